Context: an optimization exercise on an open-source flow, tuned for small area, a short achievable clock period and few clock cycles. The choices shown serve that exercise and are no tape-out recipe.
At most, simulation tests tie the RTL to the original design; equivalence was not proved.
Order is by start time. A run may have started before the one above it ended, and the first run may already hold edits.
Some runs may be left out. An edit can pass the tests and still lose a function that they never use.
Function not checked in runs 5, 11, 12, 18 and 19: the RTL went through the layout flow alone.
The flow treats the clock pin as an ideal source, which a real chip does not have.
Power and IR drop assume default switching activity.

`flow/run.sh`:
```
#!/bin/bash
# synth_recipe.tcl (not shown) runs the flow's synth.tcl, then flattens the netlist and writes it again
# the make line also repeats each setting of config.mk as NAME=value (left out here)
make -C /OpenROAD-flow-scripts/flow DESIGN_CONFIG=/design/flow/config.mk WORK_HOME=/design/flow/orfs CLKGATE_MAP_FILE= SYNTH_SCRIPT=/design/flow/synth_recipe.tcl finish
```
`flow/config.mk`:
```
export PLATFORM = sky130hd
export DESIGN_NAME = Processor
export DESIGN_NICKNAME = Processor
export VERILOG_FILES = /design/flow/design.v
export SDC_FILE = /design/flow/constraint.sdc
export NUM_CORES = 4
export LEC_CHECK = 0
export CAP_MARGIN = 20
export CORE_MARGIN = 2
export CORE_UTILIZATION = 40
export PLACE_DENSITY = 0.6
export SLEW_MARGIN = 20
```
`flow/constraint.sdc`:
```
create_clock -name core_clock -period 4.0 [get_ports {clk}]
set_input_delay 0.8000 -clock core_clock [delete_from_list [all_inputs] [get_ports {clk}]]
set_output_delay 0.8000 -clock core_clock [all_outputs]
set_load 0.01 [all_outputs]
```
`flow/design.v`:
```
module Decoder (in, out);
input [2:0]in;
output [7:0] out;
wire [7:0] out;
assign out =
(in == 3'b000 ) ? 8'b0000_0001 :
(in == 3'b001 ) ? 8'b0000_0010 :
(in == 3'b010 ) ? 8'b0000_0100 :
(in == 3'b011 ) ? 8'b0000_1000 :
(in == 3'b100 ) ? 8'b0001_0000 :
(in == 3'b101 ) ? 8'b0010_0000 :
(in == 3'b110 ) ? 8'b0100_0000 :
(in == 3'b111 ) ? 8'b1000_0000 : 8'h00;
endmodule
module Mux16Bit(a,b,sel,out);
input [15:0] a,b;
input sel;
output [15:0]out;
assign out=(sel)?b:a;
endmodule
module Addition(input [15:0]Rs,
                 input [15:0]Rd,
                 input Enable,
                 output reg[2:0] Ccr,
                 output reg[15:0] Out
               );
always@ * begin
if( Enable==1'b1)
begin
 {Ccr[2],Out}=Rs+Rd;
Ccr[0] = (Out == 16'b0) ? 1'b1 : 1'b0 ;
Ccr[1] = (Out[15]== 1'b1) ? 1'b1 : 1'b0 ;
end
else begin
Out=16'b0;
Ccr=3'b0;
end
end
endmodule
module Ldm(input[15:0] ImmediateValue,input Enable,output reg[15:0] Out);
always@* begin
if(Enable == 1'b1) begin
Out = ImmediateValue;
end else begin
Out = 16'b0;
end
end
endmodule
module Not(input[15:0] Rs,input Enable,output reg[15:0] Out,output reg[2:0] Ccr);
always@* begin
Ccr[2] = 1'b0;
if(Enable == 1'b1) begin
Out = ~Rs;
if(Out == 16'b0) begin
Ccr[0] = 1'b1;
end else begin
Ccr[0] = 1'b0;
end
if(Out[15] == 1'b1) begin
Ccr[1] = 1'b1;
end else begin
Ccr[1] = 1'b0;
end
end else begin
Out = 16'b0;
Ccr = 3'b0;
end
end
endmodule
module Sw(input[15:0] ImmediateValue,input Enable,output reg[15:0] Out);
  always@*
  begin
    if(Enable == 1'b1)
    begin
      Out = ImmediateValue;
    end
    else
    begin
      Out = 16'b0;
    end
  end
endmodule
module ALU(input [15:0]Rs,
           input [15:0]Rd,
           input[2:0]AluOp,
            output[2:0] Ccr,
            output[15:0] Out
                 );
wire [7:0] DecOut;
wire [15:0] addOut, ldmOut, notOut, swOut;
wire [2:0] addCcr, notCcr;
 Decoder deco(AluOp,DecOut);
Addition addOp (Rs,Rd,DecOut[3], addCcr, addOut);
Ldm ldmOp (Rd ,DecOut[1], ldmOut);
 Not notOp ( Rd, DecOut[4], notOut, notCcr);
 Sw swOp( Rs,DecOut[2] ,swOut);
assign Out = addOut | ldmOut | notOut | swOut;
assign Ccr = addCcr | notCcr;
endmodule
module Execution(input [15:0]op1,
                 input [15:0]op2,
                 input[15:0]immediate,
                 input[2:0]AluOp,
                 input AluScr,
                 output[2:0] Ccr,
                 output[15:0]MemoryAddress,
                 output[15:0] Out
                 );
wire [15:0] Rd;
 Mux16Bit muxRd(op2,immediate,AluScr,Rd);
 ALU alu(op1,Rd,AluOp,Ccr, Out);
assign MemoryAddress=Rd;
endmodule
module controlUnit (
    input[4:0] opCode,
    output[4:0] aluOp,
    output RegWR, MemR, MemWR, aluSrc, ldm
  );
  assign aluSrc = ~opCode[4] & ~opCode[3] & ~opCode[2] & ~opCode[1] & opCode[0];
  assign MemR = 1'b0;
  assign ldm = aluSrc;
  assign aluOp = opCode;
  assign MemWR = ~opCode[4] & ~opCode[3] & ~opCode[2] & opCode[1] & ~opCode[0];
  assign RegWR = ~opCode[4] & ~opCode[3] & (opCode[2] & ~opCode[1] & ~opCode[0] | ~opCode[2] & opCode[0]);
endmodule
module RegFile_memo #(parameter N = 16) (write_enable, read_data1, read_data2, write_data, clk, rst, read_addr1, read_addr2, write_addr);
  input write_enable, clk, rst;
  input [N-1:0] write_data;
  output [N-1:0] read_data1;
  output [N-1:0] read_data2;
  input [2:0] read_addr1;
  input [2:0] read_addr2;
  input [2:0] write_addr;
  integer i;
  reg [N-1:0] arr_regs [7:0];
  always @(posedge clk, posedge rst)
  begin
    if(rst)
    begin
      for(i = 0; i < 8; i = i + 1)
        arr_regs[i] <= 0;
    end
    else if(write_enable)
      arr_regs[write_addr] <= write_data;
  end
  assign read_data1 = arr_regs[read_addr1];
  assign read_data2 = arr_regs[read_addr2];
endmodule
module ID #(parameter width = 16) (
    instruction, RW_sig_out, aluSrc_sig, MemWR_sig, MemR_sig, RW_Sig_in, Reg_data, aluOp_sig, op1, R_op2, I_op2, RW_Out_addr, RW_In_addr, clk, rst, ldm
  );
  input clk, rst;
  input [width - 1 : 0] instruction;
  wire [2 : 0] read_addr1, read_addr2;    
  output [15 : 0] op1, R_op2, I_op2;
  output [2 : 0] RW_Out_addr;   
  input [2 : 0] RW_In_addr;
  wire [4:0] opCode;
  output wire [4:0] aluOp_sig;
  output wire RW_sig_out, aluSrc_sig, MemWR_sig, MemR_sig;   
  input RW_Sig_in;
  input [15:0] Reg_data;
  output ldm;
  RegFile_memo
    RegFile_memo_dut (
      .write_enable ( RW_Sig_in ),
      .clk ( clk ),
      .rst ( rst ),
      .write_data (Reg_data ),
      .read_data1 (op1 ),
      .read_data2 (R_op2 ),
      .read_addr1 (read_addr1 ),
      .read_addr2 (read_addr2 ),
      .write_addr  ( RW_In_addr)
    );
  controlUnit
    controlUnit_dut (
      .opCode (opCode ),
      .aluOp (aluOp_sig ),
      .RegWR (RW_sig_out ),
      .MemR (MemR_sig ),
      .MemWR (MemWR_sig ),
      .aluSrc  ( aluSrc_sig),
      .ldm(ldm)
    );
  assign opCode = instruction  [width - 1 : width - 5];
  assign read_addr1 = instruction[width - 6 : width - 8];
  assign read_addr2 = instruction[width - 9 : width - 11];
  assign RW_Out_addr = instruction[width - 9 : width - 11];
  assign I_op2 = instruction[width - 1 : 0];
endmodule
module pcCircuit #(parameter addressWidth = 20) (
    clk, enable, rst, addR
  );
  input clk, enable, rst;
  output [addressWidth - 1 : 0] addR;   
  reg [addressWidth - 1 : 0] pc;
  always @(posedge clk, posedge rst)
  begin
    if(rst)
      pc <= 20'h20;
    else if (enable)
      pc <= pc + 1'b1;
  end
  assign addR = pc;
endmodule
module IF (
    clk, rst, enable, pc, imem_data, instruction
  );
  input clk, rst, enable;
  output [19:0] pc;
  input [15:0] imem_data;
  output [15:0] instruction;
  pcCircuit
    pcCircuit_dut (
      .clk (clk ),
      .enable (enable ),
      .rst ( rst ),
      .addR  ( pc )
    );
  assign instruction = imem_data;
endmodule
module WriteBack(input [15:0]Load,
                 input [15:0]Rd,
                 input Wb,
                 output wire[15:0] WriteData
               );
Mux16Bit mux(Rd,Load,Wb,WriteData);
endmodule
module Processor (
    clk, rst, start,
    imem_addr, imem_data,
    dmem_we, dmem_addr, dmem_wdata
  );
  input clk, rst, start;
  output [19:0] imem_addr;
  input  [15:0] imem_data;
  output        dmem_we;
  output [11:0] dmem_addr;
  output [15:0] dmem_wdata;
  wire [15:0] instruction;
  wire [19:0] pc;
  reg [15:0] IFIDReg;   
  reg [40:0] IDEReg;    
  reg [15:0] IDEImm;    
  wire MemR_sig, MemWR_sig, RW_sig_out, aluSrc_sig;
  wire [15:0] I_op2, R_op2, op1, Reg_data;
  wire [4:0] aluOp_sig;
  wire [2:0] RW_Out_addr;
  reg [32:0] EXMEMO_Reg;   
  reg [19:0] MEMOWB_Reg;   
  wire [2:0] Ccr;
  wire [15:0] MemoryAddress;
  wire [15:0] Out_Excute;
  reg fetch_enable;
  wire ldm;
  reg [2:0] current_state, next_state;
  localparam idle_state = 3'd0, fetch_state = 3'd1, decode_state = 3'd2, execute_state = 3'd3, memory_state = 3'd4, write_back_state = 3'd5;
  IF
    IF_dut (
      .clk (clk ),
      .rst ( rst ),
      .enable(fetch_enable),
      .pc (pc ),
      .imem_data (imem_data ),
      .instruction  ( instruction)
    );
  ID
    ID_dut (
      .instruction (IFIDReg),
      .op1 (op1 ),
      .R_op2 ( R_op2 ),
      .I_op2 ( I_op2 ),
      .RW_Out_addr (RW_Out_addr ),
      .RW_In_addr (MEMOWB_Reg[2:0]),
      .aluOp_sig (aluOp_sig ),
      .RW_sig_out (RW_sig_out ),
      .aluSrc_sig ( aluSrc_sig ),
      .MemWR_sig ( MemWR_sig ),
      .MemR_sig ( MemR_sig ),
      .RW_Sig_in (MEMOWB_Reg[3] & (current_state == write_back_state)),
      .Reg_data  ( Reg_data),
      .clk (clk ),
      .rst ( rst ),
      .ldm(ldm)
    );
  Execution  Execute(.op1( IDEReg[31:16]),
                     .op2( IDEReg[15:0]),
                     .immediate( IDEImm),
                     .AluOp( IDEReg[34:32]),
                     .AluScr( IDEReg[35]),
                     .Ccr(Ccr),
                     .MemoryAddress(MemoryAddress),
                     .Out(Out_Excute)
                    );
  assign dmem_we    = (current_state == memory_state) & EXMEMO_Reg[4];
  assign dmem_addr  = EXMEMO_Reg[16:5];
  assign dmem_wdata = EXMEMO_Reg[32:17];
  assign imem_addr  = pc;
  WriteBack Write_Back(.Load( MEMOWB_Reg[19:4]),
                       .Rd( 16'b0 ),
                       .Wb( MEMOWB_Reg[3]),
                       .WriteData(Reg_data)
                      );
  always @(*)
  begin
    fetch_enable = 1'b0;
    if (current_state == fetch_state)
      fetch_enable = 1'b1;
    if (current_state == decode_state && ldm)
      fetch_enable = 1'b1;
  end
  always @(posedge clk, posedge rst)
  begin
    if (rst)
    begin
      IFIDReg    <= 16'b0;
      IDEReg     <= 41'b0;
      IDEImm     <= 16'b0;
      EXMEMO_Reg <= 33'b0;
      MEMOWB_Reg <= 20'b0;
    end
    else
    begin
      case (current_state)
        fetch_state:
          IFIDReg <= instruction;
        decode_state:
        begin
          IDEReg <= {RW_sig_out, RW_Out_addr, MemWR_sig, aluSrc_sig, aluOp_sig[2:0], op1, R_op2};
          IDEImm <= instruction;
        end
        execute_state:
          EXMEMO_Reg <= {Out_Excute, MemoryAddress[11:0], IDEReg[36], IDEReg[40], IDEReg[39:37]};
        memory_state:
          MEMOWB_Reg <= {EXMEMO_Reg[32:17], EXMEMO_Reg[3], EXMEMO_Reg[2:0]};
        default: ;
      endcase
    end
  end
  always @(*)
  begin
    case (current_state)
      idle_state:       next_state = start ? fetch_state : idle_state;
      fetch_state:      next_state = decode_state;
      decode_state:     next_state = execute_state;
      execute_state:    next_state = memory_state;
      memory_state:     next_state = write_back_state;
      write_back_state: next_state = fetch_state;
      default:          next_state = idle_state;
    endcase
  end
  always @(posedge clk, posedge rst)
  begin
    if (rst)
      current_state <= idle_state;
    else
      current_state <= next_state;
  end
endmodule
```
==> results of run 1 <==
## logic make-up (layout without fill, tap and decap cells)
group / count (synthesis) / after routing
buffers and inverters: 140 / 178
muxes: 108 / 108
adders and majority gates: 17 / 17
xor gates and xnor gates: 33 / 33
AOI/OAI and AO/OA: 367 / 367
DFF: 272 / 272
and+or+nand+nor: 484 / 484
## power by group through the flow
stage	registers (mW)	logic, mW	clock network [mW]
finish	2.96	0.556	2.80
global route	2.97	0.612	2.99
CTS	2.96	0.559	2.86
detailed placement	3.01	0.556	0
global placement	3.00	0.547	0
floorplan	2.97	0.367	0
## critical path, delay by kind of cell, from the launching register on
kind	cells	cell delay, ns
mux	1	0.37
buf+inv	1	0.13
fa+ha+maj	1	0.31
flops	1	0.67
compound gates	6	1.37
xor+xnor	1	0.15
## layer usage
layer | vias to the layer above | routed length (um) | GRT usage
met1 | 5034 | 16900 | 0.295
met5 | - | 0 | 0
li1 | 4944 | - | -
met4 | 0 | 767 | 0.0554
met3 | 72 | 2130 | 0.0288
met2 | 301 | 16400 | 0.336
## worst paths after layout
kind	end	slack (ns)
max in group asynchronous	IF_dut.pcCircuit_dut.pc[5]$_DFFE_PP1P_	2.38
hold reg to reg	EXMEMO_Reg[1]$_DFFE_PP0N_	0.46
min in group asynchronous	current_state[1]$_DFF_PP0_	0.78
hold / removal	EXMEMO_Reg[1]$_DFFE_PP0N_	0.46
setup reg to reg	EXMEMO_Reg[32]$_DFFE_PP0N_	0.86
setup / recovery	EXMEMO_Reg[32]$_DFFE_PP0N_	0.86
## state kept, by name, indices dropped and copies added (netlist names)
name	flops
IF_dut.pcCircuit_dut.pc	20
IDEImm	16
EXMEMO_Reg	33
ID_dut.RegFile_memo_dut.arr_regs	128
IDEReg	41
current_state	3
IFIDReg	11
MEMOWB_Reg	20
## layout by cell type (no fill, tap or decap), types with 7 or more instances in the layout
cell and count:
xnor2_1 26, nand2b_1 8, mux4_2 21, a22oi_1 17, nand3_1 11, ha_1 16, mux2i_1 36, mux2_2 51
o22ai_1 15, a21o_1 8, inv_1 18, clkdlybuf4s50_1 67, or3_1 9, a21oi_1 41, nor2b_1 7, o31ai_1 9
o221ai_1 9, dfrtp_1 270, a31oi_1 15, o21ai_0 213, xor2_1 7, nand2_1 360, clkbuf_16 29, clkinv_2 10
buf_4 33, nor2_1 52
## final cells by class
type	instances	area, um2	area share
Multi-Input combinational cell	1009	6050	0.390
Clock buffer	38	820	0.0528
Timing Repair Buffer	105	1020	0.0656
Inverter	20	78.8	0.00508
Sequential cell	272	6810	0.439
Clock inverter	15	178	0.0115
Tap cell	448	561	0.0361
## through the flow
stage          utilization  total power, mW
2_1_floorplan            -             3.34
6_report             0.465             6.31
3_5_place_dp         0.435             3.56
4_1_cts              0.465             6.37
5_1_grt              0.465             6.57
3_3_place_gp         0.435             3.55
==> metrics.md, run 1 <==
| Metric | Value |
|---|---|
| Distinct cells, synth | `58` |
| Max-slew violation count | `0` |
| Overall via count from detail_route | `about 10000` |
| Worst setup SP type | `flop` |
| Post-synth EDFFs | `0` |
| Wire length per cell | `19.0 um` |
| Clk root buf | `clkbuf_16` |
| Final period util | `0.786` |
| Io pins | `68` |
| Warnings, synthesis | `8` |
| Fraction of the yosys area taken by sequential cells | `0.504` |
| Placed Cells | `roughly 1900` |
| Number of cell rows | `67` |
| XOR/XNOR share of the synthesized area | `0.0214` |
| Combinational family with the most area after synthesis | `compound AO/OA/AOI/OAI gates` |
| Clock-pin slew on the worst setup and hold paths | `0.06 ns` |
| Ordered list of cells on the worst path | `mux2i_1 > inv_1 > ha_1 > a211oi_1 > o211ai_1 > a41oi_2 > o21ai_1 > a31oi_1 > xnor2_1 > o221ai_1` |
| Number of DRC markers after the initial detailed-route iteration | `around 810` |
| Most common flop cell mapped by yosys | `dfrtp_1` |
| Worst setup slack before clock tree synthesis | `roughly 0.9 ns` |
| Half-perimeter wire length after detailed placement | `24.4 mm` |
| Worst EP required | `about 4.4 ns` |
| Instance count of the mapped netlist | `approximately 1400` |
| Via count of the first global-routing pass | `10402` |
| Most numerous cell in the Yosys netlist | `nand2_1` |
| Post-synthesis to final-layout area growth | `14.8%` |
| H-tree levels | `1` |
| Width of the die | `~190 um` |
| Post-synth net total | `1457` |
| IO Port Bufs | `67` |
| Share of power burned in the clock network | `0.443` |
| Number of sinks handled by clock tree synthesis | `between 200 and 300` |
| Power spent charging and discharging nets | `1.53 mW` |
| Switching portion of total power | `0.242` |
| Outcome | `finished clean` |
| Share of layout cells above drive strength 1 | `0.118` |
| TritonCTS clock tree | `yes` |
| Remaining antenna violation count after routing | `0` |
| Total of cells resized after clock tree synthesis | `0` |
| Kind of critical path | `reg2reg` |
| Share of the synthesized area in compound gates (AO/OA/AOI/OAI) | `0.156` |
| Clock latency at the later pin of the worst-skew pair | `approximately 0.55 ns` |
| Max stage delay on crit path | `roughly 0.67 ns` |
| Die ar. | `0.0353 mm2` |
| Number of cells in the finished layout apart from fillers | `about 1900` |
| First-pass GRT wire length | `roughly 59 mm` |
| Max-capacitance violation count | `0` |
| Most common library cells after synthesis | `360 x nand2_1, 271 x dfrtp_1, 213 x o21ai_0` |
| Initial cell density of the core | `0.405` |
| Antenna violations before repair | `0` |
| Number of post-CTS setup repair buffers | `0` |
| Number of cells on the worst reg-to-reg path | `10` |
| Number of buffers added by the clock tree synthesis step | `29` |
| Clock buffer depth | `3` |
| Area leader, netlist | `dfrtp_1` |
| Worst voltage drop across the vdd grid | `roughly 270 uV` |
| Number of stages on the worst hold path | `2` |
| Data arrival time at the worst-slack endpoint | `roughly 3.5 ns` |
| Period minus WS final | `approximately 3.1 ns` |
| Unrepaired setup endpoints after global routing | `no` |
| Number of nets in the layout | `1473` |
| Count of final setup violators | `0` |
| Remaining routing DRC violations | `0` |
| Cell-internal power | `approximately 4.8 mW` |
| Top cells by area in the synthesized netlist | `dfrtp_1 50%, nand2_1 10%, o21ai_0 7.9%` |
| Transition time of the tightest slew-check pin | `0.946 ns` |
| Sequential power share | `0.469` |
| Maximum operating frequency | `approximately 0.32 GHz` |
| Post-layout worst setup margin | `0.856 ns` |
| Reg-to-reg startpoint | `IDEReg[35]$_DFFE_PP0P_` |
| Via/cell ratio | `between 5 and 6` |
| Total Wirelength | `about 36 mm` |
| Area fraction of the dominant cell type after synthesis | `0.502` |
| Length of the first detailed-routing pass in iterations | `5` |
| Avg Inst Size Synth | `9.51 um2` |
| Number of hold violations in the final report | `0` |
| Finished layout cell area | `between 0.015 and 0.02 mm2` |
| Kind of end point of the critical path | `flop` |
| Startpoint of the lowest-slack hold path | `IDEReg[38]$_DFFE_PP0P_` |
| Proportion of synthesized area in mux cells | `0.104` |
| All-layer global routing usage | `0.208` |
| Worst-case headroom to the max-slew limit | `0.367` |
| Highest fanout seen on the critical path | `10` |
| Post-Synthesis Cell Area | `between 0.01 and 0.015 mm2` |
| Adder-cell share of the synthesized area | `0.0163` |
| Worst path slowest cell | `dfrtp_1` |
| Worst hold slack | `about 0.46 ns` |
| Fill count | `around 3200` |
| Congestion Overflow GR | `0` |
| Crit path from | `IDEReg[35]$_DFFE_PP0P_` |
| Simple-gate share of the synthesized area | `0.149` |
| Share of total power in combinational logic | `0.088` |
| Power density of the placed cells | `407 mW/mm2` |
| Leakage Power | `slightly below 7 nW` |
| Setup skew after layout | `~0.016 ns` |
| Routability Congestion | `between 0.8 and 0.9` |
| Number of flip-flops and latches in the synthesized netlist | `~270` |
| Overall die height | `around 190 um` |
| Placement-stage cell area | `around 0.015 mm2` |
| Classification of the worst-slack hold path | `reg2reg` |
| Maximum number of pins on one net before global-route repair | `62` |
| Core Box Area | `~0.033 mm2` |
| Final sum of negative setup slack | `0 ns` |
| Share of async-settable or async-resettable flops after synthesis | `1.00` |
| Hold bufs inserted after CTS | `0` |
| Count of antenna diodes in the layout | `0` |
Testbench counts, summed over its fixed seeds: cycles 39,608.
==> inputs of run 2 (changes only) <==
--- a/flow/design.v
+++ b/flow/design.v
@@ -238,123 +238,69 @@
   output        dmem_we;
   output [11:0] dmem_addr;
   output [15:0] dmem_wdata;
-  wire [15:0] instruction;
-  wire [19:0] pc;
-  reg [15:0] IFIDReg;   
-  reg [40:0] IDEReg;    
-  reg [15:0] IDEImm;    
-  wire MemR_sig, MemWR_sig, RW_sig_out, aluSrc_sig;
-  wire [15:0] I_op2, R_op2, op1, Reg_data;
-  wire [4:0] aluOp_sig;
-  wire [2:0] RW_Out_addr;
-  reg [32:0] EXMEMO_Reg;   
-  reg [19:0] MEMOWB_Reg;   
-  wire [2:0] Ccr;
-  wire [15:0] MemoryAddress;
-  wire [15:0] Out_Excute;
-  reg fetch_enable;
-  wire ldm;
-  reg [2:0] current_state, next_state;
-  localparam idle_state = 3'd0, fetch_state = 3'd1, decode_state = 3'd2, execute_state = 3'd3, memory_state = 3'd4, write_back_state = 3'd5;
-  IF
-    IF_dut (
-      .clk (clk ),
-      .rst ( rst ),
-      .enable(fetch_enable),
-      .pc (pc ),
-      .imem_data (imem_data ),
-      .instruction  ( instruction)
-    );
-  ID
-    ID_dut (
-      .instruction (IFIDReg),
-      .op1 (op1 ),
-      .R_op2 ( R_op2 ),
-      .I_op2 ( I_op2 ),
-      .RW_Out_addr (RW_Out_addr ),
-      .RW_In_addr (MEMOWB_Reg[2:0]),
-      .aluOp_sig (aluOp_sig ),
-      .RW_sig_out (RW_sig_out ),
-      .aluSrc_sig ( aluSrc_sig ),
-      .MemWR_sig ( MemWR_sig ),
-      .MemR_sig ( MemR_sig ),
-      .RW_Sig_in (MEMOWB_Reg[3] & (current_state == write_back_state)),
-      .Reg_data  ( Reg_data),
-      .clk (clk ),
-      .rst ( rst ),
-      .ldm(ldm)
-    );
-  Execution  Execute(.op1( IDEReg[31:16]),
-                     .op2( IDEReg[15:0]),
-                     .immediate( IDEImm),
-                     .AluOp( IDEReg[34:32]),
-                     .AluScr( IDEReg[35]),
-                     .Ccr(Ccr),
-                     .MemoryAddress(MemoryAddress),
-                     .Out(Out_Excute)
-                    );
-  assign dmem_we    = (current_state == memory_state) & EXMEMO_Reg[4];
-  assign dmem_addr  = EXMEMO_Reg[16:5];
-  assign dmem_wdata = EXMEMO_Reg[32:17];
-  assign imem_addr  = pc;
-  WriteBack Write_Back(.Load( MEMOWB_Reg[19:4]),
-                       .Rd( 16'b0 ),
-                       .Wb( MEMOWB_Reg[3]),
-                       .WriteData(Reg_data)
-                      );
-  always @(*)
-  begin
-    fetch_enable = 1'b0;
-    if (current_state == fetch_state)
-      fetch_enable = 1'b1;
-    if (current_state == decode_state && ldm)
-      fetch_enable = 1'b1;
-  end
+  reg        run;           
+  reg [19:0] pc;
+  reg [15:0] IR;            
+  reg        dv;            
+  reg [15:0] A, B;          
+  reg        e_we, e_add, e_not, e_std;
+  reg [2:0]  e_wa;
+  reg [15:0] R [0:7];
+  wire go = run | start;
+  wire [4:0] op = IR[15:11];
+  wire [2:0] rs = IR[10:8];
+  wire [2:0] rt = IR[7:5];
+  wire d_ldm = dv & (op == 5'd1);
+  wire d_std = dv & (op == 5'd2);
+  wire d_add = dv & (op == 5'd3);
+  wire d_not = dv & (op == 5'd4);
+  wire [15:0] sum    = A + B;
+  wire [15:0] result = e_add ? sum : (B ^ {16{e_not}});
+  wire [15:0] rd_s = (e_we && e_wa == rs) ? result : R[rs];
+  wire [15:0] rd_t = (e_we && e_wa == rt) ? result : R[rt];
   always @(posedge clk, posedge rst)
   begin
     if (rst)
     begin
-      IFIDReg    <= 16'b0;
-      IDEReg     <= 41'b0;
-      IDEImm     <= 16'b0;
-      EXMEMO_Reg <= 33'b0;
-      MEMOWB_Reg <= 20'b0;
+      run   <= 1'b0;
+      pc    <= 20'h20;
+      dv    <= 1'b0;
+      e_we  <= 1'b0;
+      e_std <= 1'b0;
     end
     else
     begin
-      case (current_state)
-        fetch_state:
-          IFIDReg <= instruction;
-        decode_state:
-        begin
-          IDEReg <= {RW_sig_out, RW_Out_addr, MemWR_sig, aluSrc_sig, aluOp_sig[2:0], op1, R_op2};
-          IDEImm <= instruction;
-        end
-        execute_state:
-          EXMEMO_Reg <= {Out_Excute, MemoryAddress[11:0], IDEReg[36], IDEReg[40], IDEReg[39:37]};
-        memory_state:
-          MEMOWB_Reg <= {EXMEMO_Reg[32:17], EXMEMO_Reg[3], EXMEMO_Reg[2:0]};
-        default: ;
-      endcase
+      run   <= go;
+      pc    <= pc + {19'b0, go};
+      dv    <= go & ~d_ldm;
+      e_we  <= d_ldm | d_add | d_not;
+      e_std <= d_std;
     end
   end
-  always @(*)
-  begin
-    case (current_state)
-      idle_state:       next_state = start ? fetch_state : idle_state;
-      fetch_state:      next_state = decode_state;
-      decode_state:     next_state = execute_state;
-      execute_state:    next_state = memory_state;
-      memory_state:     next_state = write_back_state;
-      write_back_state: next_state = fetch_state;
-      default:          next_state = idle_state;
-    endcase
-  end
-  always @(posedge clk, posedge rst)
+  always @(posedge clk)
   begin
-    if (rst)
-      current_state <= idle_state;
-    else
-      current_state <= next_state;
+    IR    <= imem_data;
+    A     <= rd_s;
+    B     <= d_ldm ? imem_data : rd_t;
+    e_wa  <= rt;
+    e_add <= d_add;
+    e_not <= d_not;
   end
+  genvar g;
+  generate
+    for (g = 0; g < 8; g = g + 1)
+    begin : regs
+      always @(posedge clk, posedge rst)
+      begin
+        if (rst)
+          R[g] <= 16'b0;
+        else if (e_we && e_wa == g)
+          R[g] <= result;
+      end
+    end
+  endgenerate
+  assign imem_addr  = pc;
+  assign dmem_we    = e_std;
+  assign dmem_addr  = B[11:0];
+  assign dmem_wdata = A;
 endmodule
==> run 2 against run 1 <==
Compared with the run above:
- largest power group unchanged
- count of clock-buffer cells in the layout decreased by 19
- sequential cell count decreased by 72
- non-clock buffer count decreased by 4
- fmax increased by 8.0%
- still clean
- register-to-register slack improved by 0.23 ns
- first-iteration DRC count decreased by 12%
- global-route usage increased by 2.0 points
- sequential power decreased by 18%
==> metrics.md, run 2 <==
| Metric | Value |
|---|---|
| Half-perimeter wire length after detailed placement | `20.6 mm (-16%)` |
| Number of sinks handled by clock tree synthesis | `200 (-26%)` |
| Total Wirelength | `30.1 mm (-17%)` |
| Most numerous cell in the Yosys netlist | `nand2_1` |
| Post-synthesis to final-layout area growth | `15.2%` |
| Period minus WS final | `2.91 ns (-0.234 ns)` |
| Post-synth net total | `1166 (-20%)` |
| Max-slew violation count | `0 (unchanged)` |
| Clock latency at the later pin of the worst-skew pair | `0.44 ns (-0.11 ns)` |
| Remaining antenna violation count after routing | `0 (unchanged)` |
| Top Registers | `R (128), pc (20)` |
| Highest fanout seen on the critical path | `10 (unchanged)` |
| Antenna violations before repair | `0 (unchanged)` |
| Distinct cells, synth | `63 (+8.6%)` |
| Congestion Overflow GR | `0 (unchanged)` |
| Remaining routing DRC violations | `0 (unchanged)` |
| TritonCTS clock tree | `yes` |
| Clock-pin slew on the worst setup and hold paths | `0.08 ns (+0.02 ns)` |
| Outcome | `finished clean` |
| Number of buffers added by the clock tree synthesis step | `17 (-41%)` |
| Wire length per cell | `20.0 um (+5.3%)` |
| Maximum number of pins on one net before global-route repair | `71 (+15%)` |
| Warnings, synthesis | `2 (-6)` |
| Most common library cells after synthesis | `188 x nand2_1, 165 x o21ai_0, 151 x dfrtp_1` |
| First-pass GRT wire length | `47.1 mm (-20%)` |
| Number of nets in the layout | `1197 (-19%)` |
| Length of the first detailed-routing pass in iterations | `6 (+1)` |
| Max-capacitance violation count | `0 (unchanged)` |
| Max stage delay on crit path | `0.79 ns (+0.12 ns)` |
| Kind of end point of the critical path | `flop` |
| Post-layout worst setup margin | `1.09 ns (+0.234 ns)` |
| Count of antenna diodes in the layout | `0 (unchanged)` |
| Io pins | `68 (unchanged)` |
| Post-Synthesis Cell Area | `0.0104 mm2 (-23%)` |
| Most common flop cell mapped by yosys | `dfrtp_1` |
| Worst setup slack before clock tree synthesis | `1.08 ns (+0.184 ns)` |
| Total stage count of the critical path | `7 (-3)` |
| Routability Congestion | `0.860 (-3.7%)` |
| H-tree levels | `4 (+3)` |
| Fraction of the yosys area taken by sequential cells | `0.458 (-0.0459)` |
| Maximum operating frequency | `0.344 GHz (+8.0%)` |
| Final period util | `0.728 (-0.0584)` |
| Clock buffer depth | `2 (-1)` |
| All-layer global routing usage | `0.228 (+0.0200)` |
| Area fraction of the dominant cell type after synthesis | `0.363 (-0.139)` |
| IO Port Bufs | `67 (unchanged)` |
| Share of async-settable or async-resettable flops after synthesis | `0.760 (-0.240)` |
| Clk root buf | `clkbuf_16` |
| Number of hold violations in the final report | `0 (unchanged)` |
| Flip-flop count of the largest register after layout | `128 (unchanged)` |
| Worst reg2reg setup slack | `1.09 ns (+0.23 ns)` |
| Worst path slowest cell | `o211ai_1` |
| Initial cell density of the core | `0.403 (-0.00217)` |
| Instance count of the mapped netlist | `1129 (-21%)` |
| Core Box Area | `0.0258 mm2 (-23%)` |
| Number of DRC markers after the initial detailed-route iteration | `719 (-12%)` |
| Classification of the worst-slack hold path | `reg2reg` |
| Number of post-CTS setup repair buffers | `0 (unchanged)` |
| Worst voltage drop across the vdd grid | `289 uV (+6.6%)` |
| Share of layout cells above drive strength 1 | `0.0980 (-0.0198)` |
| Top cells by area in the synthesized netlist | `dfrtp_1 36%, dfxtp_1 9.2%, o21ai_0 7.9%` |
| Die ar. | `0.0273 mm2 (-23%)` |
| Width of the die | `165 um (-12%)` |
| Register with the most flip-flops | `R` |
| Power density of the placed cells | `436 mW/mm2 (+7.2%)` |
| Worst EP required | `4.32 ns (-0.08 ns)` |
| Leakage Power | `4.92 nW (-28%)` |
| Area leader, netlist | `dfrtp_1` |
| Kind of critical path | `reg2reg` |
| Total of cells resized after clock tree synthesis | `0 (unchanged)` |
| Via count of the first global-routing pass | `8191 (-21%)` |
| Via/cell ratio | `5.71 (+5.2%)` |
| Final sum of negative setup slack | `0 ns (unchanged)` |
| Highest-count cells in the layout ignoring fill and taps | `188 x nand2_1, 165 x o21ai_0, 151 x dfrtp_1` |
| Fill count | `2454 (-23%)` |
| Ordered list of cells on the worst path | `ha_1 > fa_1 > a21o_1 > a221o_1 > o211ai_1 > o22a_1 > a21oi_1` |
| Overall die height | `165 um (-12%)` |
| Number of cells on the worst reg-to-reg path | `7 (-3)` |
| Critical path buffers and inverters | `0 (-1)` |
| Count of final setup violators | `0 (unchanged)` |
| Most common cell after layout, fill and taps aside | `nand2_1` |
| Number of flip-flops and latches in the synthesized netlist | `200 (-26%)` |
| Unrepaired setup endpoints after global routing | `no` |
| Worst-case headroom to the max-slew limit | `0.324 (-0.0433)` |
| Worst setup SP type | `flop` |
| Post-synth EDFFs | `0 (unchanged)` |
| Area used by sequential logic in the layout | `0.00477 mm2 (-30%)` |
| Hold bufs inserted after CTS | `0 (unchanged)` |
| Combined area of the multi-input logic cells | `0.00518 mm2 (-14%)` |
| Cell family contributing the most delay on the critical path | `compound AO/OA/AOI/OAI gates` |
| Avg Inst Size Synth | `9.22 um2 (-3.1%)` |
| Setup skew after layout | `0.0106 ns (-0.00543 ns)` |
| Overall via count from detail_route | `8613 (-17%)` |
| Number of cell rows | `59 (-12%)` |
| Data arrival time at the worst-slack endpoint | `3.23 ns (-0.31 ns)` |
| Transition time of the tightest slew-check pin | `1.01 ns (+0.0671 ns)` |
| Number of stages on the worst hold path | `1 (-1)` |
-- run 2: cell count changes after synthesis, moves of 19 or more --
cell,delta
nand2_1,-172
dfrtp_1,-120
dfxtp_1,+48
o21ai_0,-48
mux2_2,-39
o211ai_1,+32
buf_4,-19
-- run 2: cells by family (layout without fill, tap and decap cells) --
logic type	Yosys count	in the layout	share of synthesized area
xor gates and xnor gates	52	52	0.0445
AOI/OAI and AO/OA	360	360	0.207
buffers and inverters	104	148	0.0443
adders and majority gates	18	18	0.0224
muxes	60	60	0.0844
and+or+nand+nor	335	335	0.140
DFF	200	200	0.458
-- run 2: layer usage --
metal | GRT usage | wire length (um) | up-vias
met5 | 0 | 0 | -
met4 | 0.0807 | 863 | 0
met3 | 0.0382 | 1820 | 54
met2 | 0.363 | 13800 | 291
met1 | 0.315 | 13600 | 4177
li1 | - | - | 4091
-- run 2: final timing paths --
| path | startpoint | end |
|---|---|---|
| worst min-delay path | run$_DFF_PP0_ | run$_DFF_PP0_ |
| max in group asynchronous | rst | pc[5]$_DFF_PP1_ |
| min in group asynchronous | rst | pc[17]$_DFF_PP0_ |
| worst max register to register | B[0]$_DFF_P_ | B[8]$_DFF_P_ |
| worst min register to register | run$_DFF_PP0_ | run$_DFF_PP0_ |
| worst max-delay path | B[0]$_DFF_P_ | B[8]$_DFF_P_ |
-- run 2: cell type report --
class | instances | area share
timing repair buffer | 101 | 0.0799
clock inverter | 13 | 0.0132
clock buffer | 19 | 0.0369
sequential | 200 | 0.398
multi-input combinational | 825 | 0.432
tap | 335 | 0.0350
inverter | 15 | 0.00501
-- run 2: report_power, final --
part	leakage, nW	switching (mW)	internal [mW]
combinational	2.18	0.570	0.474
sequential	2.46	0.198	2.24
clock	0.290	0.843	0.909
total	4.92	1.61	3.62
-- run 2: per-stage QoR --
stage,power (mW),cell area [um2],utilization,hold slack [ns],std cells
3_3_place_gp,3.50,11400,0.440,0.446,1475
2_1_floorplan,3.12,10400,-,0.360,1129
3_5_place_dp,3.52,11400,0.441,0.462,1476
5_1_grt,5.49,12000,0.464,0.515,1508
6_report,5.23,12000,0.464,0.477,1508
4_1_cts,5.26,12000,0.464,0.483,1508
Testbench counts for the RTL of run 2, summed over its fixed seeds: cycles 9,893.
==> inputs of run 3 (changes only) <==
--- a/flow/design.v
+++ b/flow/design.v
@@ -238,63 +238,101 @@
   output        dmem_we;
   output [11:0] dmem_addr;
   output [15:0] dmem_wdata;
-  reg        run;           
-  reg [19:0] pc;
-  reg [15:0] IR;            
-  reg        dv;            
-  reg [15:0] A, B;          
-  reg        e_we, e_add, e_not, e_std;
-  reg [2:0]  e_wa;
+  reg        run;               
+  reg [19:0] pcx;               
+  wire [19:0] pc = pcx ^ 20'h20;
+  reg        d_ldm, d_std, d_add, d_not;
+  reg [2:0]  rt;                
+  reg [7:0]  sel_s, sel_t;      
+  reg        fa_add, fa_nadd;   
+  reg        fb_add, fb_nadd;   
+  reg [15:0] A, B;              
+  reg        e_add, e_pass, e_not, e_std;
+  reg [7:0]  e_wen;             
   reg [15:0] R [0:7];
   wire go = run | start;
-  wire [4:0] op = IR[15:11];
-  wire [2:0] rs = IR[10:8];
-  wire [2:0] rt = IR[7:5];
-  wire d_ldm = dv & (op == 5'd1);
-  wire d_std = dv & (op == 5'd2);
-  wire d_add = dv & (op == 5'd3);
-  wire d_not = dv & (op == 5'd4);
-  wire [15:0] sum    = A + B;
-  wire [15:0] result = e_add ? sum : (B ^ {16{e_not}});
-  wire [15:0] rd_s = (e_we && e_wa == rs) ? result : R[rs];
-  wire [15:0] rd_t = (e_we && e_wa == rt) ? result : R[rt];
+  wire [19:0] pc_next;
+  Inc20 pc_inc (.a(pc), .ci(go), .y(pc_next));
+  wire d_wr = d_ldm | d_add | d_not;
+  wire       n_val = go & ~d_ldm;
+  wire [4:0] n_op  = imem_data[15:11];
+  wire [2:0] n_rs  = imem_data[10:8];
+  wire [2:0] n_rt  = imem_data[7:5];
+  wire       n_ldm = n_op == 5'd1;
+  wire       hit_s = rt == n_rs;    
+  wire       hit_t = rt == n_rt;
+  wire [15:0] sum;
+  Adder16 add (.a(A), .b(B), .s(sum));
+  wire [15:0] bn     = B ^ {16{e_not}};
+  wire [15:0] bx     = bn & {16{e_pass}};
+  wire [15:0] result;    
+  LateOr16 res_or (.s(sum), .en(e_add), .e(bx), .y(result));
+  reg  [15:0] rf_s, rf_t;
+  integer k;
+  always @(*)
+  begin
+    rf_s = 16'b0;
+    rf_t = 16'b0;
+    for (k = 0; k < 8; k = k + 1)
+    begin
+      rf_s = rf_s | (R[k] & {16{sel_s[k]}});
+      rf_t = rf_t | (R[k] & {16{sel_t[k]}});
+    end
+  end
+  wire [15:0] early_s = rf_s | (bn & {16{fa_nadd}});
+  wire [15:0] early_t = rf_t | (bn & {16{fb_nadd}}) | (imem_data & {16{d_ldm}});
+  wire [15:0] rd_s, rd_t;
+  LateOr16 fwd_s (.s(sum), .en(fa_add), .e(early_s), .y(rd_s));
+  LateOr16 fwd_t (.s(sum), .en(fb_add), .e(early_t), .y(rd_t));
   always @(posedge clk, posedge rst)
   begin
     if (rst)
     begin
-      run   <= 1'b0;
-      pc    <= 20'h20;
-      dv    <= 1'b0;
-      e_we  <= 1'b0;
-      e_std <= 1'b0;
+      run    <= 1'b0;
+      pcx    <= 20'h0;
+      d_ldm  <= 1'b0;
+      d_std  <= 1'b0;
+      d_add  <= 1'b0;
+      d_not  <= 1'b0;
+      e_add  <= 1'b0;
+      e_pass <= 1'b0;
+      e_std  <= 1'b0;
+      e_wen  <= 8'hff;
     end
     else
     begin
-      run   <= go;
-      pc    <= pc + {19'b0, go};
-      dv    <= go & ~d_ldm;
-      e_we  <= d_ldm | d_add | d_not;
-      e_std <= d_std;
+      run    <= go;
+      pcx    <= pc_next ^ 20'h20;
+      d_ldm  <= n_val & (n_op == 5'd1);
+      d_std  <= n_val & (n_op == 5'd2);
+      d_add  <= n_val & (n_op == 5'd3);
+      d_not  <= n_val & (n_op == 5'd4);
+      e_add  <= d_add;
+      e_pass <= d_ldm | d_not;
+      e_std  <= d_std;
+      e_wen  <= ({8{d_wr}} & (8'b1 << rt)) | {8{~go}};
     end
   end
   always @(posedge clk)
   begin
-    IR    <= imem_data;
-    A     <= rd_s;
-    B     <= d_ldm ? imem_data : rd_t;
-    e_wa  <= rt;
-    e_add <= d_add;
-    e_not <= d_not;
+    rt      <= n_rt;
+    sel_s   <= (8'b1 << n_rs) & {8{~(d_wr & hit_s)}};
+    sel_t   <= (8'b1 << n_rt) & {8{~((d_wr & hit_t) | n_ldm)}};
+    fa_add  <= d_add & hit_s;
+    fa_nadd <= (d_ldm | d_not) & hit_s;
+    fb_add  <= d_add & hit_t & ~n_ldm;
+    fb_nadd <= (d_ldm | d_not) & hit_t & ~n_ldm;
+    A       <= rd_s;
+    B       <= rd_t;
+    e_not   <= d_not;
   end
   genvar g;
   generate
     for (g = 0; g < 8; g = g + 1)
     begin : regs
-      always @(posedge clk, posedge rst)
+      always @(posedge clk)
       begin
-        if (rst)
-          R[g] <= 16'b0;
-        else if (e_we && e_wa == g)
+        if (e_wen[g])
           R[g] <= result;
       end
     end
@@ -304,3 +342,158 @@
   assign dmem_addr  = B[11:0];
   assign dmem_wdata = A;
 endmodule
+module LateOr16 (s, en, e, y);
+  input  [15:0] s, e;
+  input         en;
+  output [15:0] y;
+  genvar i;
+  generate
+    for (i = 0; i < 16; i = i + 1)
+    begin : b
+      LateOr1 c (.s(s[i]), .en(en), .e(e[i]), .y(y[i]));
+    end
+  endgenerate
+endmodule
+module LateOr1 (s, en, e, y);
+  input s, en, e;
+  output y;
+  assign y = (s & en) | e;
+endmodule
+module Adder16 (a, b, s);
+  input  [15:0] a, b;
+  output [15:0] s;
+  wire [15:0] h;                         
+  wire [15:0] gn0, pn0;                  
+  wire [15:0] g1, p1;                    
+  wire [15:0] gn2, pn2;                  
+  wire [15:0] g3, p3;                    
+  wire [15:0] gn4;                       
+  genvar i;
+  generate
+    for (i = 0; i < 16; i = i + 1)
+    begin : bt
+      AddXor  hx (.a(a[i]), .b(b[i]), .y(h[i]));
+      AddNand gg (.a(a[i]), .b(b[i]), .y(gn0[i]));
+      AddNor  pp (.a(a[i]), .b(b[i]), .y(pn0[i]));
+      if (i >= 1) begin : l1
+        AddOai21 g (.a1(pn0[i]), .a2(gn0[i-1]), .b1(gn0[i]), .y(g1[i]));
+        AddNor   p (.a(pn0[i]), .b(pn0[i-1]), .y(p1[i]));
+      end else begin : l1
+        AddInv   g (.a(gn0[i]), .y(g1[i]));
+        AddInv   p (.a(pn0[i]), .y(p1[i]));
+      end
+      if (i >= 2) begin : l2
+        AddAoi21 g (.a1(p1[i]), .a2(g1[i-2]), .b1(g1[i]), .y(gn2[i]));
+        AddNand  p (.a(p1[i]), .b(p1[i-2]), .y(pn2[i]));
+      end else begin : l2
+        AddInv   g (.a(g1[i]), .y(gn2[i]));
+        AddInv   p (.a(p1[i]), .y(pn2[i]));
+      end
+      if (i >= 4) begin : l3
+        AddOai21 g (.a1(pn2[i]), .a2(gn2[i-4]), .b1(gn2[i]), .y(g3[i]));
+        AddNor   p (.a(pn2[i]), .b(pn2[i-4]), .y(p3[i]));
+      end else begin : l3
+        AddInv   g (.a(gn2[i]), .y(g3[i]));
+        assign p3[i] = 1'b0;
+      end
+      if (i >= 8) begin : l4
+        AddAoi21 g (.a1(p3[i]), .a2(g3[i-8]), .b1(g3[i]), .y(gn4[i]));
+      end else begin : l4
+        AddInv   g (.a(g3[i]), .y(gn4[i]));
+      end
+      if (i >= 1) begin : sm
+        AddXnor x (.a(h[i]), .b(gn4[i-1]), .y(s[i]));
+      end else begin : sm
+        assign s[i] = h[i];
+      end
+    end
+  endgenerate
+endmodule
+module AddXor (a, b, y);
+  input a, b;
+  output y;
+  assign y = a ^ b;
+endmodule
+module AddXnor (a, b, y);
+  input a, b;
+  output y;
+  assign y = ~(a ^ b);
+endmodule
+module AddNand (a, b, y);
+  input a, b;
+  output y;
+  assign y = ~(a & b);
+endmodule
+module AddNor (a, b, y);
+  input a, b;
+  output y;
+  assign y = ~(a | b);
+endmodule
+module AddInv (a, y);
+  input a;
+  output y;
+  assign y = ~a;
+endmodule
+module AddOai21 (a1, a2, b1, y);
+  input a1, a2, b1;
+  output y;
+  assign y = ~((a1 | a2) & b1);
+endmodule
+module AddAoi21 (a1, a2, b1, y);
+  input a1, a2, b1;
+  output y;
+  assign y = ~((a1 & a2) | b1);
+endmodule
+module Inc20 (a, ci, y);
+  input  [19:0] a;
+  input         ci;
+  output [19:0] y;
+  wire [3:0] ones;     
+  wire [4:0] cg;       
+  wire [19:0] c;       
+  genvar k, j;
+  generate
+    for (k = 0; k < 4; k = k + 1)
+    begin : grp
+      IncAnd4 o (.a(a[4*k]), .b(a[4*k+1]), .c(a[4*k+2]), .d(a[4*k+3]), .y(ones[k]));
+    end
+  endgenerate
+  assign cg[0] = ci;
+  IncAnd2 cg1 (.a(ci), .b(ones[0]), .y(cg[1]));
+  IncAnd3 cg2 (.a(ci), .b(ones[0]), .c(ones[1]), .y(cg[2]));
+  IncAnd4 cg3 (.a(ci), .b(ones[0]), .c(ones[1]), .d(ones[2]), .y(cg[3]));
+  IncAnd5 cg4 (.a(ci), .b(ones[0]), .c(ones[1]), .d(ones[2]), .e(ones[3]), .y(cg[4]));
+  generate
+    for (k = 0; k < 5; k = k + 1)
+    begin : bits
+      assign c[4*k] = cg[k];
+      IncAnd2 c1 (.a(cg[k]), .b(a[4*k]), .y(c[4*k+1]));
+      IncAnd3 c2 (.a(cg[k]), .b(a[4*k]), .c(a[4*k+1]), .y(c[4*k+2]));
+      IncAnd4 c3 (.a(cg[k]), .b(a[4*k]), .c(a[4*k+1]), .d(a[4*k+2]), .y(c[4*k+3]));
+      for (j = 0; j < 4; j = j + 1)
+      begin : x
+        AddXor s (.a(a[4*k+j]), .b(c[4*k+j]), .y(y[4*k+j]));
+      end
+    end
+  endgenerate
+endmodule
+module IncAnd2 (a, b, y);
+  input a, b;
+  output y;
+  assign y = a & b;
+endmodule
+module IncAnd3 (a, b, c, y);
+  input a, b, c;
+  output y;
+  assign y = a & b & c;
+endmodule
+module IncAnd4 (a, b, c, d, y);
+  input a, b, c, d;
+  output y;
+  assign y = a & b & c & d;
+endmodule
+module IncAnd5 (a, b, c, d, e, y);
+  input a, b, c, d, e;
+  output y;
+  assign y = a & b & c & d & e;
+endmodule
--- a/flow/config.mk
+++ b/flow/config.mk
@@ -7,6 +7,9 @@
 export LEC_CHECK = 0
 export CAP_MARGIN = 20
 export CORE_MARGIN = 2
-export CORE_UTILIZATION = 40
-export PLACE_DENSITY = 0.6
+export CORE_UTILIZATION = 45
+export PLACE_DENSITY = 0.65
+export SETUP_SLACK_MARGIN = 2.0
 export SLEW_MARGIN = 20
+export SYNTH_HIERARCHICAL = 1
+export SYNTH_MINIMUM_KEEP_SIZE = 0
==> run 3 against run 2 <==
Compared with the run above:
- clock power increased by 31%
- still clean on timing, DRC and antenna
- critical path type is now reg2out
- total power up 12%
- core utilization rose by 7.5 points
- fmax up 47%
- sequential power is 9.4% higher
- cell area fell by 1.5%
- hold slack got worse by 0.11 ns
- largest cell class is now registers
- critical endpoint is now dmem_addr[1]
- synthesized cell count decreased by 25%
- sequential cell count grew 20
- wire length is 2.7% lower
- worst setup slack gained 0.93 ns
==> metrics.md, run 3 <==
| Metric | Value |
|---|---|
| Outcome | `finished clean` |
| Maximum operating frequency | `0.504 GHz (+47%)` |
| Most numerous cell in the Yosys netlist | `edfxtp_1` |
| Hold bufs inserted after CTS | `0 (unchanged)` |
| Number of DRC markers after the initial detailed-route iteration | `715 (-0.56%)` |
| Area fraction of the dominant cell type after synthesis | `0.383 (+0.0197)` |
| First-pass GRT wire length | `43.9 mm (-6.9%)` |
| Count of final setup violators | `0 (unchanged)` |
| Final sum of negative setup slack | `0 ns (unchanged)` |
| Top cells by area in the synthesized netlist | `edfxtp_1 38%, dfxtp_1 11%, dfrtp_1 7.0%` |
| Routability Congestion | `0.859 (-0.20%)` |
| IO Port Bufs | `67 (unchanged)` |
| Die ar. | `0.0235 mm2 (-14%)` |
| Instance count of the mapped netlist | `846 (-25%)` |
| Data arrival time at the worst-slack endpoint | `1.18 ns (-2.05 ns)` |
| Register with the most flip-flops | `R` |
| Fraction of the yosys area taken by sequential cells | `0.585 (+0.127)` |
| Wire length per cell | `24.8 um (+24%)` |
| Clock latency at the later pin of the worst-skew pair | `0.53 ns (+0.09 ns)` |
| Cell family contributing the most delay on the critical path | `flip-flops` |
| Switching portion of total power | `0.264 (-0.0441)` |
| Kind of end point of the critical path | `output port` |
| Power density of the placed cells | `494 mW/mm2 (+13%)` |
| Io pins | `68 (unchanged)` |
| Share of total power in combinational logic | `0.149 (-0.051)` |
| H-tree levels | `1 (-3)` |
| TritonCTS clock tree | `yes` |
| Maximum number of pins on one net before global-route repair | `37 (-48%)` |
| Top Registers | `R (128), pcx (20)` |
| Clock-pin slew on the worst setup and hold paths | `0.06 ns (-0.02 ns)` |
| Post-synthesis to final-layout area growth | `17.6%` |
| Leakage Power | `4.73 nW (-3.9%)` |
| Max stage delay on crit path | `0.39 ns (-0.40 ns)` |
| Total Wirelength | `29.3 mm (-2.7%)` |
| Classification of the worst-slack hold path | `reg2reg` |
| Number of nets in the layout | `904 (-24%)` |
| Highest-count cells in the layout ignoring fill and taps | `128 x edfxtp_1, 80 x a22oi_1, 63 x nand2_1` |
| Area leader, netlist | `edfxtp_1` |
| Clk root buf | `clkbuf_16` |
| Number of cell rows | `54 (-8.5%)` |
| Antenna violations before repair | `0 (unchanged)` |
| Worst voltage drop across the vdd grid | `349 uV (+21%)` |
| Post-synth net total | `865 (-26%)` |
| Most common flop cell mapped by yosys | `edfxtp_1` |
| Max-slew violation count | `0 (unchanged)` |
| Most common cell after layout, fill and taps aside | `edfxtp_1` |
| Flip-flop count of the largest register after layout | `128 (unchanged)` |
| Via count of the first global-routing pass | `7447 (-9.1%)` |
| Number of buffers added by the clock tree synthesis step | `24 (+7)` |
| Cell-internal power | `4.30 mW (+19%)` |
| Number of flip-flops and latches in the synthesized netlist | `220 (+10%)` |
| All-layer global routing usage | `0.246 (+0.0178)` |
| Distinct cells, synth | `44 (-30%)` |
| Highest fanout seen on the critical path | `5 (-5)` |
| Number of cells on the worst reg-to-reg path | `7 (unchanged)` |
| Via/cell ratio | `6.19 (+8.3%)` |
| Setup skew after layout | `0.0158 ns (+0.00524 ns)` |
| Remaining antenna violation count after routing | `0 (unchanged)` |
| Overall via count from detail_route | `7317 (-15%)` |
| Number of sinks handled by clock tree synthesis | `220 (+10%)` |
| Share of layout cells above drive strength 1 | `0.182 (+0.0836)` |
| Core Box Area | `0.0219 mm2 (-15%)` |
| Warnings, synthesis | `8 (+6)` |
| Final core utilization | `0.540 (+0.0754)` |
| Share of async-settable or async-resettable flops after synthesis | `0.164 (-0.596)` |
| Worst path slowest cell | `dfxtp_4` |
| Share of power burned in the clock network | `0.395 (+0.060)` |
| Post-Synthesis Cell Area | `0.0100 mm2 (-3.5%)` |
| Number of stages on the worst hold path | `0 (-1)` |
| Critical path buffers and inverters | `1 (+1)` |
| Unrepaired setup endpoints after global routing | `yes` |
| Overall die height | `153 um (-7.2%)` |
| Fill count | `1862 (-24%)` |
| Post-synth EDFFs | `128 (+128)` |
| Placed Cells | `1116 (-24%)` |
| Period minus WS final | `1.98 ns (-0.927 ns)` |
| Final period util | `0.496 (-0.232)` |
| Length of the first detailed-routing pass in iterations | `8 (+2)` |
| Remaining routing DRC violations | `0 (unchanged)` |
| Half-perimeter wire length after detailed placement | `17.2 mm (-17%)` |
| Power spent charging and discharging nets | `1.54 mW (-4.4%)` |
| Number of cells in the finished layout apart from fillers | `1183 (-22%)` |
| Ordered list of cells on the worst path | `dlygate4sd2_1` |
| Max-capacitance violation count | `0 (unchanged)` |
| Avg Inst Size Synth | `11.9 um2 (+29%)` |
| Most common library cells after synthesis | `128 x edfxtp_1, 80 x a22oi_1, 63 x nand2_1` |
| Worst-case headroom to the max-slew limit | `0.206 (-0.118)` |
| Congestion Overflow GR | `0 (unchanged)` |
| Initial cell density of the core | `0.459 (+0.0560)` |
| Width of the die | `153 um (-7.2%)` |
| Number of hold violations in the final report | `0 (unchanged)` |
| Transition time of the tightest slew-check pin | `1.19 ns (+0.177 ns)` |
| Worst setup SP type | `flop` |
| Count of antenna diodes in the layout | `0 (unchanged)` |
| Kind of critical path | `reg2out` |
| Sequential power share | `0.456 (-0.010)` |
| Worst EP required | `3.20 ns (-1.12 ns)` |
| Clock buffer depth | `3 (+1)` |
| Total stage count of the critical path | `1 (-6)` |
run 3: cell count changes in the layout (fill, tap and decap cells not counted), sizes merged, moves of 42 or more:
cell,delta
edfxtp,+128
o21ai,-145
a21oi,-42
nand2,-125
clkdlybuf4s50,-52
a21o,+45
dfrtp,-123
a22oi,+75
run 3: layout make-up:
cell class	count	area, um2	share of cell area
Sequential cell	220	5930	0.502
Tap cell	280	350	0.0297
Inverter	20	77.6	0.00657
Clock inverter	13	186	0.0158
Clock buffer	31	647	0.0548
Timing Repair Buffer	92	840	0.0711
Multi-Input combinational cell	527	3780	0.320
run 3: what timing repair did:
action | in CTS | in global routing
pin swaps | 2 | 3
setup endpoints to repair | 160 | 142
resized for setup | 109 | 55
setup buffers | 19 | 4
run 3: through the flow:
stage	hold slack, ns	setup slack, ns	power [mW]	area (um2)
2_1_floorplan	0.331	2.04	3.19	10000
3_3_place_gp	0.344	1.29	3.47	10600
3_5_place_dp	0.343	1.29	3.47	10600
4_1_cts	0.367	1.99	5.80	11700
5_1_grt	0.376	1.90	6.05	11800
6_report	0.363	2.02	5.84	11800
run 3: cell families (layout without fill, tap and decap cells):
group | Yosys count | in the layout | share of synthesized area
DFF | 220 | 220 | 0.585
buffers and inverters | 99 | 156 | 0.0514
xor gates and xnor gates | 73 | 73 | 0.0636
AOI/OAI and AO/OA | 230 | 230 | 0.174
and+or+nand+nor | 224 | 224 | 0.126
run 3: worst paths after layout:
kind	startpoint	end	slack, ns
worst max-delay path	B[1]$_DFF_P_	dmem_addr[1]	2.02
worst min-delay path	d_std$_DFF_PP0_	e_std$_DFF_PP0_	0.36
worst max register to register	B[6]$_DFF_P_	R[7][15]$_DFFE_PP_	2.05
worst min register to register	d_std$_DFF_PP0_	e_std$_DFF_PP0_	0.36
max in group asynchronous	rst	d_ldm$_DFF_PP0_	2.96
min in group asynchronous	rst	d_std$_DFF_PP0_	0.68
run 3: power by group through the flow:
stage	clock network, mW	logic (mW)	registers, mW
after floorplan	0	0.576	2.62
after global placement	0	0.763	2.71
after detailed placement	0	0.767	2.71
after CTS	2.32	0.819	2.65
after global routing	2.42	0.949	2.67
final	2.30	0.870	2.67
run 3: modules after synthesis, one instance, submodules excluded, a selection:
module	area [um2]	cells inside	flops+latches	times used
AddAoi21	8.76	1	0	20
AddNor	3.75	1	0	34
AddXnor	8.76	1	0	15
Adder16	7.51	1	0	1
IncAnd2	6.26	1	0	6
IncAnd3	6.26	1	0	6
IncAnd5	12.5	3	0	1
Processor	8470	601	220	1
run 3: layer usage:
| layer | up-vias | wire [um] | global-route usage |
|---|---|---|---|
| li1 | 3238 | - | - |
| met1 | 3536 | 11700 | 0.332 |
| met2 | 448 | 12900 | 0.372 |
| met3 | 95 | 3530 | 0.0680 |
| met4 | 0 | 1170 | 0.110 |
| met5 | - | 0 | 0 |
Testbench counts for the RTL of run 3, summed over its fixed seeds: cycles 9,893.
==> inputs of run 4 (changes only) <==
==> flow/flow/run.sh (new file) <==
#!/bin/bash
# The standard layout (standard.sh), with the input and output ports
# buffered by a plain buffer (sky130_fd_sc_hd__buf_2) instead of the cell
# the resizer picks by itself (a delay cell). Each tool's full output stays
# in orfs/logs/; make's own output goes to flow_make.log.
set -euo pipefail
export BUFFER_PORTS_ARGS="-buffer_cell sky130_fd_sc_hd__buf_2"
bash standard.sh finish > flow_make.log 2>&1
==> flow/standard.sh (new file) <==
#!/bin/bash
# synth_recipe.tcl (not shown) runs the flow's synth.tcl, then flattens the netlist and writes it again
# the make line also repeats each setting of config.mk as NAME=value (left out here)
make -C /OpenROAD-flow-scripts/flow DESIGN_CONFIG=/design/flow/config.mk WORK_HOME=/design/flow/orfs CLKGATE_MAP_FILE= SYNTH_SCRIPT=/design/flow/synth_recipe.tcl "${@:-finish}"
--- a/flow/config.mk
+++ b/flow/config.mk
@@ -8,8 +8,10 @@
 export CAP_MARGIN = 20
 export CORE_MARGIN = 2
 export CORE_UTILIZATION = 45
+export CTS_CLUSTER_DIAMETER = 100
+export CTS_CLUSTER_SIZE = 30
 export PLACE_DENSITY = 0.65
-export SETUP_SLACK_MARGIN = 2.0
+export SETUP_SLACK_MARGIN = 2.25
 export SLEW_MARGIN = 20
 export SYNTH_HIERARCHICAL = 1
 export SYNTH_MINIMUM_KEEP_SIZE = 0
removed: flow/run.sh
==> run 4 against run 3 <==
Compared with the run above:
- sequential cell count is the same
- worst setup slack better by 0.13 ns
- critical path depth up 6
- cell area decreased by 1.3%
- sequential power about the same
- combinational power is 22% higher
- final cell count shrank 0.34%
- largest cell class unchanged
==> metrics.md, run 4 <==
| Metric | Value |
|---|---|
| Fraction of the yosys area taken by sequential cells | `0.585 (unchanged)` |
| Kind of critical path | `reg2reg` |
| First-pass GRT wire length | `44.3 mm (+0.94%)` |
| Worst-case headroom to the max-slew limit | `0.257 (+0.0512)` |
| All-layer global routing usage | `0.248 (+0.00230)` |
| Area fraction of the dominant cell type after synthesis | `0.383 (unchanged)` |
| Number of cells on the worst reg-to-reg path | `7 (unchanged)` |
| Worst path slowest cell | `dfxtp_4` |
| Final sum of negative setup slack | `0 ns (unchanged)` |
| Share of async-settable or async-resettable flops after synthesis | `0.164 (unchanged)` |
| Most common flop cell mapped by yosys | `edfxtp_1` |
| Clock latency at the later pin of the worst-skew pair | `0.48 ns (-0.05 ns)` |
| Warnings, synthesis | `8 (unchanged)` |
| Antenna violations before repair | `0 (unchanged)` |
| Overall via count from detail_route | `7482 (+2.3%)` |
| Flip-flop count of the largest register after layout | `128 (unchanged)` |
| Worst setup slack before clock tree synthesis | `1.94 ns (+0.651 ns)` |
| Most common library cells after synthesis | `128 x edfxtp_1, 80 x a22oi_1, 63 x nand2_1` |
| Worst reg2reg path endpoint | `R[0][14]$_DFFE_PP_` |
| Via/cell ratio | `6.35 (+2.6%)` |
| GRT Max-Usage Layer | `met2` |
| Period minus WS final | `1.85 ns (-0.130 ns)` |
| Cell family contributing the most delay on the critical path | `compound AO/OA/AOI/OAI gates` |
| Most common cell after layout, fill and taps aside | `edfxtp_1` |
| Fill count | `1869 (+0.38%)` |
| Clock-pin slew on the worst setup and hold paths | `0.12 ns (+0.06 ns)` |
| Io pins | `68 (unchanged)` |
| Share of layout cells above drive strength 1 | `0.316 (+0.134)` |
| Distinct cells, synth | `44 (unchanged)` |
| TritonCTS clock tree | `yes` |
| Placement-stage cell area | `0.0103 mm2 (-2.9%)` |
| Unrepaired setup endpoints after global routing | `yes` |
| Highest-count cells in the layout ignoring fill and taps | `128 x edfxtp_1, 80 x a22oi_1, 59 x nand2_1` |
| Count of final setup violators | `0 (unchanged)` |
| Number of nets in the layout | `914 (+1.1%)` |
| Number of hold violations in the final report | `0 (unchanged)` |
| Transition time of the tightest slew-check pin | `1.11 ns (-0.0767 ns)` |
| Worst setup SP type | `flop` |
| Initial cell density of the core | `0.459 (unchanged)` |
| Instance count of the mapped netlist | `846 (unchanged)` |
| Grt met2 use | `0.388 (+0.0168)` |
| Routability Congestion | `0.869 (+1.2%)` |
| Post-synth net total | `865 (unchanged)` |
| Worst reg2reg setup slack | `2.15 ns (+0.10 ns)` |
| Most numerous cell in the Yosys netlist | `edfxtp_1` |
| Leakage Power | `4.68 nW (-0.98%)` |
| IO Port Bufs | `67 (unchanged)` |
| Data arrival time at the worst-slack endpoint | `2.06 ns (+0.88 ns)` |
| Overall die height | `153 um (unchanged)` |
| Number of DRC markers after the initial detailed-route iteration | `895 (+25%)` |
| Top cells by area in the synthesized netlist | `edfxtp_1 38%, dfxtp_1 11%, dfrtp_1 7.0%` |
| Finished layout cell area | `0.0117 mm2 (-1.3%)` |
| Top Registers | `R (128), pcx (20)` |
| Met3 global-route usage | `0.0431 (-0.0250)` |
| Number of buffers added by the clock tree synthesis step | `11 (-54%)` |
| Remaining routing DRC violations | `0 (unchanged)` |
| Core Box Area | `0.0219 mm2 (unchanged)` |
| H-tree levels | `1 (unchanged)` |
| Max stage delay on crit path | `0.39 ns (about the same)` |
| Kind of end point of the critical path | `flop` |
| Clk root buf | `clkbuf_16` |
| Count of antenna diodes in the layout | `0 (unchanged)` |
| Power density of the placed cells | `425 mW/mm2 (-14%)` |
| Register with the most flip-flops | `R` |
| Number of cell rows | `54 (unchanged)` |
| Area leader, netlist | `edfxtp_1` |
| Reg-to-reg startpoint | `B[4]$_DFF_P_` |
| Total stage count of the critical path | `7 (+6)` |
| Width of the die | `153 um (unchanged)` |
| Remaining antenna violation count after routing | `0 (unchanged)` |
| Max-capacitance violation count | `0 (unchanged)` |
| Outcome | `finished clean` |
| Congestion Overflow GR | `0 (unchanged)` |
| Post-synth EDFFs | `128 (unchanged)` |
| Highest fanout seen on the critical path | `8 (+3)` |
| Crit path from | `B[4]$_DFF_P_` |
| Number of sinks handled by clock tree synthesis | `220 (unchanged)` |
| Length of the first detailed-routing pass in iterations | `5 (-3)` |
| Half-perimeter wire length after detailed placement | `17.6 mm (+2.1%)` |
| Endpoint of the worst setup timing path | `R[0][14]$_DFFE_PP_` |
| Hold bufs inserted after CTS | `0 (unchanged)` |
| Ordered list of cells on the worst path | `nor2_4 > nor2_4 > a21oi_2 > o21ai_2 > a21oi_2 > xnor2_2 > a21o_1` |
| Post-synthesis to final-layout area growth | `16.1%` |
| Met1 usage | `0.347 (+0.0151)` |
| Post-layout worst setup margin | `2.15 ns (+0.130 ns)` |
| Maximum number of pins on one net before global-route repair | `32 (-14%)` |
| Final core utilization | `0.533 (-0.00686)` |
| Wire length per cell | `25.3 um (+2.1%)` |
| Setup skew after layout | `0.0208 ns (+0.00496 ns)` |
| Worst EP required | `4.21 ns (+1.01 ns)` |
| Total power | `4.95 mW (-15%)` |
| Classification of the worst-slack hold path | `reg2reg` |
| Number of flip-flops and latches in the synthesized netlist | `220 (unchanged)` |
| Via count of the first global-routing pass | `7318 (-1.7%)` |
| Critical path buffers and inverters | `0 (-1)` |
| Clock buffer depth | `3 (unchanged)` |
| Die ar. | `0.0235 mm2 (unchanged)` |
| Final period util | `0.463 (-0.0325)` |
| Post-Synthesis Cell Area | `0.0100 mm2 (unchanged)` |
| Worst voltage drop across the vdd grid | `264 uV (-24%)` |
| Startpoint of the lowest-slack hold path | `d_std$_DFF_PP0_` |
| Maximum operating frequency | `0.539 GHz (+7.0%)` |
| Total Wirelength | `29.8 mm (+1.8%)` |
| Max-slew violation count | `0 (unchanged)` |
| Avg Inst Size Synth | `11.9 um2 (unchanged)` |
run 4: cell count changes in the layout (fill, tap and decap cells not counted), sizes merged, moves of 4 or more:
cell | previous run | this run
buf | 27 | 115
dlygate4sd2 | 13 | 0
bufinv | 4 | 0
clkdlybuf4s15 | 33 | 0
clkinv | 6 | 2
clkdlybuf4s50 | 15 | 0
clkbuf | 33 | 15
run 4: metrics by stage:
step	cells	hold WS, ns
2_1_floorplan	846	0.331
3_3_place_gp	1116	0.333
3_5_place_dp	1116	0.348
4_1_cts	1167	0.370
5_1_grt	1179	0.396
6_report	1179	0.366
run 4: area by class of cell:
cell class | instances | area [um2] | area share
flip-flops and latches | 220 | 5990 | 0.514
multi-input cells | 527 | 4040 | 0.347
repair buffers | 115 | 887 | 0.0761
well taps | 280 | 350 | 0.0300
clock buffers | 15 | 290 | 0.0249
inverters | 20 | 76.3 | 0.00654
clock inverters | 2 | 23.8 | 0.00204
run 4: modules after synthesis (local to each module, per instance), a selection:
module | flops+latches | cells inside | copies in the design | cell area (um2)
AddAoi21 | 0 | 1 | 20 | 8.76
AddInv | 0 | 1 | 15 | 3.75
AddNand | 0 | 1 | 26 | 3.75
AddNor | 0 | 1 | 34 | 3.75
AddOai21 | 0 | 1 | 25 | 5.00
AddXnor | 0 | 1 | 15 | 8.76
AddXor | 0 | 1 | 36 | 8.76
Adder16 | 0 | 1 | 1 | 7.51
IncAnd2 | 0 | 1 | 6 | 6.26
IncAnd3 | 0 | 1 | 6 | 6.26
LateOr1 | 0 | 1 | 48 | 7.51
Processor | 220 | 601 | 1 | 8470
run 4: per-layer routing:
metal	routed length, um	part of all wire	vias to the layer above
met5	0	0	-
met4	1120	0.038	0
met2	13500	0.45	472
li1	-	-	3251
met3	3430	0.11	87
met1	11800	0.40	3672
run 4: kinds of logic after synthesis:
family / share of synthesized area
buf+inv: 0.0514
flops: 0.585
xor+xnor: 0.0636
simple gates: 0.126
compound gates: 0.174
run 4: worst min path at each step:
stage               depth (start not counted)  slack, ns               to
finish                                      0       0.37  e_std$_DFF_PP0_
CTS                                         0       0.37  e_std$_DFF_PP0_
global placement                            0       0.33  e_std$_DFF_PP0_
detailed placement                          0       0.35  e_std$_DFF_PP0_
global route                                0       0.40  e_std$_DFF_PP0_
floorplan                                   0       0.33  e_std$_DFF_PP0_
run 4: where the power goes:
part | leakage (nW) | switching (mW) | internal (mW)
clock | 0.152 | 0.705 | 0.530
sequential | 2.12 | 0.167 | 2.49
combinational | 2.41 | 0.553 | 0.506
run 4: timing repair:
action,CTS,global route
endpoints found under the setup margin,194,184
resized for setup,155,31
buffers inserted,34,12
pin swaps,22,12
endpoints found under the hold margin,0,0
==> inputs of run 5 (changes only) <==
--- a/flow/design.v
+++ b/flow/design.v
@@ -245,10 +245,13 @@
   reg [2:0]  rt;                
   reg [7:0]  sel_s, sel_t;      
   reg        fa_add, fa_nadd;   
-  reg        fb_add, fb_nadd;   
+  reg        fa_w;              
+  reg        fb_add, fb_nadd, fb_w;   
   reg [15:0] A, B;              
-  reg        e_add, e_pass, e_not, e_std;
-  reg [7:0]  e_wen;             
+  reg        e_add, e_pass, e_not, e_std, e_we;
+  reg [2:0]  e_rt;
+  reg [15:0] W;
+  reg [7:0]  w_wen;             
   reg [15:0] R [0:7];
   wire go = run | start;
   wire [19:0] pc_next;
@@ -259,8 +262,10 @@
   wire [2:0] n_rs  = imem_data[10:8];
   wire [2:0] n_rt  = imem_data[7:5];
   wire       n_ldm = n_op == 5'd1;
-  wire       hit_s = rt == n_rs;    
-  wire       hit_t = rt == n_rt;
+  wire       hit_s = d_wr & (rt == n_rs);
+  wire       hit_t = d_wr & (rt == n_rt);
+  wire       hitw_s = e_we & (e_rt == n_rs);
+  wire       hitw_t = e_we & (e_rt == n_rt);
   wire [15:0] sum;
   Adder16 add (.a(A), .b(B), .s(sum));
   wire [15:0] bn     = B ^ {16{e_not}};
@@ -279,8 +284,9 @@
       rf_t = rf_t | (R[k] & {16{sel_t[k]}});
     end
   end
-  wire [15:0] early_s = rf_s | (bn & {16{fa_nadd}});
-  wire [15:0] early_t = rf_t | (bn & {16{fb_nadd}}) | (imem_data & {16{d_ldm}});
+  wire [15:0] early_s = rf_s | (bn & {16{fa_nadd}}) | (W & {16{fa_w}});
+  wire [15:0] early_t = rf_t | (bn & {16{fb_nadd}}) | (W & {16{fb_w}})
+                      | (imem_data & {16{d_ldm}});
   wire [15:0] rd_s, rd_t;
   LateOr16 fwd_s (.s(sum), .en(fa_add), .e(early_s), .y(rd_s));
   LateOr16 fwd_t (.s(sum), .en(fb_add), .e(early_t), .y(rd_t));
@@ -297,7 +303,9 @@
       e_add  <= 1'b0;
       e_pass <= 1'b0;
       e_std  <= 1'b0;
-      e_wen  <= 8'hff;
+      e_we   <= 1'b0;
+      W      <= 16'b0;
+      w_wen  <= 8'hff;
     end
     else
     begin
@@ -310,18 +318,23 @@
       e_add  <= d_add;
       e_pass <= d_ldm | d_not;
       e_std  <= d_std;
-      e_wen  <= ({8{d_wr}} & (8'b1 << rt)) | {8{~go}};
+      e_we   <= d_wr;
+      W      <= result;
+      w_wen  <= ({8{e_we}} & (8'b1 << e_rt)) | {8{~go}};
     end
   end
   always @(posedge clk)
   begin
     rt      <= n_rt;
-    sel_s   <= (8'b1 << n_rs) & {8{~(d_wr & hit_s)}};
-    sel_t   <= (8'b1 << n_rt) & {8{~((d_wr & hit_t) | n_ldm)}};
+    e_rt    <= rt;
+    sel_s   <= (8'b1 << n_rs) & {8{~(hit_s | hitw_s)}};
+    sel_t   <= (8'b1 << n_rt) & {8{~(hit_t | hitw_t | n_ldm)}};
     fa_add  <= d_add & hit_s;
-    fa_nadd <= (d_ldm | d_not) & hit_s;
+    fa_nadd <= ~d_add & hit_s;
+    fa_w    <= hitw_s & ~hit_s;
     fb_add  <= d_add & hit_t & ~n_ldm;
-    fb_nadd <= (d_ldm | d_not) & hit_t & ~n_ldm;
+    fb_nadd <= ~d_add & hit_t & ~n_ldm;
+    fb_w    <= hitw_t & ~hit_t & ~n_ldm;
     A       <= rd_s;
     B       <= rd_t;
     e_not   <= d_not;
@@ -332,8 +345,8 @@
     begin : regs
       always @(posedge clk)
       begin
-        if (e_wen[g])
-          R[g] <= result;
+        if (w_wen[g])
+          R[g] <= W;
       end
     end
   endgenerate
==> flow/flow/run.sh (replaced) <==
#!/bin/bash
# The standard layout (standard.sh) with two changes:
#  - the input and output ports are buffered by a plain buffer
#    (sky130_fd_sc_hd__buf_2) instead of the cell the resizer picks by
#    itself (a delay cell);
#  - after CTS, the level of clock buffers between the root buffer and the
#    leaf buffers is removed (flatten_tree.tcl), so that the root buffer
#    drives the leaf buffers directly: a shorter clock tree, the same for
#    every register.
# Each tool's full output stays in orfs/logs/; make's output goes to
# flow_make_*.log and the tree edit's to flow_tree.log.
set -euo pipefail
export BUFFER_PORTS_ARGS="-buffer_cell sky130_fd_sc_hd__buf_2"
bash standard.sh cts > flow_make_1.log 2>&1
export CTS_ODB=orfs/results/${FLOW_PLATFORM}/Processor/base/4_cts.odb
openroad -no_init -exit flow/flatten_tree.tcl > flow_tree.log 2>&1
bash standard.sh finish > flow_make_2.log 2>&1
==> flow/flow/flatten_tree.tcl (new file) <==
# Drive the leaf clock buffers straight from the root clock buffer: each
# buffer between them is removed and its loads are moved to the root's net.
read_db $::env(CTS_ODB)
set block [ord::get_db_block]
set root [$block findInst clkbuf_0_clk]
if {$root eq "NULL"} {
  puts "no root clock buffer clkbuf_0_clk; tree left as it is"
} else {
  set rootnet [[$root findITerm X] getNet]
  set mids {}
  foreach it [$rootnet getITerms] {
    set inst [$it getInst]
    if {$inst eq $root} { continue }
    set master [[$inst getMaster] getName]
    if {[string match sky130_fd_sc_hd__clkbuf_* $master] && [string match clkbuf_* [$inst getName]]} {
      lappend mids $inst
    }
  }
  foreach mid $mids {
    set midnet [[$mid findITerm X] getNet]
    set loads {}
    foreach it [$midnet getITerms] {
      if {[$it getInst] ne $mid} { lappend loads $it }
    }
    foreach it $loads {
      $it disconnect
      $it connect $rootnet
    }
    [$mid findITerm A] disconnect
    [$mid findITerm X] disconnect
    puts "removed [$mid getName]: [llength $loads] loads moved to [$rootnet getName]"
    odb::dbInst_destroy $mid
    odb::dbNet_destroy $midnet
  }
  write_db $::env(CTS_ODB)
}
--- a/flow/config.mk
+++ b/flow/config.mk
@@ -11,7 +11,7 @@
 export CTS_CLUSTER_DIAMETER = 100
 export CTS_CLUSTER_SIZE = 30
 export PLACE_DENSITY = 0.65
-export SETUP_SLACK_MARGIN = 2.25
+export SETUP_SLACK_MARGIN = 2.35
 export SLEW_MARGIN = 20
 export SYNTH_HIERARCHICAL = 1
 export SYNTH_MINIMUM_KEEP_SIZE = 0
==> run 5 against run 4 <==
Compared with the run above:
- wire length up 13%
- first-iteration DRC count up 15%
- count of clock-buffer cells in the layout up 1
==> metrics.md, run 5 <==
| Metric | Value |
|---|---|
| Worst voltage drop across the vdd grid | `343 uV (+30%)` |
| Overall via count from detail_route | `8181 (+9.3%)` |
| Length of the first detailed-routing pass in iterations | `6 (+1)` |
| Number of cell rows | `56 (+3.7%)` |
| Area leader, netlist | `edfxtp_1` |
| Worst setup slack before clock tree synthesis | `1.64 ns (-0.302 ns)` |
| Post-synth EDFFs | `128 (unchanged)` |
| Setup skew after layout | `0.0447 ns (+0.0239 ns)` |
| Area fraction of the dominant cell type after synthesis | `0.353 (-0.0293)` |
| Via count of the first global-routing pass | `7865 (+7.5%)` |
| Die ar. | `0.0254 mm2 (+8.1%)` |
| Number of sinks handled by clock tree synthesis | `242 (+10%)` |
| Total power | `5.43 mW (+9.5%)` |
| Clk root buf | `clkbuf_16` |
| Kind of critical path | `reg2out` |
| Period minus WS final | `1.80 ns (-0.0552 ns)` |
| Simple-gate share of the synthesized area | `0.130 (+0.00439)` |
| Outcome | `finished clean` |
| Avg Inst Size Synth | `11.7 um2 (-1.3%)` |
| Clock-pin slew on the worst setup and hold paths | `0.12 ns (about the same)` |
| Worst path slowest cell | `dfrtp_1` |
| Finished layout cell area | `0.0130 mm2 (+11%)` |
| Maximum number of pins on one net before global-route repair | `33 (+3.1%)` |
| Max stage delay on crit path | `0.43 ns (+0.04 ns)` |
| Number of cells in the finished layout apart from fillers | `1312 (+11%)` |
| Final sum of negative setup slack | `0 ns (unchanged)` |
| Wire length per cell | `25.7 um (+1.5%)` |
| Remaining antenna violation count after routing | `0 (unchanged)` |
| Cell family contributing the most delay on the critical path | `flip-flops` |
| First-pass GRT wire length | `48.1 mm (+8.6%)` |
| Post-synthesis to final-layout area growth | `19.3%` |
| Via/cell ratio | `6.24 (-1.7%)` |
| Io pins | `68 (unchanged)` |
| Routability Congestion | `0.839 (-3.5%)` |
| H-tree levels | `1 (unchanged)` |
| Classification of the worst-slack hold path | `reg2reg` |
| Post-layout worst setup margin | `2.20 ns (+0.0552 ns)` |
| Register with the most flip-flops | `R` |
| Number of DRC markers after the initial detailed-route iteration | `1028 (+15%)` |
| Highest-count cells in the layout ignoring fill and taps | `128 x edfxtp_1, 128 x a22oi_1, 58 x xor2_1` |
| Share of async-settable or async-resettable flops after synthesis | `0.219 (+0.0554)` |
| Core Box Area | `0.0236 mm2 (+7.9%)` |
| Overall die height | `159 um (+4.0%)` |
| Critical path buffers and inverters | `1 (+1)` |
| Number of hold violations in the final report | `0 (unchanged)` |
| Post-synth net total | `947 (+9.5%)` |
| Initial cell density of the core | `0.461 (+0.00188)` |
| Unrepaired setup endpoints after global routing | `yes` |
| Worst-case headroom to the max-slew limit | `0.295 (+0.0378)` |
| Proportion of synthesized area in mux cells | `0 (unchanged)` |
| Worst hold slack | `0.386 ns (+0.0195 ns)` |
| Most common library cells after synthesis | `128 x a22oi_1, 128 x edfxtp_1, 66 x nand2_1` |
| Count of antenna diodes in the layout | `0 (unchanged)` |
| Top Registers | `R (128), pcx (20)` |
| Number of nets in the layout | `1006 (+10%)` |
| Worst EP required | `3.20 ns (-1.01 ns)` |
| Max-capacitance violation count | `0 (unchanged)` |
| Ordered list of cells on the worst path | `buf_2` |
| Warnings, synthesis | `8 (unchanged)` |
| Antenna violations before repair | `0 (unchanged)` |
| Instance count of the mapped netlist | `928 (+9.7%)` |
| IO Port Bufs | `67 (unchanged)` |
| Share of the synthesized area in compound gates (AO/OA/AOI/OAI) | `0.168 (-0.00647)` |
| Adder-cell share of the synthesized area | `0 (unchanged)` |
| Final core utilization | `0.550 (+0.0170)` |
| XOR/XNOR share of the synthesized area | `0.0636 (about the same)` |
| Highest fanout seen on the critical path | `3 (-5)` |
| Width of the die | `159 um (+4.0%)` |
| Kind of end point of the critical path | `output port` |
| Combinational family with the most area after synthesis | `compound AO/OA/AOI/OAI gates` |
| Total Wirelength | `33.7 mm (+13%)` |
| Number of buffers added by the clock tree synthesis step | `12 (+1)` |
| Count of final setup violators | `0 (unchanged)` |
| Transition time of the tightest slew-check pin | `1.06 ns (-0.0566 ns)` |
| Congestion Overflow GR | `0 (unchanged)` |
| Leakage Power | `5.21 nW (+11%)` |
| Top cells by area in the synthesized netlist | `edfxtp_1 35%, dfxtp_1 11%, dfrtp_1 10%` |
| Fraction of the yosys area taken by sequential cells | `0.588 (+0.00344)` |
| Final period util | `0.450 (-0.0138)` |
| Most common flop cell mapped by yosys | `edfxtp_1` |
| Placed Cells | `1229 (+10%)` |
| All-layer global routing usage | `0.252 (+0.00392)` |
| Clock buffer depth | `3 (unchanged)` |
| Flip-flop count of the largest register after layout | `128 (unchanged)` |
| Max-slew violation count | `0 (unchanged)` |
| Half-perimeter wire length after detailed placement | `19.0 mm (+8.1%)` |
| Hold bufs inserted after CTS | `0 (unchanged)` |
| Power density of the placed cells | `418 mW/mm2 (-1.6%)` |
| Placement-stage cell area | `0.0112 mm2 (+8.6%)` |
| Remaining routing DRC violations | `0 (unchanged)` |
| Maximum operating frequency | `0.556 GHz (+3.1%)` |
| Worst setup SP type | `flop` |
| TritonCTS clock tree | `yes` |
| Share of layout cells above drive strength 1 | `0.323 (+0.00736)` |
| Number of flip-flops and latches in the synthesized netlist | `242 (+10%)` |
| Distinct cells, synth | `44 (unchanged)` |
| Data arrival time at the worst-slack endpoint | `1.00 ns (-1.06 ns)` |
| Clock latency at the later pin of the worst-skew pair | `0.42 ns (-0.06 ns)` |
| Post-Synthesis Cell Area | `0.0109 mm2 (+8.3%)` |
[run 5: changes by cell type after synthesis, sizes merged, moves of 5 or more]
cell / change
a22o: -16
dfxtp: +5
a221oi: -16
dfrtp: +17
a22oi: +48
and3: +16
xor2: +5
nor4: +8
[run 5: layout make-up]
type / count / area [um2]
well taps: 319 / 399
repair buffers: 134 / 1100
multi-input cells: 579 / 4550
inverters: 20 / 83.8
flip-flops and latches: 242 / 6510
clock buffers: 16 / 294
clock inverters: 2 / 47.5
fillers: 1998 / 10600
[run 5: timing repair]
action	in CTS	in global routing
setup endpoints to repair	121	111
gates resized for setup	120	109
setup buffers	43	22
pin swaps	11	43
[run 5: per-module statistics from Yosys, one instance, submodules excluded, excerpt]
module     flip-flops and latches  area, um2  copies in the design  cells inside
AddAoi21                        0       8.76                    20             1
AddNand                         0       3.75                    26             1
AddNor                          0       3.75                    34             1
AddOai21                        0       5.00                    25             1
AddXnor                         0       8.76                    15             1
AddXor                          0       8.76                    36             1
Adder16                         0       7.51                     1             1
IncAnd5                         0       12.5                     1             3
LateOr1                         0       7.51                    48             1
Processor                     242       9310                     1           683
[run 5: power by group]
group	internal, mW	switching [mW]
combinational	0.545	0.642
clock	0.564	0.771
sequential	2.72	0.178
[run 5: worst paths after layout]
check                                  startpoint                 end  slack, ns  cells past startpoint
worst min-delay path              d_std$_DFF_PP0_     e_std$_DFF_PP0_       0.39                      0
worst max-delay path            pcx[14]$_DFF_PP0_       imem_addr[14]       2.20                      1
worst max register to register      B[11]$_DFF_P_     W[12]$_DFF_PP0_       2.23                      8
worst min register to register    d_std$_DFF_PP0_     e_std$_DFF_PP0_       0.39                      0
min in group asynchronous                     rst   pcx[16]$_DFF_PP0_       0.45                      2
max in group asynchronous                     rst  w_wen[4]$_DFF_PP1_       2.67                      3
[run 5: kinds of logic (layout without fill, tap and decap cells)]
kind of cell / count (synthesis) / count (layout)
DFF: 242 / 242
xor gates and xnor gates: 79 / 79
buffers and inverters: 107 / 172
and+or+nand+nor: 255 / 255
AOI/OAI and AO/OA: 245 / 245
[run 5: per-layer routing]
metal | vias up | track usage | share of wire
met5 | - | 0.0189 | 0.0019
met4 | 2 | 0.0876 | 0.033
met3 | 97 | 0.0636 | 0.10
met2 | 509 | 0.396 | 0.46
met1 | 4027 | 0.339 | 0.41
li1 | 3546 | - | -
==> inputs of run 6 (changes only) <==
--- a/flow/design.v
+++ b/flow/design.v
@@ -245,13 +245,12 @@
   reg [2:0]  rt;                
   reg [7:0]  sel_s, sel_t;      
   reg        fa_add, fa_nadd;   
-  reg        fa_w;              
-  reg        fb_add, fb_nadd, fb_w;   
+  reg        fb_add, fb_nadd;   
   reg [15:0] A, B;              
-  reg        e_add, e_pass, e_not, e_std, e_we;
+  reg        e_add, e_pass, e_not, e_std;
+  reg        e_we;              
+  reg        e_clr;             
   reg [2:0]  e_rt;
-  reg [15:0] W;
-  reg [7:0]  w_wen;             
   reg [15:0] R [0:7];
   wire go = run | start;
   wire [19:0] pc_next;
@@ -262,10 +261,8 @@
   wire [2:0] n_rs  = imem_data[10:8];
   wire [2:0] n_rt  = imem_data[7:5];
   wire       n_ldm = n_op == 5'd1;
-  wire       hit_s = d_wr & (rt == n_rs);
-  wire       hit_t = d_wr & (rt == n_rt);
-  wire       hitw_s = e_we & (e_rt == n_rs);
-  wire       hitw_t = e_we & (e_rt == n_rt);
+  wire       hit_s = rt == n_rs;    
+  wire       hit_t = rt == n_rt;
   wire [15:0] sum;
   Adder16 add (.a(A), .b(B), .s(sum));
   wire [15:0] bn     = B ^ {16{e_not}};
@@ -284,9 +281,8 @@
       rf_t = rf_t | (R[k] & {16{sel_t[k]}});
     end
   end
-  wire [15:0] early_s = rf_s | (bn & {16{fa_nadd}}) | (W & {16{fa_w}});
-  wire [15:0] early_t = rf_t | (bn & {16{fb_nadd}}) | (W & {16{fb_w}})
-                      | (imem_data & {16{d_ldm}});
+  wire [15:0] early_s = rf_s | (bn & {16{fa_nadd}});
+  wire [15:0] early_t = rf_t | (bn & {16{fb_nadd}}) | (imem_data & {16{d_ldm}});
   wire [15:0] rd_s, rd_t;
   LateOr16 fwd_s (.s(sum), .en(fa_add), .e(early_s), .y(rd_s));
   LateOr16 fwd_t (.s(sum), .en(fb_add), .e(early_t), .y(rd_t));
@@ -304,8 +300,7 @@
       e_pass <= 1'b0;
       e_std  <= 1'b0;
       e_we   <= 1'b0;
-      W      <= 16'b0;
-      w_wen  <= 8'hff;
+      e_clr  <= 1'b1;
     end
     else
     begin
@@ -319,22 +314,19 @@
       e_pass <= d_ldm | d_not;
       e_std  <= d_std;
       e_we   <= d_wr;
-      W      <= result;
-      w_wen  <= ({8{e_we}} & (8'b1 << e_rt)) | {8{~go}};
+      e_clr  <= ~go;
     end
   end
   always @(posedge clk)
   begin
     rt      <= n_rt;
     e_rt    <= rt;
-    sel_s   <= (8'b1 << n_rs) & {8{~(hit_s | hitw_s)}};
-    sel_t   <= (8'b1 << n_rt) & {8{~(hit_t | hitw_t | n_ldm)}};
+    sel_s   <= (8'b1 << n_rs) & {8{~(d_wr & hit_s)}};
+    sel_t   <= (8'b1 << n_rt) & {8{~((d_wr & hit_t) | n_ldm)}};
     fa_add  <= d_add & hit_s;
-    fa_nadd <= ~d_add & hit_s;
-    fa_w    <= hitw_s & ~hit_s;
+    fa_nadd <= (d_ldm | d_not) & hit_s;
     fb_add  <= d_add & hit_t & ~n_ldm;
-    fb_nadd <= ~d_add & hit_t & ~n_ldm;
-    fb_w    <= hitw_t & ~hit_t & ~n_ldm;
+    fb_nadd <= (d_ldm | d_not) & hit_t & ~n_ldm;
     A       <= rd_s;
     B       <= rd_t;
     e_not   <= d_not;
@@ -345,8 +337,8 @@
     begin : regs
       always @(posedge clk)
       begin
-        if (w_wen[g])
-          R[g] <= W;
+        if ((e_we && e_rt == g) || e_clr)
+          R[g] <= result;
       end
     end
   endgenerate
--- a/flow/config.mk
+++ b/flow/config.mk
@@ -7,11 +7,11 @@
 export LEC_CHECK = 0
 export CAP_MARGIN = 20
 export CORE_MARGIN = 2
-export CORE_UTILIZATION = 45
+export CORE_UTILIZATION = 50
 export CTS_CLUSTER_DIAMETER = 100
 export CTS_CLUSTER_SIZE = 30
 export PLACE_DENSITY = 0.65
-export SETUP_SLACK_MARGIN = 2.35
+export SETUP_SLACK_MARGIN = 2.3
 export SLEW_MARGIN = 20
 export SYNTH_HIERARCHICAL = 1
 export SYNTH_MINIMUM_KEEP_SIZE = 0
==> run 6 against run 5 <==
Compared with the run above:
- still clean on timing, DRC and antenna
- non-clock buffer count is 8 lower
- fmax decreased by 4.1%
- synthesized cell count decreased by 9.3%
- combinational power decreased by 7%
- count of clock-buffer cells in the layout down 2
- final cell count is 11% lower
- largest cell class unchanged
==> metrics.md, run 6 <==
| Metric | Value |
|---|---|
| Placed Cells | `1097 (-11%)` |
| Power spent charging and discharging nets | `1.42 mW (-11%)` |
| Share of async-settable or async-resettable flops after synthesis | `0.138 (-0.0808)` |
| Unrepaired setup endpoints after global routing | `yes` |
| Highest fanout seen on the critical path | `8 (+5)` |
| Worst setup SP type | `flop` |
| Cell family contributing the most delay on the critical path | `compound AO/OA/AOI/OAI gates` |
| Core Box Area | `0.0195 mm2 (-17%)` |
| Fraction of the yosys area taken by sequential cells | `0.578 (-0.0100)` |
| Area leader, netlist | `edfxtp_1` |
| Length of the first detailed-routing pass in iterations | `7 (+1)` |
| Final period util | `0.469 (+0.0192)` |
| IO Port Bufs | `67 (unchanged)` |
| Most common cell after layout, fill and taps aside | `edfxtp_1` |
| Transition time of the tightest slew-check pin | `1.10 ns (+0.0436 ns)` |
| Clk root buf | `clkbuf_16` |
| Width of the die | `145 um (-8.9%)` |
| Setup skew after layout | `0.0332 ns (-0.0115 ns)` |
| Kind of critical path | `reg2reg` |
| First-pass GRT wire length | `45.1 mm (-6.3%)` |
| Overall via count from detail_route | `7636 (-6.7%)` |
| Cell-internal power | `3.43 mW (-10%)` |
| Count of final setup violators | `0 (unchanged)` |
| Routability Congestion | `0.846 (+0.83%)` |
| Data arrival time at the worst-slack endpoint | `1.99 ns (+0.99 ns)` |
| Final sum of negative setup slack | `0 ns (unchanged)` |
| Period minus WS final | `1.88 ns (+0.0768 ns)` |
| Register with the most flip-flops | `R` |
| Power density of the placed cells | `414 mW/mm2 (-1.0%)` |
| Max stage delay on crit path | `0.39 ns (-0.04 ns)` |
| Post-synthesis to final-layout area growth | `17.6%` |
| Worst-case headroom to the max-slew limit | `0.266 (-0.0291)` |
| Worst voltage drop across the vdd grid | `351 uV (+2.5%)` |
| Number of flip-flops and latches in the synthesized netlist | `217 (-10%)` |
| Area fraction of the dominant cell type after synthesis | `0.385 (+0.0315)` |
| Clock latency at the later pin of the worst-skew pair | `0.41 ns (about the same)` |
| Initial cell density of the core | `0.512 (+0.0508)` |
| Worst EP required | `4.11 ns (+0.91 ns)` |
| Number of sinks handled by clock tree synthesis | `217 (-10%)` |
| Remaining antenna violation count after routing | `0 (unchanged)` |
| Leakage Power | `4.79 nW (-8.2%)` |
| Hold bufs inserted after CTS | `0 (unchanged)` |
| Worst reg2reg setup slack | `2.12 ns (-0.11 ns)` |
| Number of cell rows | `51 (-8.9%)` |
| Overall die height | `145 um (-8.9%)` |
| Classification of the worst-slack hold path | `reg2reg` |
| Number of cells in the finished layout apart from fillers | `1171 (-11%)` |
| Final core utilization | `0.601 (+0.0517)` |
| Maximum operating frequency | `0.533 GHz (-4.1%)` |
| Maximum number of pins on one net before global-route repair | `32 (-3.0%)` |
| H-tree levels | `1 (unchanged)` |
| Kind of end point of the critical path | `flop` |
| Critical path buffers and inverters | `0 (-1)` |
| Antenna violations before repair | `0 (unchanged)` |
| Most numerous cell in the Yosys netlist | `edfxtp_1` |
| Share of total power in combinational logic | `0.228 (+0.009)` |
| Number of DRC markers after the initial detailed-route iteration | `987 (-4.0%)` |
| Clock-pin slew on the worst setup and hold paths | `0.11 ns (about the same)` |
| Outcome | `finished clean` |
| Remaining routing DRC violations | `0 (unchanged)` |
| Via/cell ratio | `6.52 (+4.6%)` |
| Max-slew violation count | `0 (unchanged)` |
| All-layer global routing usage | `0.282 (+0.0299)` |
| Worst path slowest cell | `dfxtp_4` |
| Congestion Overflow GR | `0 (unchanged)` |
| Post-synth EDFFs | `128 (unchanged)` |
| Warnings, synthesis | `8 (unchanged)` |
| Met1 usage | `0.376 (+0.0365)` |
| Max-capacitance violation count | `0 (unchanged)` |
| Number of buffers added by the clock tree synthesis step | `11 (-1)` |
| Total Wirelength | `30.5 mm (-9.6%)` |
| Instance count of the mapped netlist | `842 (-9.3%)` |
| Via count of the first global-routing pass | `7688 (-2.3%)` |
| Met3 global-route usage | `0.0693 (+0.00572)` |
| Most common flop cell mapped by yosys | `edfxtp_1` |
| Share of layout cells above drive strength 1 | `0.328 (+0.00455)` |
| Die ar. | `0.0211 mm2 (-17%)` |
| Post-synth net total | `861 (-9.1%)` |
| Grt met2 use | `0.451 (+0.0544)` |
| Io pins | `68 (unchanged)` |
| Share of power burned in the clock network | `0.230 (-0.016)` |
| GRT Max-Usage Layer | `met2` |
| TritonCTS clock tree | `yes` |
| Post-Synthesis Cell Area | `0.00999 mm2 (-8.2%)` |
| Top Registers | `R (128), pcx (20)` |
| Ordered list of cells on the worst path | `nor2_4 > o21ai_4 > a21oi_2 > o21ai_2 > a21oi_4 > xnor2_2 > a21o_2` |
| Half-perimeter wire length after detailed placement | `17.3 mm (-8.7%)` |
| Number of hold violations in the final report | `0 (unchanged)` |
| Sequential power share | `0.542 (+0.007)` |
| Count of antenna diodes in the layout | `0 (unchanged)` |
| Worst setup slack before clock tree synthesis | `1.85 ns (+0.207 ns)` |
| Post-layout worst setup margin | `2.12 ns (-0.0768 ns)` |
| Clock buffer depth | `3 (unchanged)` |
| Wire length per cell | `26.0 um (+1.3%)` |
| Number of nets in the layout | `921 (-8.4%)` |
| Top cells by area in the synthesized netlist | `edfxtp_1 38%, dfxtp_1 12%, dfrtp_1 7.3%` |
| Switching portion of total power | `0.293 (about the same)` |
| Highest-count cells in the layout ignoring fill and taps | `128 x edfxtp_1, 80 x a22oi_1, 57 x nand2_1` |
| Flip-flop count of the largest register after layout | `128 (unchanged)` |
| Distinct cells, synth | `42 (-4.5%)` |
| Most common library cells after synthesis | `128 x edfxtp_1, 80 x a22oi_1, 62 x nand2_1` |
| Avg Inst Size Synth | `11.9 um2 (+1.2%)` |
==> run 6: layout make-up <==
cell class                 instances  area, um2
clock buffer                      14        244
clock inverter                     1       30.0
fill                            1557       7780
inverter                          23       86.3
multi-input combinational        525       4170
sequential                       217       5900
tap                              265        332
timing repair buffer             126        987
==> run 6: power groups by stage <==
stage | combinational [mW] | sequential, mW | clock (mW)
final | 1.11 | 2.63 | 1.12
after global routing | 1.19 | 2.64 | 1.22
after CTS | 0.995 | 2.62 | 1.24
after detailed placement | 0.698 | 2.67 | 0
after global placement | 0.691 | 2.66 | 0
after floorplan | 0.581 | 2.59 | 0
==> run 6: Yosys stat by module (local to each module, per instance), excerpt <==
| module | cells | area [um2] | flops+latches |
|---|---|---|---|
| AddInv | 1 | 3.75 | 0 |
| IncAnd5 | 3 | 12.5 | 0 |
| AddOai21 | 1 | 5.00 | 0 |
| AddNand | 1 | 3.75 | 0 |
| AddAoi21 | 1 | 8.76 | 0 |
| AddXnor | 1 | 8.76 | 0 |
| IncAnd2 | 1 | 6.26 | 0 |
| Adder16 | 1 | 7.51 | 0 |
| AddXor | 1 | 8.76 | 0 |
| IncAnd3 | 1 | 6.26 | 0 |
| AddNor | 1 | 3.75 | 0 |
==> run 6: cells by family after synthesis <==
family	count (synthesis)	synth area share
simple gates	223	0.127
xor+xnor	73	0.0640
buf+inv	100	0.0530
flops	217	0.578
compound gates	229	0.178
==> run 6: what timing repair did <==
action                     4_1_cts  5_1_grt
pin swaps                       24       21
setup endpoints to repair      337      207
resized for setup              172       36
setup buffers                   37       22
==> run 6: final timing paths <==
kind                                 start                 end  cells after the start
max in group asynchronous              rst     d_ldm$_DFF_PP0_                      2
min reg2reg                d_std$_DFF_PP0_     e_std$_DFF_PP0_                      0
max reg2reg                   B[4]$_DFF_P_  R[6][15]$_DFFE_PP_                      7
min                        d_std$_DFF_PP0_     e_std$_DFF_PP0_                      0
max                           B[4]$_DFF_P_  R[6][15]$_DFFE_PP_                      7
min in group asynchronous              rst    pcx[0]$_DFF_PP0_                      2
==> run 6: metal layers <==
layer | wire length, um | vias to the layer above
met5 | 0 | -
met4 | 949 | 0
met3 | 3740 | 86
met2 | 14100 | 554
met1 | 11600 | 3729
li1 | - | 3267
==> run 6: per-stage QoR <==
stage          hold slack [ns]  instance area, um2  power (mW)
2_1_floorplan            0.331               10000        3.17
3_3_place_gp             0.345               10200        3.35
3_5_place_dp             0.336               10200        3.36
4_1_cts                  0.376               11500        4.86
5_1_grt                  0.380               11700        5.04
6_report                 0.375               11700        4.86
Testbench counts for the RTL of run 6, summed over its fixed seeds: cycles 9,893.
==> inputs of run 7 (changes only) <==
--- a/flow/config.mk
+++ b/flow/config.mk
@@ -11,7 +11,7 @@
 export CTS_CLUSTER_DIAMETER = 100
 export CTS_CLUSTER_SIZE = 30
 export PLACE_DENSITY = 0.65
-export SETUP_SLACK_MARGIN = 2.3
+export SETUP_SLACK_MARGIN = 2.4
 export SLEW_MARGIN = 20
 export SYNTH_HIERARCHICAL = 1
 export SYNTH_MINIMUM_KEEP_SIZE = 0
==> run 7 against run 6 <==
Compared with the run above:
- cell area is 1.7% higher
- clock power hardly changed
- sequential share of layout area is 0.71 points lower
- synthesized cell count stayed put
- hold slack hardly changed
- area after synthesis stayed put
- core utilization is 1.0 points higher
- critical path depth stayed put
- final cell count hardly changed
==> metrics.md, run 7 <==
| Metric | Value |
|---|---|
| Antenna violations before repair | `0 (unchanged)` |
| Worst setup SP type | `flop` |
| Top cells by area in the synthesized netlist | `edfxtp_1 38%, dfxtp_1 12%, dfrtp_1 7.3%` |
| Io pins | `68 (unchanged)` |
| Clock-pin slew on the worst setup and hold paths | `0.11 ns (about the same)` |
| Half-perimeter wire length after detailed placement | `17.7 mm (+2.0%)` |
| First-pass GRT wire length | `45.8 mm (+1.7%)` |
| Combined area of the multi-input logic cells | `0.00435 mm2 (+4.5%)` |
| Max-slew violation count | `0 (unchanged)` |
| Number of buffers added by the clock tree synthesis step | `11 (unchanged)` |
| Via/cell ratio | `6.54 (+0.36%)` |
| Number of cell rows | `51 (unchanged)` |
| Width of the die | `145 um (unchanged)` |
| Number of flip-flops and latches in the synthesized netlist | `217 (unchanged)` |
| Fill count | `1520 (-2.4%)` |
| Routability Congestion | `0.869 (+2.8%)` |
| Worst voltage drop across the vdd grid | `291 uV (-17%)` |
| Total power | `4.90 mW (+0.90%)` |
| Avg Inst Size Synth | `11.9 um2 (unchanged)` |
| Max stage delay on crit path | `0.41 ns (+0.02 ns)` |
| Share of layout cells above drive strength 1 | `0.359 (+0.0313)` |
| Max-capacitance violation count | `0 (unchanged)` |
| Core Box Area | `0.0195 mm2 (unchanged)` |
| Cell family contributing the most delay on the critical path | `compound AO/OA/AOI/OAI gates` |
| Total Wirelength | `30.8 mm (+1.1%)` |
| Count of final setup violators | `0 (unchanged)` |
| Length of the first detailed-routing pass in iterations | `6 (-1)` |
| Area used by sequential logic in the layout | `0.00592 mm2 (+0.30%)` |
| Clk root buf | `clkbuf_16` |
| H-tree levels | `1 (unchanged)` |
| Most common cell on crit path | `a21oi_4` |
| Remaining routing DRC violations | `0 (unchanged)` |
| Transition time of the tightest slew-check pin | `1.04 ns (-0.0596 ns)` |
| Instance count of the mapped netlist | `842 (unchanged)` |
| Wire length per cell | `26.3 um (+1.2%)` |
| Flip-flop count of the largest register after layout | `128 (unchanged)` |
| IO Port Bufs | `67 (unchanged)` |
| Distinct cells, synth | `42 (unchanged)` |
| Register with the most flip-flops | `R` |
| Final core utilization | `0.612 (+0.0104)` |
| Most common cell after layout, fill and taps aside | `edfxtp_1` |
| TritonCTS clock tree | `yes` |
| Worst path slowest cell | `dfxtp_4` |
| Most numerous cell in the Yosys netlist | `edfxtp_1` |
| Leakage Power | `4.82 nW (+0.76%)` |
| Unrepaired setup endpoints after global routing | `yes` |
| Post-synth EDFFs | `128 (unchanged)` |
| Worst EP required | `4.15 ns (+0.04 ns)` |
| Maximum number of pins on one net before global-route repair | `32 (unchanged)` |
| Top Registers | `R (128), pcx (20)` |
| Share of async-settable or async-resettable flops after synthesis | `0.138 (unchanged)` |
| Period minus WS final | `1.88 ns (+0.00594 ns)` |
| Power density of the placed cells | `410 mW/mm2 (-0.81%)` |
| Overall die height | `145 um (unchanged)` |
| Maximum operating frequency | `0.531 GHz (-0.32%)` |
| Setup skew after layout | `0.0310 ns (-0.00225 ns)` |
| Classification of the worst-slack hold path | `reg2reg` |
| Clock buffer depth | `3 (unchanged)` |
| Area fraction of the dominant cell type after synthesis | `0.385 (unchanged)` |
| Highest-count cells in the layout ignoring fill and taps | `128 x edfxtp_1, 80 x a22oi_1, 56 x xor2_1` |
| Die ar. | `0.0211 mm2 (unchanged)` |
| Congestion Overflow GR | `0 (unchanged)` |
| Remaining antenna violation count after routing | `0 (unchanged)` |
| Most common library cells after synthesis | `128 x edfxtp_1, 80 x a22oi_1, 62 x nand2_1` |
| All-layer global routing usage | `0.288 (+0.00601)` |
| Placement-stage cell area | `0.0104 mm2 (+1.1%)` |
| Worst hold slack | `0.375 ns (-0.000401 ns)` |
| Worst-case headroom to the max-slew limit | `0.305 (+0.0398)` |
| Initial cell density of the core | `0.512 (unchanged)` |
| Number of DRC markers after the initial detailed-route iteration | `1141 (+16%)` |
| Kind of critical path | `reg2reg` |
| Via count of the first global-routing pass | `7819 (+1.7%)` |
| Critical path buffers and inverters | `0 (unchanged)` |
| Overall via count from detail_route | `7657 (+0.28%)` |
| Warnings, synthesis | `8 (unchanged)` |
| Number of hold violations in the final report | `0 (unchanged)` |
| Area leader, netlist | `edfxtp_1` |
| Hold bufs inserted after CTS | `0 (unchanged)` |
| Outcome | `finished clean` |
| Highest fanout seen on the critical path | `8 (unchanged)` |
| Count of antenna diodes in the layout | `0 (unchanged)` |
| Post-Synthesis Cell Area | `0.00999 mm2 (unchanged)` |
| Clock latency at the later pin of the worst-skew pair | `0.41 ns (about the same)` |
| Post-synthesis to final-layout area growth | `19.6%` |
| Number of nets in the layout | `920 (-0.11%)` |
| Final sum of negative setup slack | `0 ns (unchanged)` |
| Finished layout cell area | `0.0119 mm2 (+1.7%)` |
| Most common flop cell mapped by yosys | `edfxtp_1` |
| Fraction of the yosys area taken by sequential cells | `0.578 (unchanged)` |
| Ordered list of cells on the worst path | `nand2_2 > o21ai_4 > a21oi_4 > o21ai_2 > a21oi_4 > xnor2_2 > a21o_2` |
| Final period util | `0.470 (+0.00149)` |
| Post-synth net total | `861 (unchanged)` |
| Kind of end point of the critical path | `flop` |
| Number of sinks handled by clock tree synthesis | `217 (unchanged)` |
| Data arrival time at the worst-slack endpoint | `2.03 ns (+0.04 ns)` |
[run 7: cell counts after synthesis]
Identical to the previous run, type by type.
[run 7: area by class of cell]
type                            instances  area share
Clock inverter                          1     0.00251
Sequential cell                       217       0.495
Inverter                               23     0.00723
Timing Repair Buffer                  125      0.0824
Multi-Input combinational cell        525       0.364
Clock buffer                           14      0.0204
Tap cell                              265      0.0278
[run 7: per-layer routing]
| layer | vias up | wire (um) | GRT usage |
|---|---|---|---|
| met5 | - | 0 | 0 |
| met4 | 0 | 1190 | 0.123 |
| met3 | 107 | 3470 | 0.0674 |
| met2 | 556 | 14100 | 0.452 |
| met1 | 3729 | 12000 | 0.387 |
| li1 | 3265 | - | - |
[run 7: power breakdown]
group / internal, mW / switching (mW) / leakage (nW)
registers: 2.46 / 0.181 / 2.09
logic: 0.542 / 0.597 / 2.60
clock network: 0.444 / 0.676 / 0.128
total: 3.45 / 1.45 / 4.82
[run 7: path summary, 6_finish.rpt]
kind | start | to | slack [ns] | cells after the start
max in group asynchronous | rst | d_ldm$_DFF_PP0_ | 3.07 | 2
min in group asynchronous | rst | run$_DFF_PP0_ | 0.47 | 2
setup reg to reg | A[3]$_DFF_P_ | R[7][11]$_DFFE_PP_ | 2.12 | 7
hold reg to reg | d_std$_DFF_PP0_ | e_std$_DFF_PP0_ | 0.37 | 0
hold / removal | d_std$_DFF_PP0_ | e_std$_DFF_PP0_ | 0.37 | 0
setup / recovery | A[3]$_DFF_P_ | R[7][11]$_DFFE_PP_ | 2.12 | 7
[run 7: what timing repair did]
| action | CTS | global route |
|---|---|---|
| gates resized for setup | 171 | 50 |
| buffers inserted | 37 | 21 |
| endpoints found under the setup margin | 338 | 289 |
| pin swaps | 29 | 36 |
[run 7: metrics by stage]
step,std cells,worst slack (ns)
after global routing,1170,2.06
after global placement,1097,1.96
final,1170,2.12
after CTS,1151,2.12
after detailed placement,1097,1.91
after floorplan,842,2.25
[run 7: cell families (layout without fill, tap and decap cells)]
| kind of cell | count (synthesis) | in the layout | share of synthesized area |
|---|---|---|---|
| and+or+nand+nor | 223 | 223 | 0.127 |
| buffers and inverters | 100 | 163 | 0.0530 |
| xor gates and xnor gates | 73 | 73 | 0.0640 |
| DFF | 217 | 217 | 0.578 |
| AOI/OAI and AO/OA | 229 | 229 | 0.178 |
[run 7: per-module statistics from Yosys (local to each module, per instance), excerpt]
module	copies in the design	cells inside	flops+latches
AddXor	36	1	0
AddInv	15	1	0
AddAoi21	20	1	0
AddOai21	25	1	0
LateOr1	48	1	0
IncAnd4	10	1	0
AddNor	34	1	0
IncAnd2	6	1	0
==> inputs of run 8 (changes only) <==
--- a/flow/config.mk
+++ b/flow/config.mk
@@ -11,7 +11,7 @@
 export CTS_CLUSTER_DIAMETER = 100
 export CTS_CLUSTER_SIZE = 30
 export PLACE_DENSITY = 0.65
-export SETUP_SLACK_MARGIN = 2.4
+export SETUP_SLACK_MARGIN = 2.2
 export SLEW_MARGIN = 20
 export SYNTH_HIERARCHICAL = 1
 export SYNTH_MINIMUM_KEEP_SIZE = 0
==> run 8 against run 7 <==
Compared with the run above:
- clock power is essentially flat
- total power shrank 3.0%
- non-clock buffer count shrank 16
- area after synthesis is the same
- wire length shrank 4.2%
- sequential power is essentially flat
- core utilization shrank 2.8 points
- die area is the same
- cell area shrank 4.6%
- via count shrank 2.4%
- global-route usage shrank 1.2 points
- largest power group unchanged
==> metrics.md, run 8 <==
| Metric | Value |
|---|---|
| Kind of end point of the critical path | `flop` |
| Register with the most flip-flops | `R` |
| Remaining routing DRC violations | `0 (unchanged)` |
| Antenna violations before repair | `0 (unchanged)` |
| Number of cell rows | `51 (unchanged)` |
| Cell-internal power | `3.37 mW (-2.4%)` |
| Share of power burned in the clock network | `0.236 (+0.007)` |
| Worst path slowest cell | `dfxtp_4` |
| Final period util | `0.459 (-0.0110)` |
| Hold bufs inserted after CTS | `0 (unchanged)` |
| Most common cell after layout, fill and taps aside | `edfxtp_1` |
| Number of stages on the worst hold path | `0 (unchanged)` |
| Sequential power share | `0.552 (+0.013)` |
| Number of sinks handled by clock tree synthesis | `217 (unchanged)` |
| Period minus WS final | `1.84 ns (-0.0442 ns)` |
| Worst voltage drop across the vdd grid | `263 uV (-9.5%)` |
| Remaining antenna violation count after routing | `0 (unchanged)` |
| Outcome | `finished clean` |
| Kind of critical path | `reg2reg` |
| Number of cells in the finished layout apart from fillers | `1154 (-1.4%)` |
| Combined area of the multi-input logic cells | `0.00404 mm2 (-7.2%)` |
| Worst reg2reg path endpoint | `R[5][15]$_DFFE_PP_` |
| Share of total power in combinational logic | `0.212 (-0.020)` |
| Routability Congestion | `0.826 (-5.0%)` |
| Top cells by area in the synthesized netlist | `edfxtp_1 38%, dfxtp_1 12%, dfrtp_1 7.3%` |
| Length of the first detailed-routing pass in iterations | `5 (-1)` |
| Number of flip-flops and latches in the synthesized netlist | `217 (unchanged)` |
| Fill count | `1558 (+2.5%)` |
| Clock latency at the later pin of the worst-skew pair | `0.41 ns (about the same)` |
| Final sum of negative setup slack | `0 ns (unchanged)` |
| Classification of the worst-slack hold path | `reg2reg` |
| Ordered list of cells on the worst path | `nor2_4 > o21ai_2 > a21oi_4 > o21ai_2 > a21oi_4 > xnor2_2 > a21o_1` |
| Number of DRC markers after the initial detailed-route iteration | `1130 (-0.96%)` |
| Overall die height | `145 um (unchanged)` |
| Width of the die | `145 um (unchanged)` |
| Number of hold violations in the final report | `0 (unchanged)` |
| Final core utilization | `0.583 (-0.0283)` |
| Placed Cells | `1098 (+0.091%)` |
| Count of antenna diodes in the layout | `0 (unchanged)` |
| Switching portion of total power | `0.292 (-0.00478)` |
| Worst-case headroom to the max-slew limit | `0.278 (-0.0275)` |
| Transition time of the tightest slew-check pin | `1.08 ns (+0.0411 ns)` |
| Worst EP required | `4.11 ns (-0.04 ns)` |
| Power spent charging and discharging nets | `1.39 mW (-4.6%)` |
| First-pass GRT wire length | `44.2 mm (-3.5%)` |
| Power density of the placed cells | `417 mW/mm2 (+1.7%)` |
| Max-capacitance violation count | `0 (unchanged)` |
| Most common flop cell mapped by yosys | `edfxtp_1` |
| Reg-to-reg startpoint | `B[6]$_DFF_P_` |
| Max stage delay on crit path | `0.40 ns (about the same)` |
| Flip-flop count of the largest register after layout | `128 (unchanged)` |
| Warnings, synthesis | `8 (unchanged)` |
| IO Port Bufs | `67 (unchanged)` |
| Hold endpoint | `e_std$_DFF_PP0_` |
| Post-synthesis to final-layout area growth | `14.1%` |
| Startpoint of the lowest-slack hold path | `d_std$_DFF_PP0_` |
| Top Registers | `R (128), pcx (20)` |
| Via/cell ratio | `6.48 (-1.0%)` |
| Area leader, netlist | `edfxtp_1` |
| Worst hold slack | `0.386 ns (+0.0116 ns)` |
| Congestion Overflow GR | `0 (unchanged)` |
| Most common library cells after synthesis | `128 x edfxtp_1, 80 x a22oi_1, 62 x nand2_1` |
| Post-synth EDFFs | `128 (unchanged)` |
| Io pins | `68 (unchanged)` |
| Share of layout cells above drive strength 1 | `0.290 (-0.0689)` |
| Worst reg2reg setup slack | `2.16 ns (+0.04 ns)` |
| Instance count of the mapped netlist | `842 (unchanged)` |
| Post-synth net total | `861 (unchanged)` |
| All-layer global routing usage | `0.276 (-0.0118)` |
| Via count of the first global-routing pass | `7461 (-4.6%)` |
| Most numerous cell in the Yosys netlist | `edfxtp_1` |
| Die ar. | `0.0211 mm2 (unchanged)` |
| H-tree levels | `1 (unchanged)` |
| Distinct cells, synth | `42 (unchanged)` |
| Overall via count from detail_route | `7474 (-2.4%)` |
| Total power | `4.75 mW (-3.0%)` |
| Post-Synthesis Cell Area | `0.00999 mm2 (unchanged)` |
| Data arrival time at the worst-slack endpoint | `1.94 ns (-0.09 ns)` |
| TritonCTS clock tree | `yes` |
| Area used by sequential logic in the layout | `0.00588 mm2 (-0.57%)` |
| Number of buffers added by the clock tree synthesis step | `11 (unchanged)` |
| Area fraction of the dominant cell type after synthesis | `0.385 (unchanged)` |
| Highest-count cells in the layout ignoring fill and taps | `128 x edfxtp_1, 80 x a22oi_1, 58 x xor2_1, 58 x nand2_1, 47 x buf_2` |
| Maximum operating frequency | `0.544 GHz (+2.4%)` |
| Setup skew after layout | `0.0330 ns (+0.00209 ns)` |
| Count of final setup violators | `0 (unchanged)` |
| Worst setup SP type | `flop` |
| Total Wirelength | `29.5 mm (-4.2%)` |
| Highest fanout seen on the critical path | `8 (unchanged)` |
| Fraction of the yosys area taken by sequential cells | `0.578 (unchanged)` |
| Clock buffer depth | `3 (unchanged)` |
| Half-perimeter wire length after detailed placement | `17.3 mm (-1.9%)` |
| Max-slew violation count | `0 (unchanged)` |
| Share of async-settable or async-resettable flops after synthesis | `0.138 (unchanged)` |
| Initial cell density of the core | `0.512 (unchanged)` |
| Wire length per cell | `25.6 um (-2.8%)` |
| Unrepaired setup endpoints after global routing | `yes` |
| Number of nets in the layout | `904 (-1.7%)` |
| Clk root buf | `clkbuf_16` |
| Number of cells on the worst reg-to-reg path | `7 (unchanged)` |
| Clock-pin slew on the worst setup and hold paths | `0.11 ns (about the same)` |
| Maximum number of pins on one net before global-route repair | `32 (unchanged)` |
| Core Box Area | `0.0195 mm2 (unchanged)` |
| Avg Inst Size Synth | `11.9 um2 (unchanged)` |
| Leakage Power | `4.64 nW (-3.8%)` |
==> run 8: cell counts after synthesis <==
No cell type changed its count.
==> run 8: worst max path at each step <==
| stage | startpoint | to | slack (ns) | cells after the start |
|---|---|---|---|---|
| floorplan | imem_data[9] | sel_s[6]$_DFF_P_ | 2.23 | 4 |
| global placement | start | pcx[15]$_DFF_PP0_ | 1.97 | 6 |
| detailed placement | start | pcx[5]$_DFF_PP0_ | 1.91 | 7 |
| CTS | pcx[1]$_DFF_PP0_ | imem_addr[1] | 2.16 | 1 |
| global route | B[7]$_DFF_P_ | R[7][10]$_DFFE_PP_ | 2.09 | 7 |
| finish | B[6]$_DFF_P_ | R[5][15]$_DFFE_PP_ | 2.16 | 7 |
==> run 8: cell type report <==
cell class	count	share of cell area
clock buffer	14	0.0214
tap	265	0.0291
clock inverter	1	0.00264
inverter	23	0.00758
sequential	217	0.516
multi-input combinational	525	0.354
timing repair buffer	109	0.0684
==> run 8: per-module statistics from Yosys, one instance, submodules excluded, a selection <==
module / cell area, um2 / flops+latches / times used / cells inside
IncAnd5: 12.5 / 0 / 1 / 3
IncAnd4: 8.76 / 0 / 10 / 1
AddInv: 3.75 / 0 / 15 / 1
LateOr1: 7.51 / 0 / 48 / 1
AddXor: 8.76 / 0 / 36 / 1
IncAnd2: 6.26 / 0 / 6 / 1
Processor: 8420 / 217 / 1 / 597
IncAnd3: 6.26 / 0 / 6 / 1
AddXnor: 8.76 / 0 / 15 / 1
==> run 8: timing repair <==
| action | 4_1_cts | 5_1_grt |
|---|---|---|
| setup endpoints to repair | 239 | 124 |
| pin swaps | 8 | 21 |
| buffers inserted | 38 | 3 |
| gates resized for setup | 132 | 34 |
| hold endpoints to repair | 0 | 0 |
==> run 8: metal layers <==
layer | vias to the layer above | part of all wire | global-route usage
li1 | 3222 | - | -
met4 | 0 | 0.031 | 0.0975
met2 | 487 | 0.46 | 0.435
met1 | 3671 | 0.40 | 0.381
met3 | 94 | 0.10 | 0.0605
met5 | - | 0 | 0
==> run 8: power by group through the flow <==
| stage | logic (mW) | registers, mW | clock network (mW) |
|---|---|---|---|
| after floorplan | 0.578 | 2.59 | 0 |
| after global placement | 0.689 | 2.65 | 0 |
| after detailed placement | 0.697 | 2.66 | 0 |
| after CTS | 0.930 | 2.61 | 1.25 |
| after global routing | 1.08 | 2.63 | 1.23 |
| final | 1.01 | 2.63 | 1.12 |
==> run 8: cell families after synthesis <==
logic type      synth area share
xor+xnor                  0.0640
flops                      0.578
simple gates               0.127
buf+inv                   0.0530
compound gates             0.178
==> run 8: critical path, delay by kind of cell, from the launching register on <==
family,cells,cell delay [ns]
and+or+nand+nor,1,0.18
DFF,1,0.40
xor gates and xnor gates,1,0.10
AOI/OAI and AO/OA,5,0.86
==> run 8: through the flow <==
stage	setup slack [ns]	instance area, um2
global placement	1.97	10200
CTS	2.16	11300
finish	2.16	11400
floorplan	2.23	9990
detailed placement	1.91	10200
global route	2.09	11400
==> inputs of run 9 (changes only) <==
--- a/flow/config.mk
+++ b/flow/config.mk
@@ -11,7 +11,7 @@
 export CTS_CLUSTER_DIAMETER = 100
 export CTS_CLUSTER_SIZE = 30
 export PLACE_DENSITY = 0.65
-export SETUP_SLACK_MARGIN = 2.2
+export SETUP_SLACK_MARGIN = 1.9
 export SLEW_MARGIN = 20
 export SYNTH_HIERARCHICAL = 1
 export SYNTH_MINIMUM_KEEP_SIZE = 0
==> run 9 against run 8 <==
Compared with the run above:
- still clean
- sequential share of layout area grew 3.1 points
- count of clock-buffer cells in the layout decreased by 1
- clock skew is 0.0018 ns lower
- register-to-register slack worse by 0.17 ns
- critical path type unchanged
- largest cell class unchanged
==> metrics.md, run 9 <==
| Metric | Value |
|---|---|
| Most numerous cell in the Yosys netlist | `edfxtp_1` |
| Number of nets in the layout | `863 (-4.5%)` |
| Worst setup SP type | `flop` |
| Warnings, synthesis | `8 (unchanged)` |
| Hold bufs inserted after CTS | `0 (unchanged)` |
| Endpoint of the worst setup timing path | `R[3][8]$_DFFE_PP_` |
| Share of async-settable or async-resettable flops after synthesis | `0.138 (unchanged)` |
| Kind of end point of the critical path | `flop` |
| Area fraction of the dominant cell type after synthesis | `0.385 (unchanged)` |
| Core Box Area | `0.0195 mm2 (unchanged)` |
| Via count of the first global-routing pass | `7187 (-3.7%)` |
| Adder-cell share of the synthesized area | `0 (unchanged)` |
| Number of sinks handled by clock tree synthesis | `217 (unchanged)` |
| Simple-gate share of the synthesized area | `0.127 (unchanged)` |
| Highest fanout seen on the critical path | `8 (unchanged)` |
| Overall via count from detail_route | `7247 (-3.0%)` |
| XOR/XNOR share of the synthesized area | `0.0640 (unchanged)` |
| Transition time of the tightest slew-check pin | `1.16 ns (+0.0763 ns)` |
| Most common library cells after synthesis | `128 x edfxtp_1, 80 x a22oi_1, 62 x nand2_1` |
| Crit path from | `B[2]$_DFF_P_` |
| Top cells by area in the synthesized netlist | `edfxtp_1 38%, dfxtp_1 12%, dfrtp_1 7.3%` |
| Routability Congestion | `0.849 (+2.8%)` |
| Reg-to-reg startpoint | `B[2]$_DFF_P_` |
| Max-slew violation count | `0 (unchanged)` |
| Fill count | `1696 (+8.9%)` |
| Share of layout cells above drive strength 1 | `0.172 (-0.118)` |
| Total Wirelength | `28.4 mm (-3.6%)` |
| Total power | `4.48 mW (-5.6%)` |
| Congestion Overflow GR | `0 (unchanged)` |
| Initial cell density of the core | `0.512 (unchanged)` |
| Via/cell ratio | `6.51 (+0.53%)` |
| Wire length per cell | `25.5 um (about the same)` |
| Post-synth net total | `861 (unchanged)` |
| Number of cell rows | `51 (unchanged)` |
| Io pins | `68 (unchanged)` |
| Most common flop cell mapped by yosys | `edfxtp_1` |
| Max-capacitance violation count | `0 (unchanged)` |
| Maximum number of pins on one net before global-route repair | `32 (unchanged)` |
| Post-Synthesis Cell Area | `0.00999 mm2 (unchanged)` |
| Worst reg2reg path endpoint | `R[3][8]$_DFFE_PP_` |
| Top Registers | `R (128), pcx (20)` |
| Post-synthesis to final-layout area growth | `5.97%` |
| Avg Inst Size Synth | `11.9 um2 (unchanged)` |
| Clock buffer depth | `3 (unchanged)` |
| Count of antenna diodes in the layout | `0 (unchanged)` |
| Width of the die | `145 um (unchanged)` |
| Maximum operating frequency | `0.498 GHz (-8.6%)` |
| First-pass GRT wire length | `42.5 mm (-3.8%)` |
| TritonCTS clock tree | `yes` |
| Fraction of the yosys area taken by sequential cells | `0.578 (unchanged)` |
| Number of flip-flops and latches in the synthesized netlist | `217 (unchanged)` |
| Number of buffers added by the clock tree synthesis step | `11 (unchanged)` |
| Number of hold violations in the final report | `0 (unchanged)` |
| Register with the most flip-flops | `R` |
| Combinational family with the most area after synthesis | `compound AO/OA/AOI/OAI gates` |
| Number of DRC markers after the initial detailed-route iteration | `1062 (-6.0%)` |
| Final sum of negative setup slack | `0 ns (unchanged)` |
| Setup skew after layout | `0.0313 ns (-0.00178 ns)` |
| Clk root buf | `clkbuf_16` |
| Antenna violations before repair | `1 (+1)` |
| Worst voltage drop across the vdd grid | `257 uV (-2.4%)` |
| Half-perimeter wire length after detailed placement | `17.6 mm (+1.4%)` |
| Period minus WS final | `2.01 ns (+0.173 ns)` |
| Power density of the placed cells | `424 mW/mm2 (+1.6%)` |
| Flip-flop count of the largest register after layout | `128 (unchanged)` |
| Area leader, netlist | `edfxtp_1` |
| Clock-pin slew on the worst setup and hold paths | `0.11 ns (about the same)` |
| Number of stages on the worst hold path | `0 (unchanged)` |
| Kind of critical path | `reg2reg` |
| Proportion of synthesized area in mux cells | `0 (unchanged)` |
| Worst reg2reg setup slack | `1.99 ns (-0.17 ns)` |
| IO Port Bufs | `67 (unchanged)` |
| Classification of the worst-slack hold path | `reg2reg` |
| Most common cell after layout, fill and taps aside | `edfxtp_1` |
| Instance count of the mapped netlist | `842 (unchanged)` |
| Worst-case headroom to the max-slew limit | `0.228 (-0.0499)` |
| Unrepaired setup endpoints after global routing | `no` |
| All-layer global routing usage | `0.267 (-0.00919)` |
| Highest-count cells in the layout ignoring fill and taps | `128 x edfxtp_1, 80 x a22oi_1, 67 x buf_2` |
| Data arrival time at the worst-slack endpoint | `2.14 ns (+0.20 ns)` |
| H-tree levels | `1 (unchanged)` |
| Remaining antenna violation count after routing | `0 (unchanged)` |
| Clock latency at the later pin of the worst-skew pair | `0.41 ns (about the same)` |
| Share of the synthesized area in compound gates (AO/OA/AOI/OAI) | `0.178 (unchanged)` |
| Outcome | `finished clean` |
| Distinct cells, synth | `42 (unchanged)` |
| Remaining routing DRC violations | `0 (unchanged)` |
| Length of the first detailed-routing pass in iterations | `7 (+2)` |
| Overall die height | `145 um (unchanged)` |
| Final period util | `0.503 (+0.0432)` |
| Count of final setup violators | `0 (unchanged)` |
| Worst EP required | `4.13 ns (+0.02 ns)` |
| Number of cells on the worst reg-to-reg path | `7 (unchanged)` |
| Die ar. | `0.0211 mm2 (unchanged)` |
| Post-synth EDFFs | `128 (unchanged)` |
| Leakage Power | `4.32 nW (-6.9%)` |
run 9: layer usage:
metal | wire length [um] | global-route usage | vias up
li1 | - | - | 3141
met1 | 11000 | 0.351 | 3494
met2 | 13000 | 0.432 | 508
met3 | 3290 | 0.0618 | 104
met4 | 1160 | 0.105 | 0
met5 | 0 | 0 | -
run 9: stage by stage:
step,setup slack [ns],area (um2),hold slack (ns),cells,utilization
after detailed placement,1.85,10200,0.354,1098,0.523
after global placement,1.90,10200,0.345,1098,0.523
final,1.99,10600,0.377,1113,0.542
after floorplan,2.14,9990,0.331,842,-
after CTS,1.91,10600,0.380,1115,0.541
after global routing,1.90,10600,0.389,1113,0.542
run 9: area by class of cell:
cell class	instances	area [um2]	share of cell area
flip-flops and latches	217	5790	0.547
multi-input cells	525	3770	0.356
repair buffers	68	343	0.0324
well taps	265	332	0.0313
clock buffers	13	240	0.0227
inverters	23	86.3	0.00816
clock inverters	2	25.0	0.00236
run 9: where the power goes:
group	internal (mW)	total (mW)	switching (mW)	leakage [nW]
logic	0.301	0.739	0.438	2.12
registers	2.46	2.63	0.172	2.07
clock network	0.441	1.12	0.676	0.129
run 9: how the worst min path moves through the flow:
stage	startpoint	end	slack [ns]
3_3_place_gp	d_std$_DFF_PP0_	e_std$_DFF_PP0_	0.34
5_1_grt	d_std$_DFF_PP0_	e_std$_DFF_PP0_	0.39
4_1_cts	d_std$_DFF_PP0_	e_std$_DFF_PP0_	0.38
2_1_floorplan	d_std$_DFF_PP0_	e_std$_DFF_PP0_	0.33
6_report	d_std$_DFF_PP0_	e_std$_DFF_PP0_	0.38
3_5_place_dp	d_std$_DFF_PP0_	e_std$_DFF_PP0_	0.35
run 9: what timing repair did:
action                                  4_1_cts  5_1_grt
buffers inserted                              0        0
pin swaps                                     0        1
endpoints found under the setup margin       48      106
gates resized for setup                       5       26
run 9: critical path, stage by stage (launching register included):
cell and delay [ns]:
dfxtp_1 0.46, nand2_1 0.13, o21ai_1 0.27, a21oi_2 0.08
o21ai_1 0.19, inv_1 0.13, xnor2_4 0.20, a21o_1 0.28
run 9: Yosys stat by module (local to each module, per instance), excerpt:
module | cell area [um2] | flip-flops and latches | cells | times used
IncAnd5 | 12.5 | 0 | 3 | 1
AddXnor | 8.76 | 0 | 1 | 15
AddXor | 8.76 | 0 | 1 | 36
IncAnd4 | 8.76 | 0 | 1 | 10
Adder16 | 7.51 | 0 | 1 | 1
LateOr1 | 7.51 | 0 | 1 | 48
IncAnd3 | 6.26 | 0 | 1 | 6
IncAnd2 | 6.26 | 0 | 1 | 6
AddOai21 | 5.00 | 0 | 1 | 25
AddNor | 3.75 | 0 | 1 | 34
AddNand | 3.75 | 0 | 1 | 26
AddInv | 3.75 | 0 | 1 | 15
run 9: cell families (layout without fill, tap and decap cells):
| logic type | count (synthesis) | after routing |
|---|---|---|
| and+or+nand+nor | 223 | 223 |
| xor gates and xnor gates | 73 | 73 |
| AOI/OAI and AO/OA | 229 | 229 |
| DFF | 217 | 217 |
| buffers and inverters | 100 | 106 |
==> inputs of run 10 (changes only) <==
--- a/flow/config.mk
+++ b/flow/config.mk
@@ -11,7 +11,7 @@
 export CTS_CLUSTER_DIAMETER = 100
 export CTS_CLUSTER_SIZE = 30
 export PLACE_DENSITY = 0.65
-export SETUP_SLACK_MARGIN = 1.9
+export SETUP_SLACK_MARGIN = 2.0
 export SLEW_MARGIN = 20
 export SYNTH_HIERARCHICAL = 1
 export SYNTH_MINIMUM_KEEP_SIZE = 0
==> run 10 against run 9 <==
Compared with the run above:
- register-to-register slack improved by 0.05 ns
- final cell count did not move
- clock skew fell by 0.0028 ns
- total power rose by 0.43%
- die area did not move
- first-iteration DRC count fell by 12%
- wire length rose by 0.33%
- clock power barely moved
- cell area rose by 0.64%
- hold slack got worse by 0.0014 ns
- combinational power rose by 2%
- largest power group unchanged
==> metrics.md, run 10 <==
| Metric | Value |
|---|---|
| Outcome | `finished clean` |
| IO Port Bufs | `67 (unchanged)` |
| Top Registers | `R (128), pcx (20)` |
| Transition time of the tightest slew-check pin | `1.12 ns (-0.0332 ns)` |
| Register with the most flip-flops | `R` |
| Clock-pin slew on the worst setup and hold paths | `0.12 ns (about the same)` |
| Power density of the placed cells | `423 mW/mm2 (-0.21%)` |
| Sequential power share | `0.585 (about the same)` |
| Most numerous cell in the Yosys netlist | `edfxtp_1` |
| Number of flip-flops and latches in the synthesized netlist | `217 (unchanged)` |
| Highest fanout seen on the critical path | `8 (unchanged)` |
| Overall die height | `145 um (unchanged)` |
| Remaining routing DRC violations | `0 (unchanged)` |
| Worst-case headroom to the max-slew limit | `0.250 (+0.0222)` |
| Number of post-CTS setup repair buffers | `0 (unchanged)` |
| Maximum number of pins on one net before global-route repair | `32 (unchanged)` |
| Share of power burned in the clock network | `0.247 (-0.002)` |
| Congestion Overflow GR | `0 (unchanged)` |
| All-layer global routing usage | `0.267 (about the same)` |
| H-tree levels | `1 (unchanged)` |
| Fraction of the yosys area taken by sequential cells | `0.578 (unchanged)` |
| Total Wirelength | `28.5 mm (+0.33%)` |
| Final sum of negative setup slack | `0 ns (unchanged)` |
| Die ar. | `0.0211 mm2 (unchanged)` |
| Count of antenna diodes in the layout | `0 (unchanged)` |
| Distinct cells, synth | `42 (unchanged)` |
| Count of final setup violators | `0 (unchanged)` |
| Overall via count from detail_route | `7265 (+0.25%)` |
| Instance count of the mapped netlist | `842 (unchanged)` |
| Most common flop cell mapped by yosys | `edfxtp_1` |
| Period minus WS final | `1.96 ns (-0.0475 ns)` |
| Number of sinks handled by clock tree synthesis | `217 (unchanged)` |
| Leakage Power | `4.34 nW (+0.44%)` |
| Post-synth EDFFs | `128 (unchanged)` |
| Switching portion of total power | `0.287 (about the same)` |
| Antenna violations before repair | `1 (unchanged)` |
| Area fraction of the dominant cell type after synthesis | `0.385 (unchanged)` |
| Classification of the worst-slack hold path | `reg2reg` |
| Total power | `4.50 mW (+0.43%)` |
| Routability Congestion | `0.849 (unchanged)` |
| Worst EP required | `4.11 ns (-0.02 ns)` |
| Most common library cells after synthesis | `128 x edfxtp_1, 80 x a22oi_1, 62 x nand2_1` |
| Length of the first detailed-routing pass in iterations | `5 (-2)` |
| Post-Synthesis Cell Area | `0.00999 mm2 (unchanged)` |
| Avg Inst Size Synth | `11.9 um2 (unchanged)` |
| Flip-flop count of the largest register after layout | `128 (unchanged)` |
| Kind of critical path | `reg2reg` |
| Width of the die | `145 um (unchanged)` |
| Remaining antenna violation count after routing | `0 (unchanged)` |
| Placed Cells | `1098 (unchanged)` |
| Number of cell rows | `51 (unchanged)` |
| Clock latency at the later pin of the worst-skew pair | `0.40 ns (about the same)` |
| Most common cell after layout, fill and taps aside | `edfxtp_1` |
| Number of nets in the layout | `863 (unchanged)` |
| Cell-internal power | `3.21 mW (+0.39%)` |
| Maximum operating frequency | `0.510 GHz (+2.4%)` |
| Ordered list of cells on the worst path | `nor2_1 > o21ai_1 > a21oi_2 > o21ai_1 > a21oi_2 > xnor2_2 > a21o_1` |
| Highest-count cells in the layout ignoring fill and taps | `128 x edfxtp_1, 80 x a22oi_1, 67 x buf_2` |
| TritonCTS clock tree | `yes` |
| Worst voltage drop across the vdd grid | `257 uV (about the same)` |
| Max stage delay on crit path | `0.40 ns (-0.06 ns)` |
| Worst path slowest cell | `dfxtp_1` |
| Post-synthesis to final-layout area growth | `6.65%` |
| Number of hold violations in the final report | `0 (unchanged)` |
| Number of cells in the finished layout apart from fillers | `1113 (unchanged)` |
| Via count of the first global-routing pass | `7187 (unchanged)` |
| Kind of end point of the critical path | `flop` |
| Worst hold slack | `0.376 ns (-0.00143 ns)` |
| Top cells by area in the synthesized netlist | `edfxtp_1 38%, dfxtp_1 12%, dfrtp_1 7.3%` |
| Wire length per cell | `25.6 um (+0.33%)` |
| Post-synth net total | `861 (unchanged)` |
| Unrepaired setup endpoints after global routing | `yes` |
| Hold bufs inserted after CTS | `0 (unchanged)` |
| Initial cell density of the core | `0.512 (unchanged)` |
| Final period util | `0.491 (-0.0119)` |
| Cell family contributing the most delay on the critical path | `compound AO/OA/AOI/OAI gates` |
| Final core utilization | `0.546 (+0.00346)` |
| Clk root buf | `clkbuf_16` |
| Clock buffer depth | `3 (unchanged)` |
| Io pins | `68 (unchanged)` |
| Warnings, synthesis | `8 (unchanged)` |
| Critical path buffers and inverters | `0 (-1)` |
| Share of layout cells above drive strength 1 | `0.196 (+0.0236)` |
| Core Box Area | `0.0195 mm2 (unchanged)` |
| Setup skew after layout | `0.0284 ns (-0.00282 ns)` |
| Half-perimeter wire length after detailed placement | `17.6 mm (unchanged)` |
| Area leader, netlist | `edfxtp_1` |
| Data arrival time at the worst-slack endpoint | `2.07 ns (-0.07 ns)` |
| Max-slew violation count | `0 (unchanged)` |
| Number of DRC markers after the initial detailed-route iteration | `931 (-12%)` |
| First-pass GRT wire length | `42.5 mm (unchanged)` |
| Number of buffers added by the clock tree synthesis step | `11 (unchanged)` |
| Max-capacitance violation count | `0 (unchanged)` |
| Via/cell ratio | `6.53 (+0.25%)` |
| Share of async-settable or async-resettable flops after synthesis | `0.138 (unchanged)` |
| Power spent charging and discharging nets | `1.29 mW (+0.52%)` |
| Worst setup SP type | `flop` |
| Share of total power in combinational logic | `0.168 (+0.003)` |
-- run 10: power groups by stage --
stage	Clock [mW]	Combinational (mW)	Sequential [mW]
finish	1.11	0.755	2.63
global route	1.22	0.823	2.64
CTS	1.25	0.716	2.62
detailed placement	0	0.691	2.66
global placement	0	0.685	2.66
floorplan	0	0.578	2.59
-- run 10: path summary, 6_finish.rpt --
| path | end | slack, ns | from | cells past startpoint |
|---|---|---|---|---|
| min in group asynchronous | pcx[17]$_DFF_PP0_ | 0.48 | rst | 2 |
| worst min-delay path | e_std$_DFF_PP0_ | 0.38 | d_std$_DFF_PP0_ | 0 |
| worst min register to register | e_std$_DFF_PP0_ | 0.38 | d_std$_DFF_PP0_ | 0 |
| worst max-delay path | R[4][15]$_DFFE_PP_ | 2.04 | B[12]$_DFF_P_ | 7 |
| worst max register to register | R[4][15]$_DFFE_PP_ | 2.04 | B[12]$_DFF_P_ | 7 |
| max in group asynchronous | d_ldm$_DFF_PP0_ | 3.08 | rst | 2 |
-- run 10: through the flow --
stage	area (um2)	setup WS, ns
finish	10700	2.04
global route	10700	1.96
CTS	10600	2.01
detailed placement	10200	1.85
global placement	10200	1.90
floorplan	9990	2.14
-- run 10: layer usage --
layer  up-vias  GRT usage  wire length, um
met5         -          0                0
met4         0      0.105             1090
met3       102     0.0618             3130
li1       3143          -                -
met2       486      0.432            13200
met1      3534      0.351            11100
-- run 10: worst reg2reg max path: cells and delay by family (launching register included) --
kind / cells / cell delay (ns)
compound gates: 5 / 0.92
simple gates: 1 / 0.21
xor+xnor: 1 / 0.13
flops: 1 / 0.40
-- run 10: area by class of cell --
class                      count  area (um2)
clock buffer                  13         240
tap                          265         332
multi-input combinational    525        3830
inverter                      23        86.3
clock inverter                 2        25.0
sequential                   217        5800
timing repair buffer          68         343
fill                        1688        8870
-- run 10: Yosys stat by module, one instance, submodules excluded, excerpt --
module     cells inside  flip-flops and latches
AddAoi21              1                       0
AddInv                1                       0
AddNand               1                       0
AddNor                1                       0
AddOai21              1                       0
AddXnor               1                       0
AddXor                1                       0
Adder16               1                       0
IncAnd2               1                       0
IncAnd3               1                       0
IncAnd4               1                       0
IncAnd5               3                       0
LateOr1               1                       0
Processor           597                     217
-- run 10: what timing repair did --
item,CTS,global route
endpoints found under the setup margin,134,104
cloned,0,0
pin swaps,2,2
resized for setup,14,40
-- run 10: cells by family (layout without fill, tap and decap cells) --
family	Yosys count	after routing	share of synthesized area
compound gates	229	229	0.178
simple gates	223	223	0.127
flops	217	217	0.578
buf+inv	100	106	0.0530
xor+xnor	73	73	0.0640
==> inputs of run 11 (changes only) <==
--- a/flow/design.v
+++ b/flow/design.v
@@ -249,7 +249,7 @@
   reg [15:0] A, B;              
   reg        e_add, e_pass, e_not, e_std;
   reg        e_we;              
-  reg        e_clr;             
+  reg        e_run;             
   reg [2:0]  e_rt;
   reg [15:0] R [0:7];
   wire go = run | start;
@@ -267,8 +267,9 @@
   Adder16 add (.a(A), .b(B), .s(sum));
   wire [15:0] bn     = B ^ {16{e_not}};
   wire [15:0] bx     = bn & {16{e_pass}};
-  wire [15:0] result;    
-  LateOr16 res_or (.s(sum), .en(e_add), .e(bx), .y(result));
+  wire [15:0] result_lo, result_hi;
+  LateOr16 res_lo (.s(sum), .en(e_add), .e(bx), .y(result_lo));
+  LateOr16 res_hi (.s(sum), .en(e_add), .e(bx), .y(result_hi));
   reg  [15:0] rf_s, rf_t;
   integer k;
   always @(*)
@@ -300,7 +301,7 @@
       e_pass <= 1'b0;
       e_std  <= 1'b0;
       e_we   <= 1'b0;
-      e_clr  <= 1'b1;
+      e_run  <= 1'b0;
     end
     else
     begin
@@ -314,7 +315,7 @@
       e_pass <= d_ldm | d_not;
       e_std  <= d_std;
       e_we   <= d_wr;
-      e_clr  <= ~go;
+      e_run  <= go;
     end
   end
   always @(posedge clk)
@@ -337,8 +338,8 @@
     begin : regs
       always @(posedge clk)
       begin
-        if ((e_we && e_rt == g) || e_clr)
-          R[g] <= result;
+        if ((e_we && e_rt == g) || !e_run)
+          R[g] <= (g < 4) ? result_lo : result_hi;
       end
     end
   endgenerate
--- a/flow/config.mk
+++ b/flow/config.mk
@@ -9,9 +9,9 @@
 export CORE_MARGIN = 2
 export CORE_UTILIZATION = 50
 export CTS_CLUSTER_DIAMETER = 100
-export CTS_CLUSTER_SIZE = 30
+export CTS_CLUSTER_SIZE = 25
 export PLACE_DENSITY = 0.65
-export SETUP_SLACK_MARGIN = 2.0
+export SETUP_SLACK_MARGIN = 2.15
 export SLEW_MARGIN = 20
 export SYNTH_HIERARCHICAL = 1
 export SYNTH_MINIMUM_KEEP_SIZE = 0
==> run 11 against run 10 <==
Compared with the run above:
- non-clock buffer count rose by 23
- global-route usage rose by 2.7 points
- final cell count rose by 3.8%
- die area rose by 0.83%
- critical path depth fell by 6
==> metrics.md, run 11 <==
| Metric | Value |
|---|---|
| Fill count | `1654 (-2.0%)` |
| Routability Congestion | `0.895 (+5.4%)` |
| Overall die height | `146 um (+0.42%)` |
| Simple-gate share of the synthesized area | `0.126 (-0.00107)` |
| Highest fanout seen on the critical path | `4 (-4)` |
| Avg Inst Size Synth | `11.7 um2 (-1.0%)` |
| Count of antenna diodes in the layout | `0 (unchanged)` |
| Half-perimeter wire length after detailed placement | `19.2 mm (+9.1%)` |
| Length of the first detailed-routing pass in iterations | `8 (+3)` |
| Setup skew after layout | `0.0187 ns (-0.00979 ns)` |
| Post-synth net total | `877 (+1.9%)` |
| Power density of the placed cells | `425 mW/mm2 (+0.55%)` |
| Clock latency at the later pin of the worst-skew pair | `0.42 ns (+0.02 ns)` |
| Period minus WS final | `1.83 ns (-0.130 ns)` |
| Fraction of the yosys area taken by sequential cells | `0.571 (-0.00749)` |
| Maximum operating frequency | `0.546 GHz (+7.1%)` |
| Max-capacitance violation count | `0 (unchanged)` |
| Clock-pin slew on the worst setup and hold paths | `0.10 ns (-0.02 ns)` |
| Register with the most flip-flops | `R` |
| Combinational family with the most area after synthesis | `compound AO/OA/AOI/OAI gates` |
| Switching portion of total power | `0.292 (+0.00519)` |
| Instance count of the mapped netlist | `858 (+1.9%)` |
| Count of final setup violators | `0 (unchanged)` |
| Number of sinks handled by clock tree synthesis | `216 (-0.46%)` |
| Max-slew violation count | `0 (unchanged)` |
| Final sum of negative setup slack | `0 ns (unchanged)` |
| Area fraction of the dominant cell type after synthesis | `0.382 (-0.00325)` |
| Io pins | `68 (unchanged)` |
| Worst EP required | `3.20 ns (-0.91 ns)` |
| Kind of critical path | `reg2out` |
| Combined area of the multi-input logic cells | `0.00405 mm2 (+5.7%)` |
| Number of buffers added by the clock tree synthesis step | `12 (+1)` |
| Distinct cells, synth | `43 (+2.4%)` |
| Number of cells in the finished layout apart from fillers | `1155 (+3.8%)` |
| Area leader, netlist | `edfxtp_1` |
| Initial cell density of the core | `0.514 (+0.00268)` |
| Unrepaired setup endpoints after global routing | `yes` |
| Core Box Area | `0.0196 mm2 (+0.33%)` |
| Post-synthesis to final-layout area growth | `10.2%` |
| Via count of the first global-routing pass | `7544 (+5.0%)` |
| Top Registers | `R (128), pcx (20)` |
| Most numerous cell in the Yosys netlist | `edfxtp_1` |
| Maximum number of pins on one net before global-route repair | `30 (-6.3%)` |
| Number of nets in the layout | `903 (+4.6%)` |
| Highest-count cells in the layout ignoring fill and taps | `128 x edfxtp_1, 80 x a22oi_1, 65 x buf_2` |
| Congestion Overflow GR | `0 (unchanged)` |
| Sequential power share | `0.554 (-0.031)` |
| Worst setup SP type | `flop` |
| Proportion of synthesized area in mux cells | `0 (unchanged)` |
| Antenna violations before repair | `0 (-1)` |
| Most common flop cell mapped by yosys | `edfxtp_1` |
| Total power | `4.72 mW (+4.8%)` |
| Area used by sequential logic in the layout | `0.00582 mm2 (+0.26%)` |
| Final period util | `0.458 (-0.0324)` |
| Post-synth EDFFs | `128 (unchanged)` |
| Power spent charging and discharging nets | `1.38 mW (+6.7%)` |
| Via/cell ratio | `6.50 (-0.43%)` |
| Clock buffer depth | `3 (unchanged)` |
| Cell family contributing the most delay on the critical path | `flip-flops` |
| Hold bufs inserted after CTS | `0 (unchanged)` |
| Most common cell after layout, fill and taps aside | `edfxtp_1` |
| First-pass GRT wire length | `46.2 mm (+8.6%)` |
| Transition time of the tightest slew-check pin | `1.17 ns (+0.0409 ns)` |
| Number of cell rows | `51 (unchanged)` |
| Worst path slowest cell | `dfxtp_1` |
| Share of layout cells above drive strength 1 | `0.244 (+0.0481)` |
| Flip-flop count of the largest register after layout | `128 (unchanged)` |
| Overall via count from detail_route | `7507 (+3.3%)` |
| Placed Cells | `1124 (+2.4%)` |
| Worst voltage drop across the vdd grid | `326 uV (+27%)` |
| Top cells by area in the synthesized netlist | `edfxtp_1 38%, dfxtp_1 12%, dfrtp_1 7.2%` |
| Cell-internal power | `3.34 mW (+4.0%)` |
| Critical path buffers and inverters | `1 (+1)` |
| Share of async-settable or async-resettable flops after synthesis | `0.134 (-0.00399)` |
| Ordered list of cells on the worst path | `buf_2` |
| Warnings, synthesis | `8 (unchanged)` |
| Data arrival time at the worst-slack endpoint | `1.03 ns (-1.04 ns)` |
| Leakage Power | `4.65 nW (+7.3%)` |
| Number of DRC markers after the initial detailed-route iteration | `981 (+5.4%)` |
| Share of total power in combinational logic | `0.188 (+0.020)` |
| Post-Synthesis Cell Area | `0.0101 mm2 (+0.85%)` |
| Die ar. | `0.0213 mm2 (+0.83%)` |
| Number of flip-flops and latches in the synthesized netlist | `216 (-0.46%)` |
| Remaining antenna violation count after routing | `0 (unchanged)` |
| Adder-cell share of the synthesized area | `0 (unchanged)` |
| Clk root buf | `clkbuf_16` |
| XOR/XNOR share of the synthesized area | `0.0635 (-0.000541)` |
| IO Port Bufs | `67 (unchanged)` |
| TritonCTS clock tree | `yes` |
| Max stage delay on crit path | `0.44 ns (+0.04 ns)` |
| All-layer global routing usage | `0.294 (+0.0271)` |
| Kind of end point of the critical path | `output port` |
| Most common library cells after synthesis | `128 x edfxtp_1, 80 x a22oi_1, 64 x a21o_1, 64 x nand2_1, 59 x dfxtp_1` |
| Remaining routing DRC violations | `0 (unchanged)` |
| Worst setup slack before clock tree synthesis | `1.92 ns (+0.0688 ns)` |
| Outcome | `finished clean` |
| Number of hold violations in the final report | `0 (unchanged)` |
| Share of power burned in the clock network | `0.258 (+0.011)` |
| Worst-case headroom to the max-slew limit | `0.222 (-0.0283)` |
| Width of the die | `146 um (+0.42%)` |
| Share of the synthesized area in compound gates (AO/OA/AOI/OAI) | `0.187 (+0.00955)` |
| Wire length per cell | `27.0 um (+5.4%)` |
| Post-layout worst setup margin | `2.17 ns (+0.130 ns)` |
| H-tree levels | `1 (unchanged)` |
| Total Wirelength | `31.2 mm (+9.4%)` |
| Classification of the worst-slack hold path | `reg2reg` |
## run 11: changes by cell type after synthesis, sizes merged, moves of 3 or more
cell,before,now
a31o,4,0
buf,48,51
nor3,4,7
nand2b,2,5
a41o,3,0
o21ai,25,31
clkbuf,29,26
a21o,49,64
## run 11: worst paths after layout
kind / from / endpoint / slack, ns / cells past startpoint
min in group asynchronous: rst / pcx[8]$_DFF_PP0_ / 0.45 / 2
hold / removal: d_std$_DFF_PP0_ / e_std$_DFF_PP0_ / 0.36 / 0
setup reg to reg: sel_t[2]$_DFF_P_ / B[3]$_DFF_P_ / 2.17 / 4
hold reg to reg: d_std$_DFF_PP0_ / e_std$_DFF_PP0_ / 0.36 / 0
setup / recovery: A[12]$_DFF_P_ / dmem_wdata[12] / 2.17 / 1
max in group asynchronous: rst / d_ldm$_DFF_PP0_ / 3.10 / 2
## run 11: what timing repair did
| action | in CTS | in global routing |
|---|---|---|
| setup endpoints to repair | 195 | 95 |
| gates resized for setup | 60 | 40 |
| buffers inserted | 13 | 0 |
| pin swaps | 1 | 4 |
## run 11: cell type report
| type | count | area share |
|---|---|---|
| clock buffer | 17 | 0.0268 |
| clock inverter | 1 | 0.00101 |
| inverter | 21 | 0.00710 |
| multi-input combinational | 544 | 0.364 |
| sequential | 216 | 0.524 |
| tap | 265 | 0.0299 |
| timing repair buffer | 91 | 0.0472 |
## run 11: kinds of logic (layout without fill, tap and decap cells)
| kind of cell | count (synthesis) | count (layout) |
|---|---|---|
| AO/OA/AOI/OAI | 246 | 246 |
| AND/OR/NAND/NOR | 225 | 225 |
| flip-flops | 216 | 216 |
| buffers and inverters | 98 | 130 |
| XOR/XNOR | 73 | 73 |
## run 11: metal layers
| layer | track usage | wire (um) | share of wire |
|---|---|---|---|
| met5 | 0 | 0 | 0 |
| met3 | 0.0561 | 2840 | 0.091 |
| met2 | 0.488 | 15000 | 0.48 |
| met4 | 0.133 | 1300 | 0.042 |
| met1 | 0.375 | 12000 | 0.39 |
## run 11: Yosys stat by module (local to each module, per instance), a selection
module / times used / area, um2
AddXnor: 15 / 8.76
AddInv: 15 / 3.75
AddAoi21: 20 / 8.76
AddNand: 26 / 3.75
AddNor: 34 / 3.75
IncAnd5: 1 / 12.5
AddOai21: 25 / 5.00
IncAnd4: 10 / 8.76
LateOr1: 64 / 7.51
IncAnd3: 6 / 6.26
IncAnd2: 6 / 6.26
Adder16: 1 / 7.51
AddXor: 36 / 8.76
Processor: 1 / 8380
## run 11: power by group through the flow
stage	clock, mW	sequential, mW	combinational [mW]
final	1.22	2.62	0.886
after global routing	1.31	2.63	0.958
after CTS	1.34	2.60	0.842
after detailed placement	0	2.65	0.735
after global placement	0	2.64	0.729
after floorplan	0	2.58	0.596
## run 11: metrics by stage
stage | cell area [um2] | utilization | hold slack (ns)
after floorplan | 10100 | - | 0.331
final | 11100 | 0.567 | 0.363
after global placement | 10400 | 0.530 | 0.335
after global routing | 11100 | 0.567 | 0.372
after detailed placement | 10400 | 0.530 | 0.346
after CTS | 11000 | 0.562 | 0.369
==> inputs of run 12 (changes only) <==
--- a/flow/config.mk
+++ b/flow/config.mk
@@ -11,7 +11,7 @@
 export CTS_CLUSTER_DIAMETER = 100
 export CTS_CLUSTER_SIZE = 25
 export PLACE_DENSITY = 0.65
-export SETUP_SLACK_MARGIN = 2.15
+export SETUP_SLACK_MARGIN = 2.1
 export SLEW_MARGIN = 20
 export SYNTH_HIERARCHICAL = 1
 export SYNTH_MINIMUM_KEEP_SIZE = 0
==> run 12 against run 11 <==
Compared with the run above:
- sequential cell count stayed put
- global-route usage is 0.28 points lower
- first-iteration DRC count increased by 7.8%
- critical path type is now reg2reg
- synthesized cell count unchanged
- worst setup slack got worse by 0.026 ns
- largest power group unchanged
- register-to-register slack got worse by 0.03 ns
- wire length decreased by 0.65%
==> metrics.md, run 12 <==
| Metric | Value |
|---|---|
| Distinct cells, synth | `43 (unchanged)` |
| Number of stages on the worst hold path | `0 (unchanged)` |
| Half-perimeter wire length after detailed placement | `19.2 mm (unchanged)` |
| Via count of the first global-routing pass | `7465 (-1.0%)` |
| GRT Max-Usage Layer | `met2` |
| Io pins | `68 (unchanged)` |
| Register with the most flip-flops | `R` |
| Post-synth net total | `877 (unchanged)` |
| Share of async-settable or async-resettable flops after synthesis | `0.134 (unchanged)` |
| Data arrival time at the worst-slack endpoint | `2.02 ns (+0.99 ns)` |
| First-pass GRT wire length | `45.8 mm (-0.93%)` |
| Leakage Power | `4.56 nW (-1.9%)` |
| Number of buffers added by the clock tree synthesis step | `12 (unchanged)` |
| Count of final setup violators | `0 (unchanged)` |
| Ordered list of cells on the worst path | `nor2_2 > nor2_1 > nand2_1 > o21ai_1 > a21oi_2 > xnor2_2 > a21o_1` |
| Clock latency at the later pin of the worst-skew pair | `0.42 ns (about the same)` |
| Max stage delay on crit path | `0.43 ns (about the same)` |
| Wire length per cell | `27.1 um (+0.48%)` |
| Fill count | `1676 (+1.3%)` |
| Remaining antenna violation count after routing | `0 (unchanged)` |
| Met1 usage | `0.373 (-0.00224)` |
| Cell family contributing the most delay on the critical path | `compound AO/OA/AOI/OAI gates` |
| Worst path slowest cell | `dfxtp_1` |
| Hold endpoint | `e_std$_DFF_PP0_` |
| Number of hold violations in the final report | `0 (unchanged)` |
| Number of flip-flops and latches in the synthesized netlist | `216 (unchanged)` |
| Warnings, synthesis | `8 (unchanged)` |
| Kind of critical path | `reg2reg` |
| Final core utilization | `0.556 (-0.0106)` |
| Most common library cells after synthesis | `128 x edfxtp_1, 80 x a22oi_1, 64 x a21o_1, 64 x nand2_1, 59 x dfxtp_1` |
| Met3 global-route usage | `0.0564 (+0.000313)` |
| H-tree levels | `1 (unchanged)` |
| Power density of the placed cells | `427 mW/mm2 (+0.39%)` |
| Antenna violations before repair | `0 (unchanged)` |
| Number of nets in the layout | `890 (-1.4%)` |
| Top Registers | `R (128), pcx (20)` |
| Number of DRC markers after the initial detailed-route iteration | `1058 (+7.8%)` |
| Maximum operating frequency | `0.538 GHz (-1.4%)` |
| Worst reg2reg path endpoint | `R[4][14]$_DFFE_PP_` |
| Core Box Area | `0.0196 mm2 (unchanged)` |
| Final sum of negative setup slack | `0 ns (unchanged)` |
| All-layer global routing usage | `0.291 (-0.00281)` |
| Clock buffer depth | `3 (unchanged)` |
| Startpoint of the lowest-slack hold path | `d_std$_DFF_PP0_` |
| IO Port Bufs | `67 (unchanged)` |
| Worst voltage drop across the vdd grid | `328 uV (+0.82%)` |
| Period minus WS final | `1.86 ns (+0.0257 ns)` |
| Top cells by area in the synthesized netlist | `edfxtp_1 38%, dfxtp_1 12%, dfrtp_1 7.2%` |
| Grt met2 use | `0.482 (-0.00637)` |
| Crit path from | `A[5]$_DFF_P_` |
| Final period util | `0.465 (+0.00642)` |
| TritonCTS clock tree | `yes` |
| Worst setup SP type | `flop` |
| Number of sinks handled by clock tree synthesis | `216 (unchanged)` |
| Outcome | `finished clean` |
| Area leader, netlist | `edfxtp_1` |
| Critical path buffers and inverters | `0 (-1)` |
| Number of cell rows | `51 (unchanged)` |
| Classification of the worst-slack hold path | `reg2reg` |
| Hold bufs inserted after CTS | `0 (unchanged)` |
| Overall die height | `146 um (unchanged)` |
| Most common flop cell mapped by yosys | `edfxtp_1` |
| Reg-to-reg startpoint | `A[5]$_DFF_P_` |
| Die ar. | `0.0213 mm2 (unchanged)` |
| Max-capacitance violation count | `0 (unchanged)` |
| Via/cell ratio | `6.57 (+1.2%)` |
| Max-slew violation count | `0 (unchanged)` |
| Length of the first detailed-routing pass in iterations | `8 (unchanged)` |
| Initial cell density of the core | `0.514 (unchanged)` |
| Worst EP required | `4.17 ns (+0.97 ns)` |
| Instance count of the mapped netlist | `858 (unchanged)` |
| Highest-count cells in the layout ignoring fill and taps | `128 x edfxtp_1, 80 x a22oi_1, 67 x buf_2` |
| Kind of end point of the critical path | `flop` |
| Worst reg2reg setup slack | `2.14 ns (-0.03 ns)` |
| Clock-pin slew on the worst setup and hold paths | `0.10 ns (about the same)` |
| Post-synth EDFFs | `128 (unchanged)` |
| Total Wirelength | `31.0 mm (-0.65%)` |
| Post-Synthesis Cell Area | `0.0101 mm2 (unchanged)` |
| Clk root buf | `clkbuf_16` |
| Most common cell after layout, fill and taps aside | `edfxtp_1` |
| Most numerous cell in the Yosys netlist | `edfxtp_1` |
| Total power | `4.65 mW (-1.5%)` |
| Post-layout worst setup margin | `2.14 ns (-0.0257 ns)` |
| Worst setup slack before clock tree synthesis | `1.92 ns (unchanged)` |
| Avg Inst Size Synth | `11.7 um2 (unchanged)` |
| Routability Congestion | `0.895 (unchanged)` |
| Fraction of the yosys area taken by sequential cells | `0.571 (unchanged)` |
| Number of cells on the worst reg-to-reg path | `7 (+3)` |
| Share of layout cells above drive strength 1 | `0.209 (-0.0352)` |
| Unrepaired setup endpoints after global routing | `yes` |
| Overall via count from detail_route | `7508 (+0.013%)` |
| Area fraction of the dominant cell type after synthesis | `0.382 (unchanged)` |
| Setup skew after layout | `0.0192 ns (+0.000503 ns)` |
| Transition time of the tightest slew-check pin | `1.18 ns (+0.0141 ns)` |
| Highest fanout seen on the critical path | `4 (unchanged)` |
| Count of antenna diodes in the layout | `0 (unchanged)` |
| Width of the die | `146 um (unchanged)` |
| Flip-flop count of the largest register after layout | `128 (unchanged)` |
| Worst-case headroom to the max-slew limit | `0.212 (-0.00944)` |
| Congestion Overflow GR | `0 (unchanged)` |
| Post-synthesis to final-layout area growth | `8.16%` |
| Remaining routing DRC violations | `0 (unchanged)` |
| Maximum number of pins on one net before global-route repair | `30 (unchanged)` |
## run 12: cell counts after synthesis
Identical to the previous run, type by type.
## run 12: cell families after synthesis
group / share of synthesized area
AOI/OAI and AO/OA: 0.187
and+or+nand+nor: 0.126
DFF: 0.571
buffers and inverters: 0.0525
xor gates and xnor gates: 0.0635
## run 12: area by class of cell
cell class | instances | area [um2] | share of cell area
sequential | 216 | 5780 | 0.530
multi-input combinational | 544 | 3980 | 0.366
timing repair buffer | 78 | 418 | 0.0384
tap | 265 | 332 | 0.0304
clock buffer | 17 | 298 | 0.0273
inverter | 21 | 78.8 | 0.00723
clock inverter | 1 | 11.3 | 0.00103
## run 12: worst max path at each step
stage / to / slack [ns] / depth (start not counted)
final: R[4][14]$_DFFE_PP_ / 2.14 / 7
after global routing: R[4][14]$_DFFE_PP_ / 2.09 / 7
after detailed placement: R[4][7]$_DFFE_PP_ / 1.92 / 3
after global placement: sel_t[2]$_DFF_P_ / 1.91 / 3
after CTS: dmem_addr[1] / 2.09 / 1
after floorplan: R[4][0]$_DFFE_PP_ / 1.92 / 2
## run 12: worst reg2reg max path: stages (launching register included)
cell and delay [ns]:
dfxtp_1 0.43, nor2_2 0.08, nor2_1 0.20, nand2_1 0.11, o21ai_1 0.22, a21oi_2 0.12, xnor2_2 0.20, a21o_1 0.24
## run 12: modules after synthesis (local to each module, per instance), a selection
| module | cells inside | times used | area, um2 | flip-flops and latches |
|---|---|---|---|---|
| Processor | 597 | 1 | 8380 | 216 |
| AddAoi21 | 1 | 20 | 8.76 | 0 |
| LateOr1 | 1 | 64 | 7.51 | 0 |
| IncAnd5 | 3 | 1 | 12.5 | 0 |
| IncAnd2 | 1 | 6 | 6.26 | 0 |
| Adder16 | 1 | 1 | 7.51 | 0 |
| IncAnd4 | 1 | 10 | 8.76 | 0 |
| AddXor | 1 | 36 | 8.76 | 0 |
## run 12: metal layers
layer	share of wire	wire length [um]
met1	0.38	11700
met2	0.48	15000
met3	0.099	3060
met4	0.039	1210
met5	0	0
## run 12: through the flow
step | instances | hold WS [ns] | cell area, um2
floorplan | 858 | 0.331 | 10100
global placement | 1124 | 0.335 | 10400
detailed placement | 1124 | 0.346 | 10400
CTS | 1144 | 0.369 | 10800
global route | 1142 | 0.373 | 10900
finish | 1142 | 0.362 | 10900
## run 12: repair_timing
item	4_1_cts	5_1_grt
buffers inserted	0	0
setup endpoints to repair	165	105
pin swaps	1	2
gates resized for setup	31	30
## run 12: where the power goes
group	total, mW	switching [mW]	internal (mW)
Combinational	0.817	0.490	0.327
Sequential	2.62	0.172	2.45
Clock	1.21	0.691	0.522
==> inputs of run 13 (changes only) <==
--- a/flow/design.v
+++ b/flow/design.v
@@ -249,7 +249,7 @@
   reg [15:0] A, B;              
   reg        e_add, e_pass, e_not, e_std;
   reg        e_we;              
-  reg        e_run;             
+  reg        e_clr;             
   reg [2:0]  e_rt;
   reg [15:0] R [0:7];
   wire go = run | start;
@@ -267,9 +267,8 @@
   Adder16 add (.a(A), .b(B), .s(sum));
   wire [15:0] bn     = B ^ {16{e_not}};
   wire [15:0] bx     = bn & {16{e_pass}};
-  wire [15:0] result_lo, result_hi;
-  LateOr16 res_lo (.s(sum), .en(e_add), .e(bx), .y(result_lo));
-  LateOr16 res_hi (.s(sum), .en(e_add), .e(bx), .y(result_hi));
+  wire [15:0] result;    
+  LateOr16 res_or (.s(sum), .en(e_add), .e(bx), .y(result));
   reg  [15:0] rf_s, rf_t;
   integer k;
   always @(*)
@@ -301,7 +300,7 @@
       e_pass <= 1'b0;
       e_std  <= 1'b0;
       e_we   <= 1'b0;
-      e_run  <= 1'b0;
+      e_clr  <= 1'b1;
     end
     else
     begin
@@ -315,7 +314,7 @@
       e_pass <= d_ldm | d_not;
       e_std  <= d_std;
       e_we   <= d_wr;
-      e_run  <= go;
+      e_clr  <= ~go;
     end
   end
   always @(posedge clk)
@@ -338,8 +337,8 @@
     begin : regs
       always @(posedge clk)
       begin
-        if ((e_we && e_rt == g) || !e_run)
-          R[g] <= (g < 4) ? result_lo : result_hi;
+        if ((e_we && e_rt == g) || e_clr)
+          R[g] <= result;
       end
     end
   endgenerate
--- a/flow/config.mk
+++ b/flow/config.mk
@@ -9,9 +9,10 @@
 export CORE_MARGIN = 2
 export CORE_UTILIZATION = 50
 export CTS_CLUSTER_DIAMETER = 100
-export CTS_CLUSTER_SIZE = 25
+export CTS_CLUSTER_SIZE = 30
 export PLACE_DENSITY = 0.65
-export SETUP_SLACK_MARGIN = 2.1
+export SETUP_SLACK_MARGIN = 2.2
 export SLEW_MARGIN = 20
 export SYNTH_HIERARCHICAL = 1
 export SYNTH_MINIMUM_KEEP_SIZE = 0
+export TNS_END_PERCENT = 20
==> run 13 against run 12 <==
Compared with the run above:
- highest routed layer unchanged
- still clean on timing, DRC and antenna
- worst setup slack got worse by 0.057 ns
- critical endpoint is now R[6][13]$_DFFE_PP_
- final cell count fell by 2.1%
- first-iteration DRC count rose by 1.0%
==> metrics.md, run 13 <==
| Metric | Value |
|---|---|
| Classification of the worst-slack hold path | `reg2reg` |
| Unrepaired setup endpoints after global routing | `yes` |
| First-pass GRT wire length | `43.0 mm (-6.0%)` |
| Overall die height | `145 um (-0.41%)` |
| Critical path buffers and inverters | `0 (unchanged)` |
| Routability Congestion | `0.826 (-7.7%)` |
| Outcome | `finished clean` |
| Congestion Overflow GR | `0 (unchanged)` |
| Maximum number of pins on one net before global-route repair | `32 (+6.7%)` |
| Kind of end point of the critical path | `flop` |
| Max-capacitance violation count | `0 (unchanged)` |
| Total stage count of the critical path | `1 (-6)` |
| Highest fanout seen on the critical path | `16 (+12)` |
| Max-slew violation count | `0 (unchanged)` |
| H-tree levels | `1 (unchanged)` |
| Post-synthesis to final-layout area growth | `8.89%` |
| Post-synth net total | `861 (-1.8%)` |
| Half-perimeter wire length after detailed placement | `17.3 mm (-9.6%)` |
| Total power | `4.59 mW (-1.3%)` |
| Hold bufs inserted after CTS | `0 (unchanged)` |
| Number of cell rows | `51 (unchanged)` |
| TritonCTS clock tree | `yes` |
| Post-Synthesis Cell Area | `0.00999 mm2 (-0.84%)` |
| Fill count | `1615 (-3.6%)` |
| Cell family contributing the most delay on the critical path | `compound AO/OA/AOI/OAI gates` |
| Worst voltage drop across the vdd grid | `265 uV (-19%)` |
| Overall via count from detail_route | `7389 (-1.6%)` |
| Count of final setup violators | `0 (unchanged)` |
| Number of cells on the worst reg-to-reg path | `1 (-6)` |
| Number of sinks handled by clock tree synthesis | `217 (+0.46%)` |
| Top Registers | `R (128), pcx (20)` |
| Number of flip-flops and latches in the synthesized netlist | `217 (+0.46%)` |
| Maximum operating frequency | `0.522 GHz (-3.0%)` |
| Number of DRC markers after the initial detailed-route iteration | `1069 (+1.0%)` |
| Number of nets in the layout | `868 (-2.5%)` |
| Worst path slowest cell | `a41o_1` |
| Worst EP required | `4.02 ns (-0.15 ns)` |
| Count of antenna diodes in the layout | `0 (unchanged)` |
| Via/cell ratio | `6.61 (+0.53%)` |
| Wire length per cell | `25.8 um (-5.0%)` |
| Clock latency at the later pin of the worst-skew pair | `0.41 ns (about the same)` |
| Remaining antenna violation count after routing | `0 (unchanged)` |
| Warnings, synthesis | `8 (unchanged)` |
| Total Wirelength | `28.8 mm (-7.0%)` |
| Area used by sequential logic in the layout | `0.00585 mm2 (+1.3%)` |
| Worst-case headroom to the max-slew limit | `0.206 (-0.00620)` |
| Flip-flop count of the largest register after layout | `128 (unchanged)` |
| Core Box Area | `0.0195 mm2 (-0.33%)` |
| Final period util | `0.479 (+0.0143)` |
| Area leader, netlist | `edfxtp_1` |
| Max stage delay on crit path | `0.92 ns (+0.49 ns)` |
| Distinct cells, synth | `42 (-2.3%)` |
| Leakage Power | `4.40 nW (-3.6%)` |
| Period minus WS final | `1.92 ns (+0.0574 ns)` |
| Antenna violations before repair | `0 (unchanged)` |
| Share of async-settable or async-resettable flops after synthesis | `0.138 (+0.00399)` |
| Die ar. | `0.0211 mm2 (-0.83%)` |
| Share of layout cells above drive strength 1 | `0.244 (+0.0352)` |
| Power density of the placed cells | `422 mW/mm2 (-1.2%)` |
| Length of the first detailed-routing pass in iterations | `6 (-2)` |
| All-layer global routing usage | `0.269 (-0.0222)` |
| Most numerous cell in the Yosys netlist | `edfxtp_1` |
| Clock-pin slew on the worst setup and hold paths | `0.11 ns (about the same)` |
| Via count of the first global-routing pass | `7297 (-2.3%)` |
| Final sum of negative setup slack | `0 ns (unchanged)` |
| Avg Inst Size Synth | `11.9 um2 (+1.0%)` |
| Io pins | `68 (unchanged)` |
| Instance count of the mapped netlist | `842 (-1.9%)` |
| Number of stages on the worst hold path | `0 (unchanged)` |
| Transition time of the tightest slew-check pin | `1.19 ns (+0.0109 ns)` |
| Post-synth EDFFs | `128 (unchanged)` |
| Number of buffers added by the clock tree synthesis step | `11 (-1)` |
| Register with the most flip-flops | `R` |
| Placed Cells | `1098 (-2.3%)` |
| Clk root buf | `clkbuf_16` |
| Initial cell density of the core | `0.512 (-0.00268)` |
| Clock buffer depth | `3 (unchanged)` |
| Combined area of the multi-input logic cells | `0.00396 mm2 (-0.66%)` |
| Ordered list of cells on the worst path | `a41o_1` |
| Most common flop cell mapped by yosys | `edfxtp_1` |
| Fraction of the yosys area taken by sequential cells | `0.578 (+0.00749)` |
| Most common library cells after synthesis | `128 x edfxtp_1, 80 x a22oi_1, 62 x nand2_1` |
| IO Port Bufs | `67 (unchanged)` |
| Worst setup SP type | `flop` |
| Highest-count cells in the layout ignoring fill and taps | `128 x edfxtp_1, 80 x a22oi_1, 67 x buf_2` |
| Most common cell after layout, fill and taps aside | `edfxtp_1` |
| Setup skew after layout | `0.0320 ns (+0.0128 ns)` |
| Number of cells in the finished layout apart from fillers | `1118 (-2.1%)` |
| Data arrival time at the worst-slack endpoint | `1.94 ns (-0.08 ns)` |
| Remaining routing DRC violations | `0 (unchanged)` |
| Kind of critical path | `reg2reg` |
| Top cells by area in the synthesized netlist | `edfxtp_1 38%, dfxtp_1 12%, dfrtp_1 7.3%` |
| Final core utilization | `0.557 (+0.000856)` |
| Area fraction of the dominant cell type after synthesis | `0.385 (+0.00325)` |
| Number of hold violations in the final report | `0 (unchanged)` |
| Width of the die | `145 um (-0.41%)` |
==> run 13: where the power goes <==
part           leakage [nW]  internal [mW]  switching (mW)  total [mW]
clock network         0.128          0.444           0.677        1.12
registers              2.08           2.46           0.179        2.64
logic                  2.20          0.344           0.482       0.827
==> run 13: final timing paths <==
path,slack [ns],endpoint,from
max,2.08,R[6][13]$_DFFE_PP_,e_clr$_DFF_PP1_
min,0.39,e_std$_DFF_PP0_,d_std$_DFF_PP0_
max reg2reg,2.08,R[6][13]$_DFFE_PP_,e_clr$_DFF_PP1_
min reg2reg,0.39,e_std$_DFF_PP0_,d_std$_DFF_PP0_
max in group asynchronous,3.11,d_ldm$_DFF_PP0_,rst
min in group asynchronous,0.46,pcx[7]$_DFF_PP0_,rst
==> run 13: logic make-up (layout without fill, tap and decap cells) <==
| logic type | Yosys count | count (layout) | share of synthesized area |
|---|---|---|---|
| and+or+nand+nor | 223 | 223 | 0.127 |
| buffers and inverters | 100 | 111 | 0.0530 |
| xor gates and xnor gates | 73 | 73 | 0.0640 |
| AOI/OAI and AO/OA | 229 | 229 | 0.178 |
| DFF | 217 | 217 | 0.578 |
==> run 13: area by class of cell <==
cell class,count,share of cell area
Clock buffer,14,0.0224
Tap cell,265,0.0305
Inverter,23,0.00794
Clock inverter,1,0.00276
Timing Repair Buffer,73,0.0350
Multi-Input combinational cell,525,0.364
Sequential cell,217,0.538
==> run 13: repair_timing <==
item	4_1_cts	5_1_grt
setup buffers	3	2
gates cloned	0	0
endpoints found under the setup margin	239	219
gates resized for setup	73	40
endpoints found under the hold margin	0	0
pin swaps	7	18
==> run 13: per-module statistics from Yosys (local to each module, per instance), a selection <==
module	cell area [um2]	cells	copies in the design
AddAoi21	8.76	1	20
AddOai21	5.00	1	25
AddXnor	8.76	1	15
IncAnd2	6.26	1	6
IncAnd5	12.5	3	1
LateOr1	7.51	1	48
==> run 13: per-stage QoR <==
stage / hold WS (ns) / setup slack [ns] / cell area [um2]
3_5_place_dp: 0.335 / 1.91 / 10200
4_1_cts: 0.382 / 2.07 / 10800
2_1_floorplan: 0.331 / 2.23 / 9990
6_report: 0.389 / 2.08 / 10900
3_3_place_gp: 0.344 / 1.97 / 10200
5_1_grt: 0.389 / 2.05 / 10900
==> run 13: routing by layer <==
layer | part of all wire | GRT usage | vias to the layer above
li1 | - | - | 3154
met5 | 0 | 0 | -
met1 | 0.40 | 0.371 | 3608
met4 | 0.034 | 0.106 | 0
met3 | 0.12 | 0.0599 | 92
met2 | 0.45 | 0.418 | 535
Testbench counts for the RTL of run 13, summed over its fixed seeds: cycles 9,893.
==> inputs of run 14 (changes only) <==
--- a/flow/config.mk
+++ b/flow/config.mk
@@ -15,4 +15,4 @@
 export SLEW_MARGIN = 20
 export SYNTH_HIERARCHICAL = 1
 export SYNTH_MINIMUM_KEEP_SIZE = 0
-export TNS_END_PERCENT = 20
+export TNS_END_PERCENT = 0
==> run 14 against run 13 <==
Compared with the run above:
- sequential power about the same
- sequential share of layout area up 0.36 points
- combinational power is 4.6% lower
- fmax up 0.48%
- core utilization decreased by 0.70 points
- worst setup slack better by 0.0092 ns
==> metrics.md, run 14 <==
| Metric | Value |
|---|---|
| Number of buffers added by the clock tree synthesis step | `11 (unchanged)` |
| Max stage delay on crit path | `0.37 ns (-0.55 ns)` |
| Avg Inst Size Synth | `11.9 um2 (unchanged)` |
| Number of cell rows | `51 (unchanged)` |
| Overall die height | `145 um (unchanged)` |
| Flip-flop count of the largest register after layout | `128 (unchanged)` |
| Register with the most flip-flops | `R` |
| IO Port Bufs | `67 (unchanged)` |
| Kind of critical path | `reg2reg` |
| Most numerous cell in the Yosys netlist | `edfxtp_1` |
| Period minus WS final | `1.91 ns (-0.00922 ns)` |
| Length of the first detailed-routing pass in iterations | `7 (+1)` |
| Half-perimeter wire length after detailed placement | `17.3 mm (unchanged)` |
| Top Registers | `R (128), pcx (20)` |
| Total Wirelength | `28.5 mm (-1.2%)` |
| All-layer global routing usage | `0.266 (-0.00320)` |
| Outcome | `finished clean` |
| Transition time of the tightest slew-check pin | `1.17 ns (-0.0246 ns)` |
| Final core utilization | `0.550 (-0.00705)` |
| Initial cell density of the core | `0.512 (unchanged)` |
| Warnings, synthesis | `8 (unchanged)` |
| Reg-to-reg startpoint | `B[9]$_DFF_P_` |
| Die ar. | `0.0211 mm2 (unchanged)` |
| Wire length per cell | `25.6 um (-0.91%)` |
| Via count of the first global-routing pass | `7170 (-1.7%)` |
| Share of layout cells above drive strength 1 | `0.218 (-0.0262)` |
| Setup skew after layout | `0.0300 ns (-0.00202 ns)` |
| Post-synth EDFFs | `128 (unchanged)` |
| Most common flop cell mapped by yosys | `edfxtp_1` |
| Number of hold violations in the final report | `0 (unchanged)` |
| Worst reg2reg path endpoint | `R[2][10]$_DFFE_PP_` |
| Clock latency at the later pin of the worst-skew pair | `0.40 ns (about the same)` |
| Number of sinks handled by clock tree synthesis | `217 (unchanged)` |
| Width of the die | `145 um (unchanged)` |
| Total stage count of the critical path | `7 (+6)` |
| Most common cell after layout, fill and taps aside | `edfxtp_1` |
| Number of nets in the layout | `865 (-0.35%)` |
| Instance count of the mapped netlist | `842 (unchanged)` |
| Fraction of the yosys area taken by sequential cells | `0.578 (unchanged)` |
| Post-synth net total | `861 (unchanged)` |
| Overall via count from detail_route | `7213 (-2.4%)` |
| H-tree levels | `1 (unchanged)` |
| Startpoint of the lowest-slack hold path | `d_std$_DFF_PP0_` |
| Highest-count cells in the layout ignoring fill and taps | `128 x edfxtp_1, 80 x a22oi_1, 67 x buf_2` |
| Share of async-settable or async-resettable flops after synthesis | `0.138 (unchanged)` |
| Count of final setup violators | `0 (unchanged)` |
| Post-synthesis to final-layout area growth | `7.52%` |
| Power density of the placed cells | `423 mW/mm2 (+0.28%)` |
| Number of cells on the worst reg-to-reg path | `7 (+6)` |
| Remaining routing DRC violations | `0 (unchanged)` |
| Hold endpoint | `e_std$_DFF_PP0_` |
| Placement-stage cell area | `0.0102 mm2 (unchanged)` |
| Final period util | `0.477 (-0.00231)` |
| Core Box Area | `0.0195 mm2 (unchanged)` |
| Clk root buf | `clkbuf_16` |
| Maximum number of pins on one net before global-route repair | `32 (unchanged)` |
| Count of antenna diodes in the layout | `0 (unchanged)` |
| Distinct cells, synth | `42 (unchanged)` |
| Worst setup SP type | `flop` |
| Data arrival time at the worst-slack endpoint | `2.06 ns (+0.12 ns)` |
| Worst-case headroom to the max-slew limit | `0.223 (+0.0164)` |
| Max-capacitance violation count | `0 (unchanged)` |
| Top cells by area in the synthesized netlist | `edfxtp_1 38%, dfxtp_1 12%, dfrtp_1 7.3%` |
| Combined area of the multi-input logic cells | `0.00388 mm2 (-2.0%)` |
| Worst EP required | `4.15 ns (+0.13 ns)` |
| Leakage Power | `4.37 nW (-0.69%)` |
| Routability Congestion | `0.826 (unchanged)` |
| Clock-pin slew on the worst setup and hold paths | `0.12 ns (about the same)` |
| Io pins | `68 (unchanged)` |
| Number of stages on the worst hold path | `0 (unchanged)` |
| Fill count | `1628 (+0.80%)` |
| Worst reg2reg setup slack | `2.09 ns (about the same)` |
| Critical path buffers and inverters | `0 (unchanged)` |
| TritonCTS clock tree | `yes` |
| Worst setup slack before clock tree synthesis | `1.91 ns (unchanged)` |
| Worst voltage drop across the vdd grid | `264 uV (-0.51%)` |
| Total power | `4.54 mW (-0.98%)` |
| Finished layout cell area | `0.0107 mm2 (-1.3%)` |
| Final sum of negative setup slack | `0 ns (unchanged)` |
| Classification of the worst-slack hold path | `reg2reg` |
| Max-slew violation count | `0 (unchanged)` |
| Congestion Overflow GR | `0 (unchanged)` |
| Via/cell ratio | `6.47 (-2.1%)` |
| Number of flip-flops and latches in the synthesized netlist | `217 (unchanged)` |
| First-pass GRT wire length | `42.5 mm (-1.2%)` |
| Area leader, netlist | `edfxtp_1` |
| Number of DRC markers after the initial detailed-route iteration | `1064 (-0.47%)` |
| Post-layout worst setup margin | `2.09 ns (+0.00922 ns)` |
| Clock buffer depth | `3 (unchanged)` |
| Maximum operating frequency | `0.524 GHz (+0.48%)` |
| Worst path slowest cell | `dfxtp_2` |
| Area used by sequential logic in the layout | `0.00581 mm2 (-0.60%)` |
| Remaining antenna violation count after routing | `0 (unchanged)` |
| Most common library cells after synthesis | `128 x edfxtp_1, 80 x a22oi_1, 62 x nand2_1` |
| Antenna violations before repair | `0 (unchanged)` |
| Highest fanout seen on the critical path | `8 (-8)` |
| Ordered list of cells on the worst path | `nor2_1 > nor2_1 > a21oi_2 > o21ai_1 > a21oi_2 > xnor2_2 > a21o_2` |
| Kind of end point of the critical path | `flop` |
| Area fraction of the dominant cell type after synthesis | `0.385 (unchanged)` |
| Cell family contributing the most delay on the critical path | `compound AO/OA/AOI/OAI gates` |
| Post-Synthesis Cell Area | `0.00999 mm2 (unchanged)` |
| Unrepaired setup endpoints after global routing | `yes` |
==> run 14: cell counts after synthesis <==
Identical to the previous run, type by type.
==> run 14: through the flow <==
step                      cells  hold slack [ns]
after floorplan             842            0.331
after global placement     1098            0.344
after detailed placement   1098            0.335
after CTS                  1115            0.382
after global routing       1115            0.389
final                      1115            0.389
==> run 14: final cells by class <==
class | count | share of cell area
flip-flops and latches | 217 | 0.541
multi-input cells | 525 | 0.361
repair buffers | 70 | 0.0333
well taps | 265 | 0.0309
clock buffers | 14 | 0.0227
inverters | 23 | 0.00804
clock inverters | 1 | 0.00280
==> run 14: power by group <==
group	internal, mW	switching, mW
sequential	2.46	0.175
clock	0.444	0.674
combinational	0.327	0.462
total	3.23	1.31
==> run 14: per-module statistics from Yosys, one instance, submodules excluded, a selection <==
module | cells | area (um2) | copies in the design | flops+latches
Processor | 597 | 8420 | 1 | 217
AddAoi21 | 1 | 8.76 | 20 | 0
AddXor | 1 | 8.76 | 36 | 0
AddXnor | 1 | 8.76 | 15 | 0
Adder16 | 1 | 7.51 | 1 | 0
AddNand | 1 | 3.75 | 26 | 0
AddInv | 1 | 3.75 | 15 | 0
==> run 14: repair_timing <==
item / in CTS / in global routing
hold endpoints to repair: 0 / 0
setup buffers: 0 / 2
setup endpoints to repair: 239 / 265
hold buffers: 0 / 0
gates cloned: 0 / 0
gates resized for setup: 3 / 71
pin swaps: 0 / 8
==> run 14: per-layer routing <==
| metal | vias to the layer above | global-route usage | part of all wire |
|---|---|---|---|
| li1 | 3141 | - | - |
| met3 | 79 | 0.0592 | 0.12 |
| met4 | 0 | 0.101 | 0.034 |
| met5 | - | 0 | 0 |
| met1 | 3493 | 0.369 | 0.40 |
| met2 | 500 | 0.411 | 0.45 |
==> run 14: worst max-delay path by stage <==
| stage | startpoint | end | slack, ns |
|---|---|---|---|
| detailed placement | start | pcx[5]$_DFF_PP0_ | 1.91 |
| global route | B[7]$_DFF_P_ | R[5][15]$_DFFE_PP_ | 2.03 |
| global placement | start | pcx[15]$_DFF_PP0_ | 1.97 |
| finish | B[9]$_DFF_P_ | R[2][10]$_DFFE_PP_ | 2.09 |
| floorplan | imem_data[9] | sel_s[6]$_DFF_P_ | 2.23 |
| CTS | B[3]$_DFF_P_ | R[2][5]$_DFFE_PP_ | 1.94 |
==> run 14: kinds of logic (layout without fill, tap and decap cells) <==
logic type / Yosys count / count (layout) / share of synthesized area
flops: 217 / 217 / 0.578
xor+xnor: 73 / 73 / 0.0640
buf+inv: 100 / 108 / 0.0530
simple gates: 223 / 223 / 0.127
compound gates: 229 / 229 / 0.178
==> run 14: worst register-to-register path: stages (launching register included) <==
cell	delay, ns
dfxtp_2	0.37
nor2_1	0.22
nor2_1	0.13
a21oi_2	0.20
o21ai_1	0.10
a21oi_2	0.21
xnor2_2	0.13
a21o_2	0.28
==> inputs of run 15 (changes only) <==
--- a/flow/config.mk
+++ b/flow/config.mk
@@ -7,12 +7,11 @@
 export LEC_CHECK = 0
 export CAP_MARGIN = 20
 export CORE_MARGIN = 2
-export CORE_UTILIZATION = 50
+export CORE_UTILIZATION = 60
 export CTS_CLUSTER_DIAMETER = 100
 export CTS_CLUSTER_SIZE = 30
-export PLACE_DENSITY = 0.65
-export SETUP_SLACK_MARGIN = 2.2
+export PLACE_DENSITY = 0.75
+export SETUP_SLACK_MARGIN = 2.1
 export SLEW_MARGIN = 20
 export SYNTH_HIERARCHICAL = 1
 export SYNTH_MINIMUM_KEEP_SIZE = 0
-export TNS_END_PERCENT = 0
==> run 15 against run 14 <==
Compared with the run above:
- global-route usage is 6.3 points higher
- core utilization is 11 points higher
- fmax is 1.8% higher
- non-clock buffer count is 3 lower
- count of clock-buffer cells in the layout is 2 lower
- final cell count is 4.3% lower
- via count is 1.8% higher
- clock power hardly changed
- first-iteration DRC count is 6.1% lower
==> metrics.md, run 15 <==
| Metric | Value |
|---|---|
| Fraction of the yosys area taken by sequential cells | `0.578 (unchanged)` |
| Power density of the placed cells | `424 mW/mm2 (+0.30%)` |
| Warnings, synthesis | `8 (unchanged)` |
| Worst hold slack | `0.378 ns (-0.0102 ns)` |
| Area fraction of the dominant cell type after synthesis | `0.385 (unchanged)` |
| Post-synthesis to final-layout area growth | `7.62% (about the same)` |
| Number of sinks handled by clock tree synthesis | `217 (unchanged)` |
| Kind of end point of the critical path | `flop` |
| Core Box Area | `0.0164 mm2 (-16%)` |
| Clock buffer depth | `3 (unchanged)` |
| Worst-case headroom to the max-slew limit | `0.244 (+0.0213)` |
| Count of antenna diodes in the layout | `0 (unchanged)` |
| Post-synth net total | `861 (unchanged)` |
| Transition time of the tightest slew-check pin | `1.13 ns (-0.0320 ns)` |
| Most common library cells after synthesis | `128 x edfxtp_1, 80 x a22oi_1, 62 x nand2_1` |
| Critical path buffers and inverters | `0 (unchanged)` |
| Unrepaired setup endpoints after global routing | `yes` |
| Setup skew after layout | `0.0105 ns (-0.0195 ns)` |
| Most common flop cell mapped by yosys | `edfxtp_1` |
| Clock-pin slew on the worst setup and hold paths | `0.11 ns (about the same)` |
| Max-slew violation count | `0 (unchanged)` |
| Worst voltage drop across the vdd grid | `296 uV (+12%)` |
| Width of the die | `133 um (-8.5%)` |
| Avg Inst Size Synth | `11.9 um2 (unchanged)` |
| Worst setup SP type | `flop` |
| Number of nets in the layout | `862 (-0.35%)` |
| Register with the most flip-flops | `R` |
| Ordered list of cells on the worst path | `a41o_1` |
| Maximum number of pins on one net before global-route repair | `32 (unchanged)` |
| Area used by sequential logic in the layout | `0.00583 mm2 (+0.24%)` |
| TritonCTS clock tree | `yes` |
| Most common cell after layout, fill and taps aside | `edfxtp_1` |
| Outcome | `finished clean` |
| Die ar. | `0.0177 mm2 (-16%)` |
| Remaining antenna violation count after routing | `0 (unchanged)` |
| Post-synth EDFFs | `128 (unchanged)` |
| Share of power burned in the clock network | `0.243 (-0.003)` |
| Clock latency at the later pin of the worst-skew pair | `0.40 ns (about the same)` |
| Length of the first detailed-routing pass in iterations | `7 (unchanged)` |
| Number of cell rows | `47 (-7.8%)` |
| Power spent charging and discharging nets | `1.33 mW (+1.4%)` |
| Top cells by area in the synthesized netlist | `edfxtp_1 38%, dfxtp_1 12%, dfrtp_1 7.3%` |
| Most numerous cell in the Yosys netlist | `edfxtp_1` |
| All-layer global routing usage | `0.329 (+0.0634)` |
| Kind of critical path | `reg2reg` |
| Share of layout cells above drive strength 1 | `0.238 (+0.0208)` |
| Overall via count from detail_route | `7346 (+1.8%)` |
| Area leader, netlist | `edfxtp_1` |
| Top Registers | `R (128), pcx (20)` |
| First-pass GRT wire length | `43.0 mm (+1.0%)` |
| Highest-count cells in the layout ignoring fill and taps | `128 x edfxtp_1, 80 x a22oi_1, 67 x buf_2` |
| Wire length per cell | `27.0 um (+5.7%)` |
| Routability Congestion | `0.930 (+13%)` |
| Initial cell density of the core | `0.609 (+0.0973)` |
| Remaining routing DRC violations | `0 (unchanged)` |
| Total power | `4.56 mW (+0.39%)` |
| Highest fanout seen on the critical path | `16 (+8)` |
| Number of DRC markers after the initial detailed-route iteration | `999 (-6.1%)` |
| Cell-internal power | `3.23 mW (about the same)` |
| Via/cell ratio | `6.88 (+6.4%)` |
| GRT Max-Usage Layer | `met2` |
| Number of hold violations in the final report | `0 (unchanged)` |
| Instance count of the mapped netlist | `842 (unchanged)` |
| Distinct cells, synth | `42 (unchanged)` |
| Leakage Power | `4.35 nW (-0.40%)` |
| Half-perimeter wire length after detailed placement | `17.7 mm (+2.0%)` |
| Worst path slowest cell | `a41o_1` |
| Total Wirelength | `28.8 mm (+1.1%)` |
| Share of total power in combinational logic | `0.177 (+0.003)` |
| Switching portion of total power | `0.292 (+0.00300)` |
| Sequential power share | `0.580 (about the same)` |
| Share of async-settable or async-resettable flops after synthesis | `0.138 (unchanged)` |
| Count of final setup violators | `0 (unchanged)` |
| Data arrival time at the worst-slack endpoint | `1.90 ns (-0.16 ns)` |
| Fill count | `1239 (-24%)` |
| Met3 global-route usage | `0.0828 (+0.0235)` |
| Post-Synthesis Cell Area | `0.00999 mm2 (unchanged)` |
| Max stage delay on crit path | `0.88 ns (+0.51 ns)` |
| Period minus WS final | `1.87 ns (-0.0331 ns)` |
| Grt met2 use | `0.518 (+0.107)` |
| Combined area of the multi-input logic cells | `0.00396 mm2 (+2.1%)` |
| Clk root buf | `clkbuf_16` |
| Antenna violations before repair | `0 (unchanged)` |
| Final sum of negative setup slack | `0 ns (unchanged)` |
| Cell family contributing the most delay on the critical path | `compound AO/OA/AOI/OAI gates` |
| Final period util | `0.468 (-0.00828)` |
| Number of flip-flops and latches in the synthesized netlist | `217 (unchanged)` |
| Number of buffers added by the clock tree synthesis step | `11 (unchanged)` |
| Maximum operating frequency | `0.534 GHz (+1.8%)` |
| Overall die height | `133 um (-8.5%)` |
| Congestion Overflow GR | `0 (unchanged)` |
| IO Port Bufs | `67 (unchanged)` |
| Classification of the worst-slack hold path | `reg2reg` |
| Worst EP required | `4.02 ns (-0.13 ns)` |
| Met1 usage | `0.428 (+0.0582)` |
| Io pins | `68 (unchanged)` |
| H-tree levels | `1 (unchanged)` |
| Max-capacitance violation count | `0 (unchanged)` |
| Via count of the first global-routing pass | `7285 (+1.6%)` |
| Flip-flop count of the largest register after layout | `128 (unchanged)` |
[run 15: cell counts after synthesis]
No cell type changed its count.
[run 15: cell families (layout without fill, tap and decap cells)]
kind of cell,Yosys count,in the layout,synth area share
buffers and inverters,100,105,0.0530
XOR/XNOR,73,73,0.0640
AO/OA/AOI/OAI,229,229,0.178
flip-flops,217,217,0.578
AND/OR/NAND/NOR,223,223,0.127
[run 15: power by group through the flow]
| stage | sequential (mW) | combinational [mW] | clock, mW |
|---|---|---|---|
| floorplan | 2.59 | 0.578 | 0 |
| global placement | 2.66 | 0.685 | 0 |
| detailed placement | 2.66 | 0.697 | 0 |
| CTS | 2.63 | 0.755 | 1.23 |
| global route | 2.65 | 0.872 | 1.20 |
| finish | 2.64 | 0.809 | 1.11 |
[run 15: path summary, 6_finish.rpt]
path	startpoint	endpoint	slack [ns]	cells after the start
min in group asynchronous	rst	d_ldm$_DFF_PP0_	0.46	2
worst max-delay path	e_clr$_DFF_PP1_	R[7][11]$_DFFE_PP_	2.13	1
worst min register to register	d_std$_DFF_PP0_	e_std$_DFF_PP0_	0.38	0
max in group asynchronous	rst	d_ldm$_DFF_PP0_	3.10	2
worst min-delay path	d_std$_DFF_PP0_	e_std$_DFF_PP0_	0.38	0
worst max register to register	e_clr$_DFF_PP1_	R[7][11]$_DFFE_PP_	2.13	1
[run 15: routing by layer]
metal / part of all wire / vias up
li1: - / 3144
met1: 0.37 / 3530
met2: 0.47 / 560
met3: 0.12 / 112
met4: 0.044 / 0
met5: 0 / -
[run 15: what timing repair did]
action                     4_1_cts  5_1_grt
pin swaps                        2        9
buffers inserted                 0        0
resized for setup               50       54
setup endpoints to repair      128      124
hold buffers                     0        0
[run 15: cell type report]
| type | count | share of cell area |
|---|---|---|
| clock inverters | 3 | 0.00279 |
| flip-flops and latches | 217 | 0.542 |
| well taps | 220 | 0.0256 |
| multi-input cells | 525 | 0.368 |
| clock buffers | 12 | 0.0220 |
| repair buffers | 67 | 0.0312 |
| inverters | 23 | 0.00803 |
[run 15: per-module statistics from Yosys (local to each module, per instance), a selection]
module	cell area, um2	copies in the design	cells inside
IncAnd5	12.5	1	3
AddXnor	8.76	15	1
AddXor	8.76	36	1
IncAnd4	8.76	10	1
AddOai21	5.00	25	1
AddNor	3.75	34	1
AddInv	3.75	15	1
AddNand	3.75	26	1
[run 15: per-stage QoR]
stage | setup slack [ns] | instances | util | cell area [um2]
global placement | 1.87 | 1052 | 0.619 | 10200
CTS | 2.08 | 1069 | 0.648 | 10600
detailed placement | 1.76 | 1052 | 0.619 | 10200
floorplan | 2.14 | 842 | - | 9990
global route | 2.04 | 1067 | 0.655 | 10800
finish | 2.13 | 1067 | 0.655 | 10800
==> inputs of run 16 (changes only) <==
==> flow/flow/run.sh (replaced) <==
#!/bin/bash
# The standard layout (standard.sh) with two changes:
#  - the input and output ports are buffered by a plain buffer
#    (sky130_fd_sc_hd__buf_1) instead of the cell the resizer picks by
#    itself (a delay cell);
#  - after CTS, the level of clock buffers between the root buffer and the
#    leaf buffers is removed (flatten_tree.tcl), so that the root buffer
#    drives the leaf buffers directly: a shorter clock tree, the same for
#    every register.
# Each tool's full output stays in orfs/logs/; make's output goes to
# flow_make_*.log and the tree edit's to flow_tree.log.
set -euo pipefail
export BUFFER_PORTS_ARGS="-buffer_cell sky130_fd_sc_hd__buf_1"
bash standard.sh cts > flow_make_1.log 2>&1
export CTS_ODB=orfs/results/${FLOW_PLATFORM}/Processor/base/4_cts.odb
openroad -no_init -exit flow/flatten_tree.tcl > flow_tree.log 2>&1
bash standard.sh finish > flow_make_2.log 2>&1
--- a/flow/config.mk
+++ b/flow/config.mk
@@ -7,10 +7,10 @@
 export LEC_CHECK = 0
 export CAP_MARGIN = 20
 export CORE_MARGIN = 2
-export CORE_UTILIZATION = 60
+export CORE_UTILIZATION = 50
 export CTS_CLUSTER_DIAMETER = 100
 export CTS_CLUSTER_SIZE = 30
-export PLACE_DENSITY = 0.75
+export PLACE_DENSITY = 0.65
 export SETUP_SLACK_MARGIN = 2.1
 export SLEW_MARGIN = 20
 export SYNTH_HIERARCHICAL = 1
==> run 16 against run 15 <==
Compared with the run above:
- combinational power fell by 0.5%
- still clean on timing, DRC and antenna
- cell area barely moved
- core utilization fell by 10 points
==> metrics.md, run 16 <==
| Metric | Value |
|---|---|
| Overall via count from detail_route | `7236 (-1.5%)` |
| Half-perimeter wire length after detailed placement | `17.8 mm (+0.54%)` |
| Placed Cells | `1097 (+4.3%)` |
| Fill count | `1676 (+35%)` |
| Period minus WS final | `1.91 ns (+0.0322 ns)` |
| Leakage Power | `4.16 nW (-4.5%)` |
| Post-synth EDFFs | `128 (unchanged)` |
| TritonCTS clock tree | `yes` |
| Share of layout cells above drive strength 1 | `0.160 (-0.0787)` |
| Via count of the first global-routing pass | `7330 (+0.62%)` |
| Max-slew violation count | `0 (unchanged)` |
| All-layer global routing usage | `0.270 (-0.0589)` |
| Avg Inst Size Synth | `11.9 um2 (unchanged)` |
| Top cells by area in the synthesized netlist | `edfxtp_1 38%, dfxtp_1 12%, dfrtp_1 7.3%` |
| Startpoint of the lowest-slack hold path | `d_std$_DFF_PP0_` |
| Worst setup SP type | `flop` |
| Transition time of the tightest slew-check pin | `1.15 ns (+0.0144 ns)` |
| Maximum operating frequency | `0.525 GHz (-1.7%)` |
| Number of stages on the worst hold path | `0 (unchanged)` |
| Most numerous cell in the Yosys netlist | `edfxtp_1` |
| Classification of the worst-slack hold path | `reg2reg` |
| Number of flip-flops and latches in the synthesized netlist | `217 (unchanged)` |
| Io pins | `68 (unchanged)` |
| Antenna violations before repair | `0 (unchanged)` |
| Via/cell ratio | `6.48 (-5.8%)` |
| Width of the die | `145 um (+9.3%)` |
| Kind of end point of the critical path | `flop` |
| Max-capacitance violation count | `0 (unchanged)` |
| Count of final setup violators | `0 (unchanged)` |
| Register with the most flip-flops | `R` |
| Overall die height | `145 um (+9.3%)` |
| Highest fanout seen on the critical path | `8 (-8)` |
| Final core utilization | `0.551 (-0.104)` |
| Length of the first detailed-routing pass in iterations | `6 (-1)` |
| Clk root buf | `clkbuf_16` |
| Worst reg2reg setup slack | `2.09 ns (-0.03 ns)` |
| Count of antenna diodes in the layout | `0 (unchanged)` |
| Worst hold slack | `0.369 ns (-0.00956 ns)` |
| Outcome | `finished clean` |
| Initial cell density of the core | `0.512 (-0.0973)` |
| Routability Congestion | `0.837 (-10%)` |
| Number of DRC markers after the initial detailed-route iteration | `789 (-21%)` |
| Total power | `4.56 mW (+0.10%)` |
| Congestion Overflow GR | `0 (unchanged)` |
| Maximum number of pins on one net before global-route repair | `32 (unchanged)` |
| Number of cells on the worst reg-to-reg path | `7 (+6)` |
| Top Registers | `R (128), pcx (20)` |
| Core Box Area | `0.0195 mm2 (+19%)` |
| Kind of critical path | `reg2reg` |
| Number of nets in the layout | `866 (+0.46%)` |
| Number of sinks handled by clock tree synthesis | `217 (unchanged)` |
| Data arrival time at the worst-slack endpoint | `2.13 ns (+0.23 ns)` |
| Area fraction of the dominant cell type after synthesis | `0.385 (unchanged)` |
| Post-synth net total | `861 (unchanged)` |
| Most common flop cell mapped by yosys | `edfxtp_1` |
| Unrepaired setup endpoints after global routing | `yes` |
| Distinct cells, synth | `42 (unchanged)` |
| Power density of the placed cells | `424 mW/mm2 (about the same)` |
| Most common cell after layout, fill and taps aside | `edfxtp_1` |
| Final sum of negative setup slack | `0 ns (unchanged)` |
| Share of async-settable or async-resettable flops after synthesis | `0.138 (unchanged)` |
| Number of buffers added by the clock tree synthesis step | `11 (unchanged)` |
| Wire length per cell | `25.7 um (-4.9%)` |
| Reg-to-reg startpoint | `A[8]$_DFF_P_` |
| Worst EP required | `4.22 ns (+0.20 ns)` |
| Setup skew after layout | `0.0298 ns (+0.0193 ns)` |
| Total Wirelength | `28.7 mm (-0.53%)` |
| Fraction of the yosys area taken by sequential cells | `0.578 (unchanged)` |
| IO Port Bufs | `67 (unchanged)` |
| Clock buffer depth | `3 (unchanged)` |
| Worst voltage drop across the vdd grid | `443 uV (+50%)` |
| Combined area of the multi-input logic cells | `0.00395 mm2 (-0.22%)` |
| Number of cell rows | `51 (+8.5%)` |
| Number of hold violations in the final report | `0 (unchanged)` |
| Die ar. | `0.0211 mm2 (+19%)` |
| Post-synthesis to final-layout area growth | `7.67% (about the same)` |
| Instance count of the mapped netlist | `842 (unchanged)` |
| Area leader, netlist | `edfxtp_1` |
| Final period util | `0.476 (+0.00805)` |
| H-tree levels | `1 (unchanged)` |
| Most common library cells after synthesis | `128 x edfxtp_1, 80 x a22oi_1, 62 x nand2_1` |
| Number of cells in the finished layout apart from fillers | `1116 (+4.6%)` |
| Clock latency at the later pin of the worst-skew pair | `0.41 ns (about the same)` |
| Highest-count cells in the layout ignoring fill and taps | `128 x edfxtp_1, 80 x a22oi_1, 66 x buf_1` |
| Area used by sequential logic in the layout | `0.00583 mm2 (about the same)` |
| Clock-pin slew on the worst setup and hold paths | `0.11 ns (about the same)` |
| Remaining routing DRC violations | `0 (unchanged)` |
| Warnings, synthesis | `8 (unchanged)` |
| Worst reg2reg path endpoint | `R[7][12]$_DFFE_PP_` |
| Remaining antenna violation count after routing | `0 (unchanged)` |
| First-pass GRT wire length | `43.0 mm (+0.19%)` |
| Hold endpoint | `e_std$_DFF_PP0_` |
| Post-Synthesis Cell Area | `0.00999 mm2 (unchanged)` |
| Worst-case headroom to the max-slew limit | `0.233 (-0.0106)` |
| Flip-flop count of the largest register after layout | `128 (unchanged)` |
run 16: cell counts after synthesis:
No cell type changed its count.
run 16: what timing repair did:
item | in CTS | in global routing
endpoints found under the setup margin | 168 | 159
buffers inserted | 2 | 2
hold buffers | 0 | 0
endpoints found under the hold margin | 0 | 0
resized for setup | 49 | 55
pin swaps | 4 | 7
run 16: worst max path at each step:
stage | startpoint | to | slack (ns) | cells after the start
after detailed placement | imem_data[9] | sel_s[6]$_DFF_P_ | 1.82 | 4
after global placement | e_not$_DFF_P_ | R[7][5]$_DFFE_PP_ | 1.82 | 3
after floorplan | start | pcx[15]$_DFF_PP0_ | 2.14 | 5
after CTS | B[1]$_DFF_P_ | R[1][15]$_DFFE_PP_ | 2.05 | 7
final | A[8]$_DFF_P_ | R[7][12]$_DFFE_PP_ | 2.09 | 7
after global routing | A[8]$_DFF_P_ | R[0][14]$_DFFE_PP_ | 2.07 | 7
run 16: layout make-up:
class,instances,share of cell area
repair buffers,71,0.0263
inverters,23,0.00803
well taps,265,0.0308
clock inverters,1,0.00279
clock buffers,14,0.0227
flip-flops and latches,217,0.542
multi-input cells,525,0.367
run 16: layer usage:
layer | wire [um] | global-route usage
met5 | 0 | 0
met4 | 1130 | 0.135
met3 | 3470 | 0.0724
met2 | 12900 | 0.417
met1 | 11100 | 0.355
run 16: Yosys stat by module (local to each module, per instance), excerpt:
| module | times used | area [um2] | flops+latches |
|---|---|---|---|
| Adder16 | 1 | 7.51 | 0 |
| AddAoi21 | 20 | 8.76 | 0 |
| IncAnd4 | 10 | 8.76 | 0 |
| AddNand | 26 | 3.75 | 0 |
| AddNor | 34 | 3.75 | 0 |
| AddXor | 36 | 8.76 | 0 |
| Processor | 1 | 8420 | 217 |
| IncAnd3 | 6 | 6.26 | 0 |
| LateOr1 | 48 | 7.51 | 0 |
| AddOai21 | 25 | 5.00 | 0 |
| IncAnd2 | 6 | 6.26 | 0 |
run 16: critical path, cell delays in order, from the launching register on:
cell	delay, ns
dfxtp_2	0.42
nand2_1	0.12
o21ai_1	0.31
a21oi_2	0.09
o21ai_1	0.10
a21oi_2	0.07
xnor2_2	0.31
a21o_1	0.30
run 16: cell families (layout without fill, tap and decap cells):
logic type,after synthesis,count (layout),share of synthesized area
buf+inv,100,109,0.0530
xor+xnor,73,73,0.0640
simple gates,223,223,0.127
flops,217,217,0.578
compound gates,229,229,0.178
run 16: where the power goes:
part | switching [mW] | internal [mW]
Sequential | 0.185 | 2.46
Combinational | 0.476 | 0.329
Clock | 0.670 | 0.444
run 16: metrics by stage:
step           setup slack, ns  cell area (um2)
2_1_floorplan             2.14             9990
3_3_place_gp              1.82            10100
3_5_place_dp              1.82            10100
4_1_cts                   2.05            10600
5_1_grt                   2.07            10800
6_report                  2.09            10800
==> inputs of run 17 (changes only) <==
==> flow/flow/run.sh (replaced) <==
#!/bin/bash
# The standard layout (standard.sh) with two changes:
#  - the input and output ports are buffered by a plain buffer
#    (sky130_fd_sc_hd__buf_2) instead of the cell the resizer picks by
#    itself (a delay cell);
#  - after CTS, the level of clock buffers between the root buffer and the
#    leaf buffers is removed (flatten_tree.tcl), so that the root buffer
#    drives the leaf buffers directly: a shorter clock tree, the same for
#    every register.
# Each tool's full output stays in orfs/logs/; make's output goes to
# flow_make_*.log and the tree edit's to flow_tree.log.
set -euo pipefail
export BUFFER_PORTS_ARGS="-buffer_cell sky130_fd_sc_hd__buf_2"
bash standard.sh cts > flow_make_1.log 2>&1
export CTS_ODB=orfs/results/${FLOW_PLATFORM}/Processor/base/4_cts.odb
openroad -no_init -exit flow/flatten_tree.tcl > flow_tree.log 2>&1
bash standard.sh finish > flow_make_2.log 2>&1
==> run 17 against run 16 <==
Compared with the run above:
- core utilization grew 0.29 points
- cell area grew 0.52%
- combinational power is essentially flat
- final cell count is essentially flat
==> metrics.md, run 17 <==
| Metric | Value |
|---|---|
| Outcome | `finished clean` |
| Maximum number of pins on one net before global-route repair | `32 (unchanged)` |
| Share of power burned in the clock network | `0.245 (about the same)` |
| Io pins | `68 (unchanged)` |
| H-tree levels | `1 (unchanged)` |
| Share of layout cells above drive strength 1 | `0.233 (+0.0731)` |
| Kind of end point of the critical path | `flop` |
| Post-synth net total | `861 (unchanged)` |
| Overall via count from detail_route | `7291 (+0.76%)` |
| Half-perimeter wire length after detailed placement | `17.6 mm (-1.2%)` |
| Data arrival time at the worst-slack endpoint | `1.90 ns (-0.23 ns)` |
| First-pass GRT wire length | `42.6 mm (-1.1%)` |
| Worst voltage drop across the vdd grid | `257 uV (-42%)` |
| Warnings, synthesis | `8 (unchanged)` |
| Reg-to-reg startpoint | `e_clr$_DFF_PP1_` |
| Routability Congestion | `0.849 (+1.5%)` |
| Number of flip-flops and latches in the synthesized netlist | `217 (unchanged)` |
| Clock-pin slew on the worst setup and hold paths | `0.11 ns (about the same)` |
| Clock latency at the later pin of the worst-skew pair | `0.40 ns (about the same)` |
| Worst setup SP type | `flop` |
| Combined area of the multi-input logic cells | `0.00394 mm2 (-0.38%)` |
| Classification of the worst-slack hold path | `reg2reg` |
| Wire length per cell | `25.6 um (-0.27%)` |
| Final sum of negative setup slack | `0 ns (unchanged)` |
| Congestion Overflow GR | `0 (unchanged)` |
| Most numerous cell in the Yosys netlist | `edfxtp_1` |
| Worst EP required | `4.02 ns (-0.20 ns)` |
| Number of sinks handled by clock tree synthesis | `217 (unchanged)` |
| Most common cell after layout, fill and taps aside | `edfxtp_1` |
| Final period util | `0.470 (-0.00661)` |
| Instance count of the mapped netlist | `842 (unchanged)` |
| Crit path from | `e_clr$_DFF_PP1_` |
| Overall die height | `145 um (unchanged)` |
| Top Registers | `R (128), pcx (20)` |
| Clock buffer depth | `3 (unchanged)` |
| Number of cell rows | `51 (unchanged)` |
| Number of hold violations in the final report | `0 (unchanged)` |
| Post-synth EDFFs | `128 (unchanged)` |
| Length of the first detailed-routing pass in iterations | `8 (+2)` |
| Top cells by area in the synthesized netlist | `edfxtp_1 38%, dfxtp_1 12%, dfrtp_1 7.3%` |
| Switching portion of total power | `0.289 (-0.00287)` |
| All-layer global routing usage | `0.267 (-0.00313)` |
| Hold bufs inserted after CTS | `0 (unchanged)` |
| Transition time of the tightest slew-check pin | `1.14 ns (-0.00920 ns)` |
| Remaining routing DRC violations | `0 (unchanged)` |
| Number of nets in the layout | `865 (-0.12%)` |
| Area fraction of the dominant cell type after synthesis | `0.385 (unchanged)` |
| Die ar. | `0.0211 mm2 (unchanged)` |
| Max-capacitance violation count | `0 (unchanged)` |
| Area used by sequential logic in the layout | `0.00583 mm2 (about the same)` |
| Setup skew after layout | `0.0296 ns (-0.000194 ns)` |
| Post-synthesis to final-layout area growth | `8.23%` |
| TritonCTS clock tree | `yes` |
| Cell-internal power | `3.24 mW (+0.29%)` |
| Count of final setup violators | `0 (unchanged)` |
| Final core utilization | `0.554 (+0.00288)` |
| Max-slew violation count | `0 (unchanged)` |
| Count of antenna diodes in the layout | `0 (unchanged)` |
| Via/cell ratio | `6.54 (+0.85%)` |
| Antenna violations before repair | `1 (+1)` |
| Avg Inst Size Synth | `11.9 um2 (unchanged)` |
| Power spent charging and discharging nets | `1.32 mW (-1.1%)` |
| Post-Synthesis Cell Area | `0.00999 mm2 (unchanged)` |
| Period minus WS final | `1.88 ns (-0.0264 ns)` |
| Total Wirelength | `28.6 mm (-0.36%)` |
| Critical path buffers and inverters | `0 (unchanged)` |
| Share of total power in combinational logic | `0.176 (about the same)` |
| Most common flop cell mapped by yosys | `edfxtp_1` |
| Maximum operating frequency | `0.532 GHz (+1.4%)` |
| Most common library cells after synthesis | `128 x edfxtp_1, 80 x a22oi_1, 62 x nand2_1` |
| Width of the die | `145 um (unchanged)` |
| Kind of critical path | `reg2reg` |
| Ordered list of cells on the worst path | `a41o_1` |
| Worst-case headroom to the max-slew limit | `0.240 (+0.00718)` |
| Highest fanout seen on the critical path | `16 (+8)` |
| Max stage delay on crit path | `0.88 ns (+0.46 ns)` |
| Unrepaired setup endpoints after global routing | `yes` |
| Clk root buf | `clkbuf_16` |
| Distinct cells, synth | `42 (unchanged)` |
| Share of async-settable or async-resettable flops after synthesis | `0.138 (unchanged)` |
| Via count of the first global-routing pass | `7194 (-1.9%)` |
| Area leader, netlist | `edfxtp_1` |
| Number of buffers added by the clock tree synthesis step | `11 (unchanged)` |
| Highest-count cells in the layout ignoring fill and taps | `128 x edfxtp_1, 80 x a22oi_1, 67 x buf_2` |
| Number of DRC markers after the initial detailed-route iteration | `912 (+16%)` |
| IO Port Bufs | `67 (unchanged)` |
| Core Box Area | `0.0195 mm2 (unchanged)` |
| Leakage Power | `4.38 nW (+5.3%)` |
| Power density of the placed cells | `422 mW/mm2 (-0.64%)` |
| Worst path slowest cell | `a41o_1` |
| Cell family contributing the most delay on the critical path | `compound AO/OA/AOI/OAI gates` |
| Fraction of the yosys area taken by sequential cells | `0.578 (unchanged)` |
| Fill count | `1668 (-0.48%)` |
| Startpoint of the lowest-slack hold path | `d_std$_DFF_PP0_` |
| Flip-flop count of the largest register after layout | `128 (unchanged)` |
| Register with the most flip-flops | `R` |
| Initial cell density of the core | `0.512 (unchanged)` |
| Sequential power share | `0.579 (about the same)` |
| Remaining antenna violation count after routing | `0 (unchanged)` |
run 17: changes by cell type in the layout (fill, tap and decap cells not counted), sizes merged:
cell,delta
buf,-1
inv,+1
clkbuf,-1
run 17: logic make-up (layout without fill, tap and decap cells):
logic type	Yosys count	after routing	synth area share
compound gates	229	229	0.178
simple gates	223	223	0.127
flops	217	217	0.578
buf+inv	100	108	0.0530
xor+xnor	73	73	0.0640
run 17: routing by layer:
layer | global-route usage | part of all wire
met1 | 0.353 | 0.39
met4 | 0.105 | 0.038
met3 | 0.0608 | 0.11
met5 | 0 | 0
met2 | 0.432 | 0.46
run 17: area by class of cell:
| type | instances | area share |
|---|---|---|
| multi-input combinational | 525 | 0.364 |
| clock buffer | 13 | 0.0222 |
| timing repair buffer | 70 | 0.0331 |
| tap | 265 | 0.0307 |
| sequential | 217 | 0.540 |
| clock inverter | 2 | 0.00231 |
| inverter | 23 | 0.00799 |
run 17: timing repair:
item,in CTS,in global routing
setup endpoints to repair,172,107
buffers inserted,0,2
gates resized for setup,38,62
pin swaps,2,7
gates cloned,0,0
run 17: worst paths after layout:
check / end / slack, ns / depth (start not counted)
max: R[5][6]$_DFFE_PP_ / 2.12 / 1
max in group asynchronous: d_ldm$_DFF_PP0_ / 3.08 / 2
min in group asynchronous: pcx[17]$_DFF_PP0_ / 0.47 / 2
max reg2reg: R[5][6]$_DFFE_PP_ / 2.12 / 1
min: e_std$_DFF_PP0_ / 0.38 / 0
min reg2reg: e_std$_DFF_PP0_ / 0.38 / 0
run 17: through the flow:
step | area, um2 | std cells | total power [mW] | setup slack, ns | hold WS [ns]
after floorplan | 9990 | 842 | 3.17 | 2.14 | 0.331
after global placement | 10200 | 1098 | 3.34 | 1.90 | 0.345
after detailed placement | 10200 | 1098 | 3.36 | 1.85 | 0.354
after CTS | 10700 | 1115 | 4.61 | 2.06 | 0.380
after global routing | 10800 | 1115 | 4.75 | 2.06 | 0.389
final | 10800 | 1115 | 4.56 | 2.12 | 0.379
run 17: power by group through the flow:
stage	logic [mW]	registers, mW	clock network, mW
2_1_floorplan	0.578	2.59	0
3_3_place_gp	0.685	2.66	0
3_5_place_dp	0.691	2.66	0
4_1_cts	0.743	2.62	1.25
5_1_grt	0.870	2.65	1.22
6_report	0.802	2.64	1.12
run 17: per-module statistics from Yosys, one instance, submodules excluded, a selection:
| module | cells | times used | flip-flops and latches | cell area (um2) |
|---|---|---|---|---|
| IncAnd5 | 3 | 1 | 0 | 12.5 |
| AddAoi21 | 1 | 20 | 0 | 8.76 |
| LateOr1 | 1 | 48 | 0 | 7.51 |
| IncAnd4 | 1 | 10 | 0 | 8.76 |
| AddNor | 1 | 34 | 0 | 3.75 |
| IncAnd2 | 1 | 6 | 0 | 6.26 |
| AddOai21 | 1 | 25 | 0 | 5.00 |
| AddInv | 1 | 15 | 0 | 3.75 |
| Adder16 | 1 | 1 | 0 | 7.51 |
| AddNand | 1 | 26 | 0 | 3.75 |
| AddXnor | 1 | 15 | 0 | 8.76 |
| AddXor | 1 | 36 | 0 | 8.76 |
==> inputs of run 18 (changes only) <==
--- a/flow/design.v
+++ b/flow/design.v
@@ -249,7 +249,7 @@
   reg [15:0] A, B;              
   reg        e_add, e_pass, e_not, e_std;
   reg        e_we;              
-  reg        e_clr;             
+  reg        e_run;             
   reg [2:0]  e_rt;
   reg [15:0] R [0:7];
   wire go = run | start;
@@ -267,8 +267,9 @@
   Adder16 add (.a(A), .b(B), .s(sum));
   wire [15:0] bn     = B ^ {16{e_not}};
   wire [15:0] bx     = bn & {16{e_pass}};
-  wire [15:0] result;    
-  LateOr16 res_or (.s(sum), .en(e_add), .e(bx), .y(result));
+  wire [15:0] result_lo, result_hi;
+  LateOr16 res_lo (.s(sum), .en(e_add), .e(bx), .y(result_lo));
+  LateOr16 res_hi (.s(sum), .en(e_add), .e(bx), .y(result_hi));
   reg  [15:0] rf_s, rf_t;
   integer k;
   always @(*)
@@ -300,7 +301,7 @@
       e_pass <= 1'b0;
       e_std  <= 1'b0;
       e_we   <= 1'b0;
-      e_clr  <= 1'b1;
+      e_run  <= 1'b0;
     end
     else
     begin
@@ -314,7 +315,7 @@
       e_pass <= d_ldm | d_not;
       e_std  <= d_std;
       e_we   <= d_wr;
-      e_clr  <= ~go;
+      e_run  <= go;
     end
   end
   always @(posedge clk)
@@ -337,8 +338,8 @@
     begin : regs
       always @(posedge clk)
       begin
-        if ((e_we && e_rt == g) || e_clr)
-          R[g] <= result;
+        if ((e_we && e_rt == g) || !e_run)
+          R[g] <= (g < 4) ? result_lo : result_hi;
       end
     end
   endgenerate
--- a/flow/config.mk
+++ b/flow/config.mk
@@ -9,9 +9,9 @@
 export CORE_MARGIN = 2
 export CORE_UTILIZATION = 50
 export CTS_CLUSTER_DIAMETER = 100
-export CTS_CLUSTER_SIZE = 30
+export CTS_CLUSTER_SIZE = 25
 export PLACE_DENSITY = 0.65
-export SETUP_SLACK_MARGIN = 2.1
+export SETUP_SLACK_MARGIN = 2.05
 export SLEW_MARGIN = 20
 export SYNTH_HIERARCHICAL = 1
 export SYNTH_MINIMUM_KEEP_SIZE = 0
==> run 18 against run 17 <==
Compared with the run above:
- sequential share of layout area is 0.77 points lower
- count of clock-buffer cells in the layout is 4 higher
- synthesized cell count is 1.9% higher
- total power is 1.5% higher
- hold slack worse by 0.016 ns
- clock skew is 0.0090 ns lower
- via count is 3.3% higher
- sequential power hardly changed
- wire length is 8.2% higher
==> metrics.md, run 18 <==
| Metric | Value |
|---|---|
| Antenna violations before repair | `0 (-1)` |
| Via/cell ratio | `6.59 (+0.85%)` |
| Power spent charging and discharging nets | `1.34 mW (+1.7%)` |
| Avg Inst Size Synth | `11.7 um2 (-1.0%)` |
| Reg-to-reg startpoint | `B[6]$_DFF_P_` |
| Core Box Area | `0.0196 mm2 (+0.33%)` |
| Wire length per cell | `27.1 um (+5.7%)` |
| Post-synthesis to final-layout area growth | `7.64%` |
| IO Port Bufs | `67 (unchanged)` |
| Register with the most flip-flops | `R` |
| Number of cells on the worst reg-to-reg path | `7 (+6)` |
| TritonCTS clock tree | `yes` |
| Critical path buffers and inverters | `0 (unchanged)` |
| Post-synth net total | `877 (+1.9%)` |
| Cell family contributing the most delay on the critical path | `compound AO/OA/AOI/OAI gates` |
| Total power | `4.63 mW (+1.5%)` |
| Length of the first detailed-routing pass in iterations | `9 (+1)` |
| Worst setup SP type | `flop` |
| Number of DRC markers after the initial detailed-route iteration | `1090 (+20%)` |
| Half-perimeter wire length after detailed placement | `19.2 mm (+9.1%)` |
| Most common library cells after synthesis | `128 x edfxtp_1, 80 x a22oi_1, 64 x a21o_1, 64 x nand2_1, 59 x dfxtp_1` |
| Distinct cells, synth | `43 (+2.4%)` |
| Number of stages on the worst hold path | `0 (unchanged)` |
| Final sum of negative setup slack | `0 ns (unchanged)` |
| Leakage Power | `4.55 nW (+3.8%)` |
| Post-Synthesis Cell Area | `0.0101 mm2 (+0.85%)` |
| Highest-count cells in the layout ignoring fill and taps | `128 x edfxtp_1, 80 x a22oi_1, 67 x buf_2` |
| Count of final setup violators | `0 (unchanged)` |
| Top cells by area in the synthesized netlist | `edfxtp_1 38%, dfxtp_1 12%, dfrtp_1 7.2%` |
| Number of buffers added by the clock tree synthesis step | `12 (+1)` |
| Count of antenna diodes in the layout | `0 (unchanged)` |
| Fraction of the yosys area taken by sequential cells | `0.571 (-0.00749)` |
| Maximum operating frequency | `0.525 GHz (-1.4%)` |
| Number of hold violations in the final report | `0 (unchanged)` |
| Switching portion of total power | `0.289 (+0.000513)` |
| Most common flop cell mapped by yosys | `edfxtp_1` |
| Overall die height | `146 um (+0.42%)` |
| Sequential power share | `0.565 (-0.014)` |
| Max-capacitance violation count | `0 (unchanged)` |
| Number of sinks handled by clock tree synthesis | `216 (-0.46%)` |
| Via count of the first global-routing pass | `7447 (+3.5%)` |
| Initial cell density of the core | `0.514 (+0.00268)` |
| Instance count of the mapped netlist | `858 (+1.9%)` |
| Overall via count from detail_route | `7531 (+3.3%)` |
| Share of async-settable or async-resettable flops after synthesis | `0.134 (-0.00399)` |
| Worst voltage drop across the vdd grid | `324 uV (+26%)` |
| Transition time of the tightest slew-check pin | `1.22 ns (+0.0830 ns)` |
| All-layer global routing usage | `0.291 (+0.0238)` |
| Worst EP required | `4.17 ns (+0.15 ns)` |
| Hold endpoint | `e_std$_DFF_PP0_` |
| Clock-pin slew on the worst setup and hold paths | `0.11 ns (about the same)` |
| Unrepaired setup endpoints after global routing | `no` |
| Period minus WS final | `1.91 ns (+0.0262 ns)` |
| Ordered list of cells on the worst path | `nor2_2 > o21ai_1 > a21oi_2 > o21ai_1 > a21oi_2 > xnor2_2 > a21o_1` |
| Share of total power in combinational logic | `0.174 (-0.002)` |
| Remaining routing DRC violations | `0 (unchanged)` |
| Outcome | `finished clean` |
| Routability Congestion | `0.895 (+5.4%)` |
| Fill count | `1681 (+0.78%)` |
| Remaining antenna violation count after routing | `0 (unchanged)` |
| Warnings, synthesis | `8 (unchanged)` |
| Data arrival time at the worst-slack endpoint | `2.07 ns (+0.17 ns)` |
| Most common cell after layout, fill and taps aside | `edfxtp_1` |
| Io pins | `68 (unchanged)` |
| Clock latency at the later pin of the worst-skew pair | `0.42 ns (+0.02 ns)` |
| Congestion Overflow GR | `0 (unchanged)` |
| Startpoint of the lowest-slack hold path | `d_std$_DFF_PP0_` |
| Top Registers | `R (128), pcx (20)` |
| Width of the die | `146 um (+0.42%)` |
| Worst path slowest cell | `dfxtp_1` |
| Total Wirelength | `30.9 mm (+8.2%)` |
| Highest fanout seen on the critical path | `5 (-11)` |
| Area used by sequential logic in the layout | `0.00577 mm2 (-1.1%)` |
| Number of flip-flops and latches in the synthesized netlist | `216 (-0.46%)` |
| First-pass GRT wire length | `45.7 mm (+7.3%)` |
| Power density of the placed cells | `427 mW/mm2 (+1.2%)` |
| H-tree levels | `1 (unchanged)` |
| Classification of the worst-slack hold path | `reg2reg` |
| Number of nets in the layout | `890 (+2.9%)` |
| Area fraction of the dominant cell type after synthesis | `0.382 (-0.00325)` |
| Share of power burned in the clock network | `0.261 (+0.016)` |
| Crit path from | `B[6]$_DFF_P_` |
| Cell-internal power | `3.29 mW (+1.4%)` |
| Share of layout cells above drive strength 1 | `0.194 (-0.0391)` |
| Setup skew after layout | `0.0206 ns (-0.00902 ns)` |
| Worst-case headroom to the max-slew limit | `0.184 (-0.0564)` |
| Worst reg2reg setup slack | `2.09 ns (-0.03 ns)` |
| Max stage delay on crit path | `0.39 ns (-0.49 ns)` |
| Kind of critical path | `reg2reg` |
| Clk root buf | `clkbuf_16` |
| Clock buffer depth | `3 (unchanged)` |
| Number of cell rows | `51 (unchanged)` |
| Flip-flop count of the largest register after layout | `128 (unchanged)` |
| Kind of end point of the critical path | `flop` |
| Maximum number of pins on one net before global-route repair | `30 (-6.3%)` |
| Worst hold slack | `0.363 ns (-0.0160 ns)` |
| Die ar. | `0.0213 mm2 (+0.83%)` |
| Max-slew violation count | `0 (unchanged)` |
| Combined area of the multi-input logic cells | `0.00394 mm2 (about the same)` |
| Final period util | `0.476 (+0.00654)` |
| Post-synth EDFFs | `128 (unchanged)` |
| Worst reg2reg path endpoint | `R[4][15]$_DFFE_PP_` |
| Area leader, netlist | `edfxtp_1` |
| Most numerous cell in the Yosys netlist | `edfxtp_1` |
-- run 18: cell count changes after synthesis, sizes merged, moves of 2 or more --
cell,delta
a21o,+15
o21ai,+6
a31o,-4
a41o,-3
buf,+3
clkbuf,-3
nand2b,+3
nor3,+3
inv,-2
nand2,+2
nor2,-2
o31ai,+2
or3,-2
-- run 18: logic make-up (layout without fill, tap and decap cells) --
logic type      count (synthesis)  count (layout)  synth area share
compound gates                246             246             0.187
flops                         216             216             0.571
xor+xnor                       73              73            0.0635
simple gates                  225             225             0.126
buf+inv                        98             117            0.0525
-- run 18: per-module statistics from Yosys, one instance, submodules excluded, a selection --
module	cells inside	flip-flops and latches	area, um2	times used
AddInv	1	0	3.75	15
AddOai21	1	0	5.00	25
AddNor	1	0	3.75	34
IncAnd5	3	0	12.5	1
IncAnd2	1	0	6.26	6
IncAnd4	1	0	8.76	10
IncAnd3	1	0	6.26	6
AddNand	1	0	3.75	26
-- run 18: worst max-delay path by stage --
stage	to	slack, ns	cells past startpoint
floorplan	R[4][0]$_DFFE_PP_	1.92	2
global placement	sel_t[2]$_DFF_P_	1.91	3
detailed placement	R[4][7]$_DFFE_PP_	1.92	3
CTS	dmem_addr[7]	2.05	1
global route	R[6][4]$_DFFE_PP_	2.05	7
finish	R[4][15]$_DFFE_PP_	2.09	7
-- run 18: timing repair --
item	in CTS	in global routing
hold endpoints to repair	0	0
setup buffers	0	0
gates resized for setup	10	34
hold buffers	0	0
setup endpoints to repair	140	102
pin swaps	0	1
-- run 18: metal layers --
metal | track usage | vias to the layer above | share of wire
li1 | - | 3238 | -
met1 | 0.372 | 3691 | 0.38
met2 | 0.481 | 480 | 0.48
met3 | 0.0561 | 122 | 0.10
met4 | 0.134 | 0 | 0.044
met5 | 0 | - | 0
-- run 18: power by group through the flow --
| stage | clock network, mW | logic [mW] | registers [mW] |
|---|---|---|---|
| global placement | 0 | 0.729 | 2.64 |
| global route | 1.31 | 0.872 | 2.62 |
| finish | 1.21 | 0.805 | 2.61 |
| detailed placement | 0 | 0.735 | 2.65 |
| CTS | 1.34 | 0.764 | 2.60 |
| floorplan | 0 | 0.596 | 2.58 |
-- run 18: per-stage QoR --
step,utilization,setup slack [ns],cells,cell area (um2)
4_1_cts,0.551,2.05,1144,10800
6_report,0.554,2.09,1142,10800
5_1_grt,0.554,2.05,1142,10800
3_3_place_gp,0.530,1.91,1124,10400
2_1_floorplan,-,1.92,858,10100
3_5_place_dp,0.530,1.92,1124,10400
-- run 18: final cells by class --
type,instances,share of cell area
inverter,21,0.00727
tap,265,0.0306
multi-input combinational,544,0.363
timing repair buffer,78,0.0385
clock buffer,17,0.0275
clock inverter,1,0.00104
sequential,216,0.532
==> inputs of run 19 (changes only) <==
--- a/flow/design.v
+++ b/flow/design.v
@@ -267,9 +267,8 @@
   Adder16 add (.a(A), .b(B), .s(sum));
   wire [15:0] bn     = B ^ {16{e_not}};
   wire [15:0] bx     = bn & {16{e_pass}};
-  wire [15:0] result_lo, result_hi;
-  LateOr16 res_lo (.s(sum), .en(e_add), .e(bx), .y(result_lo));
-  LateOr16 res_hi (.s(sum), .en(e_add), .e(bx), .y(result_hi));
+  wire [15:0] result;    
+  LateOr16 res_or (.s(sum), .en(e_add), .e(bx), .y(result));
   reg  [15:0] rf_s, rf_t;
   integer k;
   always @(*)
@@ -339,7 +338,7 @@
       always @(posedge clk)
       begin
         if ((e_we && e_rt == g) || !e_run)
-          R[g] <= (g < 4) ? result_lo : result_hi;
+          R[g] <= result;
       end
     end
   endgenerate
--- a/flow/config.mk
+++ b/flow/config.mk
@@ -9,9 +9,9 @@
 export CORE_MARGIN = 2
 export CORE_UTILIZATION = 50
 export CTS_CLUSTER_DIAMETER = 100
-export CTS_CLUSTER_SIZE = 25
+export CTS_CLUSTER_SIZE = 30
 export PLACE_DENSITY = 0.65
-export SETUP_SLACK_MARGIN = 2.05
+export SETUP_SLACK_MARGIN = 2.1
 export SLEW_MARGIN = 20
 export SYNTH_HIERARCHICAL = 1
 export SYNTH_MINIMUM_KEEP_SIZE = 0
==> run 19 against run 18 <==
Compared with the run above:
- largest cell class unchanged
- sequential cell count stayed put
- hold slack got worse by 0.0036 ns
- highest routed layer unchanged
- clock power down 8%
- still clean on timing, DRC and antenna
- wire length down 6.9%
- via count shrank 4.1%
==> metrics.md, run 19 <==
| Metric | Value |
|---|---|
| Clock latency at the later pin of the worst-skew pair | `0.40 ns (-0.02 ns)` |
| Clock buffer depth | `3 (unchanged)` |
| TritonCTS clock tree | `yes` |
| Leakage Power | `4.37 nW (-3.8%)` |
| Hold bufs inserted after CTS | `0 (unchanged)` |
| Reg-to-reg startpoint | `B[1]$_DFF_P_` |
| Instance count of the mapped netlist | `842 (-1.9%)` |
| Met2 WL post-DR | `13.1 mm (-11%)` |
| Warnings, synthesis | `8 (unchanged)` |
| Number of sinks handled by clock tree synthesis | `216 (unchanged)` |
| Area leader, netlist | `edfxtp_1` |
| Via/cell ratio | `6.43 (-2.4%)` |
| Hold endpoint | `e_std$_DFF_PP0_` |
| Number of cell rows | `51 (unchanged)` |
| H-tree levels | `1 (unchanged)` |
| Worst voltage drop across the vdd grid | `268 uV (-17%)` |
| Distinct cells, synth | `43 (unchanged)` |
| Final core utilization | `0.560 (+0.00630)` |
| Avg Inst Size Synth | `11.8 um2 (+0.69%)` |
| Area fraction of the dominant cell type after synthesis | `0.386 (+0.00460)` |
| Kind of critical path | `reg2reg` |
| Sum of met3 wire segment lengths after detailed routing | `3.27 mm (+4.9%)` |
| Classification of the worst-slack hold path | `reg2reg` |
| Post-synth EDFFs | `128 (unchanged)` |
| Most common cell after layout, fill and taps aside | `edfxtp_1` |
| Worst reg2reg setup slack | `2.13 ns (+0.04 ns)` |
| Half-perimeter wire length after detailed placement | `18.2 mm (-5.0%)` |
| Transition time of the tightest slew-check pin | `1.12 ns (-0.104 ns)` |
| Kind of end point of the critical path | `flop` |
| IO Port Bufs | `67 (unchanged)` |
| Data arrival time at the worst-slack endpoint | `2.03 ns (-0.04 ns)` |
| Remaining antenna violation count after routing | `0 (unchanged)` |
| Io pins | `68 (unchanged)` |
| Max-slew violation count | `0 (unchanged)` |
| Highest-count cells in the layout ignoring fill and taps | `128 x edfxtp_1, 80 x a22oi_1, 67 x buf_2` |
| Total Wirelength | `28.8 mm (-6.9%)` |
| Number of DRC markers after the initial detailed-route iteration | `996 (-8.6%)` |
| Number of stages on the worst hold path | `0 (unchanged)` |
| Unrepaired setup endpoints after global routing | `yes` |
| Uppermost metal layer occupied by signal nets | `met4` |
| Flip-flop count of the largest register after layout | `128 (unchanged)` |
| Worst-case headroom to the max-slew limit | `0.253 (+0.0693)` |
| Remaining routing DRC violations | `0 (unchanged)` |
| Period minus WS final | `1.87 ns (-0.0352 ns)` |
| Fill count | `1658 (-1.4%)` |
| Maximum operating frequency | `0.535 GHz (+1.9%)` |
| Setup skew after layout | `0.0306 ns (+0.00993 ns)` |
| Via count of the first global-routing pass | `7110 (-4.5%)` |
| Worst EP required | `4.16 ns (about the same)` |
| Number of nets in the layout | `872 (-2.0%)` |
| Number of flip-flops and latches in the synthesized netlist | `216 (unchanged)` |
| First-pass GRT wire length | `43.0 mm (-5.9%)` |
| Maximum number of pins on one net before global-route repair | `32 (+6.7%)` |
| Startpoint of the lowest-slack hold path | `d_std$_DFF_PP0_` |
| Count of antenna diodes in the layout | `0 (unchanged)` |
| Most numerous cell in the Yosys netlist | `edfxtp_1` |
| Wire length the detailed router placed on met1 | `11.3 mm (-2.8%)` |
| Antenna violations before repair | `0 (unchanged)` |
| Width of the die | `145 um (-0.58%)` |
| Post-synthesis to final-layout area growth | `9.82%` |
| Routability Congestion | `0.865 (-3.4%)` |
| Number of cells on the worst reg-to-reg path | `8 (+1)` |
| Post-Synthesis Cell Area | `0.00995 mm2 (-1.2%)` |
| Worst hold slack | `0.359 ns (-0.00357 ns)` |
| Max-capacitance violation count | `0 (unchanged)` |
| Post-synth net total | `861 (-1.8%)` |
| Core Box Area | `0.0195 mm2 (-0.33%)` |
| Clock-pin slew on the worst setup and hold paths | `0.12 ns (about the same)` |
| Initial cell density of the core | `0.510 (-0.00447)` |
| Overall via count from detail_route | `7219 (-4.1%)` |
| Number of buffers added by the clock tree synthesis step | `11 (-1)` |
| Worst setup SP type | `flop` |
| Share of layout cells above drive strength 1 | `0.249 (+0.0547)` |
| Finished layout cell area | `0.0109 mm2 (+0.81%)` |
| Placement-stage cell area | `0.0102 mm2 (-1.4%)` |
| Number of hold violations in the final report | `0 (unchanged)` |
| Overall die height | `145 um (-0.58%)` |
| Congestion Overflow GR | `0 (unchanged)` |
| Outcome | `finished clean` |
| Top Registers | `R (128), pcx (20)` |
| Worst reg2reg path endpoint | `R[0][12]$_DFFE_PP_` |
| Final period util | `0.468 (-0.00880)` |
| Most common library cells after synthesis | `128 x edfxtp_1, 80 x a22oi_1, 64 x nand2_1` |
| Wire length per cell | `25.7 um (-5.2%)` |
| Die ar. | `0.0211 mm2 (-1.2%)` |
| Clk root buf | `clkbuf_16` |
| Register with the most flip-flops | `R` |
| Final sum of negative setup slack | `0 ns (unchanged)` |
| Fraction of the yosys area taken by sequential cells | `0.578 (+0.00689)` |
| Top cells by area in the synthesized netlist | `edfxtp_1 39%, dfxtp_1 12%, dfrtp_1 7.3%` |
| Most common flop cell mapped by yosys | `edfxtp_1` |
| Power density of the placed cells | `421 mW/mm2 (-1.3%)` |
| All-layer global routing usage | `0.272 (-0.0187)` |
| Count of final setup violators | `0 (unchanged)` |
| Highest fanout seen on the critical path | `8 (+3)` |
| Length of the first detailed-routing pass in iterations | `6 (-3)` |
| Share of async-settable or async-resettable flops after synthesis | `0.134 (unchanged)` |
==> run 19: cell count changes in the layout (fill, tap and decap cells not counted), sizes merged <==
| cell | delta |
|---|---|
| buf | -1 |
| clkinv | +1 |
| inv | -1 |
| a21o | -16 |
| clkbuf | -3 |
==> run 19: modules after synthesis, one instance, submodules excluded, excerpt <==
module,cells,area [um2],times used,flip-flops and latches
IncAnd4,1,8.76,10,0
AddXor,1,8.76,36,0
AddNor,1,3.75,34,0
AddNand,1,3.75,26,0
Processor,597,8380,1,216
AddXnor,1,8.76,15,0
LateOr1,1,7.51,48,0
AddInv,1,3.75,15,0
AddOai21,1,5.00,25,0
==> run 19: cell type report <==
type,count,area (um2),area share
clock inverters,1,30.0,0.00275
flip-flops and latches,216,5820,0.532
well taps,265,332,0.0303
clock buffers,14,244,0.0223
inverters,21,78.8,0.00721
repair buffers,77,410,0.0375
multi-input cells,528,4020,0.368
==> run 19: logic make-up (layout without fill, tap and decap cells) <==
group | Yosys count | after routing | synth area share
compound gates | 230 | 230 | 0.177
xor+xnor | 73 | 73 | 0.0642
buf+inv | 98 | 113 | 0.0532
flops | 216 | 216 | 0.578
simple gates | 225 | 225 | 0.128
==> run 19: what timing repair did <==
item                       in CTS  in global routing
resized for setup              39                 79
setup buffers                   0                  2
setup endpoints to repair     165                112
pin swaps                       7                 13
==> run 19: worst max-delay path, stage by stage, from the launching register on <==
cell and delay (ns):
dfxtp_4 0.39, nor2_2 0.17, o21ai_2 0.11, a21oi_4 0.19, inv_2 0.08, a21oi_4 0.20
xnor2_2 0.08, buf_4 0.16, a21o_4 0.24
==> run 19: per-stage QoR <==
stage	cells	total power [mW]	setup slack (ns)
after global placement	1105	3.36	1.82
after CTS	1122	4.61	2.05
final	1122	4.60	2.13
after detailed placement	1105	3.37	1.77
after global routing	1122	4.78	2.06
after floorplan	842	3.15	1.92
==> run 19: worst max-delay path by stage <==
stage,from,to,slack (ns),depth (start not counted)
3_5_place_dp,B[3]$_DFF_P_,R[4][5]$_DFFE_PP_,1.77,7
6_report,B[1]$_DFF_P_,R[0][12]$_DFFE_PP_,2.13,8
4_1_cts,B[2]$_DFF_P_,R[0][15]$_DFFE_PP_,2.05,7
5_1_grt,B[1]$_DFF_P_,R[0][12]$_DFFE_PP_,2.06,8
3_3_place_gp,B[3]$_DFF_P_,R[4][5]$_DFFE_PP_,1.82,7
2_1_floorplan,e_rt[1]$_DFF_P_,R[4][0]$_DFFE_PP_,1.92,2
==> run 19: where the power goes <==
group          internal, mW  switching [mW]  total, mW
combinational         0.353           0.511      0.864
clock                 0.444           0.664       1.11
sequential             2.45           0.179       2.63
==> run 19: per-layer routing <==
layer / vias to the layer above / track usage
met5: - / 0
met4: 0 / 0.112
met3: 79 / 0.0648
met2: 446 / 0.423
met1: 3537 / 0.369
li1: 3157 / -

## what the ideal ports hide
The results above use ideal ports. As a check the final layouts listed here were re-extracted and re-timed, cells and wires unchanged.
Step 1 assumes that a clkbuf_16 drives the clock port and a buf_2 every other input.
Step 2 moves the port delays by t, midway between the first and last clock arrival at a register: inputs arrive t later, outputs are due t later. That takes back most of the time a late clock gives input paths.
Three values: no drivers, after step 1, after step 2; two values: the first two.
run | shift t [ns] | setup slack, ns | worst slew at a driven data input, ns
run 1 | 0.588 | 0.856 / 0.856 / 0.856 | 0.04
run 2 | 0.487 | 1.089 / 1.089 / 1.055 | 0.04
run 3 | 0.562 | 2.016 / 1.974 / 1.560 | 0.04
run 4 | 0.510 | 2.146 / 2.113 / 1.910 | 0.05
run 5 | 0.450 | 2.201 / 2.153 / 2.051 | 0.04
run 6 | 0.432 | 2.124 / 2.124 / 2.020 | 0.05
run 7 | 0.439 | 2.119 / 2.097 / 2.055 | 0.04
run 8 | 0.431 | 2.163 / 2.135 / 1.914 | 0.04
run 9 | 0.430 | 1.990 / 1.990 / 1.844 | 0.05
run 10 | 0.426 | 2.037 / 2.037 / 1.843 | 0.05
run 11 | 0.460 | 2.167 / 2.122 / 1.937 | 0.04
run 12 | 0.459 | 2.142 / 2.122 / 1.936 | 0.04
run 13 | 0.431 | 2.084 / 2.084 / 1.925 | 0.04
run 14 | 0.429 | 2.093 / 2.093 / 1.928 | 0.04
run 15 | 0.441 | 2.127 / 2.107 / 1.914 | 0.04
run 16 | 0.435 | 2.094 / 2.094 / 1.760 | 0.04
run 17 | 0.427 | 2.121 / 2.112 / 1.845 | 0.05
run 18 | 0.459 | 2.095 / 2.084 / 1.925 | 0.04
run 19 | 0.431 | 2.130 / 2.128 / 1.965 | 0.04
After both steps setup and hold are still met in every run listed. For run 3, which loses most, drivers alone change the setup slack by -0.042 ns; drivers and shift together by -0.456 ns.
